This design comes from an exercise in tuning for small area and a short achievable clock period on the open sky130 flow, not from production work. At most, simulation tests tie the RTL to the original design; equivalence was not proved. The runs stand in the order in which they began. Some may have run side by side, so a run need not build on the results above it, and the first need not be the original design. Some runs may be left out. An edit can pass the tests and still lose a function that they never use. Function not checked in runs 1 to 7, 15, 22 to 25 and 29: the RTL went through the layout flow alone.

<file path="design/flow/run.sh">
#!/bin/bash
# synth_recipe.tcl (not shown) runs the flow's synth.tcl, then flattens the netlist and writes it again
# the make line also repeats each setting of config.mk as NAME=value (left out here)
make -C /OpenROAD-flow-scripts/flow DESIGN_CONFIG=/design/flow/config.mk WORK_HOME=/design/flow/orfs CLKGATE_MAP_FILE= SYNTH_SCRIPT=/design/flow/synth_recipe.tcl finish
</file>
<file path="design/flow/config.mk">
export PLATFORM = sky130hd
export DESIGN_NAME = viterbi_data_forward
export DESIGN_NICKNAME = viterbi_data_forward
export VERILOG_FILES = /design/flow/design.v
export SDC_FILE = /design/flow/constraint.sdc
export NUM_CORES = 8
export LEC_CHECK = 0
export CAP_MARGIN = 20
export CORE_MARGIN = 2
export CORE_UTILIZATION = 40
export SLEW_MARGIN = 20
</file>
<file path="design/flow/constraint.sdc">
create_clock -name core_clock -period 5.5 [get_ports {clk}]
set_input_delay 1.1000 -clock core_clock [delete_from_list [all_inputs] [get_ports {clk}]]
set_output_delay 1.1000 -clock core_clock [all_outputs]
set_load 0.01 [all_outputs]
</file>
<file path="design/flow/design.v">
module viterbi_add_select(
    input             clk,
    input      [11:0] m0,       
    input      [11:0] m1,       
    input      [8:0]  bA,
    input      [8:0]  bB,
    input             go,       
    input             hold,     
    output reg        du,       
    output reg        dd,       
    output reg [11:0] mu,       
    output reg [11:0] md        
);
wire [11:0] u0 = m0 + {3'd0, bA};
wire [11:0] u1 = m1 + {3'd0, bB};
wire [11:0] d0 = m0 + {3'd0, bB};
wire [11:0] d1 = m1 + {3'd0, bA};
wire [11:0] tu = u0 - u1;
wire [11:0] td = d0 - d1;
wire        cu = ~tu[11];
wire        cd = ~td[11];
wire su0 = go & ~cu;
wire su1 = go &  cu;
wire sd0 = go & ~cd;
wire sd1 = go &  cd;
always @(posedge clk) begin
    du <= cu;
    dd <= cd;
    mu <= ({12{su0}} & u0) | ({12{su1}} & u1) | ({12{hold}} & mu);
    md <= ({12{sd0}} & d0) | ({12{sd1}} & d1) | ({12{hold}} & md);
end
endmodule
module viterbi_data_forward(
    input         clk,
    input         rst,
    input  [7:0]  LLR0,
    input  [7:0]  LLR1,
    input         data_in_v,
    output [63:0] back_info,
    output        back_info_v
);
localparam [63:0] ATAB = {
    2'd3, 2'd2, 2'd3, 2'd2, 2'd0, 2'd1, 2'd0, 2'd1,
    2'd0, 2'd1, 2'd0, 2'd1, 2'd3, 2'd2, 2'd3, 2'd2,
    2'd1, 2'd0, 2'd1, 2'd0, 2'd2, 2'd3, 2'd2, 2'd3,
    2'd2, 2'd3, 2'd2, 2'd3, 2'd1, 2'd0, 2'd1, 2'd0};
wire [7:0] pa = LLR0[7] ? 8'd0 : LLR0;
wire [7:0] na = LLR0[7] ? -LLR0 : 8'd0;
wire [7:0] pb = LLR1[7] ? 8'd0 : LLR1;
wire [7:0] nb = LLR1[7] ? -LLR1 : 8'd0;
reg  [8:0] bm0, bm1, bm2, bm3;
reg        v1, v2, clr;
always @(posedge clk) begin
    bm0 <= na + nb;
    bm1 <= pa + nb;
    bm2 <= na + pb;
    bm3 <= pa + pb;
    v1  <= data_in_v & ~rst;
    v2  <= v1 & ~rst;
    clr <= rst;
end
wire go   = v1;
wire hold = ~v1 & ~clr;
wire [8:0] bm [0:3];
assign bm[0] = bm0;
assign bm[1] = bm1;
assign bm[2] = bm2;
assign bm[3] = bm3;
wire [11:0] m [0:63];
genvar i;
generate
    for (i = 0; i < 32; i = i + 1) begin : bf
        localparam integer A = ATAB[2*i +: 2];
        localparam integer B = 3 - A;
        viterbi_add_select u (
            .clk  (clk),
            .m0   (m[2*i]),
            .m1   (m[2*i+1]),
            .bA   (bm[A]),
            .bB   (bm[B]),
            .go   (go),
            .hold (hold),
            .du   (back_info[i]),
            .dd   (back_info[i+32]),
            .mu   (m[i]),
            .md   (m[i+32])
        );
    end
endgenerate
assign back_info_v = v2;
endmodule
</file>
==> results.yml, run 1 <==
logic_synthesis:
  synth_most_common_cell: "ha_1"
  synth_area_um2: 101000
  synth_common_cells: "ha_1 (1791), o21ai_0 (920), nand2_1 (893)"
  synth_top_area_cell: "ha_1"
  synth_flop_cell: "dfxtp_1"
  syn_area_per_cell_um2: 8.37
  ys_warn_count: 2
  yosysTopAreaCellShare_pct: 22.3
  yosys-top-cells-area: "ha_1 (22%), dfxtp_1 (17%), xnor2_1 (7.6%)"
  synth_edf_count: 0
  syn_nets: 14000
  ys_async_sr_fraction_pct: 0
  synth_cell_type_count: 92
  ys_seq_area_share_pct: 17.3
  synth-seq-cells: 870
  netlist_instances: 12000
sta:
  holdWs_ns: 0.486
  setup_viol: 0
  timing.fmax_mhz: 190
  clock_skew_ns: 0.0496
  final_hold_viol_count: 0
  worst_pin_slew_ns: 1.21
  fin_crit_sh_pct: 95.5
  final.setup.tns_ns: 0
  fin_crit_ns: 5.25
  max_slew_margin_pct: 19.2
  slew_viol_final: 0
global_routing:
  globalRouteTotalUtil_pct: 26.1
  grt_max_degree: 191
  globalRouteMet1Util_pct: 35.1
  grt_util_met2_pct: 42.0
  overflow: 0
  grt_pass1_wl_mm: 516
  antenna_found_initial: 15
  met3_usage_pct: 3.05
  grt.busiest_layer: "met2"
  grt_pass1_vias: 83300
worst_setup_path:
  slowest_delay_ns: 0.64
  slowest_stage: "dfxtp_4"
  worstSetupStartpointType: "flop"
  path_class: "flop to flop"
  end_kind: "flop"
  critPathRequiredTime_ns: 6.16
  worstPathArrival_ns: 5.91
  crit_fanout: 14
  crit_path_cell_trace: "buf_4 > ha_1 > inv_1 > o21ai_1 > a2111oi_1 > o22ai_1 > xnor2_1 > ha_1 > a2111oi_0 > o21ai_0 > a211oi_1 > nor2_1 > xor3_4 > mux2i_1 > o21ai_0"
  rrSetupSlack_ns: 0.25
place:
  gp_congestion: 0.944
  dpl_cell_area_um2: 106000
  hpwlAfterDp_mm: 269
  portBuffers: 83
die:
  ios: 84
  fp.dieH_um: 506
  core-area_um2: 251000
  rows: 184
  fp.dieW_um: 506
  die_area_um2: 256000
  start_util_pct: 40.1
clock_network:
  cts_inserted_buffers: 114
  clk_pin_slew_ns: 0.06
  h-tree-depth: 3
  cts.path.max_buffers: 3
  root_buffer: "clkbuf_16"
  cts.sinks: 870
  tritoncts: "built"
  clk_latency_ns: 0.82
  hold_buffers: 0
hold_path:
  hold_class: "flop to flop"
drt:
  drt_iter0_drc: 6703
  routed_wirelength_mm: 345
  avgRoutedWirePerCell_um: 22.3
  vias_per_cell: 5.70
  ant_nets: 0
  drc: 0
  vias: 88300
  firstDrtPassIters: 5
finish:
  utilization_pct: 44.0
  multi_input_area_um2: 79300
  area_growth_pct: 9.57
  drive_gt1_share_pct: 5.22
  finalInstanceArea_um2: 110000
  fillers: 24900
  fin_nets: 14000
  seqCellArea_um2: 17500
run:
  drv_cap: 0
run_status:
  status: "no timing/DRC/antenna violations"
==> repair_timing <==
item / 4_1_cts / 5_1_grt
resized for setup: 0 / 20
endpoints found under the setup margin: 0 / 89
setup buffers: 0 / 1
endpoints found under the hold margin: 0 / 0
==> layout make-up <==
cell class                      instances  share of cell area [%]
Clock inverter                         68                   0.822
Clock buffer                          142                    2.84
Tap cell                             3348                    3.80
Antenna cell                            6                  0.0136
Multi-Input combinational cell      10100                    71.9
Timing Repair Buffer                  292                    2.56
Sequential cell                       870                    15.9
Inverter                              625                    2.13
==> worst paths after layout <==
kind                                      from              to  cells past startpoint
worst max-delay path                    bm3[2]  bf[29].u.md[1]                     15
worst min-delay path            bf[26].u.mu[2]  bf[26].u.mu[2]                      2
worst max register to register          bm3[2]  bf[29].u.md[1]                     15
worst min register to register  bf[26].u.mu[2]  bf[26].u.mu[2]                      2
==> through the flow <==
| step | setup slack, ns | instances |
|---|---|---|
| 2_1_floorplan | 0.180 | 12000 |
| 3_3_place_gp | 0.220 | 15300 |
| 3_5_place_dp | 0.203 | 15300 |
| 4_1_cts | 0.207 | 15500 |
| 5_1_grt | -0.0122 | 15500 |
| 6_report | 0.250 | 15500 |
==> critical path, delay by kind of cell (launching register included) <==
| family | cells | cell delay, ns |
|---|---|---|
| mux | 1 | 0.44 |
| compound gates | 7 | 1.99 |
| xor+xnor | 2 | 0.84 |
| flops | 1 | 0.64 |
| simple gates | 1 | 0.11 |
| buf+inv | 2 | 0.47 |
| fa+ha+maj | 2 | 0.61 |
==> kinds of logic after synthesis <==
| group | synth area share, % |
|---|---|
| AOI/OAI and AO/OA | 23.2 |
| and+or+nand+nor | 13.3 |
| adders and majority gates | 24.9 |
| xor gates and xnor gates | 12.3 |
| buffers and inverters | 4.22 |
| DFF | 17.3 |
| muxes | 4.79 |
==> sequential cells by signal (all words and copies together), names as in the netlist <==
signal   count
bf.u.du     32
bf.u.mu    384
bf.u.dd     32
clr          1
bm0          9
v1           1
v2           1
bm3          8
bm1          9
bm2          9
bf.u.md    384
==> layout by cell type, fill, tap and decap left out, types with 36 or more instances in the layout <==
| cell type | synthesis | layout |
|---|---|---|
| nand4_1 | 78 | 78 |
| xnor2_1 | 874 | 852 |
| dfxtp_1 | 870 | 834 |
| a41oi_1 | 40 | 40 |
| fa_1 | 132 | 132 |
| a21boi_0 | 70 | 70 |
| nor3_1 | 114 | 114 |
| and2_1 | 138 | 138 |
| inv_1 | 624 | 623 |
| clkbuf_16 | 0 | 115 |
| o21a_1 | 165 | 165 |
| a221o_1 | 76 | 76 |
| xor2_1 | 444 | 444 |
| o211ai_1 | 38 | 38 |
| and3_1 | 46 | 46 |
| a211oi_1 | 172 | 172 |
| xnor2_2 | 26 | 36 |
| a21o_1 | 331 | 331 |
| buf_4 | 89 | 175 |
| nor2b_1 | 195 | 195 |
| clkdlybuf4s50_1 | 0 | 83 |
| nand2b_1 | 228 | 228 |
| ha_1 | 1791 | 1791 |
| a211o_1 | 50 | 50 |
| o22ai_1 | 37 | 37 |
| a21oi_1 | 775 | 774 |
| mux2i_1 | 482 | 481 |
| nand2_1 | 893 | 892 |
| nor2_1 | 764 | 763 |
| a32o_1 | 60 | 60 |
| o31ai_1 | 103 | 103 |
| o21bai_1 | 126 | 126 |
| o311ai_0 | 37 | 37 |
| or3_1 | 63 | 63 |
| or2_2 | 58 | 58 |
| o21ai_0 | 920 | 920 |
| a22o_1 | 168 | 168 |
| a31oi_1 | 71 | 71 |
| nand3_1 | 215 | 215 |
==> metal layers <==
metal	vias up	part of all wire (%)	wire (um)
met5	-	0	0
met4	0	4.9	17000
met3	567	5.8	20100
met2	2339	44	153000
met1	41700	45	155000
li1	43700	-	-
Power of run 1 is not shown: the default activity estimate is doubtful for this run.
==> run 2, diff against run 1 <==
--- a/design/flow/design.v
+++ b/design/flow/design.v
@@ -4,6 +4,7 @@
     input      [11:0] m1,       
     input      [8:0]  bA,
     input      [8:0]  bB,
+    input      [9:0]  k,        
     input             go,       
     input             hold,     
     output reg        du,       
@@ -15,8 +16,9 @@
 wire [11:0] u1 = m1 + {3'd0, bB};
 wire [11:0] d0 = m0 + {3'd0, bB};
 wire [11:0] d1 = m1 + {3'd0, bA};
-wire [11:0] tu = u0 - u1;
-wire [11:0] td = d0 - d1;
+wire [11:0] kx = {{2{k[9]}}, k};
+wire [11:0] tu = m0 - m1 - kx;
+wire [11:0] td = m0 - m1 + kx;
 wire        cu = ~tu[11];
 wire        cd = ~td[11];
 wire su0 = go & ~cu;
@@ -49,12 +51,17 @@
 wire [7:0] pb = LLR1[7] ? 8'd0 : LLR1;
 wire [7:0] nb = LLR1[7] ? -LLR1 : 8'd0;
 reg  [8:0] bm0, bm1, bm2, bm3;
+reg  [9:0] k0, k1, k2, k3;
 reg        v1, v2, clr;
 always @(posedge clk) begin
     bm0 <= na + nb;
     bm1 <= pa + nb;
     bm2 <= na + pb;
     bm3 <= pa + pb;
+    k0  <= (pa + pb) - (na + nb);
+    k1  <= (na + pb) - (pa + nb);
+    k2  <= (pa + nb) - (na + pb);
+    k3  <= (na + nb) - (pa + pb);
     v1  <= data_in_v & ~rst;
     v2  <= v1 & ~rst;
     clr <= rst;
@@ -66,6 +73,11 @@
 assign bm[1] = bm1;
 assign bm[2] = bm2;
 assign bm[3] = bm3;
+wire [9:0] kk [0:3];
+assign kk[0] = k0;
+assign kk[1] = k1;
+assign kk[2] = k2;
+assign kk[3] = k3;
 wire [11:0] m [0:63];
 genvar i;
 generate
@@ -78,6 +90,7 @@
             .m1   (m[2*i+1]),
             .bA   (bm[A]),
             .bB   (bm[B]),
+            .k    (kk[A]),
             .go   (go),
             .hold (hold),
             .du   (back_info[i]),
==> run 2 against run 1 <==
  * First-iteration DRC count increased by 67%
  * Clock skew increased by 0.0093 ns
  * Synthesized cell count increased by 13%
  * Final area up 13%
  * Routed wire length increased by 35%
  * Critical endpoint is now bf[13].u.mu[1]
  * Register-to-register slack better by 0.17 ns
  * Cell count up 14%
  * Non-clock buffer count is 117 higher
  * Via count increased by 18%
  * Flip-flop and latch count rose by 37
==> results.yml, run 2 <==
finish:
  multi_input_area_um2: 89600
  area_growth_pct: 10.1
  final_cell_mix: "ha_1 (2237), xnor2_1 (1163), inv_1 (971), a21oi_1 (968), nor2_1 (885)"
  finalInstanceArea_um2: 124000
  layout_commonest_cell: "ha_1"
  seqCellArea_um2: 18300
  fin_nets: 16100
  utilization_pct: 44.2
  drive_gt1_share_pct: 5.26
  fillers: 28300
  reg.largest.list: "bf.u.md x384, bf.u.mu x384"
worst_setup_path:
  cp_common_cell: "a21oi_1"
  slowest_delay_ns: 0.49
  path_class: "flop to flop"
  path_buf_inv: 2
  rr_endpoint: "bf[13].u.mu[1]"
  slowest_stage: "or4_1"
  crit_path_cell_trace: "inv_1 > fa_1 > a21o_1 > a21oi_1 > o21ai_0 > a21oi_1 > o21bai_1 > a21oi_1 > o21bai_1 > a21oi_1 > xnor2_1 > ha_1 > nand2_1 > or4_1 > o21ai_0 > xor2_2 > buf_4 > mux2i_1 > o22ai_1"
  crit_fanout: 15
  worstSetupStartpointType: "flop"
  ff2ff_path_depth: 19
  rrSetupSlack_ns: 0.42
  end_kind: "flop"
  critPathRequiredTime_ns: 6.20
  path_delay_family: "compound AO/OA/AOI/OAI gates"
  worstPathArrival_ns: 5.77
  reg2reg_from: "bf[27].u.mu[1]"
drt:
  drt_iter0_drc: 11200
  drc: 0
  vias: 104000
  avgRoutedWirePerCell_um: 26.5
  vias_per_cell: 5.94
  routed_wirelength_mm: 466
  firstDrtPassIters: 8
  ant_nets: 0
run:
  drv_cap: 0
logic_synthesis:
  synth-simple-area-share_pct: 12.2
  yosys-top-cells-area: "ha_1 (25%), dfxtp_1 (16%), xnor2_1 (9.2%)"
  syn_area_per_cell_um2: 8.31
  ys_warn_count: 2
  yosysTopAreaCellShare_pct: 24.8
  synth_top_family_by_area: "adder cells"
  syn_nets: 16000
  ys_seq_area_share_pct: 16.1
  synth-seq-cells: 907
  synth_area_um2: 113000
  synth_mux_area_share_pct: 4.42
  synth_common_cells: "ha_1 (2237), xnor2_1 (1180), inv_1 (972)"
  synth_most_common_cell: "ha_1"
  synth_cell_type_count: 85
  netlist_instances: 13600
  synth_xor_area_share_pct: 13.1
  ys_async_sr_fraction_pct: 0
  synthAdderAreaFrac_pct: 27.8
  synth_edf_count: 0
  synth_flop_cell: "dfxtp_1"
  synth_top_area_cell: "ha_1"
  synth-compound-area-share_pct: 21.4
sta:
  timing.fmax_mhz: 197
  rsz0062_at_grt: "false"
  fin_crit_ns: 5.08
  final.setup.tns_ns: 0
  final_hold_viol_count: 0
  fin_crit_sh_pct: 92.3
  worst_pin_slew_ns: 1.24
  fin_ws_ns: 0.425
  setup_viol: 0
  clock_skew_ns: 0.0589
  max_slew_margin_pct: 17.4
  slew_viol_final: 0
die:
  core-area_um2: 282000
  fp.dieW_um: 535
  fp.dieH_um: 535
  start_util_pct: 40.1
  rows: 195
  die_area_um2: 287000
  ios: 84
clock_network:
  cts_inserted_buffers: 132
  root_buffer: "clkbuf_16"
  cts_resized: 0
  tritoncts: "built"
  postCtsSetupBuffers: 0
  clk_latency_ns: 0.88
  clk_pin_slew_ns: 0.06
  cts.path.max_buffers: 3
  cts.sinks: 907
  h-tree-depth: 4
  hold_buffers: 0
global_routing:
  grt_max_degree: 156
  antenna_found_initial: 53
  globalRouteTotalUtil_pct: 31.5
  overflow: 0
  grt_pass1_vias: 96500
  grt_pass1_wl_mm: 664
hold_path:
  hold_class: "flop to flop"
  worstHoldStart: "bf[1].u.md[0]"
  hold-path-endpoint: "bf[1].u.md[0]"
  hold_depth: 2
place:
  gp_congestion: 1.01
  portBuffers: 83
  dpl_cell_area_um2: 120000
  hpwlAfterDp_mm: 355
  dp_worst_setup_slack_ns: 0.553
run_status:
  status: "no timing/DRC/antenna violations"
## run 2: stage by stage
stage	hold WS (ns)	std cells
final	0.513	17600
after global routing	0.535	17600
after CTS	0.512	17600
after detailed placement	0.504	17300
after global placement	0.496	17300
after floorplan	0.443	13600
## run 2: tightest hold or removal path: stages (launching register included)
cell and delay [ns]:
dfxtp_1 0.34, nand2_1 0.06, o21ai_0 0.06
## run 2: how the worst max path moves through the flow
stage,slack [ns],to,cells after the start,start
3_5_place_dp,0.55,bf[13].u.mu[1],19,bf[27].u.mu[1]
3_3_place_gp,0.59,k1[8],18,LLR1[0]
4_1_cts,0.48,bf[13].u.mu[1],19,bf[27].u.mu[1]
2_1_floorplan,0.89,bf[31].u.mu[11],10,bm3[1]
6_report,0.42,bf[13].u.mu[1],19,bf[27].u.mu[1]
5_1_grt,0.11,bf[13].u.mu[1],19,bf[27].u.mu[1]
## run 2: metal layers
metal | share of wire (%) | track usage, % | wire (um) | vias to the layer above
li1 | - | - | - | 49400
met1 | 41 | 41.3 | 192000 | 49300
met2 | 41 | 46.6 | 191000 | 4601
met3 | 11 | 7.52 | 50100 | 1091
met4 | 7.0 | 19.2 | 32900 | 46
met5 | 0.069 | 0 | 321 | -
## run 2: area by class of cell
cell class | count | area share (%)
inverters | 978 | 2.96
clock buffers | 164 | 2.90
clock inverters | 71 | 0.757
flip-flops and latches | 907 | 14.7
repair buffers | 409 | 2.82
diodes | 33 | 0.0664
multi-input cells | 11300 | 72.0
well taps | 3743 | 3.77
## run 2: cells by family after synthesis
family,after synthesis
buf+inv,1386
mux,497
xor+xnor,1672
compound gates,3711
simple gates,3003
fa+ha+maj,2405
flops,907
Power of run 2 is not shown: the default activity estimate is doubtful for this run.
==> run 3, diff against run 2 <==
==> design/flow/design.v (replaced) <==
module viterbi_add_select #(
    parameter ZA = 0,
    parameter ZB = 0
) (
    input             clk,
    input      [11:0] m0,       
    input      [11:0] m1,       
    input      [9:0]  bA,       
    input      [9:0]  bB,       
    input             go,       
    input             hold,     
    output reg        du,       
    output reg        dd,       
    output reg [11:0] mu,       
    output reg [11:0] md        
);
wire [11:0] xA = {{2{bA[9]}}, bA};
wire [11:0] xB = {{2{bB[9]}}, bB};
wire [11:0] u0 = ZA ? m0 : m0 + xA;
wire [11:0] u1 = ZB ? m1 : m1 + xB;
wire [11:0] d0 = ZB ? m0 : m0 + xB;
wire [11:0] d1 = ZA ? m1 : m1 + xA;
wire [11:0] tu = u0 - u1;
wire [11:0] td = d0 - d1;
wire        cu = ~tu[11];
wire        cd = ~td[11];
wire su0 = go & ~cu;
wire su1 = go &  cu;
wire sd0 = go & ~cd;
wire sd1 = go &  cd;
always @(posedge clk) begin
    du <= cu;
    dd <= cd;
    mu <= ({12{su0}} & u0) | ({12{su1}} & u1) | ({12{hold}} & mu);
    md <= ({12{sd0}} & d0) | ({12{sd1}} & d1) | ({12{hold}} & md);
end
endmodule
module viterbi_data_forward(
    input         clk,
    input         rst,
    input  [7:0]  LLR0,
    input  [7:0]  LLR1,
    input         data_in_v,
    output [63:0] back_info,
    output        back_info_v
);
localparam [63:0] ATAB = {
    2'd3, 2'd2, 2'd3, 2'd2, 2'd0, 2'd1, 2'd0, 2'd1,
    2'd0, 2'd1, 2'd0, 2'd1, 2'd3, 2'd2, 2'd3, 2'd2,
    2'd1, 2'd0, 2'd1, 2'd0, 2'd2, 2'd3, 2'd2, 2'd3,
    2'd2, 2'd3, 2'd2, 2'd3, 2'd1, 2'd0, 2'd1, 2'd0};
reg  [7:0] ra, rb;
reg  [9:0] rp;
reg        v1, v2, clr;
always @(posedge clk) begin
    ra  <= LLR0;
    rb  <= LLR1;
    rp  <= {LLR0[7], LLR0[7], LLR0} + {LLR1[7], LLR1[7], LLR1};
    v1  <= data_in_v & ~rst;
    v2  <= v1 & ~rst;
    clr <= rst;
end
wire go   = v1;
wire hold = ~v1 & ~clr;
wire [9:0] bm [0:3];
assign bm[0] = 10'd0;
assign bm[1] = {ra[7], ra[7], ra};
assign bm[2] = {rb[7], rb[7], rb};
assign bm[3] = rp;
wire [11:0] m [0:63];
genvar i;
generate
    for (i = 0; i < 32; i = i + 1) begin : bf
        localparam integer A = ATAB[2*i +: 2];
        localparam integer B = 3 - A;
        viterbi_add_select #(.ZA(A == 0), .ZB(B == 0)) u (
            .clk  (clk),
            .m0   (m[2*i]),
            .m1   (m[2*i+1]),
            .bA   (bm[A]),
            .bB   (bm[B]),
            .go   (go),
            .hold (hold),
            .du   (back_info[i]),
            .dd   (back_info[i+32]),
            .mu   (m[i]),
            .md   (m[i+32])
        );
    end
endgenerate
assign back_info_v = v2;
endmodule
==> run 3 against run 2 <==
  * Maximum frequency decreased by 3.3%
  * Clock skew decreased by 0.021 ns
  * Count of clock-buffer cells in the layout decreased by 7
  * Via count decreased by 14%
  * Die area decreased by 14%
  * Hold slack got worse by 0.039 ns
  * Register-to-register slack got worse by 0.17 ns
  * Flip-flop and latch count decreased by 47
  * Setup slack got worse by 0.17 ns
  * Critical endpoint is now bf[26].u.md[8]
  * Synthesized cell count decreased by 14%
==> results.yml, run 3 <==
sta:
  clock_skew_ns: 0.0383
  timing.fmax_mhz: 190
  fin_crit_sh_pct: 95.4
  final_hold_viol_count: 0
  slew_viol_final: 0
  max_slew_margin_pct: 22.5
  fin_crit_ns: 5.25
  setup_viol: 0
  worst_pin_slew_ns: 1.16
  rsz0062_at_grt: "false"
drt:
  vias: 89700
  routed_wirelength_mm: 349
  firstDrtPassIters: 8
  drc: 0
  avgRoutedWirePerCell_um: 23.3
  ant_nets: 0
  vias_per_cell: 5.98
  drt_iter0_drc: 7800
worst_setup_path:
  crit_fanout: 13
  worstSetupStartpointType: "flop"
  end_kind: "flop"
  critPathRequiredTime_ns: 6.14
  worstPathArrival_ns: 5.89
  reg2reg_from: "rb[0]"
  ff2ff_path_depth: 17
  rr_endpoint: "bf[26].u.md[8]"
  path_class: "flop to flop"
  rrSetupSlack_ns: 0.25
global_routing:
  met3_usage_pct: 3.53
  grt_pass1_vias: 85600
  antenna_found_initial: 14
  globalRouteMet1Util_pct: 37.0
  grt_util_met2_pct: 43.7
  grt_max_degree: 192
  overflow: 0
  grt_pass1_wl_mm: 522
  globalRouteTotalUtil_pct: 27.5
  grt.busiest_layer: "met2"
die:
  core-area_um2: 240000
  start_util_pct: 40.2
  fp.dieH_um: 495
  fp.dieW_um: 495
  ios: 84
  die_area_um2: 245000
  rows: 180
finish:
  layout_commonest_cell: "ha_1"
  seqCellArea_um2: 17300
  final_cell_mix: "ha_1 (1704), nor2_1 (899), dfxtp_1 (834), nand2_1 (782), xnor2_1 (732)"
  area_growth_pct: 9.80
  final_cells: 15000
  reg.largest.list: "bf.u.md x384, bf.u.mu x384"
  fin_nets: 13500
  multi_input_area_um2: 75400
  drive_gt1_share_pct: 5.29
  fillers: 23400
clock_network:
  h-tree-depth: 3
  clk_pin_slew_ns: 0.06
  clk_latency_ns: 0.80
  root_buffer: "clkbuf_16"
  cts.sinks: 860
  tritoncts: "built"
  hold_buffers: 0
  cts_inserted_buffers: 114
  cts.path.max_buffers: 3
logic_synthesis:
  synth_area_um2: 96600
  synth_cell_type_count: 91
  syn_nets: 13600
  ys_async_sr_fraction_pct: 0
  synth-seq-cells: 860
  ys_warn_count: 4
  yosys-top-cells-area: "ha_1 (22%), dfxtp_1 (18%), xnor2_1 (6.8%)"
  yosysTopAreaCellShare_pct: 22.1
  netlist_instances: 11700
  synth_top_area_cell: "ha_1"
  syn_area_per_cell_um2: 8.22
  synth_flop_cell: "dfxtp_1"
  synth_most_common_cell: "ha_1"
  synth_common_cells: "ha_1 (1704), nor2_1 (905), dfxtp_1 (860)"
  synth_edf_count: 0
  ys_seq_area_share_pct: 17.8
run:
  drv_cap: 0
hold_path:
  worstHoldStart: "bf[19].u.md[11]"
  hold-path-endpoint: "bf[19].u.md[11]"
  hold_depth: 2
  hold_class: "flop to flop"
place:
  dp.cells: 14800
  portBuffers: 83
  hpwlAfterDp_mm: 275
  gp_congestion: 0.966
run_status:
  status: "no timing/DRC/antenna violations"
-- run 3: cells by family after synthesis --
logic type / Yosys count / share of synthesized area, %
compound gates: 3055 / 21.4
simple gates: 3335 / 16.4
flops: 860 / 17.8
fa+ha+maj: 1801 / 24.1
xor+xnor: 1167 / 10.9
buf+inv: 1067 / 4.53
mux: 462 / 4.86
-- run 3: per-stage QoR --
stage / utilization [%] / hold WS, ns / cell area [um2] / worst slack (ns) / TNS, ns
after floorplan: - / 0.439 / 96600 / 0.114 / 0
after global placement: 42.4 / 0.464 / 102000 / 0.0103 / 0
after detailed placement: 42.4 / 0.468 / 102000 / -0.0781 / -0.201
after CTS: 44.0 / 0.475 / 106000 / 0.0622 / 0
after global routing: 44.1 / 0.507 / 106000 / 0.0130 / 0
final: 44.1 / 0.474 / 106000 / 0.251 / 0
-- run 3: layout make-up --
class                      count  share of cell area (%)
antenna                        3                 0.00708
clock buffer                 157                    3.17
clock inverter                55                   0.547
inverter                     635                    2.25
multi-input combinational   9820                    71.1
sequential                   860                    16.3
tap                         3185                    3.76
timing repair buffer         298                    2.91
-- run 3: repair_timing --
| item | in CTS | in global routing |
|---|---|---|
| pin swaps | 0 | 1 |
| resized for setup | 3 | 22 |
| setup buffers | 0 | 3 |
| setup endpoints to repair | 3 | 88 |
-- run 3: critical path, stage by stage (launching register included) --
cell      delay (ns)
dfxtp_2         0.34
buf_4           0.24
ha_1            0.29
fa_1            0.42
a21o_1          0.20
a211oi_1        0.23
nor2_1          0.11
or4_1           0.45
a31oi_1         0.19
o21bai_1        0.09
xor2_1          0.40
ha_1            0.34
a21o_1          0.18
a31oi_1         0.26
xor2_1          0.20
xnor2_4         0.48
mux2i_1         0.50
o22ai_1         0.15
-- run 3: worst max-delay path by stage --
stage	startpoint	to	slack, ns	cells after the start
floorplan	rp[8]	bf[2].u.md[3]	0.11	16
global placement	ra[0]	bf[24].u.mu[5]	0.01	19
detailed placement	ra[0]	bf[24].u.mu[5]	-0.08	19
CTS	ra[0]	bf[24].u.mu[5]	0.06	19
global route	ra[0]	bf[28].u.mu[7]	0.01	21
finish	rb[0]	bf[26].u.md[8]	0.25	17
-- run 3: per-layer routing --
| metal | wire length (um) | vias up | part of all wire [%] |
|---|---|---|---|
| met2 | 152000 | 2835 | 44 |
| li1 | - | 43300 | - |
| met1 | 156000 | 43000 | 45 |
| met3 | 22200 | 620 | 6.4 |
| met4 | 18700 | 4 | 5.4 |
| met5 | 28 | - | 0.0080 |
Power of run 3 is not shown: the default activity estimate is doubtful for this run.
==> run 4, diff against run 3 <==
--- a/design/flow/design.v
+++ b/design/flow/design.v
@@ -1,12 +1,9 @@
-module viterbi_add_select #(
-    parameter ZA = 0,
-    parameter ZB = 0
-) (
+module viterbi_add_select(
     input             clk,
     input      [11:0] m0,       
     input      [11:0] m1,       
-    input      [9:0]  bA,       
-    input      [9:0]  bB,       
+    input      [8:0]  bA,
+    input      [8:0]  bB,
     input             go,       
     input             hold,     
     output reg        du,       
@@ -14,12 +11,10 @@
     output reg [11:0] mu,       
     output reg [11:0] md        
 );
-wire [11:0] xA = {{2{bA[9]}}, bA};
-wire [11:0] xB = {{2{bB[9]}}, bB};
-wire [11:0] u0 = ZA ? m0 : m0 + xA;
-wire [11:0] u1 = ZB ? m1 : m1 + xB;
-wire [11:0] d0 = ZB ? m0 : m0 + xB;
-wire [11:0] d1 = ZA ? m1 : m1 + xA;
+wire [11:0] u0 = m0 + {3'd0, bA};
+wire [11:0] u1 = m1 + {3'd0, bB};
+wire [11:0] d0 = m0 + {3'd0, bB};
+wire [11:0] d1 = m1 + {3'd0, bA};
 wire [11:0] tu = u0 - u1;
 wire [11:0] td = d0 - d1;
 wire        cu = ~tu[11];
@@ -49,31 +44,35 @@
     2'd0, 2'd1, 2'd0, 2'd1, 2'd3, 2'd2, 2'd3, 2'd2,
     2'd1, 2'd0, 2'd1, 2'd0, 2'd2, 2'd3, 2'd2, 2'd3,
     2'd2, 2'd3, 2'd2, 2'd3, 2'd1, 2'd0, 2'd1, 2'd0};
-reg  [7:0] ra, rb;
-reg  [9:0] rp;
+wire [7:0] pa = LLR0[7] ? 8'd0 : LLR0;
+wire [7:0] na = LLR0[7] ? -LLR0 : 8'd0;
+wire [7:0] pb = LLR1[7] ? 8'd0 : LLR1;
+wire [7:0] nb = LLR1[7] ? -LLR1 : 8'd0;
+reg  [8:0] bm0, bm1, bm2, bm3;
 reg        v1, v2, clr;
 always @(posedge clk) begin
-    ra  <= LLR0;
-    rb  <= LLR1;
-    rp  <= {LLR0[7], LLR0[7], LLR0} + {LLR1[7], LLR1[7], LLR1};
+    bm0 <= na + nb;
+    bm1 <= pa + nb;
+    bm2 <= na + pb;
+    bm3 <= pa + pb;
     v1  <= data_in_v & ~rst;
     v2  <= v1 & ~rst;
     clr <= rst;
 end
 wire go   = v1;
 wire hold = ~v1 & ~clr;
-wire [9:0] bm [0:3];
-assign bm[0] = 10'd0;
-assign bm[1] = {ra[7], ra[7], ra};
-assign bm[2] = {rb[7], rb[7], rb};
-assign bm[3] = rp;
+wire [8:0] bm [0:3];
+assign bm[0] = bm0;
+assign bm[1] = bm1;
+assign bm[2] = bm2;
+assign bm[3] = bm3;
 wire [11:0] m [0:63];
 genvar i;
 generate
     for (i = 0; i < 32; i = i + 1) begin : bf
         localparam integer A = ATAB[2*i +: 2];
         localparam integer B = 3 - A;
-        viterbi_add_select #(.ZA(A == 0), .ZB(B == 0)) u (
+        viterbi_add_select u (
             .clk  (clk),
             .m0   (m[2*i]),
             .m1   (m[2*i+1]),
--- a/design/flow/config.mk
+++ b/design/flow/config.mk
@@ -8,4 +8,5 @@
 export CAP_MARGIN = 20
 export CORE_MARGIN = 2
 export CORE_UTILIZATION = 40
+export SETUP_SLACK_MARGIN = 0.6
 export SLEW_MARGIN = 20
==> run 4 against run 3 <==
  * Utilization grew 2.1 points
  * Maximum frequency grew 7.0%
  * Clock skew shrank 0.011 ns
  * Global-route usage is 0.98 points lower
==> results.yml, run 4 <==
logic_synthesis:
  synth_edf_count: 0
  synth_top_family_by_area: "adder cells"
  yosys-top-cells-area: "ha_1 (22%), dfxtp_1 (17%), xnor2_1 (7.6%)"
  syn_area_per_cell_um2: 8.37
  ys_warn_count: 2
  ys_seq_area_share_pct: 17.3
  synth-simple-area-share_pct: 13.3
  synth-seq-cells: 870
  synth_flop_cell: "dfxtp_1"
  synth_area_um2: 101000
  yosysTopAreaCellShare_pct: 22.3
  ys_async_sr_fraction_pct: 0
  synth-compound-area-share_pct: 23.2
  synth_mux_area_share_pct: 4.79
  synth_common_cells: "ha_1 (1791), o21ai_0 (920), nand2_1 (893)"
  synthAdderAreaFrac_pct: 24.9
  synth_cell_type_count: 92
  synth_most_common_cell: "ha_1"
  syn_nets: 14000
  synth_top_area_cell: "ha_1"
  netlist_instances: 12000
  synth_xor_area_share_pct: 12.3
drt:
  drt_iter0_drc: 7042
  highest_layer: "met5"
  vias_per_cell: 5.73
  routedLengthMet1_mm: 160
  routed_wirelength_mm: 359
  met3_length_mm: 22.9
  ant_nets: 0
  firstDrtPassIters: 6
  avgRoutedWirePerCell_um: 22.7
  routed-wl-met2_mm: 160
  drc: 0
  vias: 90600
sta:
  slew_viol_final: 0
  final_hold_viol_count: 0
  clock_skew_ns: 0.0275
  fin_crit_sh_pct: 89.2
  setup_viol: 0
  fin_crit_ns: 4.90
  fin_ws_ns: 0.596
  final.setup.tns_ns: 0
  rsz0062_at_grt: "true"
  timing.fmax_mhz: 204
  worst_pin_slew_ns: 1.37
  max_slew_margin_pct: 8.44
worst_setup_path:
  end_kind: "flop"
  critPathRequiredTime_ns: 6.17
  crit_fanout: 7
  worstSetupStartpointType: "flop"
  worstPathArrival_ns: 5.57
  path_class: "flop to flop"
die:
  rows: 184
  fp.dieH_um: 506
  fp.dieW_um: 506
  ios: 84
  die_area_um2: 256000
  core-area_um2: 251000
  start_util_pct: 40.1
finish:
  layout_commonest_cell: "ha_1"
  final_cell_mix: "ha_1 (1778), o21ai_0 (899), nand2_1 (892), dfxtp_1 (833), xnor2_1 (820)"
  multi_input_area_um2: 81800
  seqCellArea_um2: 17600
  area_growth_pct: 15.1
  fin_nets: 14300
  fillers: 24400
  drive_gt1_share_pct: 9.98
  reg.largest.list: "bf.u.md x384, bf.u.mu x384"
clock_network:
  clk_latency_ns: 0.79
  root_buffer: "clkbuf_16"
  clk_pin_slew_ns: 0.06
  tritoncts: "built"
  cts.sinks: 870
  cts.path.max_buffers: 3
  hold_buffers: 0
  h-tree-depth: 3
  cts_inserted_buffers: 112
place:
  portBuffers: 83
  dp_worst_setup_slack_ns: 0.317
  gp_congestion: 0.970
  hpwlAfterDp_mm: 274
run:
  drv_cap: 0
global_routing:
  grt_max_degree: 182
  antenna_found_initial: 28
  grt_pass1_vias: 83700
  grt_pass1_wl_mm: 524
  overflow: 0
  globalRouteTotalUtil_pct: 26.5
run_status:
  status: "no timing/DRC/antenna violations"
hold_path:
  hold_class: "flop to flop"
run 4: cell count changes in the layout (fill, tap and decap cells not counted), sizes merged, moves of 115 or more:
cell / previous run / this run
o22ai: 195 / 37
nor3: 385 / 116
nor2: 906 / 765
nand3: 361 / 215
xnor2: 773 / 921
nand4: 313 / 78
o21ai: 640 / 947
nor2b: 80 / 195
buf: 215 / 527
run 4: worst paths after layout:
path | startpoint | end | slack (ns) | depth (start not counted)
max | bm3[0] | bf[10].u.mu[10] | 0.60 | 22
min | bf[21].u.mu[0] | bf[21].u.mu[0] | 0.49 | 2
max reg2reg | bm3[0] | bf[10].u.mu[10] | 0.60 | 22
min reg2reg | bf[21].u.mu[0] | bf[21].u.mu[0] | 0.49 | 2
run 4: cells by family after synthesis:
kind of cell | after synthesis
AND/OR/NAND/NOR | 2855
multiplexers | 482
XOR/XNOR | 1362
flip-flops | 870
AO/OA/AOI/OAI | 3516
adder cells (fa/ha/maj) | 1923
buffers and inverters | 1011
run 4: cell type report:
type	count	area share [%]
Multi-Input combinational cell	10200	70.7
Sequential cell	870	15.2
Timing Repair Buffer	615	5.09
Tap cell	3348	3.62
Clock buffer	153	2.79
Inverter	625	2.03
Clock inverter	54	0.637
Antenna cell	7	0.0151
run 4: layer usage:
layer	track usage [%]	vias to the layer above
li1	-	44400
met1	36.0	43000
met2	42.9	2599
met3	2.81	620
met4	10.6	8
met5	0	-
run 4: timing repair:
action / CTS / global route
pin swaps: 40 / 188
resized for setup: 87 / 386
hold endpoints to repair: 0 / 0
endpoints found under the setup margin: 404 / 673
cloned: 9 / 28
setup buffers: 95 / 161
run 4: worst max-delay path, cell delays in order (launching register included):
cell and delay [ns]:
dfxtp_4 0.44, buf_6 0.16, buf_12 0.12, buf_8 0.13, ha_4 0.16, fa_2 0.37
a211oi_2 0.25, nor2_2 0.07, o31a_1 0.30, o21a_1 0.22, nor2_4 0.14, xnor2_2 0.10
ha_2 0.20, a211o_1 0.35, a2111oi_4 0.22, o2111a_2 0.28, nor3_4 0.06, xnor2_2 0.16
xnor2_2 0.32, xnor2_4 0.15, buf_6 0.16, and3_4 0.16, a211o_1 0.25
run 4: through the flow:
stage	std cells	util [%]	instance area (um2)	hold slack, ns
after floorplan	12000	-	101000	0.450
after global placement	15300	42.4	106000	0.483
after detailed placement	15300	42.4	106000	0.486
after CTS	15600	44.6	112000	0.496
after global routing	15800	46.2	116000	0.520
final	15800	46.2	116000	0.495
Power of run 4 is not shown: the default activity estimate is doubtful for this run.
==> run 5, diff against run 4 <==
--- a/design/flow/design.v
+++ b/design/flow/design.v
@@ -1,9 +1,12 @@
-module viterbi_add_select(
+module viterbi_add_select #(
+    parameter ZA = 0,
+    parameter ZB = 0
+) (
     input             clk,
     input      [11:0] m0,       
     input      [11:0] m1,       
-    input      [8:0]  bA,
-    input      [8:0]  bB,
+    input      [9:0]  bA,       
+    input      [9:0]  bB,       
     input             go,       
     input             hold,     
     output reg        du,       
@@ -11,10 +14,12 @@
     output reg [11:0] mu,       
     output reg [11:0] md        
 );
-wire [11:0] u0 = m0 + {3'd0, bA};
-wire [11:0] u1 = m1 + {3'd0, bB};
-wire [11:0] d0 = m0 + {3'd0, bB};
-wire [11:0] d1 = m1 + {3'd0, bA};
+wire [11:0] xA = {{2{bA[9]}}, bA};
+wire [11:0] xB = {{2{bB[9]}}, bB};
+wire [11:0] u0 = ZA ? m0 : m0 + xA;
+wire [11:0] u1 = ZB ? m1 : m1 + xB;
+wire [11:0] d0 = ZB ? m0 : m0 + xB;
+wire [11:0] d1 = ZA ? m1 : m1 + xA;
 wire [11:0] tu = u0 - u1;
 wire [11:0] td = d0 - d1;
 wire        cu = ~tu[11];
@@ -44,35 +49,31 @@
     2'd0, 2'd1, 2'd0, 2'd1, 2'd3, 2'd2, 2'd3, 2'd2,
     2'd1, 2'd0, 2'd1, 2'd0, 2'd2, 2'd3, 2'd2, 2'd3,
     2'd2, 2'd3, 2'd2, 2'd3, 2'd1, 2'd0, 2'd1, 2'd0};
-wire [7:0] pa = LLR0[7] ? 8'd0 : LLR0;
-wire [7:0] na = LLR0[7] ? -LLR0 : 8'd0;
-wire [7:0] pb = LLR1[7] ? 8'd0 : LLR1;
-wire [7:0] nb = LLR1[7] ? -LLR1 : 8'd0;
-reg  [8:0] bm0, bm1, bm2, bm3;
+reg  [7:0] ra, rb;
+reg  [9:0] rp;
 reg        v1, v2, clr;
 always @(posedge clk) begin
-    bm0 <= na + nb;
-    bm1 <= pa + nb;
-    bm2 <= na + pb;
-    bm3 <= pa + pb;
+    ra  <= LLR0;
+    rb  <= LLR1;
+    rp  <= {LLR0[7], LLR0[7], LLR0} + {LLR1[7], LLR1[7], LLR1};
     v1  <= data_in_v & ~rst;
     v2  <= v1 & ~rst;
     clr <= rst;
 end
 wire go   = v1;
 wire hold = ~v1 & ~clr;
-wire [8:0] bm [0:3];
-assign bm[0] = bm0;
-assign bm[1] = bm1;
-assign bm[2] = bm2;
-assign bm[3] = bm3;
+wire [9:0] bm [0:3];
+assign bm[0] = 10'd0;
+assign bm[1] = {ra[7], ra[7], ra};
+assign bm[2] = {rb[7], rb[7], rb};
+assign bm[3] = rp;
 wire [11:0] m [0:63];
 genvar i;
 generate
     for (i = 0; i < 32; i = i + 1) begin : bf
         localparam integer A = ATAB[2*i +: 2];
         localparam integer B = 3 - A;
-        viterbi_add_select u (
+        viterbi_add_select #(.ZA(A == 0), .ZB(B == 0)) u (
             .clk  (clk),
             .m0   (m[2*i]),
             .m1   (m[2*i+1]),
--- a/design/flow/config.mk
+++ b/design/flow/config.mk
@@ -7,6 +7,6 @@
 export LEC_CHECK = 0
 export CAP_MARGIN = 20
 export CORE_MARGIN = 2
-export CORE_UTILIZATION = 40
-export SETUP_SLACK_MARGIN = 0.6
+export CORE_UTILIZATION = 65
+export PLACE_DENSITY = 0.75
 export SLEW_MARGIN = 20
==> run 5 against run 4 <==
  * Highest routed layer unchanged
  * Utilization is 24 points higher
  * Critical endpoint is now bf[22].u.mu[2]
  * Critical path depth is 5 lower
  * Count of clock-buffer cells in the layout is 22 lower
  * Final area is 10% lower
  * Via count is 1.1% higher
  * Setup slack worse by 0.39 ns
  * First-iteration DRC count is 21% higher
  * Cell count is 13% lower
  * Area after synthesis is 4.0% lower
==> results.yml, run 5 <==
worst_setup_path:
  worstSetupStartpointType: "flop"
  crit_fanout: 17
  worstPathArrival_ns: 5.93
  path_class: "flop to flop"
  slowest_delay_ns: 0.63
  critPathRequiredTime_ns: 6.14
  crit_path_cell_trace: "buf_12 > ha_1 > fa_1 > a21o_1 > a21oi_1 > o21bai_1 > a2111o_1 > a31o_1 > a21o_1 > xor2_1 > ha_1 > o41ai_2 > xnor2_1 > xnor2_2 > inv_2 > or2_0 > a32o_1"
  end_kind: "flop"
  slowest_stage: "xnor2_2"
clock_network:
  cts_inserted_buffers: 103
  root_buffer: "clkbuf_16"
  h-tree-depth: 3
  clk_pin_slew_ns: 0.07
  clk_latency_ns: 0.75
  tritoncts: "built"
  cts.path.max_buffers: 3
  cts.sinks: 860
finish:
  fin_nets: 13500
  multi_input_area_um2: 75300
  layout_commonest_cell: "ha_1"
  fillers: 11900
  drive_gt1_share_pct: 4.87
  seqCellArea_um2: 17300
  final_cells: 13700
  final_cell_mix: "ha_1 (1704), nor2_1 (900), dfxtp_1 (834), nand2_1 (782), xnor2_1 (734)"
  area_growth_pct: 7.59
  utilization_pct: 70.4
  reg.largest.list: "bf.u.md x384, bf.u.mu x384"
logic_synthesis:
  synthAdderAreaFrac_pct: 24.1
  synth_edf_count: 0
  synth_flop_cell: "dfxtp_1"
  synth-seq-cells: 860
  yosys-top-cells-area: "ha_1 (22%), dfxtp_1 (18%), xnor2_1 (6.8%)"
  netlist_instances: 11700
  syn_nets: 13600
  synth_most_common_cell: "ha_1"
  ys_warn_count: 4
  synth_common_cells: "ha_1 (1704), nor2_1 (905), dfxtp_1 (860)"
  synth-simple-area-share_pct: 16.4
  synth_mux_area_share_pct: 4.86
  synth_cell_type_count: 91
  synth_area_um2: 96600
  yosysTopAreaCellShare_pct: 22.1
  synth_top_area_cell: "ha_1"
  ys_seq_area_share_pct: 17.8
  syn_area_per_cell_um2: 8.22
  synth_xor_area_share_pct: 10.9
  synth_top_family_by_area: "adder cells"
  synth-compound-area-share_pct: 21.4
  ys_async_sr_fraction_pct: 0
drt:
  ant_nets: 0
  vias: 91600
  routed_wirelength_mm: 330
  drc: 0
  firstDrtPassIters: 6
  avgRoutedWirePerCell_um: 24.1
  vias_per_cell: 6.68
  drt_iter0_drc: 8551
global_routing:
  globalRouteTotalUtil_pct: 42.2
  grt_pass1_vias: 88200
  overflow: 0
  grt_max_degree: 175
  antenna_found_initial: 10
  grt_pass1_wl_mm: 503
sta:
  fin_crit_ns: 5.30
  slew_viol_final: 0
  timing.fmax_mhz: 189
  clock_skew_ns: 0.0287
  max_slew_margin_pct: 23.1
  rsz0062_at_grt: "false"
  setup_viol: 0
  final_hold_viol_count: 0
  fin_crit_sh_pct: 96.3
  worst_pin_slew_ns: 1.15
die:
  die_area_um2: 152000
  ios: 84
  rows: 141
  core-area_um2: 148000
  start_util_pct: 65.4
  fp.dieH_um: 389
  fp.dieW_um: 389
place:
  portBuffers: 83
  dp.cells: 13500
  gp_congestion: 1.01
  hpwlAfterDp_mm: 257
run_status:
  status: "no timing/DRC/antenna violations"
hold_path:
  hold_class: "flop to flop"
run:
  drv_cap: 0
[run 5: changes by cell type in the layout (fill, tap and decap cells not counted), moves of 148 or more]
cell / before / now
nor3_1: 111 / 385
o21ai_0: 899 / 261
nand3_1: 213 / 361
o21ai_1: 38 / 379
buf_4: 416 / 156
o22ai_1: 33 / 195
nand4_1: 78 / 313
[run 5: repair_timing]
item,4_1_cts,5_1_grt
endpoints found under the setup margin,13,164
hold endpoints to repair,0,0
gates cloned,0,1
resized for setup,2,12
hold buffers,0,0
pin swaps,0,1
buffers inserted,0,0
[run 5: cell families (layout without fill, tap and decap cells)]
family,count (synthesis),in the layout
compound gates,3055,3055
simple gates,3335,3335
other cells,0,9
flops,860,860
mux,462,462
xor+xnor,1167,1168
buf+inv,1067,1103
fa+ha+maj,1801,1801
[run 5: final cells by class]
class,count,area share [%]
antenna,9,0.0217
clock buffer,131,2.75
clock inverter,61,0.882
inverter,635,2.30
multi-input combinational,9821,72.5
sequential,860,16.6
tap,1930,2.32
timing repair buffer,276,2.64
[run 5: critical path, delay by kind of cell, from the launching register on]
family,cells,cell delay (ns)
DFF,1,0.54
xor gates and xnor gates,3,0.96
buffers and inverters,2,0.40
and+or+nand+nor,1,0.24
AOI/OAI and AO/OA,8,2.15
adders and majority gates,3,0.88
[run 5: metal layers]
| metal | part of all wire (%) | global-route usage (%) | vias up |
|---|---|---|---|
| met3 | 9.0 | 7.93 | 1042 |
| met5 | 0.0070 | 0 | - |
| li1 | - | - | 43200 |
| met4 | 7.9 | 28.6 | 4 |
| met2 | 43 | 65.7 | 3959 |
| met1 | 40 | 52.9 | 43400 |
[run 5: through the flow]
stage	hold WS, ns	setup slack [ns]	setup TNS [ns]	cell area (um2)
2_1_floorplan	0.439	0.114	0	96600
3_3_place_gp	0.456	-0.0363	-0.0576	100000
3_5_place_dp	0.472	-0.0745	-0.239	100000
4_1_cts	0.481	0.0182	0	104000
5_1_grt	0.500	0.0104	0	104000
6_report	0.481	0.203	0	104000
[run 5: worst paths after layout]
check | start | depth (start not counted) | to | slack [ns]
worst max-delay path | ra[0] | 17 | bf[22].u.mu[2] | 0.20
worst min-delay path | bf[19].u.md[11] | 2 | bf[19].u.md[11] | 0.48
worst max register to register | ra[0] | 17 | bf[22].u.mu[2] | 0.20
worst min register to register | bf[19].u.md[11] | 2 | bf[19].u.md[11] | 0.48
Power of run 5 is not shown: the default activity estimate is doubtful for this run.
==> run 6, diff against run 5 <==
--- a/design/flow/design.v
+++ b/design/flow/design.v
@@ -49,36 +49,45 @@
     2'd0, 2'd1, 2'd0, 2'd1, 2'd3, 2'd2, 2'd3, 2'd2,
     2'd1, 2'd0, 2'd1, 2'd0, 2'd2, 2'd3, 2'd2, 2'd3,
     2'd2, 2'd3, 2'd2, 2'd3, 2'd1, 2'd0, 2'd1, 2'd0};
-reg  [7:0] ra, rb;
-reg  [9:0] rp;
+wire [9:0] p = {LLR0[7], LLR0[7], LLR0} + {LLR1[7], LLR1[7], LLR1};
+reg  [7:0] ra, rb, na, nb;
+reg  [9:0] rp, np;
 reg        v1, v2, clr;
 always @(posedge clk) begin
     ra  <= LLR0;
     rb  <= LLR1;
-    rp  <= {LLR0[7], LLR0[7], LLR0} + {LLR1[7], LLR1[7], LLR1};
+    rp  <= p;
+    na  <= ~LLR0;
+    nb  <= ~LLR1;
+    np  <= ~p;
     v1  <= data_in_v & ~rst;
     v2  <= v1 & ~rst;
     clr <= rst;
 end
 wire go   = v1;
 wire hold = ~v1 & ~clr;
-wire [9:0] bm [0:3];
+wire [9:0] bm [0:7];
 assign bm[0] = 10'd0;
 assign bm[1] = {ra[7], ra[7], ra};
 assign bm[2] = {rb[7], rb[7], rb};
 assign bm[3] = rp;
+assign bm[4] = 10'd0;
+assign bm[5] = ~{na[7], na[7], na};
+assign bm[6] = ~{nb[7], nb[7], nb};
+assign bm[7] = ~np;
 wire [11:0] m [0:63];
 genvar i;
 generate
     for (i = 0; i < 32; i = i + 1) begin : bf
         localparam integer A = ATAB[2*i +: 2];
         localparam integer B = 3 - A;
+        localparam integer C = (i >= 16) ? 4 : 0;    
         viterbi_add_select #(.ZA(A == 0), .ZB(B == 0)) u (
             .clk  (clk),
             .m0   (m[2*i]),
             .m1   (m[2*i+1]),
-            .bA   (bm[A]),
-            .bB   (bm[B]),
+            .bA   (bm[C+A]),
+            .bB   (bm[C+B]),
             .go   (go),
             .hold (hold),
             .du   (back_info[i]),
--- a/design/flow/config.mk
+++ b/design/flow/config.mk
@@ -7,6 +7,5 @@
 export LEC_CHECK = 0
 export CAP_MARGIN = 20
 export CORE_MARGIN = 2
-export CORE_UTILIZATION = 65
-export PLACE_DENSITY = 0.75
+export CORE_UTILIZATION = 40
 export SLEW_MARGIN = 20
==> run 6 against run 5 <==
  * Still clean
  * Cell count increased by 7.6%
  * Register-to-register slack got worse by 0.04 ns
  * Die area increased by 59%
  * Synthesized cell count decreased by 3.5%
  * Via count decreased by 4.9%
  * Area after synthesis decreased by 1.7%
  * Final area increased by 1.8%
  * Routed wire length increased by 13%
  * Hold slack improved by 0.019 ns
  * Critical path depth increased by 3
  * Setup slack got worse by 0.041 ns
  * Maximum frequency decreased by 0.77%
  * Largest cell class unchanged
==> results.yml, run 6 <==
logic_synthesis:
  synth_top_area_cell: "ha_1"
  syn_nets: 13200
  synth_edf_count: 0
  synth_cell_type_count: 93
  ys_seq_area_share_pct: 18.7
  synth_area_um2: 94900
  ys_async_sr_fraction_pct: 0
  ys_warn_count: 4
  synth_common_cells: "ha_1 (1704), dfxtp_1 (885), inv_1 (808)"
  synth-seq-cells: 885
  synth_most_common_cell: "ha_1"
  netlist_instances: 11300
  syn_area_per_cell_um2: 8.38
  synth_flop_cell: "dfxtp_1"
  yosysTopAreaCellShare_pct: 22.5
  yosys-top-cells-area: "ha_1 (22%), dfxtp_1 (19%), xnor2_1 (6.8%)"
sta:
  worst_pin_slew_ns: 1.09
  fin_crit_ns: 5.34
  slew_viol_final: 0
  final.setup.tns_ns: 0
  fin_ws_ns: 0.162
  setup_viol: 0
  timing.fmax_mhz: 187
  holdWs_ns: 0.500
  fin_crit_sh_pct: 97.1
  final_hold_viol_count: 0
  max_slew_margin_pct: 27.4
  clock_skew_ns: 0.0486
worst_setup_path:
  end_kind: "flop"
  worstSetupStartpointType: "flop"
  crit_fanout: 15
  worstPathArrival_ns: 5.99
  path_class: "flop to flop"
  critPathRequiredTime_ns: 6.15
hold_path:
  hold_class: "flop to flop"
finish:
  fillers: 23200
  final_cell_mix: "ha_1 (1704), dfxtp_1 (862), inv_1 (804), nor2_1 (790), o21ai_0 (770)"
  drive_gt1_share_pct: 7.04
  reg.largest.list: "bf.u.md x384, bf.u.mu x384"
  layout_commonest_cell: "ha_1"
  fin_nets: 13300
  finalInstanceArea_um2: 106000
  seqCellArea_um2: 17800
  area_growth_pct: 11.4
  multi_input_area_um2: 73000
drt:
  avgRoutedWirePerCell_um: 25.2
  vias: 87200
  drc: 0
  ant_nets: 0
  routed_wirelength_mm: 372
  vias_per_cell: 5.90
  firstDrtPassIters: 6
  drt_iter0_drc: 7027
run:
  drv_cap: 0
clock_network:
  tritoncts: "built"
  cts.path.max_buffers: 3
  cts.sinks: 885
  clk_latency_ns: 0.83
  root_buffer: "clkbuf_16"
  cts_inserted_buffers: 116
  h-tree-depth: 3
  clk_pin_slew_ns: 0.07
place:
  hpwlAfterDp_mm: 301
  dpl_cell_area_um2: 101000
  dp_worst_setup_slack_ns: 0.0148
  portBuffers: 83
  gp_congestion: 0.981
die:
  start_util_pct: 40.3
  core-area_um2: 236000
  rows: 178
  fp.dieH_um: 491
  fp.dieW_um: 491
  ios: 84
  die_area_um2: 241000
global_routing:
  overflow: 0
  grt_max_degree: 143
  antenna_found_initial: 28
  grt_pass1_wl_mm: 542
  grt_pass1_vias: 83300
  globalRouteTotalUtil_pct: 29.7
run_status:
  status: "no timing/DRC/antenna violations"
[run 6: cell count changes in the layout (fill, tap and decap cells not counted), moves of 61 or more]
cell      previous run  this run
o21ai_1            379        10
nor3_1             385       267
buf_4              156       294
o311ai_0             0        84
a31o_1              67         0
nand4_1            313        29
nand2b_1           131       195
inv_1              613       804
o311ai_1            78         8
nor2b_1             80       141
nor2_1             900       790
o21ai_0            261       770
nand3_1            361       226
[run 6: worst paths after layout]
| path | slack [ns] | end | cells past startpoint | startpoint |
|---|---|---|---|---|
| max | 0.16 | bf[15].u.md[1] | 20 | rb[0] |
| min | 0.50 | bf[1].u.md[2] | 2 | bf[1].u.md[2] |
| max reg2reg | 0.16 | bf[15].u.md[1] | 20 | rb[0] |
| min reg2reg | 0.50 | bf[1].u.md[2] | 2 | bf[1].u.md[2] |
[run 6: through the flow]
| stage | cells | utilization (%) |
|---|---|---|
| 5_1_grt | 14800 | 44.9 |
| 3_5_place_dp | 14500 | 42.9 |
| 6_report | 14800 | 44.9 |
| 4_1_cts | 14700 | 44.7 |
| 2_1_floorplan | 11300 | - |
| 3_3_place_gp | 14500 | 42.9 |
[run 6: area by class of cell]
class | instances | area share (%)
diodes | 8 | 0.0189
clock buffers | 146 | 3.04
clock inverters | 73 | 0.958
inverters | 810 | 2.88
multi-input cells | 9282 | 69.0
flip-flops and latches | 885 | 16.8
well taps | 3150 | 3.72
repair buffers | 417 | 3.62
[run 6: worst max-delay path: stages, from the launching register on]
cell and delay (ns):
dfxtp_1 0.39, buf_12 0.21, buf_4 0.19, ha_1 0.25, fa_1 0.47, a21o_1 0.17
a21oi_1 0.32, o21bai_1 0.14, a2111o_1 0.45, a31o_2 0.24, a21o_1 0.18, xor2_1 0.16
ha_1 0.22, a2111o_1 0.31, o22ai_1 0.15, a31oi_1 0.10, xnor3_1 0.28, xor2_2 0.14
buf_4 0.27, mux2i_1 0.40, o22ai_1 0.14
[run 6: timing repair]
item	CTS	global route
setup endpoints to repair	2	243
pin swaps	0	8
hold buffers	0	0
resized for setup	1	44
buffers inserted	0	17
gates cloned	0	0
hold endpoints to repair	0	0
[run 6: logic make-up after synthesis]
| group | share of synthesized area (%) |
|---|---|
| buf+inv | 5.07 |
| xor+xnor | 11.2 |
| fa+ha+maj | 24.5 |
| flops | 18.7 |
| mux | 5.41 |
| simple gates | 13.1 |
| compound gates | 22.1 |
[run 6: layer usage]
metal  vias to the layer above  GRT usage [%]  share of wire (%)
met5                         -              0                  0
met4                         0           12.4                4.8
met3                       621           4.69                7.4
met2                      2818           47.2                 44
met1                     42100           39.7                 44
li1                      41600              -                  -
Power of run 6 is not shown: the default activity estimate is doubtful for this run.
==> run 7, diff against run 6 <==
--- a/design/flow/config.mk
+++ b/design/flow/config.mk
@@ -8,4 +8,5 @@
 export CAP_MARGIN = 20
 export CORE_MARGIN = 2
 export CORE_UTILIZATION = 40
+export SETUP_SLACK_MARGIN = 0.6
 export SLEW_MARGIN = 20
==> run 7 against run 6 <==
  * Hold slack better by 0.0021 ns
  * Final area up 3.4%
  * Flip-flop and latch count unchanged
  * Register-to-register slack better by 0.46 ns
  * Critical path depth unchanged
  * Sequential share of layout area down 0.54 points
  * Clock skew down 0.0072 ns
  * Largest cell class unchanged
==> results.yml, run 7 <==
run_status:
  status: "no timing/DRC/antenna violations"
logic_synthesis:
  syn_nets: 13200
  ys_async_sr_fraction_pct: 0
  netlist_instances: 11300
  synth_common_cells: "ha_1 (1704), dfxtp_1 (885), inv_1 (808)"
  synth_top_area_cell: "ha_1"
  synth_cell_type_count: 93
  synth_most_common_cell: "ha_1"
  synth_area_um2: 94900
  ys_warn_count: 4
  yosysTopAreaCellShare_pct: 22.5
  synth-seq-cells: 885
  synth_flop_cell: "dfxtp_1"
  ys_seq_area_share_pct: 18.7
  syn_area_per_cell_um2: 8.38
  synth_edf_count: 0
  yosys-top-cells-area: "ha_1 (22%), dfxtp_1 (19%), xnor2_1 (6.8%)"
global_routing:
  grt_pass1_wl_mm: 539
  globalRouteTotalUtil_pct: 29.3
  overflow: 0
  grt_pass1_vias: 84900
  grt_max_degree: 151
  antenna_found_initial: 28
clock_network:
  hold_buffers: 0
  h-tree-depth: 3
  cts.sinks: 885
  clk_latency_ns: 0.80
  tritoncts: "built"
  root_buffer: "clkbuf_16"
  clk_pin_slew_ns: 0.07
  cts.path.max_buffers: 3
  cts_inserted_buffers: 114
drt:
  routed_wirelength_mm: 371
  vias: 88400
  ant_nets: 0
  firstDrtPassIters: 6
  drc: 0
  vias_per_cell: 5.93
  avgRoutedWirePerCell_um: 24.9
  drt_iter0_drc: 7692
die:
  fp.dieW_um: 491
  core-area_um2: 236000
  ios: 84
  start_util_pct: 40.3
  fp.dieH_um: 491
  rows: 178
  die_area_um2: 241000
place:
  hpwlAfterDp_mm: 295
  dp_worst_setup_slack_ns: 0.0578
  portBuffers: 83
  gp_congestion: 1.00
  dpl_cell_area_um2: 101000
worst_setup_path:
  crit_path_cell_trace: "buf_12 > buf_4 > ha_2 > fa_2 > a21o_1 > a21oi_2 > o21bai_1 > a2111o_1 > a31o_2 > a21o_1 > xor2_2 > ha_2 > a2111o_1 > nor2_2 > a31oi_2 > xnor3_1 > xor2_2 > buf_6 > mux2i_2 > o22ai_1"
  worstPathArrival_ns: 5.51
  reg2reg_from: "rb[0]"
  crit_fanout: 8
  end_kind: "flop"
  slowest_delay_ns: 0.41
  path_class: "flop to flop"
  slowest_stage: "a2111o_1"
  crit_start: "rb[0]"
  critPathRequiredTime_ns: 6.14
  worstSetupStartpointType: "flop"
sta:
  fin_ws_ns: 0.622
  slew_viol_final: 0
  rsz0062_at_grt: "true"
  final_hold_viol_count: 0
  worst_pin_slew_ns: 1.15
  fin_crit_ns: 4.88
  max_slew_margin_pct: 23.3
  setup_viol: 0
  final.setup.tns_ns: 0
  fin_crit_sh_pct: 88.7
  clock_skew_ns: 0.0414
  timing.fmax_mhz: 205
finish:
  utilization_pct: 46.4
  layout_commonest_cell: "ha_1"
  area_growth_pct: 15.2
  final_cell_mix: "ha_1 (1672), dfxtp_1 (861), inv_1 (799), nor2_1 (787), nand2_1 (758)"
  drive_gt1_share_pct: 10.7
  fin_nets: 13500
  reg.largest.list: "bf.u.md x384, bf.u.mu x384"
  finalInstanceArea_um2: 109000
hold_path:
  worstHoldStart: "bf[15].u.mu[7]"
  hold_class: "flop to flop"
run:
  drv_cap: 0
[run 7: cell count changes in the layout (fill, tap and decap cells not counted), sizes merged, moves of 2 or more]
cell and delta:
buf +134, xnor2 +4, clkinv +4, diode -2, clkbuf -5
[run 7: final cells by class]
class                   instances  area, um2
diodes                          6       15.0
clock buffers                 139       3140
clock inverters                76       1070
fillers                     22900     126000
inverters                     810       3070
multi-input cells            9288      75000
flip-flops and latches        885      17800
well taps                    3150       3940
repair buffers                553       5330
[run 7: repair_timing]
action / 4_1_cts / 5_1_grt
gates resized for setup: 129 / 366
gates cloned: 7 / 9
buffers inserted: 70 / 81
pin swaps: 37 / 110
endpoints found under the setup margin: 514 / 668
[run 7: critical path: cells and delay by family (launching register included)]
family,cells,cell delay [ns]
AOI/OAI and AO/OA,9,1.89
xor gates and xnor gates,3,0.64
adders and majority gates,3,0.81
buffers and inverters,3,0.57
DFF,1,0.36
muxes,1,0.25
and+or+nand+nor,1,0.15
[run 7: worst paths after layout]
check | depth (start not counted) | slack [ns] | end
max | 20 | 0.62 | bf[15].u.md[10]
min | 2 | 0.50 | bf[15].u.mu[7]
max reg2reg | 20 | 0.62 | bf[15].u.md[10]
min reg2reg | 2 | 0.50 | bf[15].u.mu[7]
[run 7: metrics by stage]
stage,cells,hold slack [ns]
after CTS,14800,0.504
after floorplan,11300,0.450
final,14900,0.502
after detailed placement,14500,0.496
after global placement,14500,0.478
after global routing,14900,0.531
[run 7: logic make-up after synthesis]
kind of cell               synth area share, %
DFF                                       18.7
xor gates and xnor gates                  11.2
AOI/OAI and AO/OA                         22.1
buffers and inverters                     5.07
adders and majority gates                 24.5
and+or+nand+nor                           13.1
muxes                                     5.41
[run 7: layer usage]
metal / part of all wire (%) / global-route usage, % / vias to the layer above
li1: - / - / 41900
met1: 43 / 38.5 / 42500
met2: 43 / 45.9 / 3241
met3: 7.9 / 4.72 / 790
met4: 6.2 / 15.6 / 12
met5: 0.017 / 0 / -
Power of run 7 is not shown: default switching activity piles up to over one toggle a cycle in this logic, so the estimate is an artifact.
==> run 8, diff against run 7 <==
--- a/design/flow/design.v
+++ b/design/flow/design.v
@@ -5,8 +5,8 @@
     input             clk,
     input      [11:0] m0,       
     input      [11:0] m1,       
-    input      [9:0]  bA,       
-    input      [9:0]  bB,       
+    input      [8:0]  bA,
+    input      [8:0]  bB,
     input             go,       
     input             hold,     
     output reg        du,       
@@ -14,12 +14,12 @@
     output reg [11:0] mu,       
     output reg [11:0] md        
 );
-wire [11:0] xA = {{2{bA[9]}}, bA};
-wire [11:0] xB = {{2{bB[9]}}, bB};
-wire [11:0] u0 = ZA ? m0 : m0 + xA;
-wire [11:0] u1 = ZB ? m1 : m1 + xB;
-wire [11:0] d0 = ZB ? m0 : m0 + xB;
-wire [11:0] d1 = ZA ? m1 : m1 + xA;
+wire [11:0] i0 = {m0[11:8] + 4'd1, m0[7:0]};    
+wire [11:0] i1 = {m1[11:8] + 4'd1, m1[7:0]};    
+wire [11:0] u0 = ZA ? i0 : m0 + {3'd0, bA};
+wire [11:0] u1 = ZB ? i1 : m1 + {3'd0, bB};
+wire [11:0] d0 = ZB ? i0 : m0 + {3'd0, bB};
+wire [11:0] d1 = ZA ? i1 : m1 + {3'd0, bA};
 wire [11:0] tu = u0 - u1;
 wire [11:0] td = d0 - d1;
 wire        cu = ~tu[11];
@@ -49,9 +49,9 @@
     2'd0, 2'd1, 2'd0, 2'd1, 2'd3, 2'd2, 2'd3, 2'd2,
     2'd1, 2'd0, 2'd1, 2'd0, 2'd2, 2'd3, 2'd2, 2'd3,
     2'd2, 2'd3, 2'd2, 2'd3, 2'd1, 2'd0, 2'd1, 2'd0};
-wire [9:0] p = {LLR0[7], LLR0[7], LLR0} + {LLR1[7], LLR1[7], LLR1};
+wire [8:0] p = {LLR0[7], LLR0} + {LLR1[7], LLR1} + 9'd256;
 reg  [7:0] ra, rb, na, nb;
-reg  [9:0] rp, np;
+reg  [8:0] rp, np;
 reg        v1, v2, clr;
 always @(posedge clk) begin
     ra  <= LLR0;
@@ -66,14 +66,14 @@
 end
 wire go   = v1;
 wire hold = ~v1 & ~clr;
-wire [9:0] bm [0:7];
-assign bm[0] = 10'd0;
-assign bm[1] = {ra[7], ra[7], ra};
-assign bm[2] = {rb[7], rb[7], rb};
+wire [8:0] bm [0:7];
+assign bm[0] = 9'd256;
+assign bm[1] = {~ra[7], ra[7], ra[6:0]};
+assign bm[2] = {~rb[7], rb[7], rb[6:0]};
 assign bm[3] = rp;
-assign bm[4] = 10'd0;
-assign bm[5] = ~{na[7], na[7], na};
-assign bm[6] = ~{nb[7], nb[7], nb};
+assign bm[4] = 9'd256;
+assign bm[5] = ~{~na[7], na[7], na[6:0]};
+assign bm[6] = ~{~nb[7], nb[7], nb[6:0]};
 assign bm[7] = ~np;
 wire [11:0] m [0:63];
 genvar i;
--- a/design/flow/config.mk
+++ b/design/flow/config.mk
@@ -8,5 +8,4 @@
 export CAP_MARGIN = 20
 export CORE_MARGIN = 2
 export CORE_UTILIZATION = 40
-export SETUP_SLACK_MARGIN = 0.6
 export SLEW_MARGIN = 20
==> run 8 against run 7 <==
  * Cell count down 7.1%
  * Register-to-register slack worse by 0.39 ns
  * Via count down 6.1%
  * Non-clock buffer count down 213
  * Final area down 9.4%
  * Count of clock-buffer cells in the layout up 9
==> results.yml, run 8 <==
clock_network:
  clk_pin_slew_ns: 0.06
  tritoncts: "built"
  h-tree-depth: 3
  cts.path.max_buffers: 3
  root_buffer: "clkbuf_16"
  cts.sinks: 885
  clk_latency_ns: 0.84
  cts_inserted_buffers: 113
drt:
  drt_iter0_drc: 7371
  drc: 0
  vias: 83100
  avgRoutedWirePerCell_um: 25.9
  firstDrtPassIters: 6
  routed_wirelength_mm: 359
  ant_nets: 0
  vias_per_cell: 6.00
sta:
  setup_viol: 0
  final_hold_viol_count: 0
  slew_viol_final: 0
  clock_skew_ns: 0.0766
  rsz0062_at_grt: "false"
  final.setup.tns_ns: 0
  fin_crit_sh_pct: 95.7
  timing.fmax_mhz: 190
  fin_crit_ns: 5.26
  max_slew_margin_pct: 29.2
  worst_pin_slew_ns: 1.06
place:
  portBuffers: 83
  hpwlAfterDp_mm: 283
  gp_congestion: 0.975
global_routing:
  overflow: 0
  grt_max_degree: 185
  grt_pass1_wl_mm: 520
  antenna_found_initial: 26
  globalRouteTotalUtil_pct: 30.4
  grt_pass1_vias: 78800
finish:
  reg.largest.list: "bf.u.md x384, bf.u.mu x384"
  final_cell_mix: "ha_1 (1551), dfxtp_1 (874), nand2_1 (738), inv_1 (706), nor2_1 (702)"
  fillers: 22000
  fin_nets: 12400
  seqCellArea_um2: 17700
  multi_input_area_um2: 67500
  area_growth_pct: 10.6
  layout_commonest_cell: "ha_1"
  drive_gt1_share_pct: 6.26
logic_synthesis:
  netlist_instances: 10700
  syn_nets: 12400
  yosys-top-cells-area: "ha_1 (22%), dfxtp_1 (20%), xnor2_1 (5.8%)"
  ys_async_sr_fraction_pct: 0
  synth_top_area_cell: "ha_1"
  synth-seq-cells: 885
  synth_mux_area_share_pct: 3.34
  synth_edf_count: 0
  synth_common_cells: "ha_1 (1551), dfxtp_1 (885), nand2_1 (739)"
  synth_xor_area_share_pct: 11.0
  syn_area_per_cell_um2: 8.37
  synth_top_family_by_area: "adder cells"
  synthAdderAreaFrac_pct: 23.8
  ys_warn_count: 4
  synth_area_um2: 89600
  synth-compound-area-share_pct: 23.0
  synth_flop_cell: "dfxtp_1"
  synth-simple-area-share_pct: 14.0
  ys_seq_area_share_pct: 19.8
  yosysTopAreaCellShare_pct: 21.7
  synth_most_common_cell: "ha_1"
  synth_cell_type_count: 99
die:
  start_util_pct: 40.3
  fp.dieW_um: 477
  fp.dieH_um: 477
  die_area_um2: 228000
  rows: 173
  ios: 84
  core-area_um2: 223000
worst_setup_path:
  end_kind: "flop"
  path_delay_family: "compound AO/OA/AOI/OAI gates"
  worstSetupStartpointType: "flop"
  rrSetupSlack_ns: 0.24
  crit_cells: 21
  ff2ff_path_depth: 21
  critPathRequiredTime_ns: 6.15
  slowest_delay_ns: 0.51
  slowest_stage: "xnor2_4"
  crit_fanout: 16
  path_class: "flop to flop"
  path_buf_inv: 4
  worstPathArrival_ns: 5.92
  crit_path_cell_trace: "inv_1 > buf_4 > ha_1 > inv_1 > fa_1 > nor2b_1 > o31a_1 > o21a_1 > nor2_1 > xnor2_1 > ha_1 > a21oi_1 > o21ai_0 > a31o_2 > a21oi_1 > o21ai_0 > xnor2_1 > xnor2_4 > mux2i_1 > buf_4 > o21ai_1"
hold_path:
  hold_class: "flop to flop"
  hold_depth: 2
run_status:
  status: "no timing/DRC/antenna violations"
run:
  drv_cap: 0
## run 8: worst register-to-register path, cell delays in order, from the launching register on
cell and delay (ns):
dfxtp_1 0.31, inv_1 0.05, buf_4 0.40, ha_1 0.31, inv_1 0.07, fa_1 0.40, nor2b_1 0.16, o31a_1 0.16
o21a_1 0.14, nor2_1 0.06, xnor2_1 0.31, ha_1 0.34, a21oi_1 0.18, o21ai_0 0.12, a31o_2 0.25, a21oi_1 0.13
o21ai_0 0.17, xnor2_1 0.24, xnor2_4 0.51, mux2i_1 0.44, buf_4 0.27, o21ai_1 0.09
## run 8: kinds of logic after synthesis
logic type               Yosys count
flip-flops                       885
AO/OA/AOI/OAI                   3035
XOR/XNOR                        1046
multiplexers                     295
adder cells (fa/ha/maj)         1648
buffers and inverters           1104
AND/OR/NAND/NOR                 2688
## run 8: final timing paths
kind | start | endpoint
setup / recovery | nb[0] | bf[30].u.mu[6]
hold / removal | bf[28].u.md[0] | bf[28].u.md[0]
setup reg to reg | nb[0] | bf[30].u.mu[6]
hold reg to reg | bf[28].u.md[0] | bf[28].u.md[0]
## run 8: cell type report
cell class	count	share of cell area (%)
Antenna cell	5	0.0126
Clock buffer	148	3.12
Sequential cell	885	17.9
Timing Repair Buffer	340	3.30
Inverter	718	2.73
Multi-Input combinational cell	8712	68.1
Clock inverter	68	1.09
Tap cell	2975	3.76
## run 8: metal layers
layer	track usage [%]	vias up	part of all wire [%]
li1	-	39200	-
met1	42.6	40200	45
met2	45.7	3091	42
met3	5.16	598	8.5
met4	12.7	4	4.5
met5	0	-	0.0081
## run 8: stage by stage
step	setup WS [ns]	utilization [%]	instance area, um2	hold WS, ns	std cells
floorplan	0.452	-	89600	0.439	10700
global placement	0.254	42.6	94900	0.483	13600
detailed placement	0.103	42.6	94900	0.482	13600
CTS	0.0886	44.5	99100	0.490	13800
global route	0.0195	44.5	99100	0.512	13800
finish	0.236	44.5	99100	0.491	13900
## run 8: repair_timing
action / 4_1_cts / 5_1_grt
setup buffers: 0 / 0
endpoints found under the hold margin: 0 / 0
hold buffers: 0 / 0
resized for setup: 0 / 12
endpoints found under the setup margin: 0 / 45
Power of run 8 is not shown: the default activity estimate is doubtful for this run.
==> run 9, diff against run 8 <==
--- a/design/flow/config.mk
+++ b/design/flow/config.mk
@@ -8,4 +8,5 @@
 export CAP_MARGIN = 20
 export CORE_MARGIN = 2
 export CORE_UTILIZATION = 40
+export SETUP_SLACK_MARGIN = 1.0
 export SLEW_MARGIN = 20
==> run 9 against run 8 <==
  * Clock skew fell by 0.021 ns
  * Synthesized cell count did not move
  * Non-clock buffer count rose by 384
  * Routed wire length rose by 2.6%
  * Cell count rose by 2.9%
  * Die area did not move
  * Global-route usage rose by 0.073 points
  * Register-to-register slack improved by 0.74 ns
  * Maximum frequency rose by 16%
  * Largest cell class unchanged
==> results.yml, run 9 <==
finish:
  final_cell_mix: "ha_1 (1490), dfxtp_1 (845), nand2_1 (728), nor2_1 (686), inv_1 (674)"
  fin_nets: 12800
  area_growth_pct: 20.3
  layout_commonest_cell: "ha_1"
  drive_gt1_share_pct: 15.9
  reg.largest.list: "bf.u.md x384, bf.u.mu x384"
worst_setup_path:
  worstPathArrival_ns: 5.20
  slowest_stage: "fa_2"
  slowest_delay_ns: 0.38
  path_delay_family: "buffers and inverters"
  crit_fanout: 5
  critPathRequiredTime_ns: 6.17
  end_kind: "flop"
  worstSetupStartpointType: "flop"
  path_buf_inv: 13
  path_class: "flop to flop"
  cp_common_cell: "buf_6"
die:
  ios: 84
  fp.dieH_um: 477
  core-area_um2: 223000
  fp.dieW_um: 477
  die_area_um2: 228000
  start_util_pct: 40.3
  rows: 173
clock_network:
  hold_buffers: 0
  cts.path.max_buffers: 3
  clk_pin_slew_ns: 0.06
  h-tree-depth: 3
  root_buffer: "clkbuf_16"
  cts.sinks: 885
  tritoncts: "built"
  clk_latency_ns: 0.82
  cts_inserted_buffers: 113
global_routing:
  grt_max_degree: 161
  globalRouteTotalUtil_pct: 30.5
  grt_pass1_wl_mm: 524
  grt_util_met2_pct: 45.7
  met3_usage_pct: 5.03
  grt.busiest_layer: "met2"
  overflow: 0
  grt_pass1_vias: 80300
  antenna_found_initial: 20
  globalRouteMet1Util_pct: 42.4
drt:
  vias_per_cell: 6.04
  drc: 0
  avgRoutedWirePerCell_um: 25.9
  vias: 86100
  routed_wirelength_mm: 369
  firstDrtPassIters: 8
  drt_iter0_drc: 7875
  ant_nets: 0
sta:
  slew_viol_final: 0
  holdWs_ns: 0.500
  final_hold_viol_count: 0
  final.setup.tns_ns: 0
  fin_crit_sh_pct: 82.2
  timing.fmax_mhz: 221
  clock_skew_ns: 0.0559
  worst_pin_slew_ns: 1.04
  setup_viol: 0
  rsz0062_at_grt: "true"
  fin_crit_ns: 4.52
  fin_ws_ns: 0.977
  max_slew_margin_pct: 29.7
logic_synthesis:
  ys_warn_count: 4
  yosys-top-cells-area: "ha_1 (22%), dfxtp_1 (20%), xnor2_1 (5.8%)"
  netlist_instances: 10700
  synth_area_um2: 89600
  synth_cell_type_count: 99
  syn_area_per_cell_um2: 8.37
  ys_seq_area_share_pct: 19.8
  synth_top_area_cell: "ha_1"
  synth-seq-cells: 885
  syn_nets: 12400
  synth_most_common_cell: "ha_1"
  synth_edf_count: 0
  ys_async_sr_fraction_pct: 0
  yosysTopAreaCellShare_pct: 21.7
  synth_common_cells: "ha_1 (1551), dfxtp_1 (885), nand2_1 (739)"
  synth_flop_cell: "dfxtp_1"
hold_path:
  hold_class: "flop to flop"
place:
  hpwlAfterDp_mm: 281
  dp_worst_setup_slack_ns: 0.271
  portBuffers: 83
  gp_congestion: 0.988
run:
  drv_cap: 0
run_status:
  status: "no timing/DRC/antenna violations"
## run 9: cell counts after synthesis
Identical to the previous run, type by type.
## run 9: stage by stage
step	utilization (%)	instances	cell area (um2)
2_1_floorplan	-	10700	89600
3_3_place_gp	42.6	13600	94800
3_5_place_dp	42.6	13600	94800
4_1_cts	45.7	14000	102000
5_1_grt	48.4	14200	108000
6_report	48.4	14300	108000
## run 9: repair_timing
item	4_1_cts	5_1_grt
endpoints found under the setup margin	679	680
endpoints found under the hold margin	0	0
buffers inserted	141	232
gates resized for setup	306	902
pin swaps	77	329
cloned	10	24
## run 9: logic make-up (layout without fill, tap and decap cells)
logic type,Yosys count,after routing,synth area share (%)
multiplexers,295,295,3.34
adder cells (fa/ha/maj),1648,1648,23.8
AND/OR/NAND/NOR,2688,2689,14.0
AO/OA/AOI/OAI,3035,3035,23.0
other,0,8,0
buffers and inverters,1104,1656,5.02
XOR/XNOR,1046,1060,11.0
flip-flops,885,885,19.8
## run 9: final timing paths
check	start	end	slack [ns]	cells past startpoint
hold / removal	bf[15].u.mu[0]	bf[15].u.mu[0]	0.50	2
hold reg to reg	bf[15].u.mu[0]	bf[15].u.mu[0]	0.50	2
setup reg to reg	na[0]	bf[18].u.mu[0]	0.98	27
setup / recovery	na[0]	bf[18].u.mu[0]	0.98	27
## run 9: final cells by class
cell class              instances  area (um2)
flip-flops and latches        885       17800
inverters                     718        2770
clock buffers                 150        3230
diodes                          8        20.0
well taps                    2975        3720
repair buffers                724        7060
clock inverters                64         987
multi-input cells            8727       72200
fillers                     21200      115000
## run 9: metal layers
metal  up-vias  part of all wire, %
met5         -               0.0062
met4         4                  5.4
met3       756                  8.6
met2      3392                   42
met1     41900                   44
li1      40000                    -
## run 9: worst reg2reg max path, stage by stage (launching register included)
cell and delay, ns:
dfxtp_2 0.31, inv_2 0.06, buf_12 0.13, buf_12 0.16, buf_12 0.13, buf_6 0.11
ha_4 0.13, inv_2 0.04, fa_2 0.38, nor2b_4 0.12, o21ai_2 0.07, buf_4 0.14
buf_6 0.11, buf_6 0.11, buf_6 0.10, buf_6 0.10, buf_6 0.10, nand2_4 0.08
xnor2_4 0.09, ha_4 0.28, o211ai_1 0.08, or3_1 0.37, a21oi_2 0.21, xnor2_1 0.16
xnor3_2 0.38, buf_6 0.20, mux2i_4 0.19, o21ai_2 0.07
Power of run 9 is not shown: the default activity estimate is doubtful for this run.
==> run 10, diff against run 9 <==
--- a/design/flow/design.v
+++ b/design/flow/design.v
@@ -7,6 +7,8 @@
     input      [11:0] m1,       
     input      [8:0]  bA,
     input      [8:0]  bB,
+    input      [9:0]  eu,       
+    input      [9:0]  ed,       
     input             go,       
     input             hold,     
     output reg        du,       
@@ -20,17 +22,24 @@
 wire [11:0] u1 = ZB ? i1 : m1 + {3'd0, bB};
 wire [11:0] d0 = ZB ? i0 : m0 + {3'd0, bB};
 wire [11:0] d1 = ZA ? i1 : m1 + {3'd0, bA};
-wire [11:0] tu = u0 - u1;
-wire [11:0] td = d0 - d1;
-wire        cu = ~tu[11];
-wire        cd = ~td[11];
-wire su0 = go & ~cu;
-wire su1 = go &  cu;
-wire sd0 = go & ~cd;
-wire sd1 = go &  cd;
+wire [11:0] n1 = ~m1;
+wire [11:0] xu = {{2{eu[9]}}, eu};
+wire [11:0] xd = {{2{ed[9]}}, ed};
+wire [11:0] su = m0 ^ n1 ^ xu;
+wire [11:0] cu = (m0 & n1) | (m0 & xu) | (n1 & xu);
+wire [11:0] sd = m0 ^ n1 ^ xd;
+wire [11:0] cd = (m0 & n1) | (m0 & xd) | (n1 & xd);
+wire [11:0] tu = su + {cu[10:0], 1'b1};
+wire [11:0] td = sd + {cd[10:0], 1'b1};
+wire        gu = ~tu[11];
+wire        gd = ~td[11];
+wire su0 = go & ~gu;
+wire su1 = go &  gu;
+wire sd0 = go & ~gd;
+wire sd1 = go &  gd;
 always @(posedge clk) begin
-    du <= cu;
-    dd <= cd;
+    du <= gu;
+    dd <= gd;
     mu <= ({12{su0}} & u0) | ({12{su1}} & u1) | ({12{hold}} & mu);
     md <= ({12{sd0}} & d0) | ({12{sd1}} & d1) | ({12{hold}} & md);
 end
@@ -52,6 +61,7 @@
 wire [8:0] p = {LLR0[7], LLR0} + {LLR1[7], LLR1} + 9'd256;
 reg  [7:0] ra, rb, na, nb;
 reg  [8:0] rp, np;
+reg  [9:0] rq, rnq, rpp, rnp;    
 reg        v1, v2, clr;
 always @(posedge clk) begin
     ra  <= LLR0;
@@ -60,6 +70,10 @@
     na  <= ~LLR0;
     nb  <= ~LLR1;
     np  <= ~p;
+    rq  <= {LLR0[7], LLR0[7], LLR0} - {LLR1[7], LLR1[7], LLR1};
+    rnq <= {LLR1[7], LLR1[7], LLR1} - {LLR0[7], LLR0[7], LLR0};
+    rpp <= {LLR0[7], LLR0[7], LLR0} + {LLR1[7], LLR1[7], LLR1};
+    rnp <= -({LLR0[7], LLR0[7], LLR0} + {LLR1[7], LLR1[7], LLR1});
     v1  <= data_in_v & ~rst;
     v2  <= v1 & ~rst;
     clr <= rst;
@@ -75,6 +89,11 @@
 assign bm[5] = ~{~na[7], na[7], na[6:0]};
 assign bm[6] = ~{~nb[7], nb[7], nb[6:0]};
 assign bm[7] = ~np;
+wire [9:0] ee [0:3];
+assign ee[0] = rnp;
+assign ee[1] = rq;
+assign ee[2] = rnq;
+assign ee[3] = rpp;
 wire [11:0] m [0:63];
 genvar i;
 generate
@@ -88,6 +107,8 @@
             .m1   (m[2*i+1]),
             .bA   (bm[C+A]),
             .bB   (bm[C+B]),
+            .eu   (ee[A]),
+            .ed   (ee[B]),
             .go   (go),
             .hold (hold),
             .du   (back_info[i]),
--- a/design/flow/config.mk
+++ b/design/flow/config.mk
@@ -8,5 +8,5 @@
 export CAP_MARGIN = 20
 export CORE_MARGIN = 2
 export CORE_UTILIZATION = 40
-export SETUP_SLACK_MARGIN = 1.0
+export SETUP_SLACK_MARGIN = 2.6
 export SLEW_MARGIN = 20
==> run 10 against run 9 <==
  * First-iteration DRC count rose by 41%
  * Critical path type unchanged
  * Critical path depth shrank 13
  * Global-route usage is 3.0 points higher
  * Largest cell class unchanged
  * Via count is 17% higher
  * Sequential share of layout area down 3.1 points
  * Cell count rose by 18%
  * Synthesized cell count grew 15%
  * Still clean
  * Clock skew up 0.0067 ns
  * Area after synthesis grew 22%
==> results.yml, run 10 <==
hold_path:
  hold_class: "flop to flop"
place:
  gp_congestion: 1.03
  portBuffers: 83
  hpwlAfterDp_mm: 345
worst_setup_path:
  worstPathArrival_ns: 4.03
  end_kind: "flop"
  critPathRequiredTime_ns: 6.14
  crit_fanout: 6
  path_class: "flop to flop"
  worstSetupStartpointType: "flop"
clock_network:
  clk_latency_ns: 0.84
  cts.path.max_buffers: 3
  cts.sinks: 917
  root_buffer: "clkbuf_16"
  clk_pin_slew_ns: 0.06
  h-tree-depth: 3
  cts_inserted_buffers: 119
  tritoncts: "built"
sta:
  clock_skew_ns: 0.0626
  max_slew_margin_pct: 22.3
  fin_crit_sh_pct: 61.6
  fin_crit_ns: 3.39
  rsz0062_at_grt: "true"
  worst_pin_slew_ns: 1.16
  final.setup.tns_ns: 0
  setup_viol: 0
  final_hold_viol_count: 0
  slew_viol_final: 0
  timing.fmax_mhz: 295
die:
  rows: 191
  die_area_um2: 277000
  fp.dieW_um: 526
  start_util_pct: 40.3
  core-area_um2: 271000
  fp.dieH_um: 526
  ios: 84
logic_synthesis:
  syn_area_per_cell_um2: 8.86
  yosys-top-cells-area: "ha_1 (18%), dfxtp_1 (17%), fa_1 (14%)"
  ys_seq_area_share_pct: 16.8
  synth-seq-cells: 917
  synth_cell_type_count: 95
  synth_edf_count: 0
  synth_most_common_cell: "ha_1"
  synth_flop_cell: "dfxtp_1"
  ys_async_sr_fraction_pct: 0
  yosysTopAreaCellShare_pct: 18.1
  synth_common_cells: "ha_1 (1584), inv_1 (1367), nand2_1 (935)"
  synth_top_area_cell: "ha_1"
  syn_nets: 14700
  netlist_instances: 12300
  synth_area_um2: 109000
  ys_warn_count: 4
drt:
  avgRoutedWirePerCell_um: 28.7
  vias: 100000
  firstDrtPassIters: 6
  drc: 0
  drt_iter0_drc: 11100
  routed_wirelength_mm: 480
  ant_nets: 0
  vias_per_cell: 5.99
global_routing:
  grt_max_degree: 174
  globalRouteTotalUtil_pct: 33.5
  antenna_found_initial: 41
  grt_pass1_vias: 94200
  grt_pass1_wl_mm: 674
  overflow: 0
finish:
  area_growth_pct: 27.4
  fin_nets: 15400
  layout_commonest_cell: "ha_1"
  drive_gt1_share_pct: 20.6
  final_cell_mix: "ha_1 (1451), inv_1 (1199), nand2_1 (907), dfxtp_1 (767), fa_1 (757)"
  reg.largest.list: "bf.u.md x384, bf.u.mu x384"
run_status:
  status: "no timing/DRC/antenna violations"
run:
  drv_cap: 0
==> run 10: logic make-up after synthesis <==
kind of cell	Yosys count	synth area share (%)
xor gates and xnor gates	1128	9.64
AOI/OAI and AO/OA	3104	19.3
muxes	448	4.12
DFF	917	16.8
and+or+nand+nor	2584	11.2
buffers and inverters	1780	6.56
adders and majority gates	2362	32.4
==> run 10: through the flow <==
step	hold slack [ns]	setup slack [ns]	util, %	std cells	instance area [um2]
floorplan	0.442	1.26	-	12300	111000
global placement	0.459	0.992	43.0	15800	117000
detailed placement	0.465	0.912	43.0	15800	117000
CTS	0.473	2.15	49.3	16600	134000
global route	0.504	2.05	51.3	16700	139000
finish	0.473	2.11	51.3	16800	139000
==> run 10: final timing paths <==
kind                        from  cells after the start        endpoint  slack (ns)
setup reg to reg          rnq[8]                     14  bf[28].u.mu[6]        2.11
setup / recovery          rnq[8]                     14  bf[28].u.mu[6]        2.11
hold reg to reg   bf[31].u.md[6]                      2  bf[31].u.md[6]        0.47
hold / removal    bf[31].u.md[6]                      2  bf[31].u.md[6]        0.47
==> run 10: layer usage <==
metal	up-vias	global-route usage [%]	part of all wire, %
met5	-	0	0.12
met4	14	21.5	8.1
met3	1394	8.40	12
met2	5191	48.3	41
met1	48700	44.3	40
li1	45100	-	-
==> run 10: area by class of cell <==
cell class | instances | area (um2)
Timing Repair inverter | 1 | 20.0
Timing Repair Buffer | 1010 | 12900
Tap cell | 3570 | 4470
Fill cell | 24300 | 132000
Sequential cell | 917 | 18600
Clock buffer | 148 | 3300
Inverter | 1373 | 5450
Antenna cell | 22 | 55.1
Multi-Input combinational cell | 9638 | 93300
Clock inverter | 78 | 977
==> run 10: critical path, cell delays in order (launching register included) <==
cell and delay, ns:
dfxtp_4 0.37, clkinvlp_4 0.11, buf_12 0.16, buf_16 0.18, fa_1 0.50, inv_2 0.05
ha_4 0.26, o21ai_2 0.05, o2bb2ai_2 0.12, or4b_4 0.54, nand2_4 0.11, xor2_4 0.17
buf_12 0.16, mux2i_2 0.30, o21ai_1 0.08
==> run 10: repair_timing <==
item / 4_1_cts / 5_1_grt
setup endpoints to repair: 852 / 831
buffers inserted: 489 / 108
hold buffers: 0 / 0
pin swaps: 401 / 387
cloned: 71 / 3
gates resized for setup: 1443 / 750
Power of run 10 is not shown: the default activity estimate is doubtful for this run.
==> run 11, diff against run 10 <==
--- a/design/flow/config.mk
+++ b/design/flow/config.mk
@@ -8,5 +8,5 @@
 export CAP_MARGIN = 20
 export CORE_MARGIN = 2
 export CORE_UTILIZATION = 40
-export SETUP_SLACK_MARGIN = 2.6
+export SETUP_SLACK_MARGIN = 3.2
 export SLEW_MARGIN = 20
==> run 11 against run 10 <==
  * Flip-flop and latch count did not move
  * Via count fell by 0.48%
  * Register-to-register slack got worse by 0.02 ns
  * Hold slack lost 0.069 ns
  * Area after synthesis did not move
  * Non-clock buffer count fell by 4
  * Count of clock-buffer cells in the layout increased by 6
  * Synthesized cell count is the same
  * Critical path depth rose by 1
==> results.yml, run 11 <==
run_status:
  status: "no timing/DRC/antenna violations"
drt:
  firstDrtPassIters: 6
  vias: 99900
  drt_iter0_drc: 10800
  vias_per_cell: 5.97
  drc: 0
  ant_nets: 0
  routed_wirelength_mm: 479
  avgRoutedWirePerCell_um: 28.6
sta:
  fin_crit_ns: 3.41
  timing.fmax_mhz: 293
  max_slew_margin_pct: 9.07
  final.setup.tns_ns: 0
  worst_pin_slew_ns: 1.36
  setup_viol: 0
  rsz0062_at_grt: "true"
  slew_viol_final: 0
  clock_skew_ns: 0.0421
  final_hold_viol_count: 0
  fin_crit_sh_pct: 61.9
global_routing:
  overflow: 0
  grt_pass1_wl_mm: 670
  grt_max_degree: 161
  antenna_found_initial: 20
  grt_pass1_vias: 93700
  globalRouteTotalUtil_pct: 33.3
worst_setup_path:
  path_delay_family: "buffers and inverters"
  rr_endpoint: "bf[0].u.md[1]"
  end_kind: "flop"
  path_buf_inv: 7
  rrSetupSlack_ns: 2.09
  crit_path_cell_trace: "clkinvlp_4 > buf_12 > buf_12 > fa_1 > inv_2 > ha_4 > a2111oi_4 > a22oi_1 > a41oi_2 > buf_6 > xnor2_4 > buf_12 > buf_4 > nand3_2 > o311ai_2"
  cp_common_cell: "buf_12"
  slowest_delay_ns: 0.50
  critPathRequiredTime_ns: 6.17
  crit_fanout: 10
  path_class: "flop to flop"
  worstSetupStartpointType: "flop"
  worstPathArrival_ns: 4.08
  reg2reg_from: "rpp[8]"
  ff2ff_path_depth: 15
  slowest_stage: "fa_1"
logic_synthesis:
  netlist_instances: 12300
  synth_flop_cell: "dfxtp_1"
  synth_edf_count: 0
  synth_most_common_cell: "ha_1"
  yosys-top-cells-area: "ha_1 (18%), dfxtp_1 (17%), fa_1 (14%)"
  synth_common_cells: "ha_1 (1584), inv_1 (1367), nand2_1 (935)"
  synth_cell_type_count: 95
  synth-seq-cells: 917
  ys_seq_area_share_pct: 16.8
  ys_warn_count: 4
  yosysTopAreaCellShare_pct: 18.1
  syn_nets: 14700
  syn_area_per_cell_um2: 8.86
  synth_area_um2: 109000
  ys_async_sr_fraction_pct: 0
  synth_top_area_cell: "ha_1"
clock_network:
  cts.sinks: 917
  tritoncts: "built"
  clk_pin_slew_ns: 0.06
  cts.path.max_buffers: 3
  cts_inserted_buffers: 119
  root_buffer: "clkbuf_16"
  h-tree-depth: 3
  clk_latency_ns: 0.84
hold_path:
  hold_depth: 1
  hold-path-endpoint: "ra[1]"
  hold_class: "input port to flop"
  worstHoldStart: "LLR0[1]"
finish:
  fillers: 24700
  layout_commonest_cell: "ha_1"
  final_cells: 16700
  reg.largest.list: "bf.u.md x384, bf.u.mu x384"
  final_cell_mix: "ha_1 (1464), inv_1 (1209), nand2_1 (911), fa_1 (753), dfxtp_1 (722)"
  fin_nets: 15400
  area_growth_pct: 26.2
  drive_gt1_share_pct: 20.7
die:
  rows: 191
  fp.dieH_um: 526
  ios: 84
  core-area_um2: 271000
  start_util_pct: 40.3
  die_area_um2: 277000
  fp.dieW_um: 526
place:
  gp_congestion: 1.01
  dp.cells: 15900
  portBuffers: 83
  hpwlAfterDp_mm: 348
run:
  drv_cap: 0
run 11: cell counts after synthesis:
Identical to the previous run, type by type.
run 11: worst max-delay path by stage:
stage / startpoint / end / cells past startpoint
floorplan: rnq[8] / bf[28].u.mu[9] / 15
global placement: rnq[8] / bf[30].u.mu[5] / 13
detailed placement: rnq[8] / bf[30].u.mu[5] / 13
CTS: rpp[8] / bf[17].u.mu[11] / 12
global route: rpp[8] / bf[0].u.md[1] / 15
finish: rpp[8] / bf[0].u.md[1] / 15
run 11: logic make-up after synthesis:
kind of cell | Yosys count | synth area share (%)
multiplexers | 448 | 4.12
AND/OR/NAND/NOR | 2584 | 11.2
adder cells (fa/ha/maj) | 2362 | 32.4
flip-flops | 917 | 16.8
XOR/XNOR | 1128 | 9.64
buffers and inverters | 1780 | 6.56
AO/OA/AOI/OAI | 3104 | 19.3
run 11: through the flow:
stage / instance area (um2) / hold slack [ns] / setup slack, ns / util, %
6_report: 138000 / 0.403 / 2.09 / 50.8
5_1_grt: 138000 / 0.407 / 2.04 / 50.8
4_1_cts: 133000 / 0.439 / 2.16 / 49.1
3_5_place_dp: 117000 / 0.469 / 1.23 / 43.1
3_3_place_gp: 117000 / 0.460 / 1.25 / 43.1
2_1_floorplan: 111000 / 0.442 / 1.26 / -
run 11: final cells by class:
cell class	instances	area [um2]	area share (%)
Clock buffer	154	3380	2.46
Tap cell	3570	4470	3.24
Sequential cell	917	18700	13.6
Multi-Input combinational cell	9630	92200	66.9
Antenna cell	12	30.0	0.0218
Timing Repair Buffer	1006	12600	9.14
Clock inverter	73	917	0.666
Timing Repair inverter	1	16.3	0.0118
Inverter	1373	5480	3.98
run 11: routing by layer:
layer | part of all wire (%) | track usage [%] | up-vias
met5 | 0.021 | 0 | -
met4 | 7.2 | 19.1 | 16
met3 | 13 | 10.0 | 1232
met2 | 40 | 47.4 | 4890
met1 | 40 | 44.4 | 48700
li1 | - | - | 45000
run 11: worst register-to-register path: stages, from the launching register on:
cell,delay (ns)
dfxtp_4,0.47
clkinvlp_4,0.19
buf_12,0.20
buf_12,0.17
fa_1,0.50
inv_2,0.05
ha_4,0.22
a2111oi_4,0.32
a22oi_1,0.13
a41oi_2,0.19
buf_6,0.17
xnor2_4,0.08
buf_12,0.18
buf_4,0.16
nand3_2,0.08
o311ai_2,0.14
run 11: timing repair:
action                                   CTS  global route
gates resized for setup                 1678           696
hold buffers                               0             0
pin swaps                                371           313
endpoints found under the setup margin   938           909
cloned                                    60             7
setup buffers                            484            94
Power of run 11 is not shown: the default activity estimate is doubtful for this run.
==> run 12, diff against run 11 <==
--- a/design/flow/config.mk
+++ b/design/flow/config.mk
@@ -8,5 +8,5 @@
 export CAP_MARGIN = 20
 export CORE_MARGIN = 2
 export CORE_UTILIZATION = 40
-export SETUP_SLACK_MARGIN = 3.2
+export SETUP_SLACK_MARGIN = 2.0
 export SLEW_MARGIN = 20
==> run 12 against run 11 <==
  * Still clean
  * Count of clock-buffer cells in the layout down 5
  * Cell count shrank 2.4%
  * Via count down 3.2%
  * Synthesized cell count is the same
  * Global-route usage down 1.7 points
  * Highest routed layer unchanged
==> results.yml, run 12 <==
worst_setup_path:
  path_buf_inv: 5
  crit_fanout: 18
  worstPathArrival_ns: 4.20
  cp_common_cell: "buf_4"
  critPathRequiredTime_ns: 6.17
  ff2ff_path_depth: 14
  worstSetupStartpointType: "flop"
  slowest_stage: "fa_1"
  reg2reg_from: "rnq[1]"
  end_kind: "flop"
  rr_endpoint: "bf[18].u.mu[8]"
  path_class: "flop to flop"
  crit_path_cell_trace: "buf_4 > inv_6 > buf_6 > fa_1 > inv_1 > ha_1 > a21oi_1 > o211ai_1 > o2111ai_1 > nand2_1 > xnor2_2 > buf_4 > mux2i_1 > o21ai_1"
  slowest_delay_ns: 0.54
  rrSetupSlack_ns: 1.98
  path_delay_family: "buffers and inverters"
drt:
  highest_layer: "met5"
  ant_nets: 0
  routed_wirelength_mm: 450
  met3_length_mm: 50.5
  avgRoutedWirePerCell_um: 27.6
  drt_iter0_drc: 10700
  firstDrtPassIters: 6
  vias_per_cell: 5.92
  routedLengthMet1_mm: 187
  drc: 0
  vias: 96700
  routed-wl-met2_mm: 183
sta:
  setup_viol: 0
  clock_skew_ns: 0.0476
  fin_crit_ns: 3.52
  final_hold_viol_count: 0
  rsz0062_at_grt: "true"
  slew_viol_final: 0
  timing.fmax_mhz: 284
  worst_pin_slew_ns: 1.22
  final.setup.tns_ns: 0
  fin_ws_ns: 1.98
  max_slew_margin_pct: 18.5
  fin_crit_sh_pct: 64.1
clock_network:
  h-tree-depth: 3
  cts_inserted_buffers: 119
  clk_pin_slew_ns: 0.06
  root_buffer: "clkbuf_16"
  hold_buffers: 0
  clk_latency_ns: 0.84
  tritoncts: "built"
  cts.path.max_buffers: 3
  cts.sinks: 917
logic_synthesis:
  synth_area_um2: 109000
  synth_flop_cell: "dfxtp_1"
  ys_seq_area_share_pct: 16.8
  ys_async_sr_fraction_pct: 0
  synth_most_common_cell: "ha_1"
  synth_common_cells: "ha_1 (1584), inv_1 (1367), nand2_1 (935)"
  yosysTopAreaCellShare_pct: 18.1
  synth_cell_type_count: 95
  synth_top_area_cell: "ha_1"
  yosys-top-cells-area: "ha_1 (18%), dfxtp_1 (17%), fa_1 (14%)"
  synth-seq-cells: 917
  ys_warn_count: 4
  netlist_instances: 12300
  syn_area_per_cell_um2: 8.86
  syn_nets: 14700
  synth_edf_count: 0
finish:
  fin_nets: 15000
  reg.largest.list: "bf.u.md x384, bf.u.mu x384"
  final_cell_mix: "ha_1 (1564), inv_1 (1294), nand2_1 (930), dfxtp_1 (863), fa_1 (778)"
  layout_commonest_cell: "ha_1"
  final_cells: 16300
  area_growth_pct: 14.0
  drive_gt1_share_pct: 9.98
place:
  gp_congestion: 1.00
  hpwlAfterDp_mm: 336
  dp.cells: 15800
  dp_worst_setup_slack_ns: 1.21
  portBuffers: 83
global_routing:
  grt_pass1_wl_mm: 637
  grt_pass1_vias: 89800
  globalRouteTotalUtil_pct: 31.6
  antenna_found_initial: 29
  grt_max_degree: 123
  overflow: 0
run_status:
  status: "no timing/DRC/antenna violations"
hold_path:
  hold-path-endpoint: "bf[31].u.md[2]"
  worstHoldStart: "bf[31].u.md[2]"
  hold_depth: 2
  hold_class: "flop to flop"
die:
  fp.dieH_um: 526
  fp.dieW_um: 526
  die_area_um2: 277000
  ios: 84
  start_util_pct: 40.3
  rows: 191
  core-area_um2: 271000
run:
  drv_cap: 0
run 12: final cells by class:
cell class,instances,area [um2]
inverter,1373,5310
multi-input combinational,9629,85800
timing repair inverter,1,8.76
clock inverter,79,1050
clock buffer,149,3270
fill,26300,147000
sequential,917,18500
tap,3570,4470
antenna,15,37.5
timing repair buffer,595,6040
run 12: cell families (layout without fill, tap and decap cells):
family          Yosys count  count (layout)  synth area share (%)
buf+inv                1780            2197                  6.56
xor+xnor               1128            1131                  9.64
fa+ha+maj              2362            2362                  32.4
flops                   917             917                  16.8
compound gates         3104            3104                  19.3
mux                     448             448                  4.12
other cells               0              15                     0
simple gates           2584            2584                  11.2
run 12: repair_timing:
action                     in CTS  in global routing
setup buffers                 153                104
pin swaps                      35                 28
cloned                          3                  4
resized for setup              86                 80
setup endpoints to repair     791                369
run 12: worst max path at each step:
stage,startpoint,cells past startpoint,slack [ns],endpoint
global placement,rq[8],13,1.21,bf[28].u.md[0]
floorplan,rnq[8],15,1.26,bf[28].u.mu[9]
finish,rnq[1],14,1.98,bf[18].u.mu[8]
detailed placement,rq[8],13,1.21,bf[28].u.md[0]
CTS,rpp[8],13,1.94,bf[12].u.md[9]
global route,rnq[1],14,1.91,bf[15].u.md[5]
run 12: metal layers:
layer / up-vias / GRT usage, %
met5: - / 0
li1: 44200 / -
met2: 4610 / 45.3
met4: 8 / 18.5
met1: 46800 / 43.0
met3: 1058 / 7.33
run 12: tightest hold or removal path: stages, from the launching register on:
cell,delay (ns)
dfxtp_1,0.32
nand2_1,0.05
o21ai_1,0.05
run 12: stage by stage:
| step | cell area, um2 | utilization (%) | hold WS (ns) |
|---|---|---|---|
| final | 125000 | 45.9 | 0.473 |
| after global routing | 124000 | 45.9 | 0.499 |
| after CTS | 123000 | 45.3 | 0.473 |
| after detailed placement | 117000 | 43.0 | 0.465 |
| after global placement | 116000 | 42.9 | 0.457 |
| after floorplan | 111000 | - | 0.442 |
Power of run 12 is not shown: the default activity estimate is doubtful for this run.
==> run 13, diff against run 12 <==
--- a/design/flow/design.v
+++ b/design/flow/design.v
@@ -62,6 +62,7 @@
 reg  [7:0] ra, rb, na, nb;
 reg  [8:0] rp, np;
 reg  [9:0] rq, rnq, rpp, rnp;    
+reg  [9:0] iq, inq, ipp, inp;    
 reg        v1, v2, clr;
 always @(posedge clk) begin
     ra  <= LLR0;
@@ -74,6 +75,10 @@
     rnq <= {LLR1[7], LLR1[7], LLR1} - {LLR0[7], LLR0[7], LLR0};
     rpp <= {LLR0[7], LLR0[7], LLR0} + {LLR1[7], LLR1[7], LLR1};
     rnp <= -({LLR0[7], LLR0[7], LLR0} + {LLR1[7], LLR1[7], LLR1});
+    iq  <= ~({LLR0[7], LLR0[7], LLR0} - {LLR1[7], LLR1[7], LLR1});
+    inq <= ~({LLR1[7], LLR1[7], LLR1} - {LLR0[7], LLR0[7], LLR0});
+    ipp <= ~({LLR0[7], LLR0[7], LLR0} + {LLR1[7], LLR1[7], LLR1});
+    inp <= ~(-({LLR0[7], LLR0[7], LLR0} + {LLR1[7], LLR1[7], LLR1}));
     v1  <= data_in_v & ~rst;
     v2  <= v1 & ~rst;
     clr <= rst;
@@ -89,11 +94,15 @@
 assign bm[5] = ~{~na[7], na[7], na[6:0]};
 assign bm[6] = ~{~nb[7], nb[7], nb[6:0]};
 assign bm[7] = ~np;
-wire [9:0] ee [0:3];
+wire [9:0] ee [0:7];
 assign ee[0] = rnp;
 assign ee[1] = rq;
 assign ee[2] = rnq;
 assign ee[3] = rpp;
+assign ee[4] = ~inp;
+assign ee[5] = ~iq;
+assign ee[6] = ~inq;
+assign ee[7] = ~ipp;
 wire [11:0] m [0:63];
 genvar i;
 generate
@@ -107,8 +116,8 @@
             .m1   (m[2*i+1]),
             .bA   (bm[C+A]),
             .bB   (bm[C+B]),
-            .eu   (ee[A]),
-            .ed   (ee[B]),
+            .eu   (ee[C+A]),
+            .ed   (ee[C+B]),
             .go   (go),
             .hold (hold),
             .du   (back_info[i]),
==> run 13 against run 12 <==
  * Still clean on timing, DRC and antenna
  * Critical path depth down 4
  * Global-route usage grew 0.77 points
  * Maximum frequency barely moved
  * Setup slack hardly changed
==> results.yml, run 13 <==
logic_synthesis:
  ys_warn_count: 4
  ys_async_sr_fraction_pct: 0
  synth_most_common_cell: "ha_1"
  synth_area_um2: 106000
  synth_cell_type_count: 90
  synth_top_area_cell: "ha_1"
  synth-seq-cells: 949
  yosysTopAreaCellShare_pct: 18.8
  synth_flop_cell: "dfxtp_1"
  ys_seq_area_share_pct: 17.9
  syn_nets: 14200
  syn_area_per_cell_um2: 9.05
  yosys-top-cells-area: "ha_1 (19%), dfxtp_1 (18%), fa_1 (15%)"
  synth_common_cells: "ha_1 (1600), inv_1 (1290), dfxtp_1 (949)"
  netlist_instances: 11800
  synth_edf_count: 0
run_status:
  status: "no timing/DRC/antenna violations"
die:
  start_util_pct: 40.2
  ios: 84
  rows: 189
  fp.dieH_um: 520
  fp.dieW_um: 520
  core-area_um2: 265000
  die_area_um2: 270000
clock_network:
  cts.path.max_buffers: 4
  hold_buffers: 0
  tritoncts: "built"
  root_buffer: "clkbuf_16"
  clk_latency_ns: 0.85
  cts_inserted_buffers: 138
  cts.sinks: 949
  clk_pin_slew_ns: 0.06
  h-tree-depth: 4
worst_setup_path:
  crit_fanout: 11
  end_kind: "flop"
  worstPathArrival_ns: 4.21
  worstSetupStartpointType: "flop"
  path_class: "flop to flop"
  critPathRequiredTime_ns: 6.19
sta:
  fin_ws_ns: 1.98
  final_hold_viol_count: 0
  final.setup.tns_ns: 0
  clock_skew_ns: 0.0662
  slew_viol_final: 0
  worst_pin_slew_ns: 1.22
  setup_viol: 0
  max_slew_margin_pct: 18.3
  fin_crit_ns: 3.52
  fin_crit_sh_pct: 64.1
  rsz0062_at_grt: "true"
  timing.fmax_mhz: 284
finish:
  drive_gt1_share_pct: 10.2
  reg.largest.list: "bf.u.md x384, bf.u.mu x384"
  final_cell_mix: "ha_1 (1600), inv_1 (1239), dfxtp_1 (853), fa_1 (771), xnor2_1 (746)"
  fillers: 25500
  fin_nets: 14600
  area_growth_pct: 15.0
  layout_commonest_cell: "ha_1"
drt:
  avgRoutedWirePerCell_um: 28.4
  firstDrtPassIters: 6
  drc: 0
  ant_nets: 0
  vias_per_cell: 5.92
  drt_iter0_drc: 11000
  routed_wirelength_mm: 450
  vias: 93700
global_routing:
  grt_util_met2_pct: 46.4
  grt_max_degree: 141
  grt.busiest_layer: "met2"
  antenna_found_initial: 29
  globalRouteMet1Util_pct: 45.1
  grt_pass1_vias: 87000
  grt_pass1_wl_mm: 635
  globalRouteTotalUtil_pct: 32.3
  met3_usage_pct: 7.52
  overflow: 0
run:
  drv_cap: 0
place:
  gp_congestion: 1.03
  dp_worst_setup_slack_ns: 1.22
  hpwlAfterDp_mm: 351
  portBuffers: 83
hold_path:
  hold_class: "flop to flop"
-- run 13: cell count changes after synthesis, sizes merged, moves of 50 or more --
| cell | previous run | this run |
|---|---|---|
| inv | 1369 | 1292 |
| o311ai | 222 | 121 |
| nand3 | 387 | 292 |
| o21ai | 772 | 669 |
| mux2i | 447 | 507 |
| o21a | 265 | 215 |
| a21oi | 555 | 637 |
| o22ai | 37 | 368 |
| nand2 | 937 | 597 |
| nor3 | 112 | 183 |
-- run 13: area by class of cell --
cell class / count / area [um2] / area share, %
multi-input cells: 9160 / 82700 / 67.6
flip-flops and latches: 949 / 19200 / 15.7
repair buffers: 647 / 6390 / 5.22
inverters: 1295 / 5030 / 4.11
well taps: 3533 / 4420 / 3.61
clock buffers: 176 / 3860 / 3.16
clock inverters: 64 / 728 / 0.595
diodes: 12 / 30.0 / 0.0245
-- run 13: logic make-up (layout without fill, tap and decap cells) --
family                   after synthesis  in the layout  share of synthesized area (%)
other                                  0             12                              0
XOR/XNOR                            1156           1159                           9.88
AND/OR/NAND/NOR                     2157           2157                           9.70
adder cells (fa/ha/maj)             2378           2378                           33.5
flip-flops                           949            949                           17.9
AO/OA/AOI/OAI                       2933           2933                           17.8
multiplexers                         533            533                           5.04
buffers and inverters               1657           2182                           6.30
-- run 13: path summary, 6_finish.rpt --
kind / from / endpoint / slack [ns] / cells past startpoint
worst min register to register: bf[0].u.mu[5] / bf[0].u.mu[5] / 0.51 / 2
worst max register to register: ra[2] / bf[7].u.md[10] / 1.98 / 10
worst max-delay path: ra[2] / bf[7].u.md[10] / 1.98 / 10
worst min-delay path: bf[0].u.mu[5] / bf[0].u.mu[5] / 0.51 / 2
-- run 13: per-stage QoR --
| stage | cell area [um2] | std cells | hold WS (ns) | util (%) |
|---|---|---|---|---|
| final | 122000 | 15800 | 0.507 | 46.2 |
| after CTS | 120000 | 15700 | 0.508 | 45.4 |
| after detailed placement | 113000 | 15300 | 0.498 | 42.5 |
| after floorplan | 107000 | 11800 | 0.455 | - |
| after global placement | 113000 | 15300 | 0.487 | 42.5 |
| after global routing | 122000 | 15800 | 0.550 | 46.2 |
-- run 13: worst max-delay path: stages, from the launching register on --
cell and delay, ns:
dfxtp_1 0.74, buf_4 0.44, ha_1 0.35, a211oi_1 0.39
o21ai_0 0.19, a31oi_1 0.33, nor2b_1 0.08, o21ai_0 0.23
xnor2_1 0.11, mux2i_2 0.32, o22ai_1 0.14
-- run 13: what timing repair did --
action,in CTS,in global routing
endpoints found under the setup margin,709,413
resized for setup,258,261
hold endpoints to repair,0,0
gates cloned,4,5
pin swaps,44,59
setup buffers,171,91
-- run 13: per-layer routing --
| layer | part of all wire, % | vias to the layer above |
|---|---|---|
| met5 | 0.014 | - |
| met1 | 42 | 45500 |
| met4 | 6.0 | 10 |
| met3 | 12 | 1047 |
| li1 | - | 42300 |
| met2 | 41 | 4868 |
Power of run 13 is not shown: the default activity estimate is doubtful for this run.
==> run 14, diff against run 13 <==
--- a/design/flow/config.mk
+++ b/design/flow/config.mk
@@ -8,5 +8,5 @@
 export CAP_MARGIN = 20
 export CORE_MARGIN = 2
 export CORE_UTILIZATION = 40
-export SETUP_SLACK_MARGIN = 2.0
+export SETUP_SLACK_MARGIN = 1.6
 export SLEW_MARGIN = 20
==> run 14 against run 13 <==
  * Still clean on timing, DRC and antenna
  * Global-route usage is 0.11 points lower
  * Routed wire length is 0.43% lower
  * Sequential share of layout area is 0.35 points higher
  * Utilization is 1.2 points lower
  * Setup slack worse by 0.42 ns
  * Final area is 2.6% lower
  * Critical path type unchanged
  * Critical endpoint is now bf[17].u.md[10]
  * Largest cell class unchanged
==> results.yml, run 14 <==
clock_network:
  h-tree-depth: 4
  root_buffer: "clkbuf_16"
  clk_pin_slew_ns: 0.06
  clk_latency_ns: 0.87
  cts.path.max_buffers: 4
  tritoncts: "built"
  cts.sinks: 949
  hold_buffers: 0
  cts_inserted_buffers: 140
logic_synthesis:
  ys_warn_count: 4
  synth_cell_type_count: 90
  yosys-top-cells-area: "ha_1 (19%), dfxtp_1 (18%), fa_1 (15%)"
  ys_seq_area_share_pct: 17.9
  synth-seq-cells: 949
  synth_edf_count: 0
  synthAdderAreaFrac_pct: 33.5
  synth-simple-area-share_pct: 9.70
  syn_area_per_cell_um2: 9.05
  synth-compound-area-share_pct: 17.8
  synth_top_area_cell: "ha_1"
  netlist_instances: 11800
  synth_top_family_by_area: "adder cells"
  synth_flop_cell: "dfxtp_1"
  yosysTopAreaCellShare_pct: 18.8
  synth_xor_area_share_pct: 9.88
  synth_common_cells: "ha_1 (1600), inv_1 (1290), dfxtp_1 (949)"
  synth_mux_area_share_pct: 5.04
  ys_async_sr_fraction_pct: 0
  synth_area_um2: 106000
  syn_nets: 14200
  synth_most_common_cell: "ha_1"
sta:
  clock_skew_ns: 0.0669
  setup_viol: 0
  fin_crit_ns: 3.94
  worst_pin_slew_ns: 1.18
  final_hold_viol_count: 0
  fin_crit_sh_pct: 71.7
  fin_ws_ns: 1.56
  max_slew_margin_pct: 21.0
  timing.fmax_mhz: 254
  final.setup.tns_ns: 0
  slew_viol_final: 0
  rsz0062_at_grt: "true"
die:
  ios: 84
  rows: 189
  start_util_pct: 40.2
  core-area_um2: 265000
  fp.dieH_um: 520
  fp.dieW_um: 520
  die_area_um2: 270000
worst_setup_path:
  end_kind: "flop"
  crit_fanout: 11
  worstPathArrival_ns: 4.61
  path_class: "flop to flop"
  worstSetupStartpointType: "flop"
  critPathRequiredTime_ns: 6.16
finish:
  fin_nets: 14500
  final_cell_mix: "ha_1 (1600), inv_1 (1257), dfxtp_1 (902), fa_1 (778), xnor2_1 (747)"
  reg.largest.list: "bf.u.md x384, bf.u.mu x384"
  layout_commonest_cell: "ha_1"
  finalInstanceArea_um2: 119000
  area_growth_pct: 12.0
  drive_gt1_share_pct: 7.41
place:
  dpl_cell_area_um2: 112000
  portBuffers: 83
  hpwlAfterDp_mm: 353
  dp_worst_setup_slack_ns: 0.894
  gp_congestion: 1.03
global_routing:
  grt_pass1_vias: 86200
  globalRouteTotalUtil_pct: 32.2
  grt_pass1_wl_mm: 630
  overflow: 0
  grt_max_degree: 167
  antenna_found_initial: 42
drt:
  routed_wirelength_mm: 448
  avgRoutedWirePerCell_um: 28.5
  ant_nets: 0
  drt_iter0_drc: 10700
  vias: 92300
  drc: 0
  vias_per_cell: 5.88
  firstDrtPassIters: 6
run:
  drv_cap: 0
run_status:
  status: "no timing/DRC/antenna violations"
hold_path:
  hold_class: "flop to flop"
==> run 14: kinds of logic (layout without fill, tap and decap cells) <==
family / count (synthesis) / count (layout)
compound gates: 2933 / 2933
fa+ha+maj: 2378 / 2378
simple gates: 2157 / 2157
buf+inv: 1657 / 2051
xor+xnor: 1156 / 1156
flops: 949 / 949
mux: 533 / 533
other cells: 0 / 12
==> run 14: final cells by class <==
cell class | count | area, um2
antenna | 12 | 30.0
clock buffer | 191 | 4030
clock inverter | 50 | 604
fill | 25900 | 146000
inverter | 1295 | 4960
multi-input combinational | 9157 | 81400
sequential | 949 | 19100
tap | 3533 | 4420
timing repair buffer | 515 | 4660
==> run 14: worst paths after layout <==
kind / start / end / slack, ns / cells past startpoint
worst min-delay path: bf[0].u.mu[3] / bf[0].u.mu[3] / 0.49 / 2
worst max register to register: bf[2].u.md[9] / bf[17].u.md[10] / 1.56 / 8
worst max-delay path: bf[2].u.md[9] / bf[17].u.md[10] / 1.56 / 8
worst min register to register: bf[0].u.mu[3] / bf[0].u.mu[3] / 0.49 / 2
==> run 14: layer usage <==
| layer | global-route usage, % | wire (um) |
|---|---|---|
| met1 | 44.3 | 188000 |
| met3 | 9.34 | 54300 |
| met5 | 0 | 56 |
| met4 | 15.1 | 24600 |
| met2 | 46.1 | 180000 |
==> run 14: what timing repair did <==
item / CTS / global route
hold endpoints to repair: 0 / 0
setup endpoints to repair: 268 / 296
resized for setup: 58 / 81
pin swaps: 11 / 17
setup buffers: 48 / 89
gates cloned: 0 / 0
==> run 14: worst max-delay path, stage by stage, from the launching register on <==
cell	delay, ns
dfxtp_1	0.95
fa_1	0.56
ha_1	0.29
and4_1	0.21
a21oi_1	0.07
and3_1	0.23
xnor2_4	0.51
mux2i_1	0.74
o22ai_1	0.17
==> run 14: per-stage QoR <==
step           utilization (%)  instances  hold WS, ns
2_1_floorplan                -      11800        0.455
3_3_place_gp              42.4      15300        0.479
3_5_place_dp              42.4      15300        0.484
4_1_cts                   44.5      15600        0.492
5_1_grt                   45.0      15700        0.519
6_report                  45.0      15700        0.491
Power of run 14 is not shown: the default activity estimate is doubtful for this run.
==> run 15, diff against run 14 <==
--- a/design/flow/design.v
+++ b/design/flow/design.v
@@ -1,7 +1,4 @@
-module viterbi_add_select #(
-    parameter ZA = 0,
-    parameter ZB = 0
-) (
+module viterbi_add_select (
     input             clk,
     input      [11:0] m0,       
     input      [11:0] m1,       
@@ -16,12 +13,6 @@
     output reg [11:0] mu,       
     output reg [11:0] md        
 );
-wire [11:0] i0 = {m0[11:8] + 4'd1, m0[7:0]};    
-wire [11:0] i1 = {m1[11:8] + 4'd1, m1[7:0]};    
-wire [11:0] u0 = ZA ? i0 : m0 + {3'd0, bA};
-wire [11:0] u1 = ZB ? i1 : m1 + {3'd0, bB};
-wire [11:0] d0 = ZB ? i0 : m0 + {3'd0, bB};
-wire [11:0] d1 = ZA ? i1 : m1 + {3'd0, bA};
 wire [11:0] n1 = ~m1;
 wire [11:0] xu = {{2{eu[9]}}, eu};
 wire [11:0] xd = {{2{ed[9]}}, ed};
@@ -37,11 +28,15 @@
 wire su1 = go &  gu;
 wire sd0 = go & ~gd;
 wire sd1 = go &  gd;
+wire [11:0] xmu = ({12{su0}} & m0) | ({12{su1}} & m1) | ({12{hold}} & mu);
+wire [11:0] xmd = ({12{sd0}} & m0) | ({12{sd1}} & m1) | ({12{hold}} & md);
+wire [8:0]  ybu = ({9{su0}} & bA) | ({9{su1}} & bB);
+wire [8:0]  ybd = ({9{sd0}} & bB) | ({9{sd1}} & bA);
 always @(posedge clk) begin
     du <= gu;
     dd <= gd;
-    mu <= ({12{su0}} & u0) | ({12{su1}} & u1) | ({12{hold}} & mu);
-    md <= ({12{sd0}} & d0) | ({12{sd1}} & d1) | ({12{hold}} & md);
+    mu <= xmu + {3'd0, ybu};
+    md <= xmd + {3'd0, ybd};
 end
 endmodule
 module viterbi_data_forward(
@@ -110,7 +105,7 @@
         localparam integer A = ATAB[2*i +: 2];
         localparam integer B = 3 - A;
         localparam integer C = (i >= 16) ? 4 : 0;    
-        viterbi_add_select #(.ZA(A == 0), .ZB(B == 0)) u (
+        viterbi_add_select u (
             .clk  (clk),
             .m0   (m[2*i]),
             .m1   (m[2*i+1]),
--- a/design/flow/config.mk
+++ b/design/flow/config.mk
@@ -8,5 +8,5 @@
 export CAP_MARGIN = 20
 export CORE_MARGIN = 2
 export CORE_UTILIZATION = 40
-export SETUP_SLACK_MARGIN = 1.6
+export SETUP_SLACK_MARGIN = 1.2
 export SLEW_MARGIN = 20
==> run 15 against run 14 <==
  * Largest cell class unchanged
  * Final area shrank 0.40%
  * Highest routed layer unchanged
  * Routed wire length increased by 8.3%
  * Maximum frequency fell by 24%
  * First-iteration DRC count rose by 17%
  * Register-to-register slack lost 1.2 ns
  * Sequential share of layout area increased by 0.095 points
  * Count of clock-buffer cells in the layout fell by 1
  * Clock skew down 0.015 ns
  * Setup slack worse by 1.2 ns
  * Die area is 7.8% lower
  * Hold slack better by 0.14 ns
  * Critical path type unchanged
  * Flip-flop and latch count unchanged
==> results.yml, run 15 <==
sta:
  fin_crit_ns: 5.16
  worst_pin_slew_ns: 1.37
  rsz0062_at_grt: "true"
  fin_ws_ns: 0.339
  final.setup.tns_ns: 0
  clock_skew_ns: 0.0514
  timing.fmax_mhz: 194
  max_slew_margin_pct: 8.26
  slew_viol_final: 0
  fin_crit_sh_pct: 93.8
  final_hold_viol_count: 0
  setup_viol: 0
die:
  core-area_um2: 243000
  rows: 181
  fp.dieH_um: 499
  start_util_pct: 40.3
  die_area_um2: 249000
  fp.dieW_um: 499
  ios: 84
global_routing:
  grt_max_degree: 114
  overflow: 0
  grt_pass1_wl_mm: 666
  grt_pass1_vias: 89100
  antenna_found_initial: 54
  globalRouteTotalUtil_pct: 37.7
worst_setup_path:
  path_class: "flop to flop"
  critPathRequiredTime_ns: 6.20
  rr_endpoint: "bf[0].u.md[10]"
  reg2reg_from: "rpp[8]"
  crit_start: "rpp[8]"
  rrSetupSlack_ns: 0.34
  worstSetupStartpointType: "flop"
  worstPathArrival_ns: 5.86
  crit_fanout: 6
  end_kind: "flop"
  ff2ff_path_depth: 24
clock_network:
  hold_buffers: 0
  tritoncts: "built"
  cts.sinks: 949
  clk_latency_ns: 0.84
  cts_inserted_buffers: 133
  clk_pin_slew_ns: 0.06
  h-tree-depth: 4
  root_buffer: "clkbuf_16"
  cts.path.max_buffers: 3
logic_synthesis:
  synth_area_um2: 98000
  synth_edf_count: 0
  synth_top_area_cell: "dfxtp_1"
  ys_warn_count: 2
  netlist_instances: 11500
  synth_cell_type_count: 86
  synth_most_common_cell: "inv_1"
  yosys-top-cells-area: "dfxtp_1 (19%), ha_1 (16%), fa_1 (15%)"
  ys_seq_area_share_pct: 19.4
  synth_common_cells: "inv_1 (1293), ha_1 (1248), nor2_1 (1031)"
  synth_flop_cell: "dfxtp_1"
  ys_async_sr_fraction_pct: 0
  yosysTopAreaCellShare_pct: 19.4
  syn_area_per_cell_um2: 8.56
  syn_nets: 13500
  synth-seq-cells: 949
finish:
  finalInstanceArea_um2: 119000
  utilization_pct: 48.8
  drive_gt1_share_pct: 17.9
  fin_nets: 14200
  reg.largest.list: "bf.u.md x384, bf.u.mu x384"
  area_growth_pct: 21.1
  final_cell_mix: "inv_1 (1251), ha_1 (1160), nor2_1 (1017), dfxtp_1 (872), buf_4 (838)"
  layout_commonest_cell: "inv_1"
drt:
  firstDrtPassIters: 8
  drt_iter0_drc: 12500
  drc: 0
  vias_per_cell: 6.03
  avgRoutedWirePerCell_um: 31.2
  routed_wirelength_mm: 485
  vias: 93800
  ant_nets: 0
hold_path:
  hold-path-endpoint: "bf[25].u.md[9]"
  hold_depth: 2
  hold_class: "flop to flop"
  worstHoldStart: "bf[25].u.md[9]"
place:
  dpl_cell_area_um2: 108000
  gp_congestion: 1.07
  hpwlAfterDp_mm: 372
  dp_worst_setup_slack_ns: -0.0143
  portBuffers: 83
run:
  drv_cap: 0
run_status:
  status: "no timing/DRC/antenna violations"
==> run 15: logic make-up (layout without fill, tap and decap cells) <==
group / count (synthesis) / count (layout) / share of synthesized area, %
fa+ha+maj: 1994 / 1994 / 31.2
xor+xnor: 783 / 787 / 7.37
compound gates: 2775 / 2775 / 17.4
other cells: 0 / 52 / 0
simple gates: 2630 / 2632 / 12.0
flops: 949 / 949 / 19.4
mux: 507 / 507 / 5.30
buf+inv: 1817 / 2641 / 7.36
==> run 15: worst max-delay path: stages, from the launching register on <==
cell and delay (ns):
dfxtp_4 0.38, clkinvlp_4 0.14, buf_12 0.19, fa_1 0.55, inv_2 0.05, ha_4 0.27
and4_4 0.26, o211ai_1 0.10, a21oi_2 0.26, nor2_2 0.10, xnor2_2 0.21, buf_12 0.16
mux2i_4 0.31, buf_6 0.14, o22ai_2 0.05, ha_2 0.22, fa_2 0.37, a21o_1 0.20
a21oi_2 0.15, o21bai_1 0.11, a21oi_2 0.17, nor2b_1 0.08, o31a_1 0.30, o21bai_1 0.17
xnor2_1 0.09
==> run 15: layout make-up <==
type | instances | area [um2]
antenna | 52 | 130
clock buffer | 190 | 3940
clock inverter | 49 | 588
fill | 22800 | 125000
inverter | 1311 | 5070
multi-input combinational | 8695 | 75800
sequential | 949 | 19100
tap | 3202 | 4010
timing repair buffer | 1091 | 10100
==> run 15: worst max path at each step <==
stage / endpoint / slack (ns) / depth (start not counted)
2_1_floorplan: bf[3].u.md[10] / 0.44 / 22
3_3_place_gp: bf[26].u.mu[10] / 0.01 / 23
3_5_place_dp: bf[26].u.mu[10] / -0.01 / 23
4_1_cts: bf[0].u.md[10] / 0.53 / 24
5_1_grt: bf[0].u.md[10] / 0.22 / 24
6_report: bf[0].u.md[10] / 0.34 / 24
==> run 15: repair_timing <==
item / 4_1_cts / 5_1_grt
setup buffers: 186 / 129
cloned: 5 / 4
setup endpoints to repair: 515 / 508
pin swaps: 162 / 230
gates resized for setup: 448 / 373
==> run 15: per-layer routing <==
metal / vias to the layer above / track usage, % / part of all wire [%]
met5: - / 0 / 0.059
met4: 28 / 23.5 / 7.3
met3: 1359 / 12.9 / 14
met2: 5988 / 51.9 / 39
met1: 45800 / 50.0 / 40
li1: 40600 / - / -
==> run 15: through the flow <==
step           std cells  hold slack [ns]
6_report           15500            0.635
5_1_grt            15500            0.667
4_1_cts            15400            0.630
3_5_place_dp       14900            0.618
3_3_place_gp       14900            0.623
2_1_floorplan      11500            0.552
Power of run 15 is not shown: the default activity estimate is doubtful for this run.
==> run 16, diff against run 15 <==
--- a/design/flow/design.v
+++ b/design/flow/design.v
@@ -1,4 +1,7 @@
-module viterbi_add_select (
+module viterbi_add_select #(
+    parameter ZA = 0,
+    parameter ZB = 0
+) (
     input             clk,
     input      [11:0] m0,       
     input      [11:0] m1,       
@@ -13,6 +16,12 @@
     output reg [11:0] mu,       
     output reg [11:0] md        
 );
+wire [11:0] i0 = {m0[11:8] + 4'd1, m0[7:0]};    
+wire [11:0] i1 = {m1[11:8] + 4'd1, m1[7:0]};    
+wire [11:0] u0 = ZA ? i0 : m0 + {3'd0, bA};
+wire [11:0] u1 = ZB ? i1 : m1 + {3'd0, bB};
+wire [11:0] d0 = ZB ? i0 : m0 + {3'd0, bB};
+wire [11:0] d1 = ZA ? i1 : m1 + {3'd0, bA};
 wire [11:0] n1 = ~m1;
 wire [11:0] xu = {{2{eu[9]}}, eu};
 wire [11:0] xd = {{2{ed[9]}}, ed};
@@ -28,15 +37,11 @@
 wire su1 = go &  gu;
 wire sd0 = go & ~gd;
 wire sd1 = go &  gd;
-wire [11:0] xmu = ({12{su0}} & m0) | ({12{su1}} & m1) | ({12{hold}} & mu);
-wire [11:0] xmd = ({12{sd0}} & m0) | ({12{sd1}} & m1) | ({12{hold}} & md);
-wire [8:0]  ybu = ({9{su0}} & bA) | ({9{su1}} & bB);
-wire [8:0]  ybd = ({9{sd0}} & bB) | ({9{sd1}} & bA);
 always @(posedge clk) begin
     du <= gu;
     dd <= gd;
-    mu <= xmu + {3'd0, ybu};
-    md <= xmd + {3'd0, ybd};
+    mu <= ({12{su0}} & u0) | ({12{su1}} & u1) | ({12{hold}} & mu);
+    md <= ({12{sd0}} & d0) | ({12{sd1}} & d1) | ({12{hold}} & md);
 end
 endmodule
 module viterbi_data_forward(
@@ -105,7 +110,7 @@
         localparam integer A = ATAB[2*i +: 2];
         localparam integer B = 3 - A;
         localparam integer C = (i >= 16) ? 4 : 0;    
-        viterbi_add_select u (
+        viterbi_add_select #(.ZA(A == 0), .ZB(B == 0)) u (
             .clk  (clk),
             .m0   (m[2*i]),
             .m1   (m[2*i+1]),
--- a/design/flow/config.mk
+++ b/design/flow/config.mk
@@ -7,6 +7,7 @@
 export LEC_CHECK = 0
 export CAP_MARGIN = 20
 export CORE_MARGIN = 2
-export CORE_UTILIZATION = 40
-export SETUP_SLACK_MARGIN = 1.2
+export CORE_UTILIZATION = 55
+export PLACE_DENSITY = 0.7
+export SETUP_SLACK_MARGIN = 2.0
 export SLEW_MARGIN = 20
==> run 16 against run 15 <==
  * First-iteration DRC count fell by 8.7%
  * Count of clock-buffer cells in the layout fell by 35
  * Critical path depth fell by 10
  * Die area fell by 21%
  * Sequential share of layout area fell by 0.40 points
  * Setup slack improved by 1.6 ns
  * Global-route usage rose by 9.5 points
  * Still clean on timing, DRC and antenna
  * Critical endpoint is now bf[3].u.md[1]
  * Utilization rose by 15 points
  * Area after synthesis rose by 8.5%
  * Final area rose by 3.1%
  * Non-clock buffer count fell by 369
  * Highest routed layer unchanged
  * Clock skew rose by 0.0010 ns
==> results.yml, run 16 <==
logic_synthesis:
  synth_most_common_cell: "ha_1"
  synth_cell_type_count: 90
  synth_top_area_cell: "ha_1"
  synth_flop_cell: "dfxtp_1"
  synth_common_cells: "ha_1 (1600), inv_1 (1290), dfxtp_1 (949)"
  ys_warn_count: 4
  syn_area_per_cell_um2: 9.05
  ys_async_sr_fraction_pct: 0
  netlist_instances: 11800
  synth_area_um2: 106000
  synth-seq-cells: 949
  yosysTopAreaCellShare_pct: 18.8
  synth_edf_count: 0
  ys_seq_area_share_pct: 17.9
  yosys-top-cells-area: "ha_1 (19%), dfxtp_1 (18%), fa_1 (15%)"
  syn_nets: 14200
global_routing:
  overflow: 0
  grt_pass1_wl_mm: 667
  globalRouteTotalUtil_pct: 47.1
  grt_pass1_vias: 93100
  grt_max_degree: 128
  antenna_found_initial: 35
finish:
  fin_nets: 14600
  final_cell_mix: "ha_1 (1592), inv_1 (1216), dfxtp_1 (830), fa_1 (768), xnor2_1 (744)"
  reg.largest.list: "bf.u.md x384, bf.u.mu x384"
  final_cells: 14900
  multi_input_area_um2: 83300
  drive_gt1_share_pct: 11.8
  area_growth_pct: 15.0
  seqCellArea_um2: 19200
  fillers: 16300
  layout_commonest_cell: "ha_1"
worst_setup_path:
  path_buf_inv: 5
  crit_path_cell_trace: "clkinvlp_4 > buf_12 > buf_6 > fa_1 > inv_2 > ha_4 > a211oi_2 > o21ai_1 > a2111o_1 > a31oi_4 > xnor2_4 > buf_8 > mux2i_4 > o22ai_1"
  crit_fanout: 7
  critPathRequiredTime_ns: 6.18
  slowest_delay_ns: 0.52
  end_kind: "flop"
  path_delay_family: "compound AO/OA/AOI/OAI gates"
  worstPathArrival_ns: 4.27
  reg2reg_from: "rnq[1]"
  crit_start: "rnq[1]"
  worstSetupStartpointType: "flop"
  path_class: "flop to flop"
  slowest_stage: "fa_1"
sta:
  fin_crit_sh_pct: 65.3
  setup_viol: 0
  max_slew_margin_pct: 16.2
  clock_skew_ns: 0.0525
  slew_viol_final: 0
  final.setup.tns_ns: 0
  timing.fmax_mhz: 278
  final_hold_viol_count: 0
  worst_pin_slew_ns: 1.26
  fin_crit_ns: 3.59
  rsz0062_at_grt: "true"
hold_path:
  hold_class: "flop to flop"
  worstHoldStart: "bf[0].u.mu[5]"
clock_network:
  h-tree-depth: 3
  cts_inserted_buffers: 120
  hold_buffers: 0
  clk_latency_ns: 0.86
  clk_pin_slew_ns: 0.07
  root_buffer: "clkbuf_16"
  cts.path.max_buffers: 3
  cts.sinks: 949
  tritoncts: "built"
drt:
  avgRoutedWirePerCell_um: 32.0
  vias: 97400
  vias_per_cell: 6.54
  firstDrtPassIters: 8
  drt_iter0_drc: 11400
  drc: 0
  routed_wirelength_mm: 476
  ant_nets: 0
die:
  start_util_pct: 55.3
  die_area_um2: 197000
  fp.dieH_um: 444
  core-area_um2: 192000
  fp.dieW_um: 444
  ios: 84
  rows: 161
run:
  drv_cap: 0
place:
  gp_congestion: 1.06
  hpwlAfterDp_mm: 368
  dp.cells: 14300
  portBuffers: 83
run_status:
  status: "no timing/DRC/antenna violations"
[run 16: cell type report]
class / count / share of cell area, %
antenna: 16 / 0.0327
clock buffer: 155 / 2.73
clock inverter: 73 / 0.909
inverter: 1295 / 4.14
multi-input combinational: 9159 / 68.1
sequential: 949 / 15.7
tap: 2526 / 2.58
timing repair buffer: 722 / 5.81
[run 16: stage by stage]
step | util (%) | hold slack (ns) | setup WS (ns) | area [um2]
global placement | 57.8 | 0.483 | 0.324 | 111000
finish | 63.6 | 0.498 | 1.91 | 122000
CTS | 62.2 | 0.499 | 1.96 | 120000
floorplan | - | 0.455 | 1.89 | 107000
detailed placement | 57.9 | 0.489 | 0.678 | 111000
global route | 63.6 | 0.533 | 1.84 | 122000
[run 16: path summary, 6_finish.rpt]
| path | end | slack (ns) | cells past startpoint |
|---|---|---|---|
| worst max-delay path | bf[3].u.md[1] | 1.91 | 14 |
| worst min-delay path | bf[0].u.mu[5] | 0.50 | 2 |
| worst max register to register | bf[3].u.md[1] | 1.91 | 14 |
| worst min register to register | bf[0].u.mu[5] | 0.50 | 2 |
[run 16: what timing repair did]
action,CTS,global route
buffers inserted,222,108
pin swaps,59,128
endpoints found under the setup margin,749,474
gates cloned,3,10
resized for setup,318,395
[run 16: routing by layer]
metal | global-route usage [%] | routed length, um | vias up
met4 | 28.7 | 36500 | 18
met2 | 64.7 | 184000 | 5910
met1 | 62.2 | 187000 | 47700
met5 | 0 | 129 | -
met3 | 17.9 | 69300 | 1427
li1 | - | - | 42400
[run 16: tightest hold or removal path, cell delays in order (launching register included)]
cell and delay (ns):
dfxtp_1 0.33, nand2_1 0.06, mux2i_1 0.06
[run 16: logic make-up (layout without fill, tap and decap cells)]
family | after synthesis | in the layout | synth area share, %
other | 0 | 16 | 0
buffers and inverters | 1657 | 2245 | 6.30
multiplexers | 533 | 533 | 5.04
AO/OA/AOI/OAI | 2933 | 2933 | 17.8
flip-flops | 949 | 949 | 17.9
XOR/XNOR | 1156 | 1158 | 9.88
AND/OR/NAND/NOR | 2157 | 2157 | 9.70
adder cells (fa/ha/maj) | 2378 | 2378 | 33.5
Power of run 16 is not shown: the default activity estimate is doubtful for this run.
==> run 17, diff against run 16 <==
--- a/design/flow/config.mk
+++ b/design/flow/config.mk
@@ -7,7 +7,9 @@
 export LEC_CHECK = 0
 export CAP_MARGIN = 20
 export CORE_MARGIN = 2
-export CORE_UTILIZATION = 55
-export PLACE_DENSITY = 0.7
+export CORE_UTILIZATION = 40
+export CTS_BUF_LIST = sky130_fd_sc_hd__clkbuf_8
+export CTS_CLUSTER_SIZE = 30
 export SETUP_SLACK_MARGIN = 2.0
 export SLEW_MARGIN = 20
+export TNS_END_PERCENT = 20
==> run 17 against run 16 <==
  * Still clean
  * Synthesized cell count is the same
  * Via count decreased by 3.9%
  * Final area shrank 1.5%
  * Register-to-register slack hardly changed
  * Area after synthesis is the same
  * Hold slack improved by 0.0018 ns
  * Non-clock buffer count shrank 133
  * Clock skew increased by 0.019 ns
  * Global-route usage shrank 14 points
  * Count of clock-buffer cells in the layout grew 99
  * Cell count increased by 6.6%
  * Maximum frequency down 0.40%
  * Highest routed layer unchanged
==> results.yml, run 17 <==
worst_setup_path:
  end_kind: "flop"
  cp_common_cell: "o211ai_1"
  critPathRequiredTime_ns: 6.35
  path_class: "flop to flop"
  path_delay_family: "compound AO/OA/AOI/OAI gates"
  crit_path_cell_trace: "inv_1 > fa_1 > ha_1 > a211o_1 > o211ai_1 > a21oi_1 > o211ai_1 > nand3_2 > xnor2_4 > mux2i_1 > o22ai_1"
  worstPathArrival_ns: 4.46
  slowest_delay_ns: 0.58
  path_buf_inv: 1
  slowest_stage: "dfxtp_1"
  worstSetupStartpointType: "flop"
  crit_fanout: 5
sta:
  fin_ws_ns: 1.89
  timing.fmax_mhz: 277
  worst_pin_slew_ns: 1.27
  fin_crit_sh_pct: 65.6
  fin_crit_ns: 3.61
  clock_skew_ns: 0.0719
  slew_viol_final: 0
  final_hold_viol_count: 0
  setup_viol: 0
  final.setup.tns_ns: 0
  rsz0062_at_grt: "true"
  max_slew_margin_pct: 15.3
  holdWs_ns: 0.500
clock_network:
  hold_buffers: 0
  cts_inserted_buffers: 199
  cts.path.max_buffers: 4
  cts.sinks: 949
  h-tree-depth: 4
  tritoncts: "built"
  root_buffer: "clkbuf_8"
  clk_latency_ns: 1.02
  clk_pin_slew_ns: 0.07
drt:
  firstDrtPassIters: 8
  avgRoutedWirePerCell_um: 28.7
  drt_iter0_drc: 10300
  drc: 0
  vias_per_cell: 5.89
  vias: 93600
  routed_wirelength_mm: 456
  ant_nets: 0
global_routing:
  globalRouteMet1Util_pct: 45.7
  globalRouteTotalUtil_pct: 32.9
  grt_pass1_wl_mm: 641
  overflow: 0
  grt_pass1_vias: 87300
  antenna_found_initial: 33
  grt_max_degree: 172
  met3_usage_pct: 8.30
  grt_util_met2_pct: 47.4
  grt.busiest_layer: "met2"
finish:
  area_growth_pct: 13.3
  layout_commonest_cell: "ha_1"
  fin_nets: 14600
  drive_gt1_share_pct: 10.1
  reg.largest.list: "bf.u.md x384, bf.u.mu x384"
  final_cell_mix: "ha_1 (1600), inv_1 (1274), dfxtp_1 (860), fa_1 (771), xnor2_1 (746)"
  utilization_pct: 45.5
logic_synthesis:
  synth_flop_cell: "dfxtp_1"
  netlist_instances: 11800
  ys_seq_area_share_pct: 17.9
  ys_warn_count: 4
  synth_area_um2: 106000
  synth_cell_type_count: 90
  yosys-top-cells-area: "ha_1 (19%), dfxtp_1 (18%), fa_1 (15%)"
  synth-seq-cells: 949
  syn_nets: 14200
  synth_most_common_cell: "ha_1"
  syn_area_per_cell_um2: 9.05
  ys_async_sr_fraction_pct: 0
  synth_edf_count: 0
  synth_common_cells: "ha_1 (1600), inv_1 (1290), dfxtp_1 (949)"
  yosysTopAreaCellShare_pct: 18.8
  synth_top_area_cell: "ha_1"
run:
  drv_cap: 0
die:
  fp.dieH_um: 520
  rows: 189
  fp.dieW_um: 520
  die_area_um2: 270000
  core-area_um2: 265000
  start_util_pct: 40.2
  ios: 84
run_status:
  status: "no timing/DRC/antenna violations"
hold_path:
  hold_class: "flop to flop"
place:
  gp_congestion: 1.01
  dp_worst_setup_slack_ns: 0.729
  portBuffers: 83
  hpwlAfterDp_mm: 357
==> run 17: worst paths after layout <==
kind,from,endpoint,slack (ns),cells past startpoint
min,bf[0].u.mu[0],bf[0].u.mu[0],0.50,2
max,bf[19].u.md[1],bf[25].u.md[3],1.89,11
max reg2reg,bf[19].u.md[1],bf[25].u.md[3],1.89,11
min reg2reg,bf[0].u.mu[0],bf[0].u.mu[0],0.50,2
==> run 17: cell families (layout without fill, tap and decap cells) <==
logic type	count (synthesis)	in the layout	share of synthesized area [%]
adders and majority gates	2378	2378	33.5
DFF	949	949	17.9
AOI/OAI and AO/OA	2933	2933	17.8
other	0	13	0
and+or+nand+nor	2157	2157	9.70
buffers and inverters	1657	2226	6.30
muxes	533	533	5.04
xor gates and xnor gates	1156	1161	9.88
==> run 17: worst register-to-register path: cells and delay by family, from the launching register on <==
kind | cells | cell delay, ns
buffers and inverters | 1 | 0.25
AOI/OAI and AO/OA | 5 | 0.80
adders and majority gates | 2 | 0.80
muxes | 1 | 0.50
DFF | 1 | 0.58
and+or+nand+nor | 1 | 0.15
xor gates and xnor gates | 1 | 0.36
==> run 17: final cells by class <==
cell class	count	area, um2
clock inverter	88	582
clock buffer	254	3500
timing repair buffer	589	5550
antenna	13	32.5
sequential	949	19200
fill	25900	144000
multi-input combinational	9162	82300
tap	3533	4420
inverter	1295	5020
==> run 17: timing repair <==
action	in CTS	in global routing
pin swaps	31	25
gates resized for setup	201	200
setup buffers	134	60
setup endpoints to repair	745	509
endpoints found under the hold margin	0	0
cloned	3	7
==> run 17: layer usage <==
layer  vias up  share of wire, %
met5         -             0.018
met4        14               5.5
met3       965                12
met2      4768                41
met1     45600                42
li1      42300                 -
==> run 17: stage by stage <==
| step | area [um2] | instances |
|---|---|---|
| floorplan | 107000 | 11800 |
| global placement | 113000 | 15300 |
| detailed placement | 113000 | 15300 |
| CTS | 119000 | 15800 |
| global route | 121000 | 15900 |
| finish | 121000 | 15900 |
Power of run 17 is not shown: the default activity estimate is doubtful for this run.
==> run 18, diff against run 17 <==
--- a/design/flow/config.mk
+++ b/design/flow/config.mk
@@ -10,6 +10,5 @@
 export CORE_UTILIZATION = 40
 export CTS_BUF_LIST = sky130_fd_sc_hd__clkbuf_8
 export CTS_CLUSTER_SIZE = 30
-export SETUP_SLACK_MARGIN = 2.0
+export SETUP_SLACK_MARGIN = 2.2
 export SLEW_MARGIN = 20
-export TNS_END_PERCENT = 20
==> run 18 against run 17 <==
  * Cell count grew 1.8%
  * Flip-flop and latch count is the same
  * Via count grew 2.0%
  * Utilization grew 3.2 points
  * Still clean on timing, DRC and antenna
  * Largest cell class unchanged
  * First-iteration DRC count grew 5.4%
==> results.yml, run 18 <==
drt:
  routed_wirelength_mm: 458
  firstDrtPassIters: 7
  vias: 95500
  drt_iter0_drc: 10800
  avgRoutedWirePerCell_um: 28.3
  ant_nets: 0
  drc: 0
  vias_per_cell: 5.91
finish:
  seqCellArea_um2: 19300
  area_growth_pct: 21.3
  utilization_pct: 48.7
  final_cell_mix: "ha_1 (1565), inv_1 (1225), dfxtp_1 (787), fa_1 (762), xnor2_1 (742)"
  multi_input_area_um2: 86400
  fin_nets: 14900
  reg.largest.list: "bf.u.md x384, bf.u.mu x384"
  layout_commonest_cell: "ha_1"
  fillers: 25000
  drive_gt1_share_pct: 16.7
sta:
  rsz0062_at_grt: "true"
  timing.fmax_mhz: 284
  fin_crit_sh_pct: 64.0
  fin_crit_ns: 3.52
  holdWs_ns: 0.374
  final.setup.tns_ns: 0
  clock_skew_ns: 0.116
  max_slew_margin_pct: 25.5
  setup_viol: 0
  slew_viol_final: 0
  final_hold_viol_count: 0
  worst_pin_slew_ns: 1.12
die:
  die_area_um2: 270000
  core-area_um2: 265000
  fp.dieW_um: 520
  start_util_pct: 40.2
  fp.dieH_um: 520
  rows: 189
  ios: 84
logic_synthesis:
  synth_most_common_cell: "ha_1"
  synth_area_um2: 106000
  ys_warn_count: 4
  synth_cell_type_count: 90
  yosysTopAreaCellShare_pct: 18.8
  synth_edf_count: 0
  yosys-top-cells-area: "ha_1 (19%), dfxtp_1 (18%), fa_1 (15%)"
  ys_async_sr_fraction_pct: 0
  syn_nets: 14200
  synth_top_area_cell: "ha_1"
  synth_common_cells: "ha_1 (1600), inv_1 (1290), dfxtp_1 (949)"
  syn_area_per_cell_um2: 9.05
  netlist_instances: 11800
  synth_flop_cell: "dfxtp_1"
  synth-seq-cells: 949
  ys_seq_area_share_pct: 17.9
clock_network:
  tritoncts: "built"
  cts_inserted_buffers: 197
  cts.sinks: 949
  root_buffer: "clkbuf_8"
  hold_buffers: 0
  cts.path.max_buffers: 4
  clk_pin_slew_ns: 0.07
  clk_latency_ns: 1.05
  h-tree-depth: 4
worst_setup_path:
  critPathRequiredTime_ns: 6.35
  worstPathArrival_ns: 4.37
  end_kind: "flop"
  crit_fanout: 6
  path_class: "flop to flop"
  worstSetupStartpointType: "flop"
place:
  portBuffers: 83
  hpwlAfterDp_mm: 348
  gp_congestion: 1.02
global_routing:
  grt_max_degree: 167
  globalRouteTotalUtil_pct: 32.5
  overflow: 0
  grt_pass1_wl_mm: 638
  grt_pass1_vias: 88500
  antenna_found_initial: 41
run_status:
  status: "no timing/DRC/antenna violations"
hold_path:
  hold_class: "input port to flop"
run:
  drv_cap: 0
run 18: cell counts after synthesis:
Identical to the previous run, type by type.
run 18: cell type report:
| cell class | instances | area share [%] |
|---|---|---|
| Multi-Input combinational cell | 9162 | 66.9 |
| Sequential cell | 949 | 15.0 |
| Timing Repair Buffer | 877 | 7.47 |
| Inverter | 1295 | 3.96 |
| Tap cell | 3533 | 3.43 |
| Clock buffer | 233 | 2.49 |
| Clock inverter | 114 | 0.733 |
| Antenna cell | 8 | 0.0155 |
run 18: routing by layer:
metal,wire length [um],track usage (%),vias up
li1,-,-,42900
met1,191000,45.3,46600
met2,184000,46.2,4879
met3,54900,8.44,1109
met4,28000,16.2,22
met5,135,0,-
run 18: what timing repair did:
action,CTS,global route
setup endpoints to repair,816,621
pin swaps,110,365
buffers inserted,297,171
cloned,17,24
gates resized for setup,685,838
run 18: final timing paths:
path                  from            end  slack [ns]  depth (start not counted)
max          bf[7].u.mu[6]  bf[3].u.md[1]        1.98                         11
min                LLR0[1]          ra[1]        0.37                          1
max reg2reg  bf[7].u.mu[6]  bf[3].u.md[1]        1.98                         11
min reg2reg  bf[0].u.mu[0]  bf[0].u.mu[0]        0.50                          2
run 18: cell families after synthesis:
| kind of cell | synth area share, % |
|---|---|
| buffers and inverters | 6.30 |
| multiplexers | 5.04 |
| AO/OA/AOI/OAI | 17.8 |
| flip-flops | 17.9 |
| adder cells (fa/ha/maj) | 33.5 |
| XOR/XNOR | 9.88 |
| AND/OR/NAND/NOR | 9.70 |
run 18: worst max-delay path, stage by stage, from the launching register on:
cell      delay [ns]
dfxtp_1         0.45
inv_1           0.15
fa_1            0.49
ha_1            0.26
nor4_2          0.34
nor3_1          0.10
a2111o_1        0.46
a31oi_4         0.23
xnor2_4         0.21
buf_12          0.20
mux2i_4         0.30
o22ai_2         0.11
run 18: metrics by stage:
| step | setup slack, ns | cell area (um2) | std cells |
|---|---|---|---|
| CTS | 2.00 | 123000 | 16000 |
| floorplan | 1.89 | 107000 | 11800 |
| global placement | 0.948 | 113000 | 15300 |
| finish | 1.98 | 129000 | 16200 |
| global route | 1.94 | 129000 | 16200 |
| detailed placement | 0.999 | 113000 | 15300 |
Power of run 18 is not shown: the default activity estimate is doubtful for this run.
==> run 19, diff against run 18 <==
--- a/design/flow/design.v
+++ b/design/flow/design.v
@@ -29,10 +29,29 @@
 wire [11:0] cu = (m0 & n1) | (m0 & xu) | (n1 & xu);
 wire [11:0] sd = m0 ^ n1 ^ xd;
 wire [11:0] cd = (m0 & n1) | (m0 & xd) | (n1 & xd);
-wire [11:0] tu = su + {cu[10:0], 1'b1};
-wire [11:0] td = sd + {cd[10:0], 1'b1};
-wire        gu = ~tu[11];
-wire        gd = ~td[11];
+wire        gu = ~sign12(su, {cu[10:0], 1'b1});
+wire        gd = ~sign12(sd, {cd[10:0], 1'b1});
+function automatic sign12;
+    input [11:0] x;
+    input [11:0] y;
+    reg   [10:0] g, p, g2, p2;
+    integer j, k;
+    begin
+        g = x[10:0] & y[10:0];
+        p = x[10:0] | y[10:0];
+        for (k = 1; k < 11; k = k * 2) begin
+            g2 = g;
+            p2 = p;
+            for (j = k; j < 11; j = j + 1) begin
+                g2[j] = g[j] | (p[j] & g[j-k]);
+                p2[j] = p[j] & p[j-k];
+            end
+            g = g2;
+            p = p2;
+        end
+        sign12 = x[11] ^ y[11] ^ g[10];
+    end
+endfunction
 wire su0 = go & ~gu;
 wire su1 = go &  gu;
 wire sd0 = go & ~gd;
--- a/design/flow/config.mk
+++ b/design/flow/config.mk
@@ -10,5 +10,5 @@
 export CORE_UTILIZATION = 40
 export CTS_BUF_LIST = sky130_fd_sc_hd__clkbuf_8
 export CTS_CLUSTER_SIZE = 30
-export SETUP_SLACK_MARGIN = 2.2
+export SETUP_SLACK_MARGIN = 2.0
 export SLEW_MARGIN = 20
==> run 19 against run 18 <==
  * Register-to-register slack worse by 0.17 ns
  * Global-route usage is 1.2 points higher
  * Final area decreased by 8.5%
  * Largest cell class unchanged
==> results.yml, run 19 <==
run_status:
  status: "no timing/DRC/antenna violations"
drt:
  routed_wirelength_mm: 449
  drc: 0
  avgRoutedWirePerCell_um: 29.0
  ant_nets: 0
  vias_per_cell: 6.05
  drt_iter0_drc: 8976
  vias: 93800
  firstDrtPassIters: 8
finish:
  final_cell_mix: "nand2_1 (995), ha_1 (958), inv_1 (895), xnor2_1 (840), dfxtp_1 (806)"
  drive_gt1_share_pct: 13.1
  final_cells: 15500
  reg.largest.list: "bf.u.md x384, bf.u.mu x384"
  layout_commonest_cell: "nand2_1"
  utilization_pct: 47.0
  area_growth_pct: 16.7
  fillers: 24000
  fin_nets: 13700
sta:
  worst_pin_slew_ns: 1.25
  max_slew_margin_pct: 16.0
  fin_ws_ns: 1.81
  clock_skew_ns: 0.0743
  fin_crit_ns: 3.69
  fin_crit_sh_pct: 67.2
  slew_viol_final: 0
  timing.fmax_mhz: 271
  rsz0062_at_grt: "true"
  setup_viol: 0
  final.setup.tns_ns: 0
  final_hold_viol_count: 0
place:
  dp_worst_setup_slack_ns: 0.817
  dp.cells: 14800
  portBuffers: 83
  gp_congestion: 1.01
  hpwlAfterDp_mm: 343
worst_setup_path:
  critPathRequiredTime_ns: 6.42
  crit_fanout: 8
  path_class: "flop to flop"
  end_kind: "flop"
  worstSetupStartpointType: "flop"
  worstPathArrival_ns: 4.61
logic_synthesis:
  ys_seq_area_share_pct: 18.8
  yosys-top-cells-area: "dfxtp_1 (19%), fa_1 (15%), ha_1 (12%)"
  synth_flop_cell: "dfxtp_1"
  synth_top_area_cell: "dfxtp_1"
  netlist_instances: 11500
  yosysTopAreaCellShare_pct: 18.8
  ys_warn_count: 4
  syn_area_per_cell_um2: 8.80
  synth-seq-cells: 949
  ys_async_sr_fraction_pct: 0
  synth_cell_type_count: 90
  synth_edf_count: 0
  synth_area_um2: 101000
  syn_nets: 13200
  synth_most_common_cell: "nand2_1"
  synth_common_cells: "nand2_1 (998), ha_1 (960), dfxtp_1 (949)"
die:
  fp.dieH_um: 507
  start_util_pct: 40.2
  rows: 184
  fp.dieW_um: 507
  die_area_um2: 257000
  ios: 84
  core-area_um2: 251000
global_routing:
  overflow: 0
  globalRouteTotalUtil_pct: 33.7
  grt_pass1_wl_mm: 632
  grt_max_degree: 165
  grt_pass1_vias: 91000
  antenna_found_initial: 23
clock_network:
  clk_pin_slew_ns: 0.06
  root_buffer: "clkbuf_8"
  cts.sinks: 949
  h-tree-depth: 4
  cts.path.max_buffers: 3
  clk_latency_ns: 1.05
  tritoncts: "built"
  cts_inserted_buffers: 186
  hold_buffers: 0
hold_path:
  hold_class: "flop to flop"
run:
  drv_cap: 0
run 19: cell count changes in the layout (fill, tap and decap cells not counted), sizes merged, moves of 52 or more:
| cell | before | now |
|---|---|---|
| o22ai | 368 | 112 |
| o21a | 216 | 62 |
| buf | 771 | 602 |
| a22oi | 4 | 56 |
| o21ai | 669 | 880 |
| maj3 | 0 | 126 |
| nand2 | 597 | 998 |
| a22o | 63 | 130 |
| a21boi | 29 | 114 |
| xnor2 | 797 | 894 |
| inv | 1271 | 921 |
| o21bai | 46 | 145 |
| ha | 1600 | 960 |
| clkinvlp | 77 | 25 |
run 19: path summary, 6_finish.rpt:
check / from / to / slack [ns] / cells past startpoint
worst max-delay path: inp[7] / bf[19].u.md[9] / 1.81 / 12
worst min-delay path: bf[3].u.mu[3] / bf[3].u.mu[3] / 0.51 / 2
worst min register to register: bf[3].u.mu[3] / bf[3].u.mu[3] / 0.51 / 2
worst max register to register: inp[7] / bf[19].u.md[9] / 1.81 / 12
run 19: layout make-up:
cell class	count	area [um2]	area share (%)
flip-flops and latches	949	19300	16.3
clock inverters	116	1060	0.895
multi-input cells	9261	80100	67.8
well taps	3348	4190	3.55
repair inverters	1	3.75	0.00318
clock buffers	224	3080	2.61
inverters	887	3410	2.89
diodes	20	50.0	0.0424
repair buffers	695	6900	5.85
run 19: repair_timing:
| action | in CTS | in global routing |
|---|---|---|
| pin swaps | 43 | 179 |
| setup buffers | 121 | 161 |
| gates cloned | 9 | 26 |
| resized for setup | 343 | 493 |
| setup endpoints to repair | 780 | 609 |
run 19: critical path, cell delays in order, from the launching register on:
cell	delay (ns)
dfxtp_4	0.49
buf_4	0.34
fa_1	0.48
a222oi_1	0.40
buf_4	0.19
nand2_1	0.06
o41ai_2	0.41
o41ai_2	0.15
xor2_2	0.21
buf_6	0.16
clkbuf_16	0.16
and4b_1	0.17
or3_1	0.36
run 19: cell families (layout without fill, tap and decap cells):
logic type / after synthesis / in the layout / synth area share [%]
flip-flops: 949 / 949 / 18.8
XOR/XNOR: 1202 / 1216 / 10.5
AO/OA/AOI/OAI: 3199 / 3200 / 20.9
multiplexers: 509 / 509 / 5.04
buffers and inverters: 1299 / 1923 / 5.18
AND/OR/NAND/NOR: 2467 / 2472 / 11.1
adder cells (fa/ha/maj): 1864 / 1864 / 28.5
other: 0 / 20 / 0
run 19: layer usage:
layer | wire, um | vias up | track usage, %
met5 | 14 | - | 0
met4 | 43100 | 2 | 26.4
met3 | 39300 | 1339 | 6.67
met2 | 193000 | 4456 | 51.8
met1 | 173000 | 46200 | 41.5
li1 | - | 41800 | -
run 19: per-stage QoR:
step / hold WS [ns] / cell area (um2)
global route: 0.533 / 118000
floorplan: 0.447 / 101000
CTS: 0.513 / 114000
finish: 0.509 / 118000
global placement: 0.506 / 107000
detailed placement: 0.508 / 107000
Power of run 19 is not shown: the default activity estimate is doubtful for this run.
==> run 20, diff against run 19 <==
--- a/design/flow/design.v
+++ b/design/flow/design.v
@@ -29,29 +29,10 @@
 wire [11:0] cu = (m0 & n1) | (m0 & xu) | (n1 & xu);
 wire [11:0] sd = m0 ^ n1 ^ xd;
 wire [11:0] cd = (m0 & n1) | (m0 & xd) | (n1 & xd);
-wire        gu = ~sign12(su, {cu[10:0], 1'b1});
-wire        gd = ~sign12(sd, {cd[10:0], 1'b1});
-function automatic sign12;
-    input [11:0] x;
-    input [11:0] y;
-    reg   [10:0] g, p, g2, p2;
-    integer j, k;
-    begin
-        g = x[10:0] & y[10:0];
-        p = x[10:0] | y[10:0];
-        for (k = 1; k < 11; k = k * 2) begin
-            g2 = g;
-            p2 = p;
-            for (j = k; j < 11; j = j + 1) begin
-                g2[j] = g[j] | (p[j] & g[j-k]);
-                p2[j] = p[j] & p[j-k];
-            end
-            g = g2;
-            p = p2;
-        end
-        sign12 = x[11] ^ y[11] ^ g[10];
-    end
-endfunction
+wire [11:0] tu = su + {cu[10:0], 1'b1};
+wire [11:0] td = sd + {cd[10:0], 1'b1};
+wire        gu = ~tu[11];
+wire        gd = ~td[11];
 wire su0 = go & ~gu;
 wire su1 = go &  gu;
 wire sd0 = go & ~gd;
==> run 20 against run 19 <==
  * Synthesized cell count rose by 2.4%
  * Highest routed layer unchanged
  * Register-to-register slack improved by 0.20 ns
  * Clock skew fell by 0.0022 ns
  * Flip-flop and latch count did not move
==> results.yml, run 20 <==
drt:
  vias: 93800
  avgRoutedWirePerCell_um: 28.2
  drc: 0
  vias_per_cell: 5.89
  routed_wirelength_mm: 449
  drt_iter0_drc: 10500
  firstDrtPassIters: 6
  ant_nets: 0
worst_setup_path:
  ff2ff_path_depth: 10
  critPathRequiredTime_ns: 6.36
  reg2reg_from: "ra[2]"
  crit_fanout: 12
  rrSetupSlack_ns: 2.01
  end_kind: "flop"
  rr_endpoint: "bf[7].u.md[10]"
  worstSetupStartpointType: "flop"
  path_class: "flop to flop"
  worstPathArrival_ns: 4.36
sta:
  fin_crit_sh_pct: 63.5
  timing.fmax_mhz: 286
  clock_skew_ns: 0.0721
  worst_pin_slew_ns: 1.17
  setup_viol: 0
  max_slew_margin_pct: 21.9
  final_hold_viol_count: 0
  slew_viol_final: 0
  fin_crit_ns: 3.49
  rsz0062_at_grt: "true"
  final.setup.tns_ns: 0
finish:
  final_cell_mix: "ha_1 (1599), inv_1 (1281), dfxtp_1 (852), fa_1 (771), xnor2_1 (746)"
  fillers: 25700
  drive_gt1_share_pct: 10.5
  area_growth_pct: 14.4
  layout_commonest_cell: "ha_1"
  fin_nets: 14600
  reg.largest.list: "bf.u.md x384, bf.u.mu x384"
die:
  die_area_um2: 270000
  start_util_pct: 40.2
  fp.dieH_um: 520
  rows: 189
  fp.dieW_um: 520
  ios: 84
  core-area_um2: 265000
logic_synthesis:
  ys_seq_area_share_pct: 17.9
  syn_area_per_cell_um2: 9.05
  synth-seq-cells: 949
  synth_flop_cell: "dfxtp_1"
  ys_async_sr_fraction_pct: 0
  netlist_instances: 11800
  ys_warn_count: 4
  yosysTopAreaCellShare_pct: 18.8
  syn_nets: 14200
  synth_common_cells: "ha_1 (1600), inv_1 (1290), dfxtp_1 (949)"
  yosys-top-cells-area: "ha_1 (19%), dfxtp_1 (18%), fa_1 (15%)"
  synth_top_area_cell: "ha_1"
  synth_most_common_cell: "ha_1"
  synth_area_um2: 106000
  synth_edf_count: 0
  synth_cell_type_count: 90
global_routing:
  antenna_found_initial: 30
  overflow: 0
  grt_pass1_wl_mm: 635
  globalRouteTotalUtil_pct: 32.3
  grt_max_degree: 141
  grt_pass1_vias: 87200
clock_network:
  clk_latency_ns: 1.02
  hold_buffers: 0
  cts_inserted_buffers: 196
  cts.sinks: 949
  cts.path.max_buffers: 4
  tritoncts: "built"
  root_buffer: "clkbuf_8"
  clk_pin_slew_ns: 0.06
  h-tree-depth: 4
place:
  hpwlAfterDp_mm: 351
  portBuffers: 83
  gp_congestion: 1.03
hold_path:
  hold_depth: 2
  hold_class: "flop to flop"
  hold-path-endpoint: "bf[0].u.mu[5]"
  worstHoldStart: "bf[0].u.mu[5]"
run:
  drv_cap: 0
run_status:
  status: "no timing/DRC/antenna violations"
## run 20: cell count changes after synthesis, sizes merged, moves of 85 or more
cell,change
a21boi,-85
ha,+640
inv,+406
maj3,-126
nand2,-401
o21a,+153
o21ai,-211
o21bai,-99
o22ai,+256
xnor2,-87
## run 20: cells by family after synthesis
kind of cell | share of synthesized area [%]
buffers and inverters | 6.30
and+or+nand+nor | 9.70
AOI/OAI and AO/OA | 17.8
xor gates and xnor gates | 9.88
adders and majority gates | 33.5
muxes | 5.04
DFF | 17.9
## run 20: critical path: stages (launching register included)
cell and delay, ns:
dfxtp_1 0.75, buf_4 0.44, ha_1 0.35, a211oi_1 0.41, o21ai_0 0.19, a31oi_1 0.32, nor2b_1 0.08, o21ai_0 0.23
xnor2_1 0.12, mux2i_2 0.30, o22ai_1 0.14
## run 20: layout make-up
type                    count  area [um2]  share of cell area [%]
diodes                     14        35.0                  0.0288
inverters                1295        5030                    4.14
multi-input cells        9161       82600                    67.8
repair buffers            623        6120                    5.03
clock buffers             245        3370                    2.77
clock inverters           102         978                   0.804
flip-flops and latches    949       19200                    15.8
well taps                3533        4420                    3.63
## run 20: per-layer routing
metal / wire length [um] / global-route usage [%] / vias up
li1: - / - / 42400
met1: 187000 / 44.9 / 45500
met2: 181000 / 46.1 / 4819
met3: 52200 / 7.66 / 1085
met4: 28700 / 17.1 / 8
met5: 52 / 0 / -
## run 20: what timing repair did
action                                  in CTS  in global routing
gates resized for setup                    218                268
gates cloned                                 5                  5
endpoints found under the setup margin     711                413
buffers inserted                           143                 95
pin swaps                                   38                 52
## run 20: per-stage QoR
step	util (%)	std cells	cell area (um2)	worst slack [ns]	hold slack [ns]
2_1_floorplan	-	11800	107000	1.89	0.455
3_3_place_gp	42.5	15300	113000	1.28	0.487
3_5_place_dp	42.5	15300	113000	1.22	0.498
4_1_cts	45.2	15800	120000	1.95	0.508
5_1_grt	45.9	15900	122000	1.96	0.551
6_report	45.9	15900	122000	2.01	0.505
## run 20: worst max-delay path by stage
stage / startpoint / end / depth (start not counted) / slack [ns]
final: ra[2] / bf[7].u.md[10] / 10 / 2.01
after CTS: bf[29].u.mu[4] / bf[14].u.mu[10] / 10 / 1.95
after global routing: rnq[3] / bf[1].u.md[3] / 13 / 1.96
after floorplan: ipp[1] / bf[21].u.md[10] / 12 / 1.89
after detailed placement: rpp[1] / bf[10].u.mu[11] / 15 / 1.22
after global placement: rpp[1] / bf[10].u.mu[11] / 15 / 1.28
Power of run 20 is not shown: the default activity estimate is doubtful for this run.
==> run 21, diff against run 20 <==
--- a/design/flow/design.v
+++ b/design/flow/design.v
@@ -29,10 +29,29 @@
 wire [11:0] cu = (m0 & n1) | (m0 & xu) | (n1 & xu);
 wire [11:0] sd = m0 ^ n1 ^ xd;
 wire [11:0] cd = (m0 & n1) | (m0 & xd) | (n1 & xd);
-wire [11:0] tu = su + {cu[10:0], 1'b1};
-wire [11:0] td = sd + {cd[10:0], 1'b1};
-wire        gu = ~tu[11];
-wire        gd = ~td[11];
+wire        gu = ~sign12(su, {cu[10:0], 1'b1});
+wire        gd = ~sign12(sd, {cd[10:0], 1'b1});
+function automatic sign12;
+    input [11:0] x;
+    input [11:0] y;
+    reg   [10:0] g, p, g2, p2;
+    integer j, k;
+    begin
+        g = x[10:0] & y[10:0];
+        p = x[10:0] | y[10:0];
+        for (k = 1; k < 11; k = k * 2) begin
+            g2 = g;
+            p2 = p;
+            for (j = k; j < 11; j = j + 1) begin
+                g2[j] = g[j] | (p[j] & g[j-k]);
+                p2[j] = p[j] & p[j-k];
+            end
+            g = g2;
+            p = p2;
+        end
+        sign12 = x[11] ^ y[11] ^ g[10];
+    end
+endfunction
 wire su0 = go & ~gu;
 wire su1 = go &  gu;
 wire sd0 = go & ~gd;
--- a/design/flow/config.mk
+++ b/design/flow/config.mk
@@ -10,5 +10,5 @@
 export CORE_UTILIZATION = 40
 export CTS_BUF_LIST = sky130_fd_sc_hd__clkbuf_8
 export CTS_CLUSTER_SIZE = 30
-export SETUP_SLACK_MARGIN = 2.0
+export SETUP_SLACK_MARGIN = 2.3
 export SLEW_MARGIN = 20
==> run 21 against run 20 <==
  * Still clean
  * Synthesized cell count decreased by 2.3%
  * Critical path depth increased by 3
  * Register-to-register slack got worse by 0.07 ns
  * Utilization increased by 4.0 points
  * First-iteration DRC count decreased by 15%
  * Count of clock-buffer cells in the layout decreased by 9
  * Critical path type unchanged
  * Critical endpoint is now bf[31].u.mu[4]
==> results.yml, run 21 <==
finish:
  layout_commonest_cell: "nand2_1"
  area_growth_pct: 24.0
  final_cell_mix: "nand2_1 (978), ha_1 (953), inv_1 (862), xnor2_1 (828), fa_1 (754)"
  drive_gt1_share_pct: 19.7
  fin_nets: 14000
  reg.largest.list: "bf.u.md x384, bf.u.mu x384"
  fillers: 23400
  final_cells: 15700
drt:
  drt_iter0_drc: 8980
  firstDrtPassIters: 6
  vias_per_cell: 6.09
  drc: 0
  ant_nets: 0
  routed_wirelength_mm: 469
  vias: 95800
  avgRoutedWirePerCell_um: 29.8
logic_synthesis:
  syn_nets: 13200
  synth_cell_type_count: 90
  yosysTopAreaCellShare_pct: 18.8
  netlist_instances: 11500
  synth_edf_count: 0
  synth-seq-cells: 949
  synth_flop_cell: "dfxtp_1"
  ys_warn_count: 4
  ys_async_sr_fraction_pct: 0
  syn_area_per_cell_um2: 8.80
  synth_top_area_cell: "dfxtp_1"
  ys_seq_area_share_pct: 18.8
  yosys-top-cells-area: "dfxtp_1 (19%), fa_1 (15%), ha_1 (12%)"
  synth_area_um2: 101000
  synth_most_common_cell: "nand2_1"
  synth_common_cells: "nand2_1 (998), ha_1 (960), dfxtp_1 (949)"
global_routing:
  grt_util_met2_pct: 53.0
  met3_usage_pct: 7.96
  grt_pass1_wl_mm: 656
  overflow: 0
  grt.busiest_layer: "met2"
  globalRouteTotalUtil_pct: 35.2
  grt_pass1_vias: 93200
  antenna_found_initial: 33
  grt_max_degree: 140
  globalRouteMet1Util_pct: 42.8
sta:
  timing.fmax_mhz: 281
  fin_crit_sh_pct: 64.7
  clock_skew_ns: 0.0715
  setup_viol: 0
  max_slew_margin_pct: 26.0
  rsz0062_at_grt: "true"
  worst_pin_slew_ns: 1.11
  final_hold_viol_count: 0
  fin_crit_ns: 3.56
  final.setup.tns_ns: 0
  slew_viol_final: 0
die:
  start_util_pct: 40.2
  fp.dieH_um: 507
  die_area_um2: 257000
  core-area_um2: 251000
  fp.dieW_um: 507
  rows: 184
  ios: 84
run_status:
  status: "no timing/DRC/antenna violations"
place:
  portBuffers: 83
  gp_congestion: 1.01
  hpwlAfterDp_mm: 347
  dp.cells: 14800
worst_setup_path:
  path_class: "flop to flop"
  critPathRequiredTime_ns: 6.34
  cp_common_cell: "maj3_2"
  rr_endpoint: "bf[31].u.mu[4]"
  reg2reg_from: "inp[0]"
  rrSetupSlack_ns: 1.94
  end_kind: "flop"
  ff2ff_path_depth: 13
  crit_path_cell_trace: "clkinvlp_4 > buf_8 > fa_2 > a21boi_2 > o2111ai_1 > a31oi_1 > maj3_2 > maj3_2 > maj3_2 > xnor2_4 > clkbuf_16 > mux2i_1 > o21ai_1"
  crit_fanout: 6
  worstPathArrival_ns: 4.40
  slowest_stage: "fa_2"
  slowest_delay_ns: 0.56
  path_buf_inv: 3
  path_delay_family: "adder cells"
  worstSetupStartpointType: "flop"
clock_network:
  h-tree-depth: 4
  tritoncts: "built"
  hold_buffers: 0
  cts.path.max_buffers: 3
  cts.sinks: 949
  cts_inserted_buffers: 187
  clk_latency_ns: 1.03
  root_buffer: "clkbuf_8"
  clk_pin_slew_ns: 0.06
hold_path:
  worstHoldStart: "LLR0[3]"
  hold-path-endpoint: "ra[3]"
  hold_depth: 1
  hold_class: "input port to flop"
run:
  drv_cap: 0
## run 21: cell count changes after synthesis, sizes merged, moves of 67 or more
| cell | before | now |
|---|---|---|
| a21boi | 29 | 114 |
| inv | 1292 | 886 |
| o22ai | 368 | 112 |
| o21bai | 46 | 145 |
| nand2 | 597 | 998 |
| o21a | 215 | 62 |
| a22o | 63 | 130 |
| clkbuf | 215 | 286 |
| ha | 1600 | 960 |
| o21ai | 669 | 880 |
| xnor2 | 793 | 880 |
| maj3 | 0 | 126 |
## run 21: final cells by class
type	instances	area, um2	share of cell area, %
clock inverter	113	1100	0.875
sequential	949	19400	15.5
antenna	13	32.5	0.0259
multi-input combinational	9275	84200	67.1
tap	3348	4190	3.34
clock buffer	236	3250	2.59
inverter	887	3450	2.75
timing repair buffer	906	9810	7.82
## run 21: through the flow
stage / hold slack, ns / instance area (um2) / setup WS (ns) / util, %
final: 0.434 / 125000 / 1.94 / 49.9
after global routing: 0.414 / 125000 / 1.84 / 49.9
after CTS: 0.482 / 121000 / 1.97 / 47.9
after detailed placement: 0.472 / 107000 / 1.07 / 42.6
after global placement: 0.472 / 107000 / 1.08 / 42.6
after floorplan: 0.445 / 102000 / 1.85 / -
## run 21: cell families after synthesis
| group | after synthesis | synth area share, % |
|---|---|---|
| and+or+nand+nor | 2467 | 11.1 |
| xor gates and xnor gates | 1202 | 10.5 |
| muxes | 509 | 5.04 |
| DFF | 949 | 18.8 |
| adders and majority gates | 1864 | 28.5 |
| AOI/OAI and AO/OA | 3199 | 20.9 |
| buffers and inverters | 1299 | 5.18 |
## run 21: worst max-delay path by stage
stage / cells past startpoint / startpoint / slack (ns) / to
after CTS: 14 / inp[0] / 1.97 / bf[28].u.md[11]
after detailed placement: 13 / inp[0] / 1.07 / bf[27].u.mu[10]
final: 13 / inp[0] / 1.94 / bf[31].u.mu[4]
after global placement: 12 / inp[0] / 1.08 / bf[31].u.mu[0]
after floorplan: 12 / rnp[0] / 1.85 / bf[10].u.md[10]
after global routing: 13 / inp[0] / 1.84 / bf[31].u.mu[6]
## run 21: repair_timing
action                                  in CTS  in global routing
endpoints found under the setup margin     840                809
hold endpoints to repair                     0                  0
gates cloned                                51                 18
pin swaps                                  336                345
setup buffers                              370                157
gates resized for setup                   1258                941
## run 21: routing by layer
metal / vias to the layer above / share of wire [%]
met5: - / 0.020
met1: 47300 / 38
met2: 4527 / 42
met3: 1533 / 9.1
met4: 14 / 10
li1: 42400 / -
Power of run 21 is not shown: the default activity estimate is doubtful for this run.
==> run 22, diff against run 21 <==
--- a/design/flow/design.v
+++ b/design/flow/design.v
@@ -77,66 +77,50 @@
     2'd0, 2'd1, 2'd0, 2'd1, 2'd3, 2'd2, 2'd3, 2'd2,
     2'd1, 2'd0, 2'd1, 2'd0, 2'd2, 2'd3, 2'd2, 2'd3,
     2'd2, 2'd3, 2'd2, 2'd3, 2'd1, 2'd0, 2'd1, 2'd0};
-wire [8:0] p = {LLR0[7], LLR0} + {LLR1[7], LLR1} + 9'd256;
-reg  [7:0] ra, rb, na, nb;
-reg  [8:0] rp, np;
+wire [9:0] sa = {LLR0[7], LLR0[7], LLR0};
+wire [9:0] sb = {LLR1[7], LLR1[7], LLR1};
+reg  [7:0] ra, rb;
+reg  [8:0] rp;
 reg  [9:0] rq, rnq, rpp, rnp;    
-reg  [9:0] iq, inq, ipp, inp;    
 reg        v1, v2, clr;
 always @(posedge clk) begin
     ra  <= LLR0;
     rb  <= LLR1;
-    rp  <= p;
-    na  <= ~LLR0;
-    nb  <= ~LLR1;
-    np  <= ~p;
-    rq  <= {LLR0[7], LLR0[7], LLR0} - {LLR1[7], LLR1[7], LLR1};
-    rnq <= {LLR1[7], LLR1[7], LLR1} - {LLR0[7], LLR0[7], LLR0};
-    rpp <= {LLR0[7], LLR0[7], LLR0} + {LLR1[7], LLR1[7], LLR1};
-    rnp <= -({LLR0[7], LLR0[7], LLR0} + {LLR1[7], LLR1[7], LLR1});
-    iq  <= ~({LLR0[7], LLR0[7], LLR0} - {LLR1[7], LLR1[7], LLR1});
-    inq <= ~({LLR1[7], LLR1[7], LLR1} - {LLR0[7], LLR0[7], LLR0});
-    ipp <= ~({LLR0[7], LLR0[7], LLR0} + {LLR1[7], LLR1[7], LLR1});
-    inp <= ~(-({LLR0[7], LLR0[7], LLR0} + {LLR1[7], LLR1[7], LLR1}));
+    rp  <= sa[8:0] + sb[8:0] + 9'd256;
+    rq  <= sa - sb;
+    rnq <= sb - sa;
+    rpp <= sa + sb;
+    rnp <= -(sa + sb);
     v1  <= data_in_v & ~rst;
     v2  <= v1 & ~rst;
     clr <= rst;
 end
 wire go   = v1;
 wire hold = ~v1 & ~clr;
-wire [8:0] bm [0:7];
+wire [8:0] bm [0:3];
 assign bm[0] = 9'd256;
 assign bm[1] = {~ra[7], ra[7], ra[6:0]};
 assign bm[2] = {~rb[7], rb[7], rb[6:0]};
 assign bm[3] = rp;
-assign bm[4] = 9'd256;
-assign bm[5] = ~{~na[7], na[7], na[6:0]};
-assign bm[6] = ~{~nb[7], nb[7], nb[6:0]};
-assign bm[7] = ~np;
-wire [9:0] ee [0:7];
+wire [9:0] ee [0:3];
 assign ee[0] = rnp;
 assign ee[1] = rq;
 assign ee[2] = rnq;
 assign ee[3] = rpp;
-assign ee[4] = ~inp;
-assign ee[5] = ~iq;
-assign ee[6] = ~inq;
-assign ee[7] = ~ipp;
 wire [11:0] m [0:63];
 genvar i;
 generate
     for (i = 0; i < 32; i = i + 1) begin : bf
         localparam integer A = ATAB[2*i +: 2];
         localparam integer B = 3 - A;
-        localparam integer C = (i >= 16) ? 4 : 0;    
         viterbi_add_select #(.ZA(A == 0), .ZB(B == 0)) u (
             .clk  (clk),
             .m0   (m[2*i]),
             .m1   (m[2*i+1]),
-            .bA   (bm[C+A]),
-            .bB   (bm[C+B]),
-            .eu   (ee[C+A]),
-            .ed   (ee[C+B]),
+            .bA   (bm[A]),
+            .bB   (bm[B]),
+            .eu   (ee[A]),
+            .ed   (ee[B]),
             .go   (go),
             .hold (hold),
             .du   (back_info[i]),
--- a/design/flow/config.mk
+++ b/design/flow/config.mk
@@ -10,5 +10,5 @@
 export CORE_UTILIZATION = 40
 export CTS_BUF_LIST = sky130_fd_sc_hd__clkbuf_8
 export CTS_CLUSTER_SIZE = 30
-export SETUP_SLACK_MARGIN = 2.3
+export SETUP_SLACK_MARGIN = 1.7
 export SLEW_MARGIN = 20
==> run 22 against run 21 <==
  * First-iteration DRC count decreased by 9.6%
  * Count of clock-buffer cells in the layout unchanged
  * Largest cell class unchanged
  * Synthesized cell count decreased by 5.5%
  * Maximum frequency decreased by 13%
  * Setup slack got worse by 0.55 ns
  * Highest routed layer unchanged
  * Critical endpoint is now bf[26].u.md[1]
==> results.yml, run 22 <==
finish:
  final_cell_mix: "ha_1 (960), inv_1 (874), xnor2_1 (821), dfxtp_1 (788), fa_1 (772)"
  reg.largest.list: "bf.u.md x384, bf.u.mu x384"
  finalInstanceArea_um2: 119000
  layout_commonest_cell: "ha_1"
  drive_gt1_share_pct: 16.4
  area_growth_pct: 21.5
  utilization_pct: 48.8
  fin_nets: 13200
worst_setup_path:
  worstPathArrival_ns: 5.01
  worstSetupStartpointType: "flop"
  reg2reg_from: "rnp[0]"
  crit_start: "rnp[0]"
  end_kind: "flop"
  crit_fanout: 5
  path_class: "flop to flop"
  critPathRequiredTime_ns: 6.40
sta:
  clock_skew_ns: 0.0566
  setup_viol: 0
  fin_crit_ns: 4.11
  max_slew_margin_pct: 17.4
  rsz0062_at_grt: "true"
  slew_viol_final: 0
  final.setup.tns_ns: 0
  final_hold_viol_count: 0
  timing.fmax_mhz: 243
  worst_pin_slew_ns: 1.24
  fin_crit_sh_pct: 74.8
drt:
  vias: 89900
  ant_nets: 0
  drt_iter0_drc: 8119
  routed_wirelength_mm: 423
  avgRoutedWirePerCell_um: 28.6
  firstDrtPassIters: 6
  vias_per_cell: 6.08
  drc: 0
place:
  portBuffers: 83
  gp_congestion: 0.975
  hpwlAfterDp_mm: 309
  dpl_cell_area_um2: 104000
clock_network:
  clk_pin_slew_ns: 0.06
  root_buffer: "clkbuf_8"
  cts.sinks: 892
  h-tree-depth: 4
  cts_inserted_buffers: 186
  clk_latency_ns: 1.05
  cts.path.max_buffers: 3
  tritoncts: "built"
die:
  fp.dieW_um: 498
  ios: 84
  start_util_pct: 40.2
  core-area_um2: 243000
  rows: 181
  fp.dieH_um: 498
  die_area_um2: 248000
logic_synthesis:
  synth_top_area_cell: "dfxtp_1"
  synth_area_um2: 97700
  synth_most_common_cell: "ha_1"
  synth_common_cells: "ha_1 (960), dfxtp_1 (892), xnor2_1 (848)"
  ys_warn_count: 4
  syn_area_per_cell_um2: 9.00
  synth_cell_type_count: 81
  ys_seq_area_share_pct: 18.3
  netlist_instances: 10900
  yosys-top-cells-area: "dfxtp_1 (18%), fa_1 (16%), ha_1 (12%)"
  yosysTopAreaCellShare_pct: 18.3
  syn_nets: 12600
  synth_flop_cell: "dfxtp_1"
  synth_edf_count: 0
  ys_async_sr_fraction_pct: 0
  synth-seq-cells: 892
global_routing:
  antenna_found_initial: 30
  grt_pass1_vias: 87600
  grt_pass1_wl_mm: 599
  overflow: 0
  globalRouteTotalUtil_pct: 32.7
  grt_max_degree: 168
hold_path:
  hold_class: "flop to flop"
  worstHoldStart: "bf[16].u.md[0]"
run_status:
  status: "no timing/DRC/antenna violations"
run:
  drv_cap: 0
run 22: cells by family after synthesis:
kind of cell | Yosys count | synth area share, %
muxes | 609 | 6.25
DFF | 892 | 18.3
xor gates and xnor gates | 1239 | 11.3
adders and majority gates | 1903 | 30.0
buffers and inverters | 1208 | 5.00
and+or+nand+nor | 1993 | 9.31
AOI/OAI and AO/OA | 3008 | 19.9
run 22: critical path, cell delays in order, from the launching register on:
cell and delay [ns]:
dfxtp_4 0.37, buf_12 0.13, buf_16 0.15, buf_6 0.12, fa_1 0.46, maj3_2 0.34
a2111o_1 0.46, a31oi_4 0.21, o21ai_2 0.10, maj3_2 0.33, a221oi_2 0.21, nor4_2 0.10
a211oi_4 0.31, buf_12 0.18, mux2i_4 0.37, o22ai_1 0.11
run 22: path summary, 6_finish.rpt:
| path | to | slack [ns] | cells after the start |
|---|---|---|---|
| max reg2reg | bf[26].u.md[1] | 1.39 | 15 |
| max | bf[26].u.md[1] | 1.39 | 15 |
| min reg2reg | bf[16].u.md[0] | 0.54 | 2 |
| min | bf[16].u.md[0] | 0.54 | 2 |
run 22: final cells by class:
type | instances | area, um2
clock buffer | 236 | 3250
multi-input combinational | 8759 | 81000
sequential | 892 | 18100
fill | 22400 | 124000
tap | 3202 | 4010
inverter | 849 | 3280
antenna | 8 | 20.0
timing repair inverter | 2 | 13.8
clock inverter | 100 | 674
timing repair buffer | 739 | 8390
run 22: through the flow:
step / hold slack (ns) / cells / worst slack [ns]
after floorplan: 0.454 / 10900 / 0.985
after global placement: 0.518 / 14000 / 0.300
after detailed placement: 0.536 / 14000 / 0.272
after global routing: 0.577 / 14800 / 1.29
after CTS: 0.525 / 14600 / 1.44
final: 0.538 / 14800 / 1.39
run 22: repair_timing:
item / in CTS / in global routing
endpoints found under the setup margin: 790 / 711
resized for setup: 664 / 619
hold buffers: 0 / 0
gates cloned: 28 / 19
buffers inserted: 242 / 135
pin swaps: 168 / 345
run 22: metal layers:
| layer | up-vias | GRT usage [%] | wire [um] |
|---|---|---|---|
| li1 | 40000 | - | - |
| met1 | 44600 | 42.9 | 174000 |
| met2 | 4197 | 49.6 | 182000 |
| met3 | 1114 | 7.00 | 38800 |
| met4 | 14 | 18.9 | 28500 |
| met5 | - | 0 | 119 |
Power of run 22 is not shown: the default activity estimate is doubtful for this run.
==> run 23, diff against run 22 <==
--- a/design/flow/config.mk
+++ b/design/flow/config.mk
@@ -10,5 +10,5 @@
 export CORE_UTILIZATION = 40
 export CTS_BUF_LIST = sky130_fd_sc_hd__clkbuf_8
 export CTS_CLUSTER_SIZE = 30
-export SETUP_SLACK_MARGIN = 1.7
+export SETUP_SLACK_MARGIN = 2.0
 export SLEW_MARGIN = 20
==> run 23 against run 22 <==
  * Clock skew down 0.0024 ns
  * Count of clock-buffer cells in the layout unchanged
  * Die area unchanged
  * Non-clock buffer count up 85
  * Setup slack better by 0.033 ns
  * Sequential share of layout area down 0.45 points
  * Flip-flop and latch count unchanged
  * Final area up 3.0%
  * Highest routed layer unchanged
==> results.yml, run 23 <==
logic_synthesis:
  ys_async_sr_fraction_pct: 0
  yosysTopAreaCellShare_pct: 18.3
  synth_cell_type_count: 81
  synth-seq-cells: 892
  synth_common_cells: "ha_1 (960), dfxtp_1 (892), xnor2_1 (848)"
  ys_seq_area_share_pct: 18.3
  netlist_instances: 10900
  synth_top_area_cell: "dfxtp_1"
  synth_most_common_cell: "ha_1"
  syn_nets: 12600
  synth_edf_count: 0
  synth_flop_cell: "dfxtp_1"
  yosys-top-cells-area: "dfxtp_1 (18%), fa_1 (16%), ha_1 (12%)"
  syn_area_per_cell_um2: 9.00
  ys_warn_count: 4
  synth_area_um2: 97700
worst_setup_path:
  end_kind: "flop"
  crit_start: "bf[8].u.md[0]"
  rrSetupSlack_ns: 1.42
  worstPathArrival_ns: 4.95
  ff2ff_path_depth: 13
  critPathRequiredTime_ns: 6.37
  endpoint: "bf[20].u.md[9]"
  crit_fanout: 5
  reg2reg_from: "bf[8].u.md[0]"
  path_class: "flop to flop"
  rr_endpoint: "bf[20].u.md[9]"
  worstSetupStartpointType: "flop"
drt:
  drc: 0
  vias: 90800
  ant_nets: 0
  firstDrtPassIters: 9
  routed_wirelength_mm: 427
  drt_iter0_drc: 8458
  vias_per_cell: 6.11
  avgRoutedWirePerCell_um: 28.7
die:
  fp.dieH_um: 498
  fp.dieW_um: 498
  core-area_um2: 243000
  start_util_pct: 40.2
  die_area_um2: 248000
  rows: 181
  ios: 84
sta:
  final_hold_viol_count: 0
  clock_skew_ns: 0.0542
  max_slew_margin_pct: 13.4
  fin_ws_ns: 1.42
  timing.fmax_mhz: 245
  rsz0062_at_grt: "true"
  fin_crit_ns: 4.08
  slew_viol_final: 0
  worst_pin_slew_ns: 1.30
  fin_crit_sh_pct: 74.2
  setup_viol: 0
  final.setup.tns_ns: 0
global_routing:
  overflow: 0
  grt_pass1_wl_mm: 610
  grt_pass1_vias: 89400
  grt_max_degree: 168
  antenna_found_initial: 22
  globalRouteTotalUtil_pct: 33.3
place:
  dp_worst_setup_slack_ns: 0.272
  dp.cells: 14000
  gp_congestion: 0.975
  portBuffers: 83
  hpwlAfterDp_mm: 309
clock_network:
  root_buffer: "clkbuf_8"
  hold_buffers: 0
  h-tree-depth: 4
  cts.sinks: 892
  clk_pin_slew_ns: 0.06
  tritoncts: "built"
  cts.path.max_buffers: 3
  cts_inserted_buffers: 186
  clk_latency_ns: 1.05
finish:
  final_cells: 14900
  final_cell_mix: "ha_1 (960), inv_1 (864), xnor2_1 (818), dfxtp_1 (791), fa_1 (773)"
  multi_input_area_um2: 83000
  area_growth_pct: 25.2
  reg.largest.list: "bf.u.md x384, bf.u.mu x384"
  fillers: 22000
  fin_nets: 13300
  seqCellArea_um2: 18100
  layout_commonest_cell: "ha_1"
  drive_gt1_share_pct: 19.3
hold_path:
  worstHoldStart: "bf[22].u.md[11]"
  hold_class: "flop to flop"
  hold_depth: 2
run_status:
  status: "no timing/DRC/antenna violations"
run:
  drv_cap: 0
==> run 23: stage by stage <==
step	utilization, %	area, um2	hold slack, ns
after floorplan	-	98700	0.454
after global placement	42.8	104000	0.518
after detailed placement	42.8	104000	0.536
after CTS	48.9	119000	0.525
after global routing	50.3	122000	0.567
final	50.3	122000	0.531
==> run 23: area by class of cell <==
cell class	count	area share, %
sequential	892	14.8
inverter	849	2.68
antenna	7	0.0143
clock buffer	236	2.66
clock inverter	100	0.551
timing repair buffer	824	8.18
multi-input combinational	8757	67.9
tap	3202	3.28
==> run 23: how the worst min path moves through the flow <==
stage	endpoint	slack [ns]
3_5_place_dp	bf[30].u.md[11]	0.54
6_report	bf[22].u.md[11]	0.53
3_3_place_gp	bf[10].u.md[0]	0.52
4_1_cts	clr	0.53
5_1_grt	bf[0].u.md[4]	0.57
2_1_floorplan	bf[17].u.md[11]	0.45
==> run 23: logic make-up (layout without fill, tap and decap cells) <==
kind of cell	Yosys count	after routing	synth area share (%)
AOI/OAI and AO/OA	3008	3009	19.9
xor gates and xnor gates	1239	1242	11.3
adders and majority gates	1903	1903	30.0
buffers and inverters	1208	2009	5.00
DFF	892	892	18.3
muxes	609	609	6.25
other	0	7	0
and+or+nand+nor	1993	1994	9.31
==> run 23: per-layer routing <==
metal	wire length [um]	GRT usage [%]	up-vias
met1	174000	43.6	45200
li1	-	-	40100
met2	185000	50.8	4356
met4	28700	19.3	10
met5	77	0	-
met3	39400	6.90	1125
==> run 23: critical path, stage by stage (launching register included) <==
cell       delay, ns
dfxtp_1         0.64
fa_1            0.56
maj3_2          0.38
a2111oi_4       0.32
nor3b_2         0.10
a21o_1          0.19
maj3_2          0.30
o221a_1         0.27
maj3_2          0.37
xnor2_4         0.19
clkbuf_16       0.18
buf_4           0.13
a32oi_1         0.18
o31ai_1         0.09
==> run 23: what timing repair did <==
item	4_1_cts	5_1_grt
hold endpoints to repair	0	0
pin swaps	460	321
setup buffers	362	87
gates cloned	52	4
resized for setup	1331	535
endpoints found under the setup margin	828	812
Power of run 23 is left out: the tool's default activity adds up to more than one toggle a clock period on the data nets, which glitch-free logic cannot reach.
==> run 24, diff against run 23 <==
--- a/design/flow/design.v
+++ b/design/flow/design.v
@@ -1,6 +1,7 @@
 module viterbi_add_select #(
     parameter ZA = 0,
-    parameter ZB = 0
+    parameter ZB = 0,
+    parameter INV = 0        
 ) (
     input             clk,
     input      [11:0] m0,       
@@ -22,15 +23,16 @@
 wire [11:0] u1 = ZB ? i1 : m1 + {3'd0, bB};
 wire [11:0] d0 = ZB ? i0 : m0 + {3'd0, bB};
 wire [11:0] d1 = ZA ? i1 : m1 + {3'd0, bA};
-wire [11:0] n1 = ~m1;
+wire [11:0] x0 = INV ? ~m0 : m0;
+wire [11:0] x1 = INV ? m1 : ~m1;
 wire [11:0] xu = {{2{eu[9]}}, eu};
 wire [11:0] xd = {{2{ed[9]}}, ed};
-wire [11:0] su = m0 ^ n1 ^ xu;
-wire [11:0] cu = (m0 & n1) | (m0 & xu) | (n1 & xu);
-wire [11:0] sd = m0 ^ n1 ^ xd;
-wire [11:0] cd = (m0 & n1) | (m0 & xd) | (n1 & xd);
-wire        gu = ~sign12(su, {cu[10:0], 1'b1});
-wire        gd = ~sign12(sd, {cd[10:0], 1'b1});
+wire [11:0] su = x0 ^ x1 ^ xu;
+wire [11:0] cu = (x0 & x1) | (x0 & xu) | (x1 & xu);
+wire [11:0] sd = x0 ^ x1 ^ xd;
+wire [11:0] cd = (x0 & x1) | (x0 & xd) | (x1 & xd);
+wire        gu = INV ^ ~sign12(su, {cu[10:0], 1'b1});
+wire        gd = INV ^ ~sign12(sd, {cd[10:0], 1'b1});
 function automatic sign12;
     input [11:0] x;
     input [11:0] y;
@@ -77,50 +79,66 @@
     2'd0, 2'd1, 2'd0, 2'd1, 2'd3, 2'd2, 2'd3, 2'd2,
     2'd1, 2'd0, 2'd1, 2'd0, 2'd2, 2'd3, 2'd2, 2'd3,
     2'd2, 2'd3, 2'd2, 2'd3, 2'd1, 2'd0, 2'd1, 2'd0};
-wire [9:0] sa = {LLR0[7], LLR0[7], LLR0};
-wire [9:0] sb = {LLR1[7], LLR1[7], LLR1};
-reg  [7:0] ra, rb;
-reg  [8:0] rp;
+wire [8:0] p = {LLR0[7], LLR0} + {LLR1[7], LLR1} + 9'd256;
+reg  [7:0] ra, rb, na, nb;
+reg  [8:0] rp, np;
 reg  [9:0] rq, rnq, rpp, rnp;    
+reg  [9:0] iq, inq, ipp, inp;    
 reg        v1, v2, clr;
 always @(posedge clk) begin
     ra  <= LLR0;
     rb  <= LLR1;
-    rp  <= sa[8:0] + sb[8:0] + 9'd256;
-    rq  <= sa - sb;
-    rnq <= sb - sa;
-    rpp <= sa + sb;
-    rnp <= -(sa + sb);
+    rp  <= p;
+    na  <= ~LLR0;
+    nb  <= ~LLR1;
+    np  <= ~p;
+    rq  <= {LLR0[7], LLR0[7], LLR0} - {LLR1[7], LLR1[7], LLR1};
+    rnq <= {LLR1[7], LLR1[7], LLR1} - {LLR0[7], LLR0[7], LLR0};
+    rpp <= {LLR0[7], LLR0[7], LLR0} + {LLR1[7], LLR1[7], LLR1};
+    rnp <= -({LLR0[7], LLR0[7], LLR0} + {LLR1[7], LLR1[7], LLR1});
+    iq  <= ~({LLR0[7], LLR0[7], LLR0} - {LLR1[7], LLR1[7], LLR1});
+    inq <= ~({LLR1[7], LLR1[7], LLR1} - {LLR0[7], LLR0[7], LLR0});
+    ipp <= ~({LLR0[7], LLR0[7], LLR0} + {LLR1[7], LLR1[7], LLR1});
+    inp <= ~(-({LLR0[7], LLR0[7], LLR0} + {LLR1[7], LLR1[7], LLR1}));
     v1  <= data_in_v & ~rst;
     v2  <= v1 & ~rst;
     clr <= rst;
 end
 wire go   = v1;
 wire hold = ~v1 & ~clr;
-wire [8:0] bm [0:3];
+wire [8:0] bm [0:7];
 assign bm[0] = 9'd256;
 assign bm[1] = {~ra[7], ra[7], ra[6:0]};
 assign bm[2] = {~rb[7], rb[7], rb[6:0]};
 assign bm[3] = rp;
-wire [9:0] ee [0:3];
+assign bm[4] = 9'd256;
+assign bm[5] = ~{~na[7], na[7], na[6:0]};
+assign bm[6] = ~{~nb[7], nb[7], nb[6:0]};
+assign bm[7] = ~np;
+wire [9:0] ee [0:7];
 assign ee[0] = rnp;
 assign ee[1] = rq;
 assign ee[2] = rnq;
 assign ee[3] = rpp;
+assign ee[4] = inp;     
+assign ee[5] = iq;
+assign ee[6] = inq;
+assign ee[7] = ipp;
 wire [11:0] m [0:63];
 genvar i;
 generate
     for (i = 0; i < 32; i = i + 1) begin : bf
         localparam integer A = ATAB[2*i +: 2];
         localparam integer B = 3 - A;
-        viterbi_add_select #(.ZA(A == 0), .ZB(B == 0)) u (
+        localparam integer C = (i >= 16) ? 4 : 0;    
+        viterbi_add_select #(.ZA(A == 0), .ZB(B == 0), .INV(C != 0)) u (
             .clk  (clk),
             .m0   (m[2*i]),
             .m1   (m[2*i+1]),
-            .bA   (bm[A]),
-            .bB   (bm[B]),
-            .eu   (ee[A]),
-            .ed   (ee[B]),
+            .bA   (bm[C+A]),
+            .bB   (bm[C+B]),
+            .eu   (ee[C+A]),
+            .ed   (ee[C+B]),
             .go   (go),
             .hold (hold),
             .du   (back_info[i]),
--- a/design/flow/config.mk
+++ b/design/flow/config.mk
@@ -10,5 +10,5 @@
 export CORE_UTILIZATION = 40
 export CTS_BUF_LIST = sky130_fd_sc_hd__clkbuf_8
 export CTS_CLUSTER_SIZE = 30
-export SETUP_SLACK_MARGIN = 2.0
+export SETUP_SLACK_MARGIN = 1.7
 export SLEW_MARGIN = 20
==> run 24 against run 23 <==
  * Still clean on timing, DRC and antenna
  * Hold slack got worse by 0.0076 ns
  * Setup slack improved by 0.23 ns
  * Routed wire length is 9.4% higher
  * Die area is 2.9% higher
  * Critical path depth decreased by 2
  * Flip-flop and latch count increased by 57
  * First-iteration DRC count up 25%
  * Global-route usage up 2.1 points
  * Sequential share of layout area up 2.1 points
  * Count of clock-buffer cells in the layout grew 15
  * Critical path type unchanged
  * Critical endpoint is now bf[22].u.mu[1]
==> results.yml, run 24 <==
run_status:
  status: "no timing/DRC/antenna violations"
place:
  hpwlAfterDp_mm: 365
  gp_congestion: 1.04
  portBuffers: 83
worst_setup_path:
  critPathRequiredTime_ns: 6.49
  worstPathArrival_ns: 4.84
  end_kind: "flop"
  path_class: "flop to flop"
  crit_fanout: 22
  worstSetupStartpointType: "flop"
die:
  die_area_um2: 255000
  fp.dieH_um: 505
  ios: 84
  fp.dieW_um: 505
  rows: 184
  core-area_um2: 251000
  start_util_pct: 40.1
global_routing:
  met3_usage_pct: 11.2
  grt_max_degree: 134
  grt_pass1_vias: 90600
  grt_util_met2_pct: 50.9
  antenna_found_initial: 28
  grt.busiest_layer: "met2"
  overflow: 0
  globalRouteTotalUtil_pct: 35.4
  grt_pass1_wl_mm: 652
  globalRouteMet1Util_pct: 45.8
sta:
  slew_viol_final: 0
  fin_crit_ns: 3.85
  rsz0062_at_grt: "true"
  fin_crit_sh_pct: 70.0
  max_slew_margin_pct: 19.5
  worst_pin_slew_ns: 1.20
  setup_viol: 0
  timing.fmax_mhz: 260
  final.setup.tns_ns: 0
  clock_skew_ns: 0.0652
  final_hold_viol_count: 0
logic_synthesis:
  yosysTopAreaCellShare_pct: 18.9
  ys_async_sr_fraction_pct: 0
  yosys-top-cells-area: "dfxtp_1 (19%), fa_1 (15%), ha_1 (12%)"
  synth_edf_count: 0
  netlist_instances: 11300
  syn_nets: 13100
  synth_common_cells: "ha_1 (950), dfxtp_1 (949), inv_1 (865)"
  synth_area_um2: 101000
  synth_cell_type_count: 80
  ys_seq_area_share_pct: 18.9
  synth-seq-cells: 949
  synth_top_area_cell: "dfxtp_1"
  ys_warn_count: 7
  synth_most_common_cell: "ha_1"
  syn_area_per_cell_um2: 8.86
  synth_flop_cell: "dfxtp_1"
finish:
  fin_nets: 13400
  area_growth_pct: 12.8
  layout_commonest_cell: "ha_1"
  fillers: 24100
  drive_gt1_share_pct: 9.77
  final_cell_mix: "ha_1 (950), inv_1 (883), dfxtp_1 (862), xnor2_1 (794), fa_1 (778)"
  reg.largest.list: "bf.u.md x384, bf.u.mu x384"
clock_network:
  root_buffer: "clkbuf_8"
  cts.path.max_buffers: 3
  h-tree-depth: 4
  clk_latency_ns: 1.08
  cts.sinks: 949
  cts_inserted_buffers: 195
  clk_pin_slew_ns: 0.06
  tritoncts: "built"
drt:
  vias: 94400
  avgRoutedWirePerCell_um: 30.8
  drt_iter0_drc: 10600
  vias_per_cell: 6.23
  routed_wirelength_mm: 467
  drc: 0
  firstDrtPassIters: 10
  ant_nets: 0
run:
  drv_cap: 0
hold_path:
  hold_class: "flop to flop"
## run 24: cell count changes after synthesis, sizes merged, moves of 39 or more
cell / change
nor2: +58
o21ai: +80
maj3: -52
a21o: -100
o21bai: -86
nor2b: +81
nor3: +60
o22ai: +41
nand2b: +45
dfxtp: +57
mux2i: -92
or3: +39
xor2: -49
## run 24: kinds of logic (layout without fill, tap and decap cells)
family / after synthesis / in the layout / synth area share [%]
AOI/OAI and AO/OA: 3243 / 3243 / 21.0
muxes: 531 / 531 / 5.32
xor gates and xnor gates: 1173 / 1177 / 10.3
adders and majority gates: 1841 / 1841 / 28.5
and+or+nand+nor: 2299 / 2300 / 10.8
other: 0 / 11 / 0
DFF: 949 / 949 / 18.9
buffers and inverters: 1307 / 1756 / 5.27
## run 24: critical path, stage by stage (launching register included)
cell and delay (ns):
dfxtp_1 0.41, inv_1 0.20, fa_1 0.51, nor2b_1 0.15
maj3_1 0.35, a2111oi_1 0.51, a211oi_1 0.10, o22ai_1 0.33
xnor2_2 0.17, buf_6 0.27, mux2i_2 0.57, a22o_1 0.22
## run 24: worst paths after layout
check	startpoint	to	slack, ns	cells after the start
hold reg to reg	bf[0].u.mu[0]	bf[0].u.mu[0]	0.52	1
setup reg to reg	bf[13].u.md[2]	bf[22].u.mu[1]	1.65	11
setup / recovery	bf[13].u.md[2]	bf[22].u.mu[1]	1.65	11
hold / removal	bf[0].u.mu[0]	bf[0].u.mu[0]	0.52	1
## run 24: repair_timing
| action | 4_1_cts | 5_1_grt |
|---|---|---|
| setup endpoints to repair | 640 | 402 |
| hold buffers | 0 | 0 |
| pin swaps | 12 | 26 |
| hold endpoints to repair | 0 | 0 |
| resized for setup | 133 | 149 |
| setup buffers | 35 | 55 |
| cloned | 3 | 5 |
## run 24: final cells by class
class	instances	area [um2]	area share, %
Clock buffer	251	3450	3.05
Clock inverter	109	1000	0.881
Sequential cell	949	19200	16.9
Tap cell	3348	4190	3.69
Antenna cell	11	27.5	0.0243
Inverter	873	3330	2.94
Multi-Input combinational cell	9092	77600	68.4
Timing Repair Buffer	523	4640	4.09
## run 24: routing by layer
layer | wire (um) | part of all wire [%] | vias up
li1 | - | - | 41400
met1 | 184000 | 39 | 46300
met2 | 190000 | 41 | 5351
met3 | 59100 | 13 | 1298
met4 | 33600 | 7.2 | 22
met5 | 149 | 0.032 | -
## run 24: per-stage QoR
| step | std cells | cell area (um2) | hold slack, ns | setup WS [ns] | utilization, % |
|---|---|---|---|---|---|
| 6_report | 15200 | 113000 | 0.524 | 1.65 | 45.2 |
| 5_1_grt | 15100 | 113000 | 0.545 | 1.57 | 45.2 |
| 4_1_cts | 15100 | 112000 | 0.486 | 1.63 | 44.7 |
| 3_5_place_dp | 14700 | 107000 | 0.506 | 1.05 | 42.6 |
| 3_3_place_gp | 14700 | 107000 | 0.498 | 0.752 | 42.6 |
| 2_1_floorplan | 11300 | 101000 | 0.480 | 1.71 | - |
Power of run 24 is not shown: the default activity estimate is doubtful for this run.
==> run 25, diff against run 24 <==
--- a/design/flow/config.mk
+++ b/design/flow/config.mk
@@ -10,5 +10,5 @@
 export CORE_UTILIZATION = 40
 export CTS_BUF_LIST = sky130_fd_sc_hd__clkbuf_8
 export CTS_CLUSTER_SIZE = 30
-export SETUP_SLACK_MARGIN = 1.7
+export SETUP_SLACK_MARGIN = 2.0
 export SLEW_MARGIN = 20
==> run 25 against run 24 <==
  * Maximum frequency increased by 4.1%
  * Hold slack got worse by 0.036 ns
  * Count of clock-buffer cells in the layout fell by 20
  * Largest cell class unchanged
  * Synthesized cell count stayed put
  * Routed wire length rose by 0.61%
  * Die area stayed put
==> results.yml, run 25 <==
logic_synthesis:
  synth_mux_area_share_pct: 5.32
  synthAdderAreaFrac_pct: 28.5
  synth-seq-cells: 949
  synth-compound-area-share_pct: 21.0
  yosys-top-cells-area: "dfxtp_1 (19%), fa_1 (15%), ha_1 (12%)"
  synth_area_um2: 101000
  syn_area_per_cell_um2: 8.86
  synth_xor_area_share_pct: 10.3
  synth_top_area_cell: "dfxtp_1"
  synth_common_cells: "ha_1 (950), dfxtp_1 (949), inv_1 (865)"
  synth_cell_type_count: 80
  ys_async_sr_fraction_pct: 0
  synth_flop_cell: "dfxtp_1"
  synth-simple-area-share_pct: 10.8
  syn_nets: 13100
  netlist_instances: 11300
  synth_edf_count: 0
  ys_warn_count: 7
  synth_most_common_cell: "ha_1"
  ys_seq_area_share_pct: 18.9
  yosysTopAreaCellShare_pct: 18.9
  synth_top_family_by_area: "adder cells"
clock_network:
  root_buffer: "clkbuf_8"
  tritoncts: "built"
  h-tree-depth: 4
  cts_inserted_buffers: 190
  clk_latency_ns: 1.07
  cts.sinks: 949
  cts.path.max_buffers: 3
  clk_pin_slew_ns: 0.07
drt:
  vias_per_cell: 6.20
  drt_iter0_drc: 10500
  avgRoutedWirePerCell_um: 30.4
  ant_nets: 0
  routed_wirelength_mm: 470
  vias: 95800
  drc: 0
  firstDrtPassIters: 9
global_routing:
  grt_pass1_vias: 90600
  grt_max_degree: 136
  grt_pass1_wl_mm: 650
  antenna_found_initial: 28
  overflow: 0
  globalRouteTotalUtil_pct: 35.1
place:
  portBuffers: 83
  gp_congestion: 1.02
  hpwlAfterDp_mm: 356
  dp_worst_setup_slack_ns: 0.835
sta:
  final.setup.tns_ns: 0
  rsz0062_at_grt: "true"
  clock_skew_ns: 0.0797
  worst_pin_slew_ns: 1.25
  holdWs_ns: 0.488
  max_slew_margin_pct: 16.5
  final_hold_viol_count: 0
  fin_crit_sh_pct: 67.2
  timing.fmax_mhz: 270
  fin_ws_ns: 1.80
  setup_viol: 0
  fin_crit_ns: 3.70
  slew_viol_final: 0
worst_setup_path:
  path_class: "flop to flop"
  slowest_delay_ns: 0.59
  worstSetupStartpointType: "flop"
  rrSetupSlack_ns: 1.80
  reg2reg_from: "inp[0]"
  rr_endpoint: "bf[21].u.mu[10]"
  worstPathArrival_ns: 4.55
  slowest_stage: "fa_2"
  end_kind: "flop"
  ff2ff_path_depth: 14
  crit_path_cell_trace: "clkinvlp_4 > buf_12 > buf_12 > fa_2 > o21bai_1 > a21oi_1 > o21bai_1 > maj3_2 > maj3_2 > a211oi_4 > xnor2_4 > buf_4 > mux2i_1 > o22ai_1"
  crit_fanout: 6
  critPathRequiredTime_ns: 6.36
hold_path:
  hold_depth: 2
  hold-path-endpoint: "bf[5].u.md[10]"
  hold_class: "flop to flop"
  worstHoldStart: "bf[5].u.md[10]"
run:
  drv_cap: 0
die:
  fp.dieH_um: 505
  die_area_um2: 255000
  ios: 84
  rows: 184
  core-area_um2: 251000
  start_util_pct: 40.1
  fp.dieW_um: 505
finish:
  area_growth_pct: 20.4
  final_cell_mix: "ha_1 (950), inv_1 (866), dfxtp_1 (834), xnor2_1 (791), fa_1 (766)"
  layout_commonest_cell: "ha_1"
  drive_gt1_share_pct: 16.5
  fin_nets: 13700
  reg.largest.list: "bf.u.md x384, bf.u.mu x384"
run_status:
  status: "no timing/DRC/antenna violations"
[run 25: cell count changes in the layout (fill, tap and decap cells not counted), sizes merged]
cell,before,now
buf,438,707
clkinvlp,16,19
xnor2,844,852
diode,11,13
bufbuf,0,2
bufinv,14,19
clkinv,44,50
inv,908,901
clkbuf,253,244
or3,50,60
[run 25: metal layers]
layer,vias up,global-route usage (%),part of all wire [%]
li1,42000,-,-
met1,47200,45.8,40
met2,5276,50.5,41
met3,1297,11.1,12
met4,6,21.1,7.4
met5,-,0,0.012
[run 25: worst max-delay path by stage]
| stage | from | slack (ns) | to | cells after the start |
|---|---|---|---|---|
| floorplan | ipp[1] | 1.95 | bf[21].u.md[11] | 12 |
| global placement | inq[1] | 0.86 | bf[30].u.mu[2] | 11 |
| detailed placement | inq[1] | 0.83 | bf[30].u.mu[2] | 11 |
| CTS | inp[3] | 1.81 | bf[27].u.mu[10] | 12 |
| global route | na[0] | 1.70 | bf[26].u.mu[10] | 15 |
| finish | inp[0] | 1.80 | bf[21].u.mu[10] | 14 |
[run 25: logic make-up after synthesis]
logic type      count (synthesis)
simple gates                 2299
buf+inv                      1307
flops                         949
fa+ha+maj                    1841
mux                           531
xor+xnor                     1173
compound gates               3243
[run 25: stage by stage]
step | cells | instance area [um2] | util, %
6_report | 15400 | 121000 | 48.3
5_1_grt | 15400 | 121000 | 48.3
4_1_cts | 15300 | 116000 | 46.2
3_5_place_dp | 14700 | 107000 | 42.6
3_3_place_gp | 14700 | 107000 | 42.6
2_1_floorplan | 11300 | 101000 | -
[run 25: cell type report]
class                           count  area, um2
Tap cell                         3348       4190
Timing Repair Buffer              805       8100
Fill cell                       23400     130000
Clock inverter                    115       1080
Clock buffer                      231       3180
Multi-Input combinational cell   9110      81900
Timing Repair inverter              1       5.00
Antenna cell                       13       32.5
Sequential cell                   949      19200
Inverter                          873       3360
[run 25: worst max-delay path: cells and delay by family (launching register included)]
family | cells | cell delay [ns]
muxes | 1 | 0.21
DFF | 1 | 0.40
adders and majority gates | 3 | 1.25
xor gates and xnor gates | 1 | 0.22
buffers and inverters | 4 | 0.67
AOI/OAI and AO/OA | 5 | 0.75
[run 25: what timing repair did]
action	4_1_cts	5_1_grt
cloned	22	26
setup endpoints to repair	814	691
hold buffers	0	0
hold endpoints to repair	0	0
buffers inserted	198	150
pin swaps	166	305
gates resized for setup	618	752
Power of run 25 is not shown: the default activity estimate is doubtful for this run.
==> run 26, diff against run 25 <==
--- a/design/flow/design.v
+++ b/design/flow/design.v
@@ -1,7 +1,6 @@
 module viterbi_add_select #(
     parameter ZA = 0,
-    parameter ZB = 0,
-    parameter INV = 0        
+    parameter ZB = 0
 ) (
     input             clk,
     input      [11:0] m0,       
@@ -23,16 +22,15 @@
 wire [11:0] u1 = ZB ? i1 : m1 + {3'd0, bB};
 wire [11:0] d0 = ZB ? i0 : m0 + {3'd0, bB};
 wire [11:0] d1 = ZA ? i1 : m1 + {3'd0, bA};
-wire [11:0] x0 = INV ? ~m0 : m0;
-wire [11:0] x1 = INV ? m1 : ~m1;
+wire [11:0] n1 = ~m1;
 wire [11:0] xu = {{2{eu[9]}}, eu};
 wire [11:0] xd = {{2{ed[9]}}, ed};
-wire [11:0] su = x0 ^ x1 ^ xu;
-wire [11:0] cu = (x0 & x1) | (x0 & xu) | (x1 & xu);
-wire [11:0] sd = x0 ^ x1 ^ xd;
-wire [11:0] cd = (x0 & x1) | (x0 & xd) | (x1 & xd);
-wire        gu = INV ^ ~sign12(su, {cu[10:0], 1'b1});
-wire        gd = INV ^ ~sign12(sd, {cd[10:0], 1'b1});
+wire [11:0] su = m0 ^ n1 ^ xu;
+wire [11:0] cu = (m0 & n1) | (m0 & xu) | (n1 & xu);
+wire [11:0] sd = m0 ^ n1 ^ xd;
+wire [11:0] cd = (m0 & n1) | (m0 & xd) | (n1 & xd);
+wire        gu = ~sign12(su, {cu[10:0], 1'b1});
+wire        gd = ~sign12(sd, {cd[10:0], 1'b1});
 function automatic sign12;
     input [11:0] x;
     input [11:0] y;
@@ -120,10 +118,10 @@
 assign ee[1] = rq;
 assign ee[2] = rnq;
 assign ee[3] = rpp;
-assign ee[4] = inp;     
-assign ee[5] = iq;
-assign ee[6] = inq;
-assign ee[7] = ipp;
+assign ee[4] = ~inp;
+assign ee[5] = ~iq;
+assign ee[6] = ~inq;
+assign ee[7] = ~ipp;
 wire [11:0] m [0:63];
 genvar i;
 generate
@@ -131,7 +129,7 @@
         localparam integer A = ATAB[2*i +: 2];
         localparam integer B = 3 - A;
         localparam integer C = (i >= 16) ? 4 : 0;    
-        viterbi_add_select #(.ZA(A == 0), .ZB(B == 0), .INV(C != 0)) u (
+        viterbi_add_select #(.ZA(A == 0), .ZB(B == 0)) u (
             .clk  (clk),
             .m0   (m[2*i]),
             .m1   (m[2*i+1]),
--- a/design/flow/config.mk
+++ b/design/flow/config.mk
@@ -10,5 +10,5 @@
 export CORE_UTILIZATION = 40
 export CTS_BUF_LIST = sky130_fd_sc_hd__clkbuf_8
 export CTS_CLUSTER_SIZE = 30
-export SETUP_SLACK_MARGIN = 2.0
+export SETUP_SLACK_MARGIN = 1.7
 export SLEW_MARGIN = 20
==> run 26 against run 25 <==
  * Final area fell by 5.7%
  * Largest cell class unchanged
  * Critical path type unchanged
  * Critical path depth fell by 1
  * Routed wire length fell by 5.8%
  * Non-clock buffer count fell by 288
  * Clock skew fell by 0.0053 ns
  * Count of clock-buffer cells in the layout fell by 1
  * Maximum frequency fell by 2.6%
  * Flip-flop and latch count did not move
==> results.yml, run 26 <==
die:
  core-area_um2: 251000
  fp.dieH_um: 507
  start_util_pct: 40.2
  ios: 84
  rows: 184
  fp.dieW_um: 507
  die_area_um2: 257000
sta:
  clock_skew_ns: 0.0744
  rsz0062_at_grt: "true"
  timing.fmax_mhz: 263
  max_slew_margin_pct: 21.4
  fin_crit_sh_pct: 69.0
  holdWs_ns: 0.484
  final.setup.tns_ns: 0
  worst_pin_slew_ns: 1.18
  fin_crit_ns: 3.80
  setup_viol: 0
  slew_viol_final: 0
  final_hold_viol_count: 0
logic_synthesis:
  syn_nets: 13200
  synth-seq-cells: 949
  netlist_instances: 11500
  synth_flop_cell: "dfxtp_1"
  syn_area_per_cell_um2: 8.80
  synth_area_um2: 101000
  synth_cell_type_count: 90
  yosys-top-cells-area: "dfxtp_1 (19%), fa_1 (15%), ha_1 (12%)"
  synth_top_area_cell: "dfxtp_1"
  synth_most_common_cell: "nand2_1"
  ys_warn_count: 4
  yosysTopAreaCellShare_pct: 18.8
  synth_edf_count: 0
  ys_async_sr_fraction_pct: 0
  ys_seq_area_share_pct: 18.8
  synth_common_cells: "nand2_1 (998), ha_1 (960), dfxtp_1 (949)"
drt:
  firstDrtPassIters: 7
  drc: 0
  avgRoutedWirePerCell_um: 28.9
  vias: 92900
  routed_wirelength_mm: 443
  drt_iter0_drc: 9130
  ant_nets: 0
  vias_per_cell: 6.06
run_status:
  status: "no timing/DRC/antenna violations"
clock_network:
  clk_pin_slew_ns: 0.07
  cts_inserted_buffers: 189
  cts.sinks: 949
  tritoncts: "built"
  root_buffer: "clkbuf_8"
  clk_latency_ns: 1.05
  h-tree-depth: 4
  hold_buffers: 0
  cts.path.max_buffers: 3
worst_setup_path:
  worstSetupStartpointType: "flop"
  ff2ff_path_depth: 13
  critPathRequiredTime_ns: 6.37
  worstPathArrival_ns: 4.67
  end_kind: "flop"
  crit_fanout: 14
  path_class: "flop to flop"
finish:
  fillers: 24400
  layout_commonest_cell: "nand2_1"
  multi_input_area_um2: 78300
  reg.largest.list: "bf.u.md x384, bf.u.mu x384"
  area_growth_pct: 12.9
  utilization_pct: 45.4
  final_cell_mix: "nand2_1 (998), ha_1 (960), inv_1 (897), dfxtp_1 (869), xnor2_1 (844)"
  seqCellArea_um2: 19200
  fin_nets: 13600
  drive_gt1_share_pct: 9.29
place:
  portBuffers: 83
  gp_congestion: 1.01
  hpwlAfterDp_mm: 344
global_routing:
  antenna_found_initial: 32
  grt_pass1_vias: 90200
  globalRouteTotalUtil_pct: 33.5
  overflow: 0
  grt_max_degree: 174
  grt_pass1_wl_mm: 626
hold_path:
  hold_class: "flop to flop"
  hold_depth: 2
run:
  drv_cap: 0
==> run 26: cell count changes after synthesis, moves of 34 or more <==
| cell | before | now |
|---|---|---|
| o21bai_1 | 109 | 145 |
| xnor2_1 | 834 | 875 |
| a21boi_0 | 69 | 114 |
| nor3_1 | 196 | 154 |
| o22ai_1 | 468 | 112 |
| nand2_1 | 727 | 998 |
| a22o_1 | 92 | 130 |
| o21ai_0 | 624 | 843 |
| a31oi_1 | 111 | 77 |
| a21oi_1 | 745 | 620 |
| a21o_1 | 178 | 219 |
| a41oi_1 | 54 | 20 |
| o311ai_0 | 95 | 134 |
| nor2b_1 | 219 | 169 |
==> run 26: worst max-delay path, stage by stage, from the launching register on <==
cell        delay (ns)
dfxtp_4           0.37
clkinvlp_4        0.20
buf_4             0.27
fa_1              0.53
nor2_1            0.16
a211o_1           0.13
o221ai_1          0.11
a221oi_1          0.28
a211oi_1          0.10
o311a_1           0.34
xnor2_2           0.15
buf_4             0.31
mux2i_2           0.57
o21ai_0           0.14
==> run 26: final cells by class <==
| type | instances | share of cell area, % |
|---|---|---|
| multi-input cells | 9251 | 68.6 |
| diodes | 17 | 0.0373 |
| clock buffers | 230 | 2.77 |
| flip-flops and latches | 949 | 16.8 |
| clock inverters | 120 | 1.17 |
| inverters | 887 | 2.97 |
| well taps | 3348 | 3.67 |
| repair buffers | 517 | 4.00 |
==> run 26: per-stage QoR <==
| step | worst slack, ns | cells | area, um2 |
|---|---|---|---|
| 2_1_floorplan | 1.70 | 11500 | 101000 |
| 3_3_place_gp | 0.525 | 14800 | 107000 |
| 3_5_place_dp | 0.726 | 14800 | 107000 |
| 4_1_cts | 1.62 | 15200 | 113000 |
| 5_1_grt | 1.65 | 15300 | 114000 |
| 6_report | 1.70 | 15300 | 114000 |
==> run 26: kinds of logic (layout without fill, tap and decap cells) <==
family                   count (synthesis)  after routing  synth area share, %
flip-flops                             949            949                 18.8
AND/OR/NAND/NOR                       2467           2467                 11.1
adder cells (fa/ha/maj)               1864           1864                 28.5
multiplexers                           509            509                 5.04
AO/OA/AOI/OAI                         3199           3204                 20.9
other                                    0             17                    0
XOR/XNOR                              1202           1207                 10.5
buffers and inverters                 1299           1754                 5.18
==> run 26: worst paths after layout <==
path	end	slack, ns	from
min	bf[27].u.mu[10]	0.48	bf[27].u.mu[10]
max	bf[21].u.md[5]	1.70	inp[0]
max reg2reg	bf[21].u.md[5]	1.70	inp[0]
min reg2reg	bf[27].u.mu[10]	0.48	bf[27].u.mu[10]
==> run 26: layer usage <==
layer,track usage [%],routed length (um)
met3,6.86,39200
met4,26.4,42800
met1,40.7,169000
met5,0,179
met2,51.6,191000
==> run 26: timing repair <==
item | in CTS | in global routing
pin swaps | 9 | 25
gates resized for setup | 112 | 135
buffers inserted | 44 | 59
gates cloned | 2 | 8
endpoints found under the setup margin | 594 | 347
Power of run 26 is not shown: the default activity estimate is doubtful for this run.
==> run 27, diff against run 26 <==
--- a/design/flow/config.mk
+++ b/design/flow/config.mk
@@ -5,10 +5,10 @@
 export SDC_FILE = /design/flow/constraint.sdc
 export NUM_CORES = 8
 export LEC_CHECK = 0
-export CAP_MARGIN = 20
+export CAP_MARGIN = 5
 export CORE_MARGIN = 2
 export CORE_UTILIZATION = 40
 export CTS_BUF_LIST = sky130_fd_sc_hd__clkbuf_8
 export CTS_CLUSTER_SIZE = 30
 export SETUP_SLACK_MARGIN = 1.7
-export SLEW_MARGIN = 20
+export SLEW_MARGIN = 5
==> run 27 against run 26 <==
  * Still clean on timing, DRC and antenna
  * Non-clock buffer count fell by 15
  * Critical path depth fell by 1
  * Maximum frequency rose by 0.72%
  * Synthesized cell count did not move
  * First-iteration DRC count fell by 0.18%
  * Hold slack improved by 0.0045 ns
  * Cell count barely moved
  * Largest cell class unchanged
==> results.yml, run 27 <==
run_status:
  status: "no timing/DRC/antenna violations"
clock_network:
  cts.sinks: 949
  clk_latency_ns: 1.07
  cts_inserted_buffers: 189
  root_buffer: "clkbuf_8"
  h-tree-depth: 4
  tritoncts: "built"
  clk_pin_slew_ns: 0.06
  cts.path.max_buffers: 3
logic_synthesis:
  netlist_instances: 11500
  synth_edf_count: 0
  syn_nets: 13200
  syn_area_per_cell_um2: 8.80
  yosys-top-cells-area: "dfxtp_1 (19%), fa_1 (15%), ha_1 (12%)"
  ys_seq_area_share_pct: 18.8
  synth-seq-cells: 949
  synth_top_area_cell: "dfxtp_1"
  ys_warn_count: 4
  synth_flop_cell: "dfxtp_1"
  synth_most_common_cell: "nand2_1"
  synth_cell_type_count: 90
  synth_common_cells: "nand2_1 (998), ha_1 (960), dfxtp_1 (949)"
  yosysTopAreaCellShare_pct: 18.8
  ys_async_sr_fraction_pct: 0
  synth_area_um2: 101000
hold_path:
  hold_class: "flop to flop"
finish:
  area_growth_pct: 12.6
  layout_commonest_cell: "nand2_1"
  final_cell_mix: "nand2_1 (997), ha_1 (960), inv_1 (898), dfxtp_1 (871), xnor2_1 (844)"
  drive_gt1_share_pct: 9.26
  reg.largest.list: "bf.u.md x384, bf.u.mu x384"
  finalInstanceArea_um2: 114000
  fin_nets: 13500
  fillers: 24300
  utilization_pct: 45.3
drt:
  drt_iter0_drc: 9114
  routed_wirelength_mm: 443
  vias: 92500
  avgRoutedWirePerCell_um: 29.0
  drc: 0
  firstDrtPassIters: 6
  ant_nets: 0
  vias_per_cell: 6.05
global_routing:
  grt_pass1_vias: 90500
  overflow: 0
  globalRouteTotalUtil_pct: 33.6
  grt_max_degree: 174
  grt_pass1_wl_mm: 628
  antenna_found_initial: 24
sta:
  fin_crit_sh_pct: 68.5
  rsz0062_at_grt: "true"
  final.setup.tns_ns: 0
  worst_pin_slew_ns: 1.34
  setup_viol: 0
  slew_viol_final: 0
  fin_crit_ns: 3.77
  timing.fmax_mhz: 265
  final_hold_viol_count: 0
  clock_skew_ns: 0.0842
  max_slew_margin_pct: 10.4
  fin_ws_ns: 1.73
place:
  portBuffers: 83
  gp_congestion: 1.01
  dp_worst_setup_slack_ns: 0.661
  dpl_cell_area_um2: 107000
  hpwlAfterDp_mm: 344
die:
  start_util_pct: 40.2
  die_area_um2: 257000
  rows: 184
  core-area_um2: 251000
  fp.dieW_um: 507
  fp.dieH_um: 507
  ios: 84
worst_setup_path:
  critPathRequiredTime_ns: 6.50
  crit_cells: 12
  path_delay_family: "adder cells"
  path_buf_inv: 2
  slowest_stage: "dfxtp_2"
  end_kind: "flop"
  cp_common_cell: "maj3_2"
  slowest_delay_ns: 0.52
  crit_fanout: 11
  crit_start: "ipp[4]"
  worstSetupStartpointType: "flop"
  reg2reg_from: "ipp[4]"
  rrSetupSlack_ns: 1.73
  worstPathArrival_ns: 4.77
  rr_endpoint: "bf[31].u.mu[1]"
  ff2ff_path_depth: 12
  path_class: "flop to flop"
  crit_path_cell_trace: "buf_4 > fa_1 > or2_2 > o2111ai_1 > a31oi_1 > maj3_2 > maj3_2 > maj3_2 > xnor2_4 > buf_12 > mux2i_1 > a22o_1"
  endpoint: "bf[31].u.mu[1]"
run:
  drv_cap: 0
## run 27: how the worst min path moves through the flow
stage | from | end | slack [ns] | depth (start not counted)
floorplan | bf[27].u.mu[10] | bf[27].u.mu[10] | 0.45 | 2
global route | bf[9].u.mu[5] | bf[9].u.mu[5] | 0.52 | 2
CTS | bf[27].u.mu[10] | bf[27].u.mu[10] | 0.49 | 2
global placement | bf[27].u.mu[10] | bf[27].u.mu[10] | 0.47 | 2
finish | bf[27].u.mu[10] | bf[27].u.mu[10] | 0.49 | 2
detailed placement | bf[27].u.mu[10] | bf[27].u.mu[10] | 0.47 | 2
## run 27: stage by stage
stage | hold slack [ns] | std cells
after global routing | 0.518 | 15300
after CTS | 0.487 | 15200
after global placement | 0.467 | 14800
final | 0.489 | 15300
after floorplan | 0.447 | 11500
after detailed placement | 0.473 | 14800
## run 27: layout make-up
type | count | area [um2] | share of cell area [%]
Tap cell | 3348 | 4190 | 3.68
Clock inverter | 113 | 1170 | 1.03
Timing Repair Buffer | 502 | 4360 | 3.83
Multi-Input combinational cell | 9249 | 78300 | 68.7
Antenna cell | 16 | 40.0 | 0.0351
Inverter | 887 | 3390 | 2.97
Sequential cell | 949 | 19200 | 16.8
Clock buffer | 241 | 3320 | 2.91
## run 27: tightest hold or removal path, stage by stage, from the launching register on
cell and delay [ns]:
dfxtp_1 0.33, nand2_1 0.05, o21ai_0 0.06
## run 27: timing repair
action	4_1_cts	5_1_grt
hold buffers	0	0
setup endpoints to repair	621	344
buffers inserted	42	48
cloned	4	4
pin swaps	9	20
gates resized for setup	123	142
## run 27: cell families after synthesis
logic type,count (synthesis),share of synthesized area [%]
AO/OA/AOI/OAI,3199,20.9
AND/OR/NAND/NOR,2467,11.1
adder cells (fa/ha/maj),1864,28.5
buffers and inverters,1299,5.18
XOR/XNOR,1202,10.5
flip-flops,949,18.8
multiplexers,509,5.04
## run 27: metal layers
layer	global-route usage, %	vias up	part of all wire, %	wire [um]
met5	0	-	0.0029	13
met4	26.5	2	9.7	42900
met3	6.41	1332	8.6	38000
met2	52.0	4357	43	192000
met1	41.0	45400	38	171000
li1	-	41500	-	-
Power of run 27 is not shown: the default activity estimate is doubtful for this run.
==> run 28, diff against run 27 <==
==> design/flow/config.mk (replaced) <==
export PLATFORM = sky130hd
export DESIGN_NAME = viterbi_data_forward
export DESIGN_NICKNAME = viterbi_data_forward
export VERILOG_FILES = /design/flow/design.v
export SDC_FILE = /design/flow/constraint.sdc
export NUM_CORES = 8
export LEC_CHECK = 0
export CAP_MARGIN = 20
export CORE_MARGIN = 2
export CORE_UTILIZATION = 40
export CTS_BUF_LIST = sky130_fd_sc_hd__clkbuf_8
export CTS_CLUSTER_SIZE = 30
export SETUP_SLACK_MARGIN = 1.5
export SLEW_MARGIN = 20
==> run 28 against run 27 <==
  * Critical path depth rose by 1
  * Critical endpoint is now bf[5].u.md[3]
  * Area after synthesis did not move
  * Global-route usage fell by 0.55 points
  * Routed wire length shrank 1.7%
  * Utilization fell by 0.66 points
  * Non-clock buffer count fell by 79
  * Highest routed layer unchanged
==> results.yml, run 28 <==
drt:
  firstDrtPassIters: 9
  routed_wirelength_mm: 436
  vias: 91600
  avgRoutedWirePerCell_um: 28.6
  ant_nets: 0
  drc: 0
  vias_per_cell: 6.02
  drt_iter0_drc: 8786
sta:
  timing.fmax_mhz: 250
  fin_crit_sh_pct: 72.6
  worst_pin_slew_ns: 1.33
  fin_ws_ns: 1.51
  slew_viol_final: 0
  max_slew_margin_pct: 11.4
  rsz0062_at_grt: "true"
  setup_viol: 0
  clock_skew_ns: 0.0747
  final_hold_viol_count: 0
  final.setup.tns_ns: 0
  fin_crit_ns: 3.99
worst_setup_path:
  critPathRequiredTime_ns: 6.33
  worstPathArrival_ns: 4.82
  end_kind: "flop"
  path_class: "flop to flop"
  endpoint: "bf[5].u.md[3]"
  worstSetupStartpointType: "flop"
  crit_fanout: 13
  rr_endpoint: "bf[5].u.md[3]"
  reg2reg_from: "rq[2]"
  rrSetupSlack_ns: 1.51
  ff2ff_path_depth: 13
  crit_start: "rq[2]"
logic_synthesis:
  synth_top_family_by_area: "adder cells"
  yosysTopAreaCellShare_pct: 18.8
  synth-simple-area-share_pct: 11.1
  synth-seq-cells: 949
  synth_xor_area_share_pct: 10.5
  synth_common_cells: "nand2_1 (998), ha_1 (960), dfxtp_1 (949)"
  synth_flop_cell: "dfxtp_1"
  netlist_instances: 11500
  syn_area_per_cell_um2: 8.80
  synth_top_area_cell: "dfxtp_1"
  synth_edf_count: 0
  synth_mux_area_share_pct: 5.04
  ys_warn_count: 4
  yosys-top-cells-area: "dfxtp_1 (19%), fa_1 (15%), ha_1 (12%)"
  synth-compound-area-share_pct: 20.9
  syn_nets: 13200
  ys_async_sr_fraction_pct: 0
  synth_area_um2: 101000
  synth_most_common_cell: "nand2_1"
  synth_cell_type_count: 90
  ys_seq_area_share_pct: 18.8
  synthAdderAreaFrac_pct: 28.5
global_routing:
  overflow: 0
  globalRouteTotalUtil_pct: 33.0
  grt_pass1_wl_mm: 618
  antenna_found_initial: 26
  grt_max_degree: 163
  grt_pass1_vias: 89500
finish:
  fillers: 24600
  final_cell_mix: "nand2_1 (998), ha_1 (960), inv_1 (905), dfxtp_1 (893), xnor2_1 (846)"
  area_growth_pct: 11.0
  fin_nets: 13400
  layout_commonest_cell: "nand2_1"
  reg.largest.list: "bf.u.md x384, bf.u.mu x384"
  drive_gt1_share_pct: 7.80
die:
  die_area_um2: 257000
  start_util_pct: 40.2
  core-area_um2: 251000
  rows: 184
  fp.dieH_um: 507
  fp.dieW_um: 507
  ios: 84
clock_network:
  hold_buffers: 0
  cts.path.max_buffers: 3
  cts.sinks: 949
  clk_latency_ns: 1.02
  h-tree-depth: 4
  root_buffer: "clkbuf_8"
  clk_pin_slew_ns: 0.07
  tritoncts: "built"
  cts_inserted_buffers: 185
place:
  dp_worst_setup_slack_ns: 0.867
  gp_congestion: 1.01
  portBuffers: 83
  hpwlAfterDp_mm: 339
hold_path:
  hold_class: "flop to flop"
run_status:
  status: "no timing/DRC/antenna violations"
run:
  drv_cap: 0
run 28: cell counts after synthesis:
No cell type changed its count.
run 28: cells by family after synthesis:
kind of cell | Yosys count
buffers and inverters | 1299
multiplexers | 509
AND/OR/NAND/NOR | 2467
adder cells (fa/ha/maj) | 1864
flip-flops | 949
XOR/XNOR | 1202
AO/OA/AOI/OAI | 3199
run 28: what timing repair did:
item	in CTS	in global routing
pin swaps	2	5
setup buffers	19	22
cloned	0	4
endpoints found under the hold margin	0	0
resized for setup	55	76
endpoints found under the setup margin	337	267
run 28: per-layer routing:
layer | track usage, % | wire, um
met1 | 40.1 | 169000
met2 | 51.6 | 190000
met3 | 6.87 | 37600
met4 | 24.6 | 39200
met5 | 0 | 53
run 28: cell type report:
type | count | area (um2) | share of cell area, %
Antenna cell | 20 | 50.0 | 0.0446
Clock buffer | 231 | 3180 | 2.83
Multi-Input combinational cell | 9244 | 77700 | 69.2
Sequential cell | 949 | 19100 | 17.0
Inverter | 887 | 3360 | 3.00
Tap cell | 3348 | 4190 | 3.73
Timing Repair Buffer | 423 | 3700 | 3.30
Clock inverter | 105 | 957 | 0.853
run 28: worst min path at each step:
| stage | startpoint | to | slack [ns] | depth (start not counted) |
|---|---|---|---|---|
| 2_1_floorplan | bf[27].u.mu[10] | bf[27].u.mu[10] | 0.45 | 2 |
| 3_3_place_gp | bf[9].u.mu[4] | bf[9].u.mu[4] | 0.48 | 2 |
| 3_5_place_dp | bf[9].u.mu[4] | bf[9].u.mu[4] | 0.48 | 2 |
| 4_1_cts | bf[9].u.mu[4] | bf[9].u.mu[4] | 0.49 | 2 |
| 5_1_grt | bf[9].u.mu[4] | bf[9].u.mu[4] | 0.53 | 2 |
| 6_report | bf[9].u.mu[4] | bf[9].u.mu[4] | 0.49 | 2 |
run 28: through the flow:
step	cell area [um2]	cells	hold WS, ns	util, %
final	112000	15200	0.489	44.7
after global routing	112000	15200	0.529	44.6
after CTS	112000	15200	0.491	44.4
after detailed placement	107000	14800	0.480	42.6
after global placement	107000	14800	0.481	42.6
after floorplan	101000	11500	0.447	-
run 28: critical path: stages, from the launching register on:
cell        delay [ns]
dfxtp_1           0.37
clkinvlp_4        0.33
buf_4             0.35
fa_1              0.45
inv_1             0.08
a21oi_1           0.06
or3_1             0.37
a32oi_1           0.25
maj3_1            0.28
a2111oi_0         0.09
nor3_2            0.17
buf_4             0.34
mux2i_2           0.54
o21ai_0           0.14
Power of run 28 is not shown: the default activity estimate is doubtful for this run.
==> run 29, diff against run 28 <==
--- a/design/flow/design.v
+++ b/design/flow/design.v
@@ -34,22 +34,23 @@
 function automatic sign12;
     input [11:0] x;
     input [11:0] y;
-    reg   [10:0] g, p, g2, p2;
-    integer j, k;
+    reg   [10:0] g, p;
+    reg   g01, p01, g23, p23, g45, p45, g67, p67, g89, p89;
+    reg   g03, p03, g47, p47, g8a, p8a, g07, p07, g0a;
     begin
         g = x[10:0] & y[10:0];
         p = x[10:0] | y[10:0];
-        for (k = 1; k < 11; k = k * 2) begin
-            g2 = g;
-            p2 = p;
-            for (j = k; j < 11; j = j + 1) begin
-                g2[j] = g[j] | (p[j] & g[j-k]);
-                p2[j] = p[j] & p[j-k];
-            end
-            g = g2;
-            p = p2;
-        end
-        sign12 = x[11] ^ y[11] ^ g[10];
+        g01 = g[1] | (p[1] & g[0]);   p01 = p[1] & p[0];
+        g23 = g[3] | (p[3] & g[2]);   p23 = p[3] & p[2];
+        g45 = g[5] | (p[5] & g[4]);   p45 = p[5] & p[4];
+        g67 = g[7] | (p[7] & g[6]);   p67 = p[7] & p[6];
+        g89 = g[9] | (p[9] & g[8]);   p89 = p[9] & p[8];
+        g03 = g23 | (p23 & g01);      p03 = p23 & p01;
+        g47 = g67 | (p67 & g45);      p47 = p67 & p45;
+        g8a = g[10] | (p[10] & g89);  p8a = p[10] & p89;
+        g07 = g47 | (p47 & g03);      p07 = p47 & p03;
+        g0a = g8a | (p8a & g07);
+        sign12 = x[11] ^ y[11] ^ g0a;
     end
 endfunction
 wire su0 = go & ~gu;
--- a/design/flow/config.mk
+++ b/design/flow/config.mk
@@ -10,5 +10,5 @@
 export CORE_UTILIZATION = 40
 export CTS_BUF_LIST = sky130_fd_sc_hd__clkbuf_8
 export CTS_CLUSTER_SIZE = 30
-export SETUP_SLACK_MARGIN = 1.5
+export SETUP_SLACK_MARGIN = 1.7
 export SLEW_MARGIN = 20
==> run 29 against run 28 <==
  * Still clean on timing, DRC and antenna
  * Global-route usage decreased by 0.57 points
  * Hold slack worse by 0.0020 ns
  * Critical path depth shrank 1
  * Highest routed layer unchanged
  * Register-to-register slack gained 0.22 ns
  * Largest cell class unchanged
==> results.yml, run 29 <==
run_status:
  status: "no timing/DRC/antenna violations"
clock_network:
  h-tree-depth: 4
  cts_inserted_buffers: 197
  cts.path.max_buffers: 4
  root_buffer: "clkbuf_8"
  clk_latency_ns: 1.07
  clk_pin_slew_ns: 0.07
  hold_buffers: 0
  cts.sinks: 949
  tritoncts: "built"
logic_synthesis:
  synth-seq-cells: 949
  yosysTopAreaCellShare_pct: 18.2
  ys_warn_count: 4
  synth_common_cells: "inv_1 (1195), nand2_1 (1192), ha_1 (960)"
  syn_area_per_cell_um2: 8.57
  synth_most_common_cell: "inv_1"
  syn_nets: 13900
  synth_flop_cell: "dfxtp_1"
  synth_top_area_cell: "dfxtp_1"
  synth_cell_type_count: 97
  yosys-top-cells-area: "dfxtp_1 (18%), fa_1 (15%), ha_1 (12%)"
  synth_area_um2: 104000
  netlist_instances: 12200
  ys_async_sr_fraction_pct: 0
  synth_edf_count: 0
  ys_seq_area_share_pct: 18.2
worst_setup_path:
  rrSetupSlack_ns: 1.73
  slowest_stage: "dfxtp_1"
  crit_fanout: 7
  slowest_delay_ns: 1.05
  critPathRequiredTime_ns: 6.36
  worstSetupStartpointType: "flop"
  worstPathArrival_ns: 4.64
  cp_common_cell: "a21o_1"
  path_class: "flop to flop"
  path_buf_inv: 1
  crit_path_cell_trace: "buf_4 > ha_1 > a21o_1 > a21o_1 > a21o_1 > a21o_1 > a21oi_1 > o21ai_0 > nand2_1 > xnor2_1 > mux2i_2 > o21ai_1"
  path_delay_family: "compound AO/OA/AOI/OAI gates"
  end_kind: "flop"
sta:
  slew_viol_final: 0
  setup_viol: 0
  final.setup.tns_ns: 0
  worst_pin_slew_ns: 1.23
  fin_crit_ns: 3.77
  fin_ws_ns: 1.73
  clock_skew_ns: 0.116
  fin_crit_sh_pct: 68.6
  rsz0062_at_grt: "true"
  timing.fmax_mhz: 265
  final_hold_viol_count: 0
  max_slew_margin_pct: 18.1
place:
  portBuffers: 83
  hpwlAfterDp_mm: 342
  gp_congestion: 1.02
  dp_worst_setup_slack_ns: 0.999
  dp.cells: 15500
global_routing:
  grt_util_met2_pct: 46.4
  globalRouteTotalUtil_pct: 32.5
  globalRouteMet1Util_pct: 43.6
  met3_usage_pct: 9.81
  grt_max_degree: 185
  grt.busiest_layer: "met2"
  antenna_found_initial: 35
  overflow: 0
  grt_pass1_vias: 88700
  grt_pass1_wl_mm: 627
die:
  start_util_pct: 40.2
  core-area_um2: 259000
  ios: 84
  fp.dieW_um: 515
  fp.dieH_um: 515
  die_area_um2: 265000
  rows: 187
drt:
  ant_nets: 0
  avgRoutedWirePerCell_um: 27.4
  drt_iter0_drc: 11000
  vias_per_cell: 5.94
  routed_wirelength_mm: 441
  drc: 0
  vias: 95500
  firstDrtPassIters: 6
finish:
  final_cell_mix: "inv_1 (1190), nand2_1 (1188), ha_1 (960), dfxtp_1 (866), xnor2_1 (823)"
  final_cells: 16100
  drive_gt1_share_pct: 9.68
  area_growth_pct: 12.9
  fin_nets: 14300
  reg.largest.list: "bf.u.md x384, bf.u.mu x384"
  layout_commonest_cell: "inv_1"
hold_path:
  hold_class: "flop to flop"
run:
  drv_cap: 0
run 29: final cells by class:
type	count	area, um2
diodes	22	55.1
flip-flops and latches	949	19100
well taps	3402	4260
fillers	25300	142000
repair buffers	576	5320
multi-input cells	9578	80100
clock inverters	99	980
clock buffers	249	3430
inverters	1198	4620
run 29: worst paths after layout:
path / endpoint / depth (start not counted) / from
worst max-delay path: bf[12].u.mu[10] / 12 / rp[2]
worst min-delay path: bf[31].u.md[3] / 2 / bf[31].u.md[3]
worst max register to register: bf[12].u.mu[10] / 12 / rp[2]
worst min register to register: bf[31].u.md[3] / 2 / bf[31].u.md[3]
run 29: repair_timing:
action	4_1_cts	5_1_grt
buffers inserted	75	79
pin swaps	18	39
endpoints found under the setup margin	644	529
resized for setup	99	201
cloned	4	9
run 29: through the flow:
stage	area, um2	utilization (%)	hold slack, ns
3_3_place_gp	110000	42.5	0.470
2_1_floorplan	105000	-	0.447
3_5_place_dp	110000	42.5	0.479
5_1_grt	118000	45.4	0.523
6_report	118000	45.4	0.487
4_1_cts	116000	44.8	0.487
run 29: logic make-up after synthesis:
| group | share of synthesized area [%] |
|---|---|
| muxes | 3.21 |
| DFF | 18.2 |
| adders and majority gates | 27.9 |
| buffers and inverters | 6.39 |
| and+or+nand+nor | 13.6 |
| AOI/OAI and AO/OA | 20.2 |
| xor gates and xnor gates | 10.6 |
run 29: layer usage:
| metal | wire length, um | vias up |
|---|---|---|
| met5 | 134 | - |
| met4 | 27600 | 20 |
| met3 | 53100 | 1077 |
| met2 | 178000 | 4670 |
| met1 | 182000 | 46200 |
| li1 | - | 43600 |
run 29: tightest hold or removal path: stages (launching register included):
cell	delay, ns
dfxtp_1	0.33
nand2_1	0.05
o21ai_0	0.06
Power of run 29 is not shown: the default activity estimate is doubtful for this run.

==> port drivers added, routing unchanged <==
The results above use ideal ports. As a check the final layouts listed here were re-extracted and re-timed, cells and wires unchanged. Step 1: set_driving_cell puts a clkbuf_16 on clk and a buf_2 on each other input, an assumption about the parent block. Step 2 times the ports against the registers' clock, not the clock port: input delays grow and output delays shrink by t, the midpoint of the rising clock arrivals with the driver on. a / b / c = no drivers / after step 1 / after step 2; a / b = the first two.
run	shift t [ns]	setup WS [ns]	clock arrival spread, ns
run 1	0.889	0.250 / 0.250 / 0.250	0.050 / 0.050
run 2	0.951	0.425 / 0.425 / 0.425	0.059 / 0.059
run 3	0.875	0.251 / 0.251 / 0.251	0.039 / 0.039
run 4	0.879	0.596 / 0.596 / 0.596	0.034 / 0.033
run 5	0.829	0.203 / 0.203 / 0.203	0.033 / 0.032
run 6	0.891	0.162 / 0.162 / 0.162	0.052 / 0.051
run 7	0.873	0.622 / 0.622 / 0.622	0.046 / 0.045
run 8	0.885	0.236 / 0.236 / 0.236	0.081 / 0.081
run 9	0.884	0.977 / 0.977 / 0.977	0.064 / 0.064
run 10	0.906	2.110 / 2.110 / 1.903	0.065 / 0.065
run 11	0.925	2.093 / 2.093 / 2.093	0.042 / 0.043
run 12	0.911	1.976 / 1.976 / 1.356	0.053 / 0.052
run 13	0.916	1.976 / 1.976 / 1.233	0.077 / 0.076
run 14	0.937	1.556 / 1.556 / 1.075	0.068 / 0.068
run 15	0.920	0.339 / 0.339 / 0.339	0.052 / 0.052
run 16	0.928	1.907 / 1.906 / 1.138	0.052 / 0.052
run 17	1.082	1.892 / 1.892 / 1.204	0.081 / 0.081
run 18	1.079	1.979 / 1.979 / 1.307	0.116 / 0.117
run 19	1.122	1.805 / 1.805 / 1.026	0.078 / 0.078
run 20	1.069	2.007 / 2.007 / 1.024	0.072 / 0.073
run 21	1.094	1.940 / 1.940 / 1.306	0.076 / 0.076
run 22	1.109	1.387 / 1.387 / 1.277	0.058 / 0.058
run 23	1.104	1.420 / 1.420 / 1.330	0.054 / 0.055
run 24	1.151	1.650 / 1.650 / 1.075	0.068 / 0.067
run 25	1.118	1.802 / 1.802 / 1.181	0.081 / 0.080
run 26	1.110	1.703 / 1.703 / 0.781	0.074 / 0.074
run 27	1.113	1.730 / 1.730 / 0.740	0.086 / 0.086
run 28	1.079	1.508 / 1.508 / 0.760	0.075 / 0.075
run 29	1.113	1.726 / 1.726 / 0.864	0.124 / 0.124
After both steps every run listed still meets setup and hold. For run 27, which loses most, drivers alone change the setup slack by 0.000 ns; drivers and shift together by -0.990 ns.
